This design comes from an exercise in tuning for small area on the open sky130 flow, not from production work. Where RTL was checked, it was by simulation tests only, not by an equivalence proof against the original. The runs stand in the order in which they began. Some may have run side by side, so a run need not build on the results above it, and the first need not be the original design. Not every run is shown, and edits may drop behaviour that the tests do not exercise. Function not checked in runs 6 and 8: the RTL went through the layout flow alone. Power and IR drop assume default switching activity.

==> flow/design.v <==
`timescale 1ns / 1ps
module synch_fifo #(
    parameter   FIFO_WIDTH = 32,                       
    parameter   FIFO_DEPTH = 16,                       
    parameter   FIFO_PTR = 4                           
) (
    input       clk,                                   
    input       rst_n,                                 
    input       fifo_wren,                             
    input       fifo_rden,                             
    input       [FIFO_WIDTH-1:0] fifo_wrdata,          
    output reg  [FIFO_WIDTH-1:0] fifo_rddata,          
    output      fifo_full,                             
    output      fifo_empty,                            
    output      [FIFO_PTR:0] fifo_room_avail,          
    output      [FIFO_PTR:0] fifo_data_avail           
);
reg [FIFO_WIDTH-1:0] mem [0:FIFO_DEPTH-1];       
reg [FIFO_PTR-1:0] wr_ptr, rd_ptr;               
reg [FIFO_PTR:0] count;                          
assign fifo_data_avail = count;
assign fifo_full = (count == FIFO_DEPTH - 1);        
assign fifo_empty = (count == 0);                
assign fifo_room_avail = FIFO_DEPTH - count;
always @(posedge clk or negedge rst_n) begin
    if (!rst_n) begin
        wr_ptr <= 0;
        rd_ptr <= 0;
        count <= 0;
    end else begin
        if (fifo_wren && !fifo_full && !fifo_rden) begin
            mem[wr_ptr] <= fifo_wrdata;
            wr_ptr <= (wr_ptr + 1) % FIFO_DEPTH;
            count <= count + 1;
        end
        if (fifo_rden && !fifo_wren && !fifo_empty) begin
            fifo_rddata <= mem[rd_ptr];
            rd_ptr <= (rd_ptr + 1) % FIFO_DEPTH;
            count <= count - 1;
        end
        if (fifo_wren && fifo_rden && !fifo_full) begin
            if (fifo_empty)
                fifo_rddata <= fifo_wrdata;
            else begin
                mem[wr_ptr] <= fifo_wrdata;
                fifo_rddata <= mem[rd_ptr];
                wr_ptr <= wr_ptr + 1;
                rd_ptr <= rd_ptr + 1;
            end
        end
    end
end
endmodule
==> flow/run.sh <==
#!/bin/bash
# synth_recipe.tcl (not shown) runs the flow's synth.tcl, then flattens the netlist and writes it again
# the make line also repeats each setting of config.mk as NAME=value (left out here)
make -C /OpenROAD-flow-scripts/flow DESIGN_CONFIG=/design/flow/config.mk WORK_HOME=/design/flow/orfs CLKGATE_MAP_FILE= SYNTH_SCRIPT=/design/flow/synth_recipe.tcl finish
==> flow/config.mk <==
export PLATFORM = sky130hd
export DESIGN_NAME = synch_fifo
export DESIGN_NICKNAME = synch_fifo
export VERILOG_FILES = /design/flow/design.v
export SDC_FILE = /design/flow/constraint.sdc
export NUM_CORES = 4
export LEC_CHECK = 0
export CAP_MARGIN = 20
export CORE_MARGIN = 2
export CORE_UTILIZATION = 40
export SLEW_MARGIN = 20
==> flow/constraint.sdc <==
create_clock -name core_clock -period 10.0 [get_ports {clk}]
set_input_delay 2.0000 -clock core_clock [delete_from_list [all_inputs] [get_ports {clk}]]
set_output_delay 2.0000 -clock core_clock [all_outputs]
set_load 0.01 [all_outputs]
==> results of run 1 <==
-- through the flow --
stage	instances	hold WS (ns)	setup slack (ns)	util, %	instance area (µm²)
6_report	2880	0.567	5.14	44.8	31300
5_1_grt	2880	0.574	5.12	44.8	31300
4_1_cts	2879	0.570	5.21	44.8	31300
3_5_place_dp	2769	0.555	4.53	42.2	29400
3_3_place_gp	2769	0.539	4.59	42.2	29400
2_1_floorplan	1897	0.527	4.54	-	28100
-- routing by layer --
| layer | share of wire, % | vias to the layer above |
|---|---|---|
| met4 | 2.5 | 0 |
| met2 | 48 | 619 |
| met1 | 43 | 9107 |
| li1 | - | 7589 |
| met5 | 0 | - |
| met3 | 6.6 | 122 |
-- cells by family (layout without fill, tap and decap cells) --
group,after synthesis,after routing,share of synthesized area (%)
simple gates,207,207,4.30
fa+ha+maj,12,12,0.534
buf+inv,190,232,3.55
flops,557,557,59.3
compound gates,347,347,9.14
other cells,0,1,0
xor+xnor,13,13,0.405
mux,571,571,22.8
-- worst max-delay path by stage --
stage                                end  slack (ns)  depth (start not counted)
after floorplan           fifo_rddata[0]        4.54                          3
after global placement       mem[12][27]        4.59                          5
after detailed placement      mem[13][9]        4.53                          5
after CTS                     mem[13][9]        5.21                          5
after global routing         mem[13][14]        5.12                          5
final                         mem[13][9]        5.14                          5
-- power breakdown --
group	internal, mW	total [mW]	switching [mW]
clock network	1.21	2.12	0.910
logic	1.22	3.18	1.96
registers	3.07	3.34	0.267
-- cells in the final DEF (no fill, tap or decap), types with 8 or more instances in the layout --
cell	n
sky130_fd_sc_hd__a22o_1	15
sky130_fd_sc_hd__mux2_2	488
sky130_fd_sc_hd__a221oi_1	38
sky130_fd_sc_hd__buf_4	28
sky130_fd_sc_hd__ha_1	8
sky130_fd_sc_hd__edfxtp_1	544
sky130_fd_sc_hd__inv_1	13
sky130_fd_sc_hd__a211oi_1	15
sky130_fd_sc_hd__nand3_1	40
sky130_fd_sc_hd__mux2i_1	48
sky130_fd_sc_hd__clkbuf_16	61
sky130_fd_sc_hd__clkbuf_1	21
sky130_fd_sc_hd__a21oi_1	44
sky130_fd_sc_hd__nor3_1	10
sky130_fd_sc_hd__o21ai_0	45
sky130_fd_sc_hd__nand4_1	9
sky130_fd_sc_hd__nor4_1	8
sky130_fd_sc_hd__xnor2_1	11
sky130_fd_sc_hd__a22oi_1	57
sky130_fd_sc_hd__nor2_1	32
sky130_fd_sc_hd__a31oi_1	12
sky130_fd_sc_hd__nor2b_1	9
sky130_fd_sc_hd__nand2_1	59
sky130_fd_sc_hd__a222oi_1	18
sky130_fd_sc_hd__mux2_1	33
sky130_fd_sc_hd__o22ai_1	40
sky130_fd_sc_hd__dfrtp_1	11
sky130_fd_sc_hd__nand3_4	12
sky130_fd_sc_hd__o22ai_2	10
sky130_fd_sc_hd__clkdlybuf4s50_1	78
sky130_fd_sc_hd__clkinv_1	18
-- flip-flops by register name, summed over array words and instances (netlist names) --
signal       count
mem            512
fifo_rddata     32
count            5
rd_ptr           4
wr_ptr           4
-- final cells by class --
| cell class | instances | area [µm²] | share of cell area [%] |
|---|---|---|---|
| antenna | 1 | 2.50 | 0.00801 |
| clock buffer | 82 | 1610 | 5.14 |
| clock inverter | 28 | 218 | 0.696 |
| inverter | 14 | 52.6 | 0.168 |
| multi-input combinational | 1150 | 10500 | 33.6 |
| sequential | 557 | 16700 | 53.3 |
| tap | 940 | 1180 | 3.76 |
| timing repair buffer | 108 | 1030 | 3.28 |
==> results.py, run 1 <==
metrics = {
    "place": {
        "dp.final_hpwl_mm": 41.5,
        "buffer_ports.inserted": 79,
        "place.gp.congestion": 0.755,
    },
    "cells_and_area": {
        "flow.area_growth_from_synthesis_pct": 11.3,
        "layout-drive-gt1-share_pct": 32.7,
        "final_nets": 1938,
        "num-fill-cells": 6153,
    },
    "floorplanning": {
        "coreArea_mm2": 0.0698,
        "start_util_pct": 40.3,
        "rows": 97,
        "die_h_um": 269,
        "io_pins": 80,
        "floorplan.die_area_mm2": 0.0724,
        "die_width_um": 269,
    },
    "logic_synthesis": {
        "synth_enable_flop_cells": 544,
        "post_synth.cell_area_avg_um2": 14.8,
        "synth_cell_types": 69,
        "synth.top_cell.area_share_pct": 58.2,
        "top_cells_by_count_synth": "sky130_fd_sc_hd__edfxtp_1 (544), sky130_fd_sc_hd__mux2_2 (488), sky130_fd_sc_hd__buf_2 (78)",
        "yosysTopAreaCell": "sky130_fd_sc_hd__edfxtp_1",
        "yosys_register_bits": 557,
        "synthTopCellsByArea": "sky130_fd_sc_hd__edfxtp_1 (58%), sky130_fd_sc_hd__mux2_2 (20%), sky130_fd_sc_hd__mux2i_1 (1.7%)",
        "syn_nets": 1945,
        "syn-instance-count": 1897,
        "synth.cell_area_mm2": 0.0281,
        "synth_sequential_area_ratio_pct": 59.3,
        "dominantRegCellSynth": "sky130_fd_sc_hd__edfxtp_1",
        "synth.most_common_cell": "sky130_fd_sc_hd__edfxtp_1",
        "post_synthesis_async_set_or_reset_flop_share_pct": 2.33,
        "yosys_warnings": 2,
    },
    "global_route": {
        "grt_use_met3_pct": 3.91,
        "grt_use_total_pct": 22.1,
        "grt_antenna_before_repair": 3,
        "grt_use_met1_pct": 29.8,
        "groute.layer.met2.usage_pct": 36.6,
        "gr-max-usage-layer": "met2",
        "grt_remaining_overflow": 0,
        "grt_first_pass_wirelength_mm": 118,
        "grt_start_max_net_pins": 138,
        "first_global_vias": 17600,
    },
    "sta": {
        "setup_viol_count_final": 0,
        "report.final.hold_viol_count": 0,
        "timing.slew.headroom_pct": 23.8,
        "clock_tree_skew_after_final_layout_ns": 0.0154,
        "maxClockFrequency_ghz": 0.206,
        "share_of_the_cycle_needed_by_the_critical_path_after_routing_pct": 48.6,
        "maxSlewViolCount": 0,
        "final.setup.tns_ns": 0,
        "worst_pin_slew_ns": 1.14,
        "period_needed_ns": 4.86,
        "rsz0062_at_grt": "false",
    },
    "drt": {
        "route.final.wire_length_mm": 79.8,
        "routedWlPerCell_um": 27.7,
        "via_per_inst": 6.05,
        "drc": 0,
        "drtPass1Iterations": 5,
        "detailroute.via_count": 17400,
        "dr.first_iter.drc_count": 1982,
        "postRouteAntennaNets": 0,
    },
    "critical_path": {
        "worst_path_required_ns": 10.36,
        "crit_path_arrival_time_ns": 5.22,
        "worst_r2r_endpoint": "fifo_rddata[4]",
        "worstReg2RegStart": "rd_ptr[3]",
        "worst-setup-path-type": "primary input to flop",
        "critical_path.startpoint": "fifo_wren",
        "worst-r2r-cell-count": 6,
        "cpMaxStageDelayCell": "sky130_fd_sc_hd__nand4_4",
        "startpoint_type": "primary input",
        "cp_top_family": "simple AND/OR/NAND/NOR gates",
        "timing.reg2reg.setup_slack_ns": 5.71,
        "critical_path_buf_inv_count": 1,
        "crit_fanout": 32,
        "path_cells": "clkdlybuf4s50_1 > nand2_1 > a21oi_4 > nand4_4 > mux2_1",
        "critPathMaxStageDelay_ns": 1.00,
        "setup.worst_path.end_class": "flop",
    },
    "power": {
        "power.density_cell_area_mw_per_mm2": 277,
        "power_leakage_nw": 10.5,
        "totalPowerFinal_mw": 8.64,
        "irDropWorstVdd_mv": 0.139,
    },
    "clock_tree": {
        "clkSinkCount": 557,
        "cts_hold_buffers": 0,
        "post-cts-setup-buffers": 0,
        "clockBufferDepth": 3,
        "cts_root_buf": "sky130_fd_sc_hd__clkbuf_16",
        "cts_tree": "built",
        "clkLatencyLatePin_ns": 0.62,
        "ctsResizeCount": 0,
        "total_clock_buffers_created_by_cts": 59,
        "htree_num_levels": 2,
        "clkTransAtPathRegs_ns": 0.06,
    },
    "run": {
        "maxCapViolations": 0,
    },
    "run_status": {
        "status": "finished clean",
    },
    "worst_hold_path": {
        "hold_path.startpoint": "mem[0][21]",
        "min_delay_path_depth": 1,
        "holdPathEnd": "mem[0][21]",
        "worst_hold_path_type": "flop to flop",
    },
}
==> inputs of run 2 (changes only) <==
==> flow/design.v (replaced) <==
`timescale 1ns / 1ps
module synch_fifo #(
    parameter   FIFO_WIDTH = 32,                       
    parameter   FIFO_DEPTH = 16,                       
    parameter   FIFO_PTR = 4                           
) (
    input       clk,                                   
    input       rst_n,                                 
    input       fifo_wren,                             
    input       fifo_rden,                             
    input       [FIFO_WIDTH-1:0] fifo_wrdata,          
    output      [FIFO_WIDTH-1:0] fifo_rddata,          
    output      fifo_full,                             
    output      fifo_empty,                            
    output      [FIFO_PTR:0] fifo_room_avail,          
    output      [FIFO_PTR:0] fifo_data_avail           
);
reg [FIFO_WIDTH-1:0] mem [0:FIFO_DEPTH-1];       
reg [FIFO_PTR-1:0] count;                        
assign fifo_full = (count == FIFO_DEPTH - 1);
assign fifo_empty = (count == 0);
assign fifo_data_avail = {1'b0, count};
assign fifo_room_avail = FIFO_DEPTH - {1'b0, count};
assign fifo_rddata = mem[count];
wire shift = fifo_wren && !fifo_full;
integer i;
always @(posedge clk) begin
    if (shift) begin
        mem[0] <= fifo_wrdata;
        for (i = 1; i < FIFO_DEPTH; i = i + 1)
            mem[i] <= mem[i-1];
    end
end
always @(posedge clk or negedge rst_n) begin
    if (!rst_n)
        count <= 0;
    else if (fifo_wren && !fifo_rden && !fifo_full)
        count <= count + 1'b1;
    else if (fifo_rden && !fifo_wren && !fifo_empty)
        count <= count - 1'b1;
end
endmodule
==> run 2 against run 1 <==
Effect of this change: cell count decreased by 36%; largest power group unchanged; sequential cell count decreased by 41; clock skew decreased by 0.00084 ns; final area decreased by 27%; critical path type is now flop to output port; synthesized cell count decreased by 42%; sequential power decreased by 7.2%; fmax decreased by 24%; combinational power decreased by about 20%; routed wire length decreased by 44%; synthesized area decreased by 30%; setup slack got worse by 1.6 ns; largest cell class unchanged.
==> results.py, run 2 <==
metrics = {
    "logic_synthesis": {
        "syn-instance-count": 1101,
        "synth_cell_types": 49,
        "synth_sequential_area_ratio_pct": 78.9,
        "post_synth.cell_area_avg_um2": 17.8,
        "yosys_warnings": 2,
        "yosys.area_share.adder_pct": 0.319,
        "synth.most_common_cell": "sky130_fd_sc_hd__edfxtp_1",
        "yosysTopAreaCell": "sky130_fd_sc_hd__edfxtp_1",
        "top_cells_by_count_synth": "sky130_fd_sc_hd__edfxtp_1 (512), sky130_fd_sc_hd__a22oi_1 (83), sky130_fd_sc_hd__a221oi_1 (56)",
        "synth_compound_area_share_pct": 13.6,
        "synth_xor_xnor_area_share_pct": 0.223,
        "yosys_register_bits": 516,
        "synth.mux.area_fraction_pct": 2.19,
        "synth_enable_flop_cells": 512,
        "synth.cell_area_mm2": 0.0196,
        "synthTopCellsByArea": "sky130_fd_sc_hd__edfxtp_1 (78%), sky130_fd_sc_hd__a22oi_1 (3.2%), sky130_fd_sc_hd__a221oi_1 (2.5%)",
        "syn_nets": 1142,
        "dominantRegCellSynth": "sky130_fd_sc_hd__edfxtp_1",
        "post_synthesis_async_set_or_reset_flop_share_pct": 0.775,
        "share_of_synthesized_cell_area_in_and_or_nand_and_nor_gates_pct": 2.29,
        "synth_top_family_by_area": "compound AO/OA/AOI/OAI gates",
        "synth.top_cell.area_share_pct": 78.4,
    },
    "clock_tree": {
        "clockBufferDepth": 3,
        "clkSinkCount": 516,
        "cts_hold_buffers": 0,
        "clkLatencyLatePin_ns": 0.58,
        "total_clock_buffers_created_by_cts": 52,
        "ctsResizeCount": 0,
        "clkTransAtPathRegs_ns": 0.06,
        "post-cts-setup-buffers": 0,
        "cts_root_buf": "sky130_fd_sc_hd__clkbuf_16",
        "cts_tree": "built",
        "htree_num_levels": 2,
    },
    "critical_path": {
        "timing.reg2reg.setup_slack_ns": 6.07,
        "worst-r2r-cell-count": 7,
        "crit_path_arrival_time_ns": 4.43,
        "worst-setup-path-type": "flop to output port",
        "crit_fanout": 47,
        "startpoint_type": "flop",
        "worst_path_required_ns": 8.00,
        "setup.worst_path.end_class": "output port",
    },
    "power": {
        "p_int_mw": 5.11,
        "power.share.sequential_pct": 40.3,
        "p_sw_mw": 2.58,
        "irDropWorstVdd_mv": 0.395,
        "power.share.switching_pct": 33.5,
        "power_leakage_nw": 7.52,
        "power.density_cell_area_mw_per_mm2": 338,
        "power_frac_comb_pct": 33.1,
        "clockPowerShare_pct": 26.6,
    },
    "sta": {
        "clock_tree_skew_after_final_layout_ns": 0.0146,
        "final.setup.tns_ns": 0,
        "report.final.hold_viol_count": 0,
        "whs_ns": 0.443,
        "worst_pin_slew_ns": 1.13,
        "maxClockFrequency_ghz": 0.156,
        "setup_viol_count_final": 0,
        "share_of_the_cycle_needed_by_the_critical_path_after_routing_pct": 64.3,
        "timing.slew.headroom_pct": 24.7,
        "period_needed_ns": 6.43,
        "maxSlewViolCount": 0,
        "rsz0062_at_grt": "false",
    },
    "drt": {
        "routedWlPerCell_um": 24.5,
        "drc": 0,
        "postRouteAntennaNets": 0,
        "route.final.wire_length_mm": 44.9,
        "detailroute.via_count": 11000,
        "drtPass1Iterations": 5,
        "dr.first_iter.drc_count": 1362,
        "via_per_inst": 5.97,
    },
    "global_route": {
        "gr-max-usage-layer": "met1",
        "groute.layer.met2.usage_pct": 26.3,
        "grt_use_met3_pct": 3.00,
        "grt_first_pass_wirelength_mm": 69.0,
        "grt_remaining_overflow": 0,
        "first_global_vias": 11200,
        "grt_start_max_net_pins": 181,
        "grt_use_met1_pct": 26.8,
        "grt_use_total_pct": 17.8,
        "grt_antenna_before_repair": 0,
    },
    "worst_hold_path": {
        "worst_hold_path_type": "flop to flop",
        "min_delay_path_depth": 0,
    },
    "cells_and_area": {
        "final_standard_cell_utilization_of_the_core_pct": 46.7,
        "layout-drive-gt1-share_pct": 9.98,
        "reg_top3": "mem: 512 flops, count: 4 flops",
        "most_common_cell_after_layout_fill_and_taps_aside": "sky130_fd_sc_hd__edfxtp_1",
        "most-common-layout-cells": "sky130_fd_sc_hd__edfxtp_1 (512), sky130_fd_sc_hd__a22oi_1 (83), sky130_fd_sc_hd__clkdlybuf4s50_1 (78)",
        "flow.area_growth_from_synthesis_pct": 15.9,
        "largest_register": "mem",
        "final_nets": 1210,
        "number_of_antenna_cells_inserted": 0,
        "largest_reg_flops": 512,
    },
    "floorplanning": {
        "die_h_um": 225,
        "coreArea_mm2": 0.0486,
        "rows": 81,
        "die_width_um": 225,
        "floorplan.die_area_mm2": 0.0508,
        "start_util_pct": 40.3,
        "io_pins": 80,
    },
    "place": {
        "buffer_ports.inserted": 78,
        "dp.final_hpwl_mm": 23.6,
        "place.gp.congestion": 0.784,
    },
    "run": {
        "maxCapViolations": 0,
    },
    "run_status": {
        "status": "finished clean",
    },
}
[run 2: changes by cell type in the layout (fill, tap and decap cells not counted), sizes merged, moves of 25 or more]
| cell | before | now |
|---|---|---|
| nand2 | 61 | 16 |
| mux2 | 521 | 7 |
| a22o | 15 | 40 |
| a22oi | 57 | 83 |
| nand3 | 52 | 7 |
| edfxtp | 544 | 512 |
| o21ai | 45 | 7 |
[run 2: stage by stage]
stage | setup slack [ns] | cell area [µm²] | instances | total power [mW]
floorplan | -0.0766 | 19600 | 1101 | 4.64
global placement | 4.31 | 20900 | 1737 | 5.66
detailed placement | 4.18 | 20900 | 1737 | 5.68
finish | 3.57 | 22700 | 1834 | 7.69
global route | 3.40 | 22700 | 1834 | 8.04
CTS | 3.52 | 22700 | 1834 | 7.74
[run 2: final timing paths]
check,to,startpoint
max,fifo_rddata[8],count[3]
min,mem[4][8],mem[3][8]
max reg2reg,mem[6][13],count[0]
min reg2reg,mem[4][8],mem[3][8]
max in group asynchronous,count[3],rst_n
min in group asynchronous,count[3],rst_n
[run 2: layout make-up]
type	instances	area, µm²
Inverter	4	15.0
Tap cell	622	778
Clock inverter	35	422
Multi-Input combinational cell	498	3720
Clock buffer	62	1380
Sequential cell	516	15500
Timing Repair Buffer	97	936
Fill cell	4163	25900
[run 2: layer usage]
metal,wire length [µm],vias up
met2,20300,469
met5,0,-
met1,20100,5671
met4,1070,0
li1,-,4738
met3,3420,78
[run 2: power groups by stage]
stage               combinational (mW)  clock, mW  sequential [mW]
finish                            2.55       2.05             3.10
global route                      2.73       2.17             3.15
CTS                               2.56       2.09             3.10
detailed placement                2.54          0             3.14
global placement                  2.53          0             3.13
floorplan                         1.55          0             3.09
[run 2: logic make-up (layout without fill, tap and decap cells)]
logic type | after synthesis | after routing
mux | 42 | 42
flops | 516 | 516
other cells | 1 | 1
fa+ha+maj | 5 | 5
xor+xnor | 5 | 5
buf+inv | 87 | 198
simple gates | 93 | 93
compound gates | 352 | 352
[run 2: worst max-delay path: stages, from the launching register on]
cell and delay [ns]:
sky130_fd_sc_hd__dfrtp_4 0.91, sky130_fd_sc_hd__or2_2 0.79, sky130_fd_sc_hd__a21o_2 0.50, sky130_fd_sc_hd__buf_4 0.46
sky130_fd_sc_hd__o211ai_1 0.20, sky130_fd_sc_hd__o32a_1 0.43, sky130_fd_sc_hd__clkdlybuf4s50_1 0.50
==> inputs of run 3 (changes only) <==
--- a/flow/design.v
+++ b/flow/design.v
@@ -23,3 +23,2 @@
 assign fifo_room_avail = FIFO_DEPTH - {1'b0, count};
-assign fifo_rddata = mem[count];
 wire shift = fifo_wren && !fifo_full;
@@ -41,2 +40,45 @@
 end
+wire [FIFO_DEPTH-1:0] sel;
+fifo_dec u_dec (.a(count), .y(sel));
+genvar b, w;
+generate
+    for (b = 0; b < FIFO_WIDTH; b = b + 1) begin : g_bit
+        wire [FIFO_DEPTH-1:0] col;
+        for (w = 0; w < FIFO_DEPTH; w = w + 1) begin : g_word
+            assign col[w] = mem[w][b];
+        end
+        wire [5:0] y;
+        for (w = 0; w < 5; w = w + 1) begin : g_grp
+            fifo_aoi222 u_aoi (.a(col[3*w+2:3*w]), .s(sel[3*w+2:3*w]), .y(y[w]));
+        end
+        fifo_nand2 u_last (.a(col[15]), .b(sel[15]), .y(y[5]));
+        fifo_nand6 u_out (.a(y), .y(fifo_rddata[b]));
+    end
+endgenerate
 endmodule
+module fifo_dec (
+    input  [3:0] a,
+    output [15:0] y
+);
+assign y = 16'd1 << a;
+endmodule
+module fifo_aoi222 (
+    input  [2:0] a,
+    input  [2:0] s,
+    output y
+);
+assign y = ~|(a & s);
+endmodule
+module fifo_nand2 (
+    input  a,
+    input  b,
+    output y
+);
+assign y = ~(a & b);
+endmodule
+module fifo_nand6 (
+    input  [5:0] a,
+    output y
+);
+assign y = ~&a;
+endmodule
--- a/flow/config.mk
+++ b/flow/config.mk
@@ -11 +11,2 @@
 export SLEW_MARGIN = 20
+export SYNTH_HIERARCHICAL = 1
==> run 3 against run 2 <==
Effect of this change: critical path type unchanged; largest power group unchanged; still clean on timing, DRC and antenna; sequential power hardly changed; routed wire length is 17% lower; sequential share of layout area is 4.0 points higher; highest routed layer unchanged; first-iteration DRC count is 18% higher; clock skew is 0.0014 ns lower; total power is 15% lower.
==> results.py, run 3 <==
metrics = {
    "drt": {
        "detailroute.via_count": 9399,
        "postRouteAntennaNets": 0,
        "routedWlPerCell_um": 23.3,
        "dr.first_iter.drc_count": 1613,
        "drc": 0,
        "route.final.wire_length_mm": 37.4,
        "drtPass1Iterations": 10,
        "via_per_inst": 5.87,
    },
    "floorplanning": {
        "io_pins": 80,
        "start_util_pct": 40.8,
        "die_width_um": 217,
        "die_h_um": 217,
        "rows": 77,
        "floorplan.die_area_mm2": 0.0470,
        "coreArea_mm2": 0.0444,
    },
    "critical_path": {
        "crit_path_arrival_time_ns": 3.84,
        "crit_fanout": 32,
        "worst-setup-path-type": "flop to output port",
        "worst_path_required_ns": 8.00,
        "startpoint_type": "flop",
        "setup.worst_path.end_class": "output port",
    },
    "cells_and_area": {
        "reg_top3": "mem: 512 flops, count: 4 flops",
        "most-common-layout-cells": "sky130_fd_sc_hd__edfxtp_1 (512), sky130_fd_sc_hd__a222oi_1 (160), sky130_fd_sc_hd__clkdlybuf4s50_1 (78)",
        "final_std_cells_w_o_fill": 1602,
        "final_standard_cell_utilization_of_the_core_pct": 48.3,
        "stdcell_area_mm2": 0.0215,
        "final_nets": 1007,
        "largest_reg_flops": 512,
        "largest_register": "mem",
        "flow.area_growth_from_synthesis_pct": 18.5,
        "layout-drive-gt1-share_pct": 10.2,
        "most_common_cell_after_layout_fill_and_taps_aside": "sky130_fd_sc_hd__edfxtp_1",
        "number_of_antenna_cells_inserted": 0,
    },
    "power": {
        "clockPowerShare_pct": 28.4,
        "power.density_cell_area_mw_per_mm2": 304,
        "p_int_mw": 4.67,
        "p_sw_mw": 1.87,
        "power.share.sequential_pct": 47.9,
        "irDropWorstVdd_mv": 0.128,
        "power_leakage_nw": 6.93,
        "power.share.switching_pct": 28.6,
        "power_frac_comb_pct": 23.7,
    },
    "logic_synthesis": {
        "post_synthesis_async_set_or_reset_flop_share_pct": 0.775,
        "yosys_warnings": 8,
        "synthTopCellsByArea": "sky130_fd_sc_hd__edfxtp_1 (85%), sky130_fd_sc_hd__a222oi_1 (8.8%), sky130_fd_sc_hd__and4_1 (1.6%)",
        "synth.cell_area_mm2": 0.0181,
        "syn_nets": 862,
        "synth_cell_types": 27,
        "dominantRegCellSynth": "sky130_fd_sc_hd__edfxtp_1",
        "yosys_register_bits": 516,
        "synth_enable_flop_cells": 512,
        "syn-instance-count": 821,
        "yosysTopAreaCell": "sky130_fd_sc_hd__edfxtp_1",
        "top_cells_by_count_synth": "sky130_fd_sc_hd__edfxtp_1 (512), sky130_fd_sc_hd__a222oi_1 (160), sky130_fd_sc_hd__and4_1 (33), sky130_fd_sc_hd__nand3_1 (33), sky130_fd_sc_hd__nand2_1 (32)",
        "post_synth.cell_area_avg_um2": 22.1,
        "synth.most_common_cell": "sky130_fd_sc_hd__edfxtp_1",
        "synth_sequential_area_ratio_pct": 85.4,
        "synth.top_cell.area_share_pct": 84.9,
    },
    "sta": {
        "clock_tree_skew_after_final_layout_ns": 0.0132,
        "maxClockFrequency_ghz": 0.171,
        "maxSlewViolCount": 0,
        "final.setup.tns_ns": 0,
        "share_of_the_cycle_needed_by_the_critical_path_after_routing_pct": 58.4,
        "worst_pin_slew_ns": 1.13,
        "setup_viol_count_final": 0,
        "timing.slew.headroom_pct": 24.8,
        "period_needed_ns": 5.84,
        "report.final.hold_viol_count": 0,
        "rsz0062_at_grt": "false",
    },
    "global_route": {
        "first_global_vias": 9339,
        "grt_antenna_before_repair": 0,
        "grt_start_max_net_pins": 230,
        "grt_remaining_overflow": 0,
        "grt_use_total_pct": 15.7,
        "grt_first_pass_wirelength_mm": 57.0,
    },
    "clock_tree": {
        "post-cts-setup-buffers": 0,
        "cts_hold_buffers": 0,
        "htree_num_levels": 2,
        "clkSinkCount": 516,
        "total_clock_buffers_created_by_cts": 53,
        "clkLatencyLatePin_ns": 0.58,
        "cts_tree": "built",
        "cts_root_buf": "sky130_fd_sc_hd__clkbuf_16",
        "clkTransAtPathRegs_ns": 0.06,
        "clockBufferDepth": 3,
        "ctsResizeCount": 0,
    },
    "run": {
        "maxCapViolations": 0,
    },
    "place": {
        "buffer_ports.inserted": 78,
        "place.gp.congestion": 0.712,
        "dp.final_hpwl_mm": 18.8,
        "dpl.cell_count": 1501,
        "place_area_mm2": 0.0198,
    },
    "worst_hold_path": {
        "worst_hold_path_type": "flop to flop",
    },
    "run_status": {
        "status": "finished clean",
    },
}
==> run 3: critical path, cell delays in order, from the launching register on <==
cell and delay, ns:
sky130_fd_sc_hd__dfrtp_1 0.94, sky130_fd_sc_hd__and4bb_2 1.09, sky130_fd_sc_hd__a222oi_1 0.25, sky130_fd_sc_hd__and4_1 0.27, sky130_fd_sc_hd__nand3_1 0.14, sky130_fd_sc_hd__clkdlybuf4s50_1 0.57
==> run 3: final cells by class <==
class                      count  area [µm²]
clock buffer                  68        1380
tap                          592         741
clock inverter                31         249
timing repair buffer          97         988
inverter                       3        11.3
sequential                   516       15500
fill                        3603       22900
multi-input combinational    295        2620
==> run 3: stage by stage <==
stage / worst slack, ns / total power [mW] / hold WS, ns
final: 4.16 / 6.53 / 0.445
after global routing: 3.99 / 6.84 / 0.453
after CTS: 4.14 / 6.61 / 0.443
after detailed placement: 4.76 / 4.72 / 0.431
after global placement: 4.78 / 4.71 / 0.429
after floorplan: 1.33 / 3.93 / 0.426
==> run 3: kinds of logic after synthesis <==
logic type / synth area share [%]
other cells: 0.0207
flops: 85.4
fa+ha+maj: 0.387
mux: 0.221
compound gates: 8.91
buf+inv: 0.352
simple gates: 4.45
xor+xnor: 0.242
==> run 3: per-module statistics from Yosys (local to each module, per instance) <==
module       cells  flops+latches  times used
fifo_aoi222      1              0         160
fifo_dec        20              0           1
fifo_nand2       1              0          32
fifo_nand6       2              0          32
synch_fifo     545            516           1
==> run 3: worst paths after layout <==
path | cells past startpoint | to | start | slack, ns
max | 5 | fifo_rddata[30] | count[0] | 4.16
min | 0 | mem[14][7] | mem[13][7] | 0.45
max reg2reg | 5 | mem[12][23] | count[0] | 6.50
min reg2reg | 0 | mem[14][7] | mem[13][7] | 0.45
max in group asynchronous | 1 | count[1] | rst_n | 8.20
min in group asynchronous | 1 | count[3] | rst_n | 1.63
==> run 3: power by group through the flow <==
stage / Sequential (mW) / Combinational [mW] / Clock [mW]
after floorplan: 3.14 / 0.793 / 0
after global placement: 3.15 / 1.56 / 0
after detailed placement: 3.16 / 1.56 / 0
after CTS: 3.13 / 1.57 / 1.91
after global routing: 3.18 / 1.67 / 1.99
final: 3.13 / 1.55 / 1.86
==> run 3: routing by layer <==
layer  vias up  routed length (µm)  global-route usage (%)
li1       4100                   -                       -
met1      4793               16300                    23.3
met2       451               17100                    23.8
met3        55                3270                    2.75
met4         0                 777                    4.63
met5         -                   0                       0
==> inputs of run 4 (changes only) <==
--- a/flow/config.mk
+++ b/flow/config.mk
@@ -10,2 +10,3 @@
 export CORE_UTILIZATION = 40
+export CTS_BUF_LIST = sky130_fd_sc_hd__clkbuf_4
 export SLEW_MARGIN = 20
==> run 4 against run 3 <==
Effect of this change: still clean; setup slack worse by 0.26 ns; clock skew is 0.027 ns higher; sequential cell count did not move; routed wire length grew 3.1%; critical path depth unchanged; final area barely moved; non-clock buffer count is the same; register-to-register slack worse by 0.05 ns; cell count increased by 8.1%; critical endpoint is now fifo_rddata[7]; largest cell class unchanged; largest power group unchanged.
==> results.py, run 4 <==
metrics = {
    "logic_synthesis": {
        "synth_compound_area_share_pct": 8.91,
        "synthTopCellsByArea": "sky130_fd_sc_hd__edfxtp_1 (85%), sky130_fd_sc_hd__a222oi_1 (8.8%), sky130_fd_sc_hd__and4_1 (1.6%)",
        "post_synth.cell_area_avg_um2": 22.1,
        "synth_cell_types": 27,
        "yosys_warnings": 8,
        "share_of_synthesized_cell_area_in_and_or_nand_and_nor_gates_pct": 4.45,
        "synth_top_family_by_area": "compound AO/OA/AOI/OAI gates",
        "post_synthesis_async_set_or_reset_flop_share_pct": 0.775,
        "yosysTopAreaCell": "sky130_fd_sc_hd__edfxtp_1",
        "top_cells_by_count_synth": "sky130_fd_sc_hd__edfxtp_1 (512), sky130_fd_sc_hd__a222oi_1 (160), sky130_fd_sc_hd__and4_1 (33), sky130_fd_sc_hd__nand3_1 (33), sky130_fd_sc_hd__nand2_1 (32)",
        "synth_xor_xnor_area_share_pct": 0.242,
        "yosys_register_bits": 516,
        "dominantRegCellSynth": "sky130_fd_sc_hd__edfxtp_1",
        "synth_sequential_area_ratio_pct": 85.4,
        "synth_enable_flop_cells": 512,
        "yosys.area_share.adder_pct": 0.387,
        "synth.top_cell.area_share_pct": 84.9,
        "synth.mux.area_fraction_pct": 0.221,
        "syn-instance-count": 821,
        "synth.most_common_cell": "sky130_fd_sc_hd__edfxtp_1",
        "syn_nets": 862,
        "synth.cell_area_mm2": 0.0181,
    },
    "global_route": {
        "grt_first_pass_wirelength_mm": 58.9,
        "grt_remaining_overflow": 0,
        "first_global_vias": 10100,
        "grt_antenna_before_repair": 1,
        "grt_use_total_pct": 16.3,
        "grt_start_max_net_pins": 230,
    },
    "sta": {
        "rsz0062_at_grt": "false",
        "worst_pin_slew_ns": 1.12,
        "period_needed_ns": 6.10,
        "whs_ns": 0.412,
        "maxSlewViolCount": 0,
        "maxClockFrequency_ghz": 0.164,
        "setup_viol_count_final": 0,
        "clock_tree_skew_after_final_layout_ns": 0.0404,
        "report.final.hold_viol_count": 0,
        "share_of_the_cycle_needed_by_the_critical_path_after_routing_pct": 61.0,
        "timing.slew.headroom_pct": 25.1,
        "final.setup.tns_ns": 0,
        "final_critical_path_setup_slack_ns": 3.90,
    },
    "floorplanning": {
        "die_h_um": 217,
        "floorplan.die_area_mm2": 0.0470,
        "start_util_pct": 40.8,
        "die_width_um": 217,
        "rows": 77,
        "coreArea_mm2": 0.0444,
        "io_pins": 80,
    },
    "drt": {
        "detailroute.via_count": 9939,
        "postRouteAntennaNets": 0,
        "drc": 0,
        "drtPass1Iterations": 10,
        "route.final.wire_length_mm": 38.6,
        "routedWlPerCell_um": 22.3,
        "via_per_inst": 5.74,
        "dr.first_iter.drc_count": 1646,
    },
    "critical_path": {
        "startpoint_type": "flop",
        "critical_path_buf_inv_count": 1,
        "critPathMaxStageDelay_ns": 1.13,
        "crit_path_arrival_time_ns": 4.10,
        "path_cells": "and4bb_2 > a222oi_1 > and4_1 > nand3_1 > clkdlybuf4s50_1",
        "cp_top_family": "simple AND/OR/NAND/NOR gates",
        "worst_path_required_ns": 8.00,
        "worst-setup-path-type": "flop to output port",
        "crit_fanout": 32,
        "setup.worst_path.end_class": "output port",
        "cpMaxStageDelayCell": "sky130_fd_sc_hd__and4bb_2",
    },
    "clock_tree": {
        "clockBufferDepth": 3,
        "post-cts-setup-buffers": 0,
        "cts_root_buf": "sky130_fd_sc_hd__clkbuf_4",
        "clkLatencyLatePin_ns": 0.81,
        "cts_tree": "built",
        "clkSinkCount": 516,
        "ctsResizeCount": 0,
        "htree_num_levels": 4,
        "total_clock_buffers_created_by_cts": 133,
        "clkTransAtPathRegs_ns": 0.06,
        "cts_hold_buffers": 0,
    },
    "cells_and_area": {
        "most_common_cell_after_layout_fill_and_taps_aside": "sky130_fd_sc_hd__edfxtp_1",
        "largest_register": "mem",
        "layout-drive-gt1-share_pct": 20.9,
        "final_nets": 1087,
        "final_standard_cell_utilization_of_the_core_pct": 48.4,
        "largest_reg_flops": 512,
        "most-common-layout-cells": "sky130_fd_sc_hd__edfxtp_1 (512), sky130_fd_sc_hd__clkbuf_4 (194), sky130_fd_sc_hd__a222oi_1 (160)",
        "flow.area_growth_from_synthesis_pct": 18.6,
        "reg_top3": "mem: 512 flops, count: 4 flops",
    },
    "power": {
        "power.density_cell_area_mw_per_mm2": 300,
        "power_leakage_nw": 7.13,
        "totalPowerFinal_mw": 6.45,
        "irDropWorstVdd_mv": 0.110,
    },
    "worst_hold_path": {
        "worst_hold_path_type": "flop to flop",
    },
    "place": {
        "preCtsSetupSlack_ns": 4.76,
        "buffer_ports.inserted": 78,
        "place.gp.congestion": 0.712,
        "dp.final_hpwl_mm": 18.8,
    },
    "run_status": {
        "status": "finished clean",
    },
    "run": {
        "maxCapViolations": 0,
    },
}
==> run 4: cell counts after synthesis <==
Identical to the previous run, type by type.
==> run 4: routing by layer <==
| layer | global-route usage (%) | routed length (µm) |
|---|---|---|
| met5 | 0 | 0 |
| met1 | 23.2 | 16600 |
| met4 | 7.10 | 727 |
| met3 | 3.98 | 3410 |
| met2 | 24.1 | 17800 |
==> run 4: logic make-up after synthesis <==
group / count (synthesis)
AND/OR/NAND/NOR: 119
XOR/XNOR: 5
flip-flops: 516
multiplexers: 3
AO/OA/AOI/OAI: 162
buffers and inverters: 10
other: 1
adder cells (fa/ha/maj): 5
==> run 4: final timing paths <==
kind | from | endpoint | slack (ns) | depth (start not counted)
max in group asynchronous | rst_n | count[2] | 8.42 | 1
worst min-delay path | mem[2][29] | mem[3][29] | 0.41 | 0
min in group asynchronous | rst_n | count[3] | 1.41 | 1
worst max-delay path | count[2] | fifo_rddata[7] | 3.90 | 5
worst max register to register | count[0] | mem[14][22] | 6.45 | 5
worst min register to register | mem[2][29] | mem[3][29] | 0.41 | 0
==> run 4: final cells by class <==
| class | count | area (µm²) |
|---|---|---|
| inverters | 3 | 11.3 |
| clock inverters | 33 | 186 |
| repair buffers | 97 | 988 |
| flip-flops and latches | 516 | 15500 |
| fillers | 3683 | 22900 |
| multi-input cells | 295 | 2630 |
| well taps | 592 | 741 |
| clock buffers | 194 | 1460 |
| diodes | 1 | 2.50 |
==> run 4: where the power goes <==
| part | switching (mW) | internal [mW] |
|---|---|---|
| clock | 0.828 | 0.938 |
| sequential | 0.241 | 2.89 |
| combinational | 0.832 | 0.722 |
==> run 4: stage by stage <==
| step | cells | area, µm² |
|---|---|---|
| after global routing | 1731 | 21500 |
| after CTS | 1728 | 21400 |
| after global placement | 1501 | 19800 |
| after detailed placement | 1501 | 19800 |
| final | 1731 | 21500 |
| after floorplan | 821 | 18100 |
==> run 4: modules after synthesis (local to each module, per instance) <==
module       flops+latches  cells
synch_fifo             516    545
fifo_nand6               0      2
fifo_nand2               0      1
fifo_dec                 0     20
fifo_aoi222              0      1
==> inputs of run 5 (changes only) <==
--- a/flow/design.v
+++ b/flow/design.v
@@ -62,3 +62,24 @@
 );
-assign y = 16'd1 << a;
+wire [3:0] lo_n, hi_n;
+fifo_dec2n u_lo (.a(a[1:0]), .y_n(lo_n));
+fifo_dec2n u_hi (.a(a[3:2]), .y_n(hi_n));
+genvar k;
+generate
+    for (k = 0; k < 16; k = k + 1) begin : g_sel
+        fifo_nor2 u_nor (.a(lo_n[k%4]), .b(hi_n[k/4]), .y(y[k]));
+    end
+endgenerate
+endmodule
+module fifo_dec2n (
+    input  [1:0] a,
+    output [3:0] y_n
+);
+assign y_n = ~(4'd1 << a);
+endmodule
+module fifo_nor2 (
+    input  a,
+    input  b,
+    output y
+);
+assign y = ~(a | b);
 endmodule
==> flow/flow/run.sh (new file) <==
#!/bin/bash
# The standard layout, with smaller port buffers and no CTS dummy loads.
set -euo pipefail
export BUFFER_PORTS_ARGS="-buffer_cell sky130_fd_sc_hd__buf_1"
export CTS_ARGS="-sink_clustering_enable -repair_clock_nets -dont_use_dummy_load -buf_list sky130_fd_sc_hd__clkbuf_16 -sink_clustering_size 26 -sink_clustering_max_diameter 100"
bash standard.sh finish > standard.log 2>&1
==> flow/standard.sh (new file) <==
#!/bin/bash
# synth_recipe.tcl (not shown) runs the flow's synth.tcl, then flattens the netlist and writes it again
# the make line also repeats each setting of config.mk as NAME=value (left out here)
make -C /OpenROAD-flow-scripts/flow DESIGN_CONFIG=/design/flow/config.mk WORK_HOME=/design/flow/orfs CLKGATE_MAP_FILE= SYNTH_SCRIPT=/design/flow/synth_recipe.tcl "${@:-finish}"
--- a/flow/config.mk
+++ b/flow/config.mk
@@ -10,3 +10,2 @@
 export CORE_UTILIZATION = 40
-export CTS_BUF_LIST = sky130_fd_sc_hd__clkbuf_4
 export SLEW_MARGIN = 20
removed: flow/run.sh
==> run 5 against run 4 <==
Effect of this change: worst hold slack gained 0.028 ns; combinational power is 15% lower; sequential share of layout area up 6.1 points; via count down 6.7%; count of clock-buffer cells in the layout is 171 lower; die area fell by 0.66%; utilization down 3.7 points; critical path depth grew 1; final area fell by 7.8%; sequential power shrank 1%; clock skew fell by 0.0063 ns.
==> results.py, run 5 <==
metrics = {
    "critical_path": {
        "path_cells": "or2_1 > nor2_2 > buf_4 > a222oi_1 > nand3_1 > buf_1",
        "crit_fanout": 18,
        "worst-setup-path-type": "flop to output port",
        "setup.worst_path.end_class": "output port",
        "worst_path_required_ns": 8.00,
        "cpMaxStageDelayCell": "sky130_fd_sc_hd__nor2_2",
        "crit_path_arrival_time_ns": 3.24,
        "critPathMaxStageDelay_ns": 0.82,
        "startpoint_type": "flop",
    },
    "clock_tree": {
        "cts_root_buf": "sky130_fd_sc_hd__clkbuf_16",
        "post-cts-setup-buffers": 0,
        "clkSinkCount": 516,
        "clkTransAtPathRegs_ns": 0.10,
        "htree_num_levels": 1,
        "total_clock_buffers_created_by_cts": 23,
        "cts_tree": "built",
        "ctsResizeCount": 0,
        "cts_hold_buffers": 0,
        "clockBufferDepth": 3,
        "clkLatencyLatePin_ns": 0.56,
    },
    "global_route": {
        "grt_start_max_net_pins": 200,
        "grt_first_pass_wirelength_mm": 57.2,
        "grt_antenna_before_repair": 0,
        "grt_use_met3_pct": 2.01,
        "grt_use_total_pct": 15.7,
        "grt_remaining_overflow": 0,
        "grt_use_met1_pct": 24.3,
        "first_global_vias": 9074,
        "groute.layer.met2.usage_pct": 24.4,
        "gr-max-usage-layer": "met2",
    },
    "floorplanning": {
        "die_width_um": 216,
        "coreArea_mm2": 0.0443,
        "die_h_um": 216,
        "io_pins": 80,
        "start_util_pct": 40.6,
        "rows": 77,
        "floorplan.die_area_mm2": 0.0467,
    },
    "place": {
        "place.gp.congestion": 0.723,
        "buffer_ports.inserted": 78,
        "place_area_mm2": 0.0192,
        "dp.final_hpwl_mm": 19.3,
    },
    "logic_synthesis": {
        "yosysTopAreaCell": "sky130_fd_sc_hd__edfxtp_1",
        "synth.top_cell.area_share_pct": 85.4,
        "synthTopCellsByArea": "sky130_fd_sc_hd__edfxtp_1 (85%), sky130_fd_sc_hd__a222oi_1 (8.9%), sky130_fd_sc_hd__and4_1 (1.6%)",
        "synth_sequential_area_ratio_pct": 86.0,
        "syn_nets": 866,
        "yosys_register_bits": 516,
        "top_cells_by_count_synth": "sky130_fd_sc_hd__edfxtp_1 (512), sky130_fd_sc_hd__a222oi_1 (160), sky130_fd_sc_hd__nand2_1 (34)",
        "syn-instance-count": 825,
        "synth_enable_flop_cells": 512,
        "post_synthesis_async_set_or_reset_flop_share_pct": 0.775,
        "dominantRegCellSynth": "sky130_fd_sc_hd__edfxtp_1",
        "synth_cell_types": 26,
        "synth.most_common_cell": "sky130_fd_sc_hd__edfxtp_1",
        "post_synth.cell_area_avg_um2": 21.8,
        "synth.cell_area_mm2": 0.0180,
        "yosys_warnings": 8,
    },
    "cells_and_area": {
        "largest_reg_flops": 512,
        "final_nets": 985,
        "largest_register": "mem",
        "stdcell_area_mm2": 0.0198,
        "reg_top3": "mem: 512 flops, count: 4 flops",
        "most-common-layout-cells": "sky130_fd_sc_hd__edfxtp_1 (512), sky130_fd_sc_hd__a222oi_1 (160), sky130_fd_sc_hd__buf_1 (78)",
        "number_of_antenna_cells_inserted": 0,
        "num-fill-cells": 3786,
        "flow.area_growth_from_synthesis_pct": 10.2,
        "layout-drive-gt1-share_pct": 6.58,
        "most_common_cell_after_layout_fill_and_taps_aside": "sky130_fd_sc_hd__edfxtp_1",
    },
    "power": {
        "irDropWorstVdd_mv": 0.171,
        "totalPowerFinal_mw": 5.43,
        "power_leakage_nw": 6.16,
        "power.density_cell_area_mw_per_mm2": 274,
    },
    "sta": {
        "timing.slew.headroom_pct": 22.0,
        "setup_viol_count_final": 0,
        "maxClockFrequency_ghz": 0.191,
        "maxSlewViolCount": 0,
        "report.final.hold_viol_count": 0,
        "rsz0062_at_grt": "false",
        "worst_pin_slew_ns": 1.17,
        "final.setup.tns_ns": 0,
        "clock_tree_skew_after_final_layout_ns": 0.0342,
        "share_of_the_cycle_needed_by_the_critical_path_after_routing_pct": 52.4,
        "period_needed_ns": 5.24,
    },
    "drt": {
        "drtPass1Iterations": 8,
        "dr.first_iter.drc_count": 1973,
        "routedWlPerCell_um": 24.7,
        "drc": 0,
        "route.final.wire_length_mm": 37.8,
        "via_per_inst": 6.04,
        "postRouteAntennaNets": 0,
        "detailroute.via_count": 9272,
    },
    "worst_hold_path": {
        "worst_hold_path_type": "flop to flop",
    },
    "run": {
        "maxCapViolations": 0,
    },
    "run_status": {
        "status": "finished clean",
    },
}
## run 5: cell types whose count changed after synthesis
cell,previous run,this run
sky130_fd_sc_hd__nand2_1,32,34
sky130_fd_sc_hd__and4bb_2,6,0
sky130_fd_sc_hd__nor4_2,1,0
sky130_fd_sc_hd__and4_1,33,32
sky130_fd_sc_hd__or2_1,0,2
sky130_fd_sc_hd__nor2_1,0,16
sky130_fd_sc_hd__and4b_1,4,0
sky130_fd_sc_hd__nor4b_2,4,0
sky130_fd_sc_hd__nand2b_1,0,4
sky130_fd_sc_hd__buf_4,7,3
## run 5: layer usage
layer | up-vias | share of wire, %
li1 | 3979 | -
met1 | 4807 | 44
met2 | 460 | 46
met3 | 26 | 8.3
met4 | 0 | 0.90
met5 | - | 0
## run 5: final timing paths
path                        startpoint              end  slack (ns)  cells after the start
setup reg to reg              count[0]       mem[2][30]        6.93                      4
hold reg to reg            mem[10][31]      mem[11][31]        0.44                      0
hold / removal             mem[10][31]      mem[11][31]        0.44                      0
max in group asynchronous        rst_n         count[1]        8.53                      1
setup / recovery              count[2]  fifo_rddata[29]        4.76                      6
min in group asynchronous        rst_n         count[3]        1.28                      1
## run 5: through the flow
step                setup WS, ns  cells  hold slack (ns)  utilization, %
floorplan                   1.33    825            0.426               -
global placement            5.35   1511            0.429            43.4
global route                4.63   1534            0.447            44.7
detailed placement          5.28   1511            0.432            43.4
finish                      4.76   1534            0.440            44.7
CTS                         4.71   1534            0.436            44.7
## run 5: kinds of logic (layout without fill, tap and decap cells)
logic type / Yosys count / after routing / synth area share [%]
flops: 516 / 516 / 86.0
other cells: 1 / 1 / 0.0208
mux: 3 / 3 / 0.223
fa+ha+maj: 5 / 5 / 0.389
simple gates: 127 / 127 / 3.97
xor+xnor: 5 / 5 / 0.243
compound gates: 162 / 162 / 8.97
buf+inv: 6 / 123 / 0.188
## run 5: report_power, final
part / internal [mW] / total (mW) / switching [mW]
combinational: 0.439 / 1.32 / 0.883
clock: 0.414 / 1.02 / 0.603
sequential: 2.89 / 3.09 / 0.201
## run 5: per-module statistics from Yosys, one instance, submodules excluded, excerpt
module | cell area [µm²] | flip-flops and latches | times used
fifo_nand6 | 13.8 | 0 | 32
fifo_nand2 | 3.75 | 0 | 32
fifo_dec2n | 22.5 | 0 | 2
fifo_aoi222 | 10.0 | 0 | 160
synch_fifo | 15700 | 516 | 1
fifo_nor2 | 3.75 | 0 | 16
## run 5: layout make-up
type                       count  area [µm²]  area share [%]
multi-input combinational    303        2560            12.9
clock buffer                  23         576            2.90
tap                          592         741            3.74
timing repair buffer          97         460            2.32
sequential                   516       15500            78.1
inverter                       3        11.3          0.0568
## run 5: worst max-delay path, delay by kind of cell, from the launching register on
kind	cells	cell delay (ns)
compound gates	1	0.17
buf+inv	2	0.64
flops	1	0.51
simple gates	3	1.37
==> inputs of run 6 (changes only) <==
--- a/flow/design.v
+++ b/flow/design.v
@@ -40,31 +40,24 @@
 end
-wire [FIFO_DEPTH-1:0] sel;
-fifo_dec u_dec (.a(count), .y(sel));
-genvar b, w;
+wire [3:0] lo_n, hi_n;
+fifo_dec2n u_lo (.a(count[1:0]), .y_n(lo_n));
+fifo_dec2n u_hi (.a(count[3:2]), .y_n(hi_n));
+genvar b, w, h;
 generate
-    for (b = 0; b < FIFO_WIDTH; b = b + 1) begin : g_bit
-        wire [FIFO_DEPTH-1:0] col;
-        for (w = 0; w < FIFO_DEPTH; w = w + 1) begin : g_word
-            assign col[w] = mem[w][b];
+    for (h = 0; h < 2; h = h + 1) begin : g_half
+        wire [FIFO_DEPTH-1:0] sel;
+        for (w = 0; w < FIFO_DEPTH; w = w + 1) begin : g_sel
+            fifo_nor2 u_nor (.a(lo_n[w%4]), .b(hi_n[w/4]), .y(sel[w]));
         end
-        wire [5:0] y;
-        for (w = 0; w < 5; w = w + 1) begin : g_grp
-            fifo_aoi222 u_aoi (.a(col[3*w+2:3*w]), .s(sel[3*w+2:3*w]), .y(y[w]));
+        for (b = h * FIFO_WIDTH / 2; b < (h + 1) * FIFO_WIDTH / 2; b = b + 1) begin : g_bit
+            wire [FIFO_DEPTH-1:0] col;
+            for (w = 0; w < FIFO_DEPTH; w = w + 1) begin : g_word
+                assign col[w] = mem[w][b];
+            end
+            wire [5:0] y;
+            for (w = 0; w < 5; w = w + 1) begin : g_grp
+                fifo_aoi222 u_aoi (.a(col[3*w+2:3*w]), .s(sel[3*w+2:3*w]), .y(y[w]));
+            end
+            fifo_nand2 u_last (.a(col[15]), .b(sel[15]), .y(y[5]));
+            fifo_nand6 u_out (.a(y), .y(fifo_rddata[b]));
         end
-        fifo_nand2 u_last (.a(col[15]), .b(sel[15]), .y(y[5]));
-        fifo_nand6 u_out (.a(y), .y(fifo_rddata[b]));
-    end
-endgenerate
-endmodule
-module fifo_dec (
-    input  [3:0] a,
-    output [15:0] y
-);
-wire [3:0] lo_n, hi_n;
-fifo_dec2n u_lo (.a(a[1:0]), .y_n(lo_n));
-fifo_dec2n u_hi (.a(a[3:2]), .y_n(hi_n));
-genvar k;
-generate
-    for (k = 0; k < 16; k = k + 1) begin : g_sel
-        fifo_nor2 u_nor (.a(lo_n[k%4]), .b(hi_n[k/4]), .y(y[k]));
     end
==> flow/flow/run.sh (replaced) <==
#!/bin/bash
# The standard layout, with smaller port buffers and no CTS dummy loads.
set -euo pipefail
export BUFFER_PORTS_ARGS="-buffer_cell sky130_fd_sc_hd__buf_1"
export CTS_ARGS="-sink_clustering_enable -repair_clock_nets -dont_use_dummy_load -buf_list sky130_fd_sc_hd__clkbuf_16 -sink_clustering_size 30 -sink_clustering_max_diameter 100"
bash standard.sh finish > standard.log 2>&1
--- a/flow/config.mk
+++ b/flow/config.mk
@@ -7,6 +7,6 @@
 export LEC_CHECK = 0
-export CAP_MARGIN = 20
+export CAP_MARGIN = 5
 export CORE_MARGIN = 2
 export CORE_UTILIZATION = 40
-export SLEW_MARGIN = 20
+export SLEW_MARGIN = 5
 export SYNTH_HIERARCHICAL = 1
==> run 6 against run 5 <==
Effect of this change: synthesized area up 0.33%; via count is 1.5% higher; cell count rose by 0.98%; critical path type unchanged; still clean on timing, DRC and antenna.
==> results.py, run 6 <==
metrics = {
    "run_status": {
        "status": "finished clean",
    },
    "power": {
        "power.share.sequential_pct": 56.8,
        "totalPowerFinal_mw": 5.44,
        "power.density_cell_area_mw_per_mm2": 275,
        "power_frac_comb_pct": 25.4,
        "p_sw_mw": 1.73,
        "power.share.switching_pct": 31.8,
        "clockPowerShare_pct": 17.8,
        "irDropWorstVdd_mv": 0.259,
        "p_int_mw": 3.71,
        "power_leakage_nw": 6.16,
    },
    "drt": {
        "dr.first_iter.drc_count": 2138,
        "drtPass1Iterations": 11,
        "via_per_inst": 6.08,
        "detailroute.via_count": 9415,
        "drc": 0,
        "routedWlPerCell_um": 23.5,
        "route.final.wire_length_mm": 36.4,
        "postRouteAntennaNets": 0,
    },
    "clock_tree": {
        "clockBufferDepth": 3,
        "cts_root_buf": "sky130_fd_sc_hd__clkbuf_16",
        "ctsResizeCount": 0,
        "cts_tree": "built",
        "clkTransAtPathRegs_ns": 0.11,
        "total_clock_buffers_created_by_cts": 21,
        "post-cts-setup-buffers": 0,
        "htree_num_levels": 1,
        "clkSinkCount": 516,
        "cts_hold_buffers": 0,
        "clkLatencyLatePin_ns": 0.56,
    },
    "logic_synthesis": {
        "post_synthesis_async_set_or_reset_flop_share_pct": 0.775,
        "synth.cell_area_mm2": 0.0181,
        "synth_cell_types": 26,
        "dominantRegCellSynth": "sky130_fd_sc_hd__edfxtp_1",
        "top_cells_by_count_synth": "sky130_fd_sc_hd__edfxtp_1 (512), sky130_fd_sc_hd__a222oi_1 (160), sky130_fd_sc_hd__nand2_1 (34)",
        "synth.most_common_cell": "sky130_fd_sc_hd__edfxtp_1",
        "yosysTopAreaCell": "sky130_fd_sc_hd__edfxtp_1",
        "synth_sequential_area_ratio_pct": 85.7,
        "syn-instance-count": 841,
        "yosys_register_bits": 516,
        "syn_nets": 882,
        "yosys_warnings": 8,
        "post_synth.cell_area_avg_um2": 21.5,
        "synth_enable_flop_cells": 512,
        "synthTopCellsByArea": "sky130_fd_sc_hd__edfxtp_1 (85%), sky130_fd_sc_hd__a222oi_1 (8.9%), sky130_fd_sc_hd__and4_1 (1.6%)",
        "synth.top_cell.area_share_pct": 85.2,
    },
    "cells_and_area": {
        "flow.area_growth_from_synthesis_pct": 9.66,
        "reg_top3": "mem: 512 flops, count: 4 flops",
        "final_std_cells_w_o_fill": 1549,
        "layout-drive-gt1-share_pct": 6.48,
        "number_of_antenna_cells_inserted": 0,
        "most_common_cell_after_layout_fill_and_taps_aside": "sky130_fd_sc_hd__edfxtp_1",
        "largest_reg_flops": 512,
        "final_standard_cell_utilization_of_the_core_pct": 44.6,
        "largest_register": "mem",
        "final_nets": 1000,
        "most-common-layout-cells": "sky130_fd_sc_hd__edfxtp_1 (512), sky130_fd_sc_hd__a222oi_1 (160), sky130_fd_sc_hd__buf_1 (78)",
    },
    "place": {
        "buffer_ports.inserted": 78,
        "dpl.cell_count": 1528,
        "dp.final_hpwl_mm": 21.6,
        "preCtsSetupSlack_ns": 5.40,
        "place.gp.congestion": 0.768,
    },
    "critical_path": {
        "crit_path_arrival_time_ns": 3.25,
        "setup.worst_path.end_class": "output port",
        "worst_path_required_ns": 8.00,
        "crit_fanout": 16,
        "startpoint_type": "flop",
        "worst-setup-path-type": "flop to output port",
    },
    "sta": {
        "period_needed_ns": 5.25,
        "timing.slew.headroom_pct": 25.3,
        "clock_tree_skew_after_final_layout_ns": 0.0592,
        "report.final.hold_viol_count": 0,
        "setup_viol_count_final": 0,
        "maxSlewViolCount": 0,
        "rsz0062_at_grt": "false",
        "share_of_the_cycle_needed_by_the_critical_path_after_routing_pct": 52.5,
        "maxClockFrequency_ghz": 0.191,
        "final.setup.tns_ns": 0,
        "worst_pin_slew_ns": 1.12,
        "final_critical_path_setup_slack_ns": 4.75,
    },
    "global_route": {
        "grt_start_max_net_pins": 164,
        "grt_remaining_overflow": 0,
        "grt_antenna_before_repair": 0,
        "first_global_vias": 8881,
        "grt_use_total_pct": 14.8,
        "grt_first_pass_wirelength_mm": 54.4,
    },
    "floorplanning": {
        "start_util_pct": 40.7,
        "rows": 77,
        "coreArea_mm2": 0.0444,
        "io_pins": 80,
        "floorplan.die_area_mm2": 0.0469,
        "die_h_um": 216,
        "die_width_um": 216,
    },
    "run": {
        "maxCapViolations": 0,
    },
    "worst_hold_path": {
        "worst_hold_path_type": "flop to flop",
    },
}
run 6: changes by cell type after synthesis:
cell and change:
sky130_fd_sc_hd__nor2_1 +16
run 6: power groups by stage:
stage / registers, mW / clock network (mW) / logic, mW
6_report: 3.09 / 0.967 / 1.38
2_1_floorplan: 3.13 / 0 / 0.782
3_5_place_dp: 3.14 / 0 / 1.38
3_3_place_gp: 3.11 / 0 / 1.37
4_1_cts: 3.09 / 1.00 / 1.39
5_1_grt: 3.14 / 1.06 / 1.48
run 6: metrics by stage:
| step | hold WS [ns] | area [µm²] |
|---|---|---|
| after global routing | 0.393 | 19800 |
| after global placement | 0.428 | 19300 |
| after detailed placement | 0.433 | 19300 |
| after CTS | 0.385 | 19800 |
| final | 0.386 | 19800 |
| after floorplan | 0.426 | 18100 |
run 6: routing by layer:
metal  up-vias  GRT usage (%)  share of wire (%)
li1       4026              -                  -
met1      4868           23.6                 45
met2       495           21.8                 44
met3        26           2.09                9.2
met4         0           3.20                1.3
met5         -              0                  0
run 6: final timing paths:
check	from	endpoint	slack, ns	cells after the start
setup / recovery	count[0]	fifo_rddata[28]	4.75	6
hold reg to reg	mem[1][22]	mem[2][22]	0.39	0
min in group asynchronous	rst_n	count[2]	1.25	1
setup reg to reg	count[0]	mem[12][19]	7.00	4
hold / removal	mem[1][22]	mem[2][22]	0.39	0
max in group asynchronous	rst_n	count[3]	8.51	1
run 6: cell families (layout without fill, tap and decap cells):
kind of cell / count (synthesis) / count (layout) / synth area share (%)
other cells: 1 / 1 / 0.0208
simple gates: 143 / 143 / 4.29
buf+inv: 6 / 122 / 0.187
mux: 3 / 3 / 0.222
xor+xnor: 5 / 5 / 0.243
flops: 516 / 516 / 85.7
compound gates: 162 / 162 / 8.94
fa+ha+maj: 5 / 5 / 0.388
run 6: critical path, stage by stage, from the launching register on:
cell	delay [ns]
sky130_fd_sc_hd__dfrtp_1	0.62
sky130_fd_sc_hd__nand2_1	0.34
sky130_fd_sc_hd__nor2_2	0.85
sky130_fd_sc_hd__a222oi_1	0.20
sky130_fd_sc_hd__and4_1	0.29
sky130_fd_sc_hd__nand3_1	0.16
sky130_fd_sc_hd__buf_1	0.21
run 6: area by class of cell:
cell class | count | area [µm²]
Clock buffer | 21 | 526
Sequential cell | 516 | 15500
Multi-Input combinational cell | 319 | 2590
Tap cell | 592 | 741
Timing Repair Buffer | 98 | 455
Fill cell | 3754 | 24600
Inverter | 3 | 11.3
run 6: modules after synthesis, one instance, submodules excluded:
module,flip-flops and latches,cells inside,cell area [µm²]
synch_fifo,516,545,15700
fifo_dec2n,0,4,22.5
fifo_nand6,0,2,13.8
fifo_aoi222,0,1,10.0
fifo_nand2,0,1,3.75
fifo_nor2,0,1,3.75
==> inputs of run 7 (changes only) <==
--- a/flow/design.v
+++ b/flow/design.v
@@ -40,24 +40,31 @@
 end
+wire [FIFO_DEPTH-1:0] sel;
+fifo_dec u_dec (.a(count), .y(sel));
+genvar b, w;
+generate
+    for (b = 0; b < FIFO_WIDTH; b = b + 1) begin : g_bit
+        wire [FIFO_DEPTH-1:0] col;
+        for (w = 0; w < FIFO_DEPTH; w = w + 1) begin : g_word
+            assign col[w] = mem[w][b];
+        end
+        wire [5:0] y;
+        for (w = 0; w < 5; w = w + 1) begin : g_grp
+            fifo_aoi222 u_aoi (.a(col[3*w+2:3*w]), .s(sel[3*w+2:3*w]), .y(y[w]));
+        end
+        fifo_nand2 u_last (.a(col[15]), .b(sel[15]), .y(y[5]));
+        fifo_nand6 u_out (.a(y), .y(fifo_rddata[b]));
+    end
+endgenerate
+endmodule
+module fifo_dec (
+    input  [3:0] a,
+    output [15:0] y
+);
 wire [3:0] lo_n, hi_n;
-fifo_dec2n u_lo (.a(count[1:0]), .y_n(lo_n));
-fifo_dec2n u_hi (.a(count[3:2]), .y_n(hi_n));
-genvar b, w, h;
+fifo_dec2n u_lo (.a(a[1:0]), .y_n(lo_n));
+fifo_dec2n u_hi (.a(a[3:2]), .y_n(hi_n));
+genvar k;
 generate
-    for (h = 0; h < 2; h = h + 1) begin : g_half
-        wire [FIFO_DEPTH-1:0] sel;
-        for (w = 0; w < FIFO_DEPTH; w = w + 1) begin : g_sel
-            fifo_nor2 u_nor (.a(lo_n[w%4]), .b(hi_n[w/4]), .y(sel[w]));
-        end
-        for (b = h * FIFO_WIDTH / 2; b < (h + 1) * FIFO_WIDTH / 2; b = b + 1) begin : g_bit
-            wire [FIFO_DEPTH-1:0] col;
-            for (w = 0; w < FIFO_DEPTH; w = w + 1) begin : g_word
-                assign col[w] = mem[w][b];
-            end
-            wire [5:0] y;
-            for (w = 0; w < 5; w = w + 1) begin : g_grp
-                fifo_aoi222 u_aoi (.a(col[3*w+2:3*w]), .s(sel[3*w+2:3*w]), .y(y[w]));
-            end
-            fifo_nand2 u_last (.a(col[15]), .b(sel[15]), .y(y[5]));
-            fifo_nand6 u_out (.a(y), .y(fifo_rddata[b]));
-        end
+    for (k = 0; k < 16; k = k + 1) begin : g_sel
+        fifo_nor2 u_nor (.a(lo_n[k%4]), .b(hi_n[k/4]), .y(y[k]));
     end
==> flow/flow/run.sh (replaced) <==
#!/bin/bash
# The standard layout, with smaller port buffers and no CTS dummy loads.
set -euo pipefail
export BUFFER_PORTS_ARGS="-buffer_cell sky130_fd_sc_hd__buf_1"
export CTS_ARGS="-sink_clustering_enable -repair_clock_nets -dont_use_dummy_load -buf_list sky130_fd_sc_hd__clkbuf_8 -sink_clustering_size 16 -sink_clustering_max_diameter 80"
bash standard.sh finish > standard.log 2>&1
--- a/flow/config.mk
+++ b/flow/config.mk
@@ -7,6 +7,6 @@
 export LEC_CHECK = 0
-export CAP_MARGIN = 5
+export CAP_MARGIN = 20
 export CORE_MARGIN = 2
 export CORE_UTILIZATION = 40
-export SLEW_MARGIN = 5
+export SLEW_MARGIN = 20
 export SYNTH_HIERARCHICAL = 1
==> run 7 against run 6 <==
Effect of this change: highest routed layer unchanged; worst hold slack gained 0.023 ns; critical path type unchanged; final area shrank 0.15%; combinational power shrank 4%; clock power shrank 0.8%; cell count is the same; largest power group unchanged; still clean; sequential cell count is the same; non-clock buffer count shrank 1.
==> results.py, run 7 <==
metrics = {
    "cells_and_area": {
        "stdcell_area_mm2": 0.0198,
        "num-fill-cells": 3797,
        "most_common_cell_after_layout_fill_and_taps_aside": "sky130_fd_sc_hd__edfxtp_1",
        "largest_register": "mem",
        "layout-drive-gt1-share_pct": 8.05,
        "largest_reg_flops": 512,
        "number_of_antenna_cells_inserted": 0,
        "final_nets": 1000,
        "reg_top3": "mem: 512 flops, count: 4 flops",
        "most-common-layout-cells": "sky130_fd_sc_hd__edfxtp_1 (512), sky130_fd_sc_hd__a222oi_1 (160), sky130_fd_sc_hd__buf_1 (78)",
        "flow.area_growth_from_synthesis_pct": 9.86,
    },
    "clock_tree": {
        "cts_hold_buffers": 0,
        "clkTransAtPathRegs_ns": 0.10,
        "cts_tree": "built",
        "clkLatencyLatePin_ns": 0.54,
        "clkSinkCount": 516,
        "clockBufferDepth": 3,
        "post-cts-setup-buffers": 0,
        "total_clock_buffers_created_by_cts": 38,
        "cts_root_buf": "sky130_fd_sc_hd__clkbuf_8",
        "htree_num_levels": 2,
        "ctsResizeCount": 0,
    },
    "critical_path": {
        "critical_path_buf_inv_count": 2,
        "crit_fanout": 18,
        "worst-setup-path-type": "flop to output port",
        "cpMaxStageDelayCell": "sky130_fd_sc_hd__nor2_2",
        "critPathMaxStageDelay_ns": 0.83,
        "cp_top_family": "simple AND/OR/NAND/NOR gates",
        "startpoint_type": "flop",
        "worst_path_required_ns": 8.00,
        "crit_path_arrival_time_ns": 3.26,
        "setup.worst_path.end_class": "output port",
        "path_cells": "or2_1 > nor2_2 > buf_4 > a222oi_1 > nand3_1 > buf_1",
    },
    "logic_synthesis": {
        "post_synth.cell_area_avg_um2": 21.8,
        "post_synthesis_async_set_or_reset_flop_share_pct": 0.775,
        "synth.top_cell.area_share_pct": 85.4,
        "dominantRegCellSynth": "sky130_fd_sc_hd__edfxtp_1",
        "synthTopCellsByArea": "sky130_fd_sc_hd__edfxtp_1 (85%), sky130_fd_sc_hd__a222oi_1 (8.9%), sky130_fd_sc_hd__and4_1 (1.6%)",
        "top_cells_by_count_synth": "sky130_fd_sc_hd__edfxtp_1 (512), sky130_fd_sc_hd__a222oi_1 (160), sky130_fd_sc_hd__nand2_1 (34)",
        "syn_nets": 866,
        "yosys_register_bits": 516,
        "yosys_warnings": 8,
        "yosysTopAreaCell": "sky130_fd_sc_hd__edfxtp_1",
        "syn-instance-count": 825,
        "synth_enable_flop_cells": 512,
        "synth_sequential_area_ratio_pct": 86.0,
        "synth_cell_types": 26,
        "synth.most_common_cell": "sky130_fd_sc_hd__edfxtp_1",
        "synth.cell_area_mm2": 0.0180,
    },
    "global_route": {
        "grt_first_pass_wirelength_mm": 57.5,
        "grt_antenna_before_repair": 0,
        "grt_remaining_overflow": 0,
        "grt_use_total_pct": 15.9,
        "first_global_vias": 9241,
        "grt_start_max_net_pins": 200,
    },
    "floorplanning": {
        "coreArea_mm2": 0.0443,
        "floorplan.die_area_mm2": 0.0467,
        "die_h_um": 216,
        "rows": 77,
        "start_util_pct": 40.6,
        "die_width_um": 216,
        "io_pins": 80,
    },
    "run_status": {
        "status": "finished clean",
    },
    "drt": {
        "drtPass1Iterations": 10,
        "drc": 0,
        "routedWlPerCell_um": 24.6,
        "route.final.wire_length_mm": 38.2,
        "via_per_inst": 6.04,
        "postRouteAntennaNets": 0,
        "dr.first_iter.drc_count": 1932,
        "detailroute.via_count": 9349,
    },
    "worst_hold_path": {
        "worst_hold_path_type": "flop to flop",
    },
    "sta": {
        "worst_pin_slew_ns": 1.20,
        "share_of_the_cycle_needed_by_the_critical_path_after_routing_pct": 52.6,
        "clock_tree_skew_after_final_layout_ns": 0.0465,
        "final_critical_path_setup_slack_ns": 4.74,
        "report.final.hold_viol_count": 0,
        "timing.slew.headroom_pct": 20.0,
        "maxClockFrequency_ghz": 0.190,
        "rsz0062_at_grt": "false",
        "maxSlewViolCount": 0,
        "final.setup.tns_ns": 0,
        "setup_viol_count_final": 0,
        "period_needed_ns": 5.26,
    },
    "run": {
        "maxCapViolations": 0,
    },
    "place": {
        "dp.final_hpwl_mm": 19.3,
        "place.gp.congestion": 0.723,
        "place_area_mm2": 0.0192,
        "preCtsSetupSlack_ns": 5.28,
        "buffer_ports.inserted": 78,
    },
    "power": {
        "clockPowerShare_pct": 17.9,
        "power_leakage_nw": 6.15,
        "power_frac_comb_pct": 24.7,
        "p_sw_mw": 1.70,
        "irDropWorstVdd_mv": 0.169,
        "p_int_mw": 3.67,
        "power.density_cell_area_mw_per_mm2": 272,
        "power.share.sequential_pct": 57.5,
        "power.share.switching_pct": 31.7,
    },
}
-- run 7: cell count changes after synthesis --
cell and change:
sky130_fd_sc_hd__nor2_1 -16
-- run 7: per-layer routing --
metal / part of all wire, % / GRT usage, % / vias to the layer above
li1: - / - / 4006
met1: 44 / 24.1 / 4864
met2: 47 / 24.4 / 448
met3: 8.0 / 2.60 / 31
met5: 0 / 0 / -
met4: 1.3 / 3.49 / 0
-- run 7: final timing paths --
kind,from,end,slack (ns),cells after the start
worst min register to register,mem[1][7],mem[2][7],0.41,0
worst min-delay path,mem[1][7],mem[2][7],0.41,0
max in group asynchronous,rst_n,count[1],8.54,1
min in group asynchronous,rst_n,count[3],1.27,1
worst max-delay path,count[2],fifo_rddata[5],4.74,6
worst max register to register,count[0],mem[4][18],6.93,4
-- run 7: power by group through the flow --
stage / Combinational [mW] / Clock (mW) / Sequential, mW
finish: 1.33 / 0.959 / 3.09
global route: 1.43 / 1.08 / 3.13
CTS: 1.35 / 1.01 / 3.09
detailed placement: 1.34 / 0 / 3.13
global placement: 1.34 / 0 / 3.11
floorplan: 0.769 / 0 / 3.13
-- run 7: logic make-up after synthesis --
family	synth area share [%]
adder cells (fa/ha/maj)	0.389
multiplexers	0.223
buffers and inverters	0.188
XOR/XNOR	0.243
AO/OA/AOI/OAI	8.97
other	0.0208
flip-flops	86.0
AND/OR/NAND/NOR	3.97
-- run 7: area by class of cell --
class                   count  area (µm²)  share of cell area, %
inverters                   3        11.3                 0.0570
flip-flops and latches    516       15500                   78.3
well taps                 592         741                   3.75
multi-input cells         303        2560                   12.9
clock buffers              38         523                   2.65
repair buffers             97         460                   2.33
-- run 7: metrics by stage --
step           hold WS [ns]  utilization, %  cells  power (mW)
3_3_place_gp          0.429            43.4   1511        4.45
5_1_grt               0.408            44.6   1549        5.64
6_report              0.409            44.6   1549        5.37
4_1_cts               0.404            44.6   1549        5.44
2_1_floorplan         0.426               -    825        3.90
3_5_place_dp          0.432            43.4   1511        4.47
-- run 7: modules after synthesis (local to each module, per instance), a selection --
module	cells	times used	flip-flops and latches
fifo_dec2n	4	2	0
fifo_nor2	1	16	0
synch_fifo	545	1	516
fifo_nand6	2	32	0
fifo_nand2	1	32	0
fifo_aoi222	1	160	0
==> inputs of run 8 (changes only) <==
--- a/flow/design.v
+++ b/flow/design.v
@@ -40,31 +40,24 @@
 end
-wire [FIFO_DEPTH-1:0] sel;
-fifo_dec u_dec (.a(count), .y(sel));
-genvar b, w;
+wire [3:0] lo_n, hi_n;
+fifo_dec2n u_lo (.a(count[1:0]), .y_n(lo_n));
+fifo_dec2n u_hi (.a(count[3:2]), .y_n(hi_n));
+genvar b, w, h;
 generate
-    for (b = 0; b < FIFO_WIDTH; b = b + 1) begin : g_bit
-        wire [FIFO_DEPTH-1:0] col;
-        for (w = 0; w < FIFO_DEPTH; w = w + 1) begin : g_word
-            assign col[w] = mem[w][b];
+    for (h = 0; h < 2; h = h + 1) begin : g_half
+        wire [FIFO_DEPTH-1:0] sel;
+        for (w = 0; w < FIFO_DEPTH; w = w + 1) begin : g_sel
+            fifo_nor2 u_nor (.a(lo_n[w%4]), .b(hi_n[w/4]), .y(sel[w]));
         end
-        wire [5:0] y;
-        for (w = 0; w < 5; w = w + 1) begin : g_grp
-            fifo_aoi222 u_aoi (.a(col[3*w+2:3*w]), .s(sel[3*w+2:3*w]), .y(y[w]));
+        for (b = h * FIFO_WIDTH / 2; b < (h + 1) * FIFO_WIDTH / 2; b = b + 1) begin : g_bit
+            wire [FIFO_DEPTH-1:0] col;
+            for (w = 0; w < FIFO_DEPTH; w = w + 1) begin : g_word
+                assign col[w] = mem[w][b];
+            end
+            wire [5:0] y;
+            for (w = 0; w < 5; w = w + 1) begin : g_grp
+                fifo_aoi222 u_aoi (.a(col[3*w+2:3*w]), .s(sel[3*w+2:3*w]), .y(y[w]));
+            end
+            fifo_nand2 u_last (.a(col[15]), .b(sel[15]), .y(y[5]));
+            fifo_nand6 u_out (.a(y), .y(fifo_rddata[b]));
         end
-        fifo_nand2 u_last (.a(col[15]), .b(sel[15]), .y(y[5]));
-        fifo_nand6 u_out (.a(y), .y(fifo_rddata[b]));
-    end
-endgenerate
-endmodule
-module fifo_dec (
-    input  [3:0] a,
-    output [15:0] y
-);
-wire [3:0] lo_n, hi_n;
-fifo_dec2n u_lo (.a(a[1:0]), .y_n(lo_n));
-fifo_dec2n u_hi (.a(a[3:2]), .y_n(hi_n));
-genvar k;
-generate
-    for (k = 0; k < 16; k = k + 1) begin : g_sel
-        fifo_nor2 u_nor (.a(lo_n[k%4]), .b(hi_n[k/4]), .y(y[k]));
     end
==> flow/flow/run.sh (replaced) <==
#!/bin/bash
# The standard layout, with smaller port buffers and no CTS dummy loads.
set -euo pipefail
export BUFFER_PORTS_ARGS="-buffer_cell sky130_fd_sc_hd__buf_1"
export CTS_ARGS="-sink_clustering_enable -repair_clock_nets -dont_use_dummy_load -buf_list sky130_fd_sc_hd__clkbuf_16 -sink_clustering_size 30 -sink_clustering_max_diameter 100"
bash standard.sh finish > standard.log 2>&1
--- a/flow/config.mk
+++ b/flow/config.mk
@@ -7,6 +7,6 @@
 export LEC_CHECK = 0
-export CAP_MARGIN = 20
+export CAP_MARGIN = 5
 export CORE_MARGIN = 2
-export CORE_UTILIZATION = 40
-export SLEW_MARGIN = 20
+export CORE_UTILIZATION = 65
+export SLEW_MARGIN = 5
 export SYNTH_HIERARCHICAL = 1
==> run 8 against run 7 <==
Effect of this change: critical path type unchanged; first-iteration DRC count is 14% higher; largest power group unchanged; clock skew increased by 0.017 ns; clock power about the same; utilization up 26 points; highest routed layer is now met5; worst hold slack got worse by 0.017 ns.
==> results.py, run 8 <==
metrics = {
    "power": {
        "power_frac_comb_pct": 25.6,
        "power.share.switching_pct": 32.1,
        "power_leakage_nw": 6.15,
        "power.density_cell_area_mw_per_mm2": 280,
        "p_int_mw": 3.71,
        "power.share.sequential_pct": 56.9,
        "irDropWorstVdd_mv": 0.303,
        "p_sw_mw": 1.75,
        "clockPowerShare_pct": 17.5,
    },
    "clock_tree": {
        "clockBufferDepth": 3,
        "ctsResizeCount": 0,
        "total_clock_buffers_created_by_cts": 21,
        "cts_root_buf": "sky130_fd_sc_hd__clkbuf_16",
        "post-cts-setup-buffers": 0,
        "cts_tree": "built",
        "clkTransAtPathRegs_ns": 0.11,
        "cts_hold_buffers": 0,
        "clkSinkCount": 516,
        "clkLatencyLatePin_ns": 0.54,
        "htree_num_levels": 1,
    },
    "global_route": {
        "grt_start_max_net_pins": 202,
        "grt_first_pass_wirelength_mm": 54.2,
        "grt_antenna_before_repair": 1,
        "first_global_vias": 8804,
        "grt_remaining_overflow": 0,
        "grt_use_total_pct": 24.8,
    },
    "worst_hold_path": {
        "worst_hold_path_type": "flop to flop",
    },
    "place": {
        "dp.final_hpwl_mm": 21.6,
        "place.gp.congestion": 0.842,
        "buffer_ports.inserted": 78,
    },
    "logic_synthesis": {
        "yosys_register_bits": 516,
        "synth.top_cell.area_share_pct": 85.2,
        "synth_cell_types": 26,
        "synth.mux.area_fraction_pct": 0.222,
        "yosysTopAreaCell": "sky130_fd_sc_hd__edfxtp_1",
        "synth.cell_area_mm2": 0.0181,
        "synth_compound_area_share_pct": 8.94,
        "synth.most_common_cell": "sky130_fd_sc_hd__edfxtp_1",
        "post_synth.cell_area_avg_um2": 21.5,
        "share_of_synthesized_cell_area_in_and_or_nand_and_nor_gates_pct": 4.29,
        "synth_enable_flop_cells": 512,
        "synth_xor_xnor_area_share_pct": 0.243,
        "yosys_warnings": 8,
        "yosys.area_share.adder_pct": 0.388,
        "dominantRegCellSynth": "sky130_fd_sc_hd__edfxtp_1",
        "synthTopCellsByArea": "sky130_fd_sc_hd__edfxtp_1 (85%), sky130_fd_sc_hd__a222oi_1 (8.9%), sky130_fd_sc_hd__and4_1 (1.6%)",
        "synth_top_family_by_area": "compound AO/OA/AOI/OAI gates",
        "post_synthesis_async_set_or_reset_flop_share_pct": 0.775,
        "synth_sequential_area_ratio_pct": 85.7,
        "syn-instance-count": 841,
        "top_cells_by_count_synth": "sky130_fd_sc_hd__edfxtp_1 (512), sky130_fd_sc_hd__a222oi_1 (160), sky130_fd_sc_hd__nand2_1 (34)",
        "syn_nets": 882,
    },
    "critical_path": {
        "crit_path_arrival_time_ns": 3.22,
        "worst-setup-path-type": "flop to output port",
        "worst_r2r_endpoint": "mem[1][16]",
        "worst-r2r-cell-count": 4,
        "worst_path_required_ns": 8.00,
        "setup.worst_path.end_class": "output port",
        "capture_point_of_the_worst_path": "fifo_rddata[24]",
        "critical_path.startpoint": "count[0]",
        "startpoint_type": "flop",
        "worstReg2RegStart": "count[0]",
        "crit_fanout": 16,
        "timing.reg2reg.setup_slack_ns": 6.71,
    },
    "sta": {
        "timing.slew.headroom_pct": 20.9,
        "final.setup.tns_ns": 0,
        "report.final.hold_viol_count": 0,
        "maxClockFrequency_ghz": 0.191,
        "share_of_the_cycle_needed_by_the_critical_path_after_routing_pct": 52.2,
        "rsz0062_at_grt": "false",
        "worst_pin_slew_ns": 1.18,
        "maxSlewViolCount": 0,
        "setup_viol_count_final": 0,
        "period_needed_ns": 5.22,
        "whs_ns": 0.392,
        "clock_tree_skew_after_final_layout_ns": 0.0635,
    },
    "cells_and_area": {
        "most_common_cell_after_layout_fill_and_taps_aside": "sky130_fd_sc_hd__edfxtp_1",
        "flow.area_growth_from_synthesis_pct": 8.02,
        "largest_reg_flops": 512,
        "largest_register": "mem",
        "final_nets": 996,
        "reg_top3": "mem: 512 flops, count: 4 flops",
        "number_of_antenna_cells_inserted": 0,
        "most-common-layout-cells": "sky130_fd_sc_hd__edfxtp_1 (512), sky130_fd_sc_hd__a222oi_1 (160), sky130_fd_sc_hd__buf_1 (78)",
        "layout-drive-gt1-share_pct": 5.67,
        "num-fill-cells": 1721,
        "final_standard_cell_utilization_of_the_core_pct": 70.8,
    },
    "drt": {
        "drtPass1Iterations": 10,
        "dr.first_iter.drc_count": 2205,
        "detailroute.via_count": 9602,
        "drc": 0,
        "postRouteAntennaNets": 0,
        "routedWlPerCell_um": 27.2,
        "route.final.wire_length_mm": 36.1,
        "via_per_inst": 7.21,
    },
    "floorplanning": {
        "start_util_pct": 65.5,
        "io_pins": 80,
        "rows": 61,
        "floorplan.die_area_mm2": 0.0291,
        "coreArea_mm2": 0.0276,
        "die_h_um": 171,
        "die_width_um": 171,
    },
    "run_status": {
        "status": "finished clean",
    },
    "run": {
        "maxCapViolations": 0,
    },
}
==> run 8: cell types whose count changed after synthesis <==
cell and change:
sky130_fd_sc_hd__nor2_1 +16
==> run 8: worst min path at each step <==
stage                startpoint           to  cells after the start
global placement     mem[4][11]   mem[5][11]                      0
global route        mem[13][27]  mem[14][27]                      0
detailed placement    mem[3][5]    mem[4][5]                      0
floorplan             mem[9][0]   mem[10][0]                      0
finish              mem[13][27]  mem[14][27]                      0
CTS                 mem[13][27]  mem[14][27]                      0
==> run 8: routing by layer <==
metal / track usage [%] / up-vias / share of wire [%] / routed length (µm)
li1: - / 4019 / - / -
met1: 42.4 / 4882 / 44 / 15800
met2: 33.4 / 661 / 43 / 15400
met3: 5.78 / 38 / 12 / 4450
met4: 3.94 / 2 / 1.3 / 479
met5: 0 / - / 0.028 / 10
==> run 8: kinds of logic (layout without fill, tap and decap cells) <==
group           count (synthesis)  after routing
flops                         516            516
xor+xnor                        5              5
mux                             3              3
compound gates                162            162
simple gates                  143            143
buf+inv                         6            118
fa+ha+maj                       5              5
other cells                     1              1
==> run 8: final cells by class <==
cell class	instances	area, µm²	area share [%]
Tap cell	378	473	2.42
Inverter	3	11.3	0.0577
Clock buffer	21	526	2.69
Multi-Input combinational cell	319	2580	13.2
Timing Repair Buffer	94	438	2.25
Sequential cell	516	15500	79.3
==> run 8: critical path: stages (launching register included) <==
cell and delay [ns]:
sky130_fd_sc_hd__dfrtp_1 0.54, sky130_fd_sc_hd__nand2b_1 0.38, sky130_fd_sc_hd__nor2_2 0.83, sky130_fd_sc_hd__a222oi_1 0.27, sky130_fd_sc_hd__and4_1 0.34, sky130_fd_sc_hd__nand3_1 0.14, sky130_fd_sc_hd__buf_1 0.17
==> run 8: power by group through the flow <==
stage / registers [mW] / clock network (mW) / logic, mW
after global routing: 3.15 / 1.04 / 1.49
final: 3.11 / 0.958 / 1.40
after CTS: 3.10 / 0.977 / 1.38
after global placement: 3.11 / 0 / 1.35
after floorplan: 3.13 / 0 / 0.782
after detailed placement: 3.14 / 0 / 1.37
==> run 8: through the flow <==
step                      power (mW)  setup WS, ns  cells  instance area (µm²)
after global routing            5.68          4.64   1331                19500
final                           5.46          4.78   1331                19500
after global placement          4.47          5.43   1310                19000
after CTS                       5.46          4.75   1331                19500
after floorplan                 3.91          1.33    841                18100
after detailed placement        4.51          5.39   1310                19000
==> run 8: modules after synthesis, one instance, submodules excluded <==
module       flops+latches  times used
fifo_aoi222              0         160
fifo_dec2n               0           2
fifo_nand2               0          32
fifo_nand6               0          32
fifo_nor2                0          32
synch_fifo             516           1
==> inputs of run 9 (changes only) <==
==> flow/design.v (replaced) <==
`timescale 1ns / 1ps
module synch_fifo #(
    parameter   FIFO_WIDTH = 32,                       
    parameter   FIFO_DEPTH = 16,                       
    parameter   FIFO_PTR = 4                           
) (
    input       clk,                                   
    input       rst_n,                                 
    input       fifo_wren,                             
    input       fifo_rden,                             
    input       [FIFO_WIDTH-1:0] fifo_wrdata,          
    output      [FIFO_WIDTH-1:0] fifo_rddata,          
    output      fifo_full,                             
    output      fifo_empty,                            
    output      [FIFO_PTR:0] fifo_room_avail,          
    output      [FIFO_PTR:0] fifo_data_avail           
);
reg [FIFO_WIDTH-1:0] mem [0:FIFO_DEPTH-1];       
reg [FIFO_PTR-1:0] count;                        
wire shift, shift_n;                             
wire [FIFO_PTR-1:0] count_nxt;
fifo_ctl u_ctl (
    .wren(fifo_wren), .rden(fifo_rden), .count(count), .count_nxt(count_nxt),
    .full(fifo_full), .empty(fifo_empty), .room(fifo_room_avail), .shift(shift),
    .shift_n(shift_n)
);
assign fifo_data_avail = {1'b0, count};
wire [FIFO_WIDTH-1:0] mem_d [0:FIFO_DEPTH-1];
genvar p;
generate
    for (p = 0; p < FIFO_DEPTH; p = p + 1) begin : g_place
        fifo_hold #(.W(FIFO_WIDTH)) u_hold (
            .a(p == 0 ? fifo_wrdata : mem[p == 0 ? 0 : p-1]), .q(mem[p]),
            .s(shift), .sn(shift_n), .y(mem_d[p])
        );
    end
endgenerate
integer i;
always @(posedge clk) begin
    for (i = 0; i < FIFO_DEPTH; i = i + 1)
        mem[i] <= mem_d[i];
end
always @(posedge clk or negedge rst_n) begin
    if (!rst_n)
        count <= 0;
    else
        count <= count_nxt;
end
wire [FIFO_DEPTH-1:0] sel;
fifo_dec u_dec (.a(count), .y(sel));
genvar b, w;
generate
    for (b = 0; b < FIFO_WIDTH; b = b + 1) begin : g_bit
        wire [FIFO_DEPTH-1:0] col;
        for (w = 0; w < FIFO_DEPTH; w = w + 1) begin : g_word
            assign col[w] = mem[w][b];
        end
        wire [5:0] y;
        for (w = 0; w < 5; w = w + 1) begin : g_grp
            fifo_aoi222 u_aoi (.a(col[3*w+2:3*w]), .s(sel[3*w+2:3*w]), .y(y[w]));
        end
        fifo_nand2 u_last (.a(col[15]), .b(sel[15]), .y(y[5]));
        fifo_nand6 u_out (.a(y), .y(fifo_rddata[b]));
    end
endgenerate
endmodule
module fifo_ctl (
    input        wren,
    input        rden,
    input  [3:0] count,
    output [3:0] count_nxt,
    output       full,
    output       empty,
    output [4:0] room,
    output       shift,
    output       shift_n
);
wire o1 = count[0] | count[1];
wire o2 = o1 | count[2];
wire a1 = count[0] & count[1];
wire a2 = a1 & count[2];
assign full = a2 & count[3];
assign empty = ~(o2 | count[3]);
assign room = {empty, count[3] ^ o2, count[2] ^ o1, count[1] ^ count[0], count[0]};
assign shift = wren & ~full;
assign shift_n = ~(wren & ~full);
wire en = (wren ^ rden) & (wren ? ~full : ~empty);
wire [3:0] tog = {en & (wren ? a2 : ~o2), en & (wren ? a1 : ~o1), en & ~(wren ^ count[0]), en};
assign count_nxt = count ^ tog;
endmodule
module fifo_hold #(parameter W = 32) (
    input  [W-1:0] a,
    input  [W-1:0] q,
    input          s,
    input          sn,
    output [W-1:0] y
);
assign y = (a & {W{s}}) | (q & {W{sn}});
endmodule
module fifo_dec (
    input  [3:0] a,
    output [15:0] y
);
wire [3:0] lo_n, hi_n;
fifo_dec2n u_lo (.a(a[1:0]), .y_n(lo_n));
fifo_dec2n u_hi (.a(a[3:2]), .y_n(hi_n));
genvar k;
generate
    for (k = 0; k < 16; k = k + 1) begin : g_sel
        fifo_nor2 u_nor (.a(lo_n[k%4]), .b(hi_n[k/4]), .y(y[k]));
    end
endgenerate
endmodule
module fifo_dec2n (
    input  [1:0] a,
    output [3:0] y_n
);
assign y_n = ~(4'd1 << a);
endmodule
module fifo_nor2 (
    input  a,
    input  b,
    output y
);
assign y = ~(a | b);
endmodule
module fifo_aoi222 (
    input  [2:0] a,
    input  [2:0] s,
    output y
);
assign y = ~|(a & s);
endmodule
module fifo_nand2 (
    input  a,
    input  b,
    output y
);
assign y = ~(a & b);
endmodule
module fifo_nand6 (
    input  [5:0] a,
    output y
);
assign y = ~&a;
endmodule
==> flow/flow/run.sh (replaced) <==
#!/bin/bash
# The standard layout, with smaller port buffers and no CTS dummy loads.
set -euo pipefail
export BUFFER_PORTS_ARGS="-buffer_cell sky130_fd_sc_hd__buf_1"
export CTS_ARGS="-sink_clustering_enable -repair_clock_nets -dont_use_dummy_load -buf_list sky130_fd_sc_hd__clkbuf_8 -sink_clustering_size 16 -sink_clustering_max_diameter 80"
bash standard.sh finish > standard.log 2>&1
--- a/flow/config.mk
+++ b/flow/config.mk
@@ -7,6 +7,6 @@
 export LEC_CHECK = 0
-export CAP_MARGIN = 5
+export CAP_MARGIN = 20
 export CORE_MARGIN = 2
-export CORE_UTILIZATION = 65
-export SLEW_MARGIN = 5
+export CORE_UTILIZATION = 40
+export SLEW_MARGIN = 20
 export SYNTH_HIERARCHICAL = 1
==> run 9 against run 8 <==
Effect of this change: cell count rose by 56%; synthesized area rose by 2.2%; synthesized cell count rose by 71%; register-to-register slack got worse by 0.35 ns; worst hold slack improved by 0.078 ns; still clean; utilization fell by 29 points; total power rose by 22%; sequential share of layout area fell by 25 points.
==> results.py, run 9 <==
metrics = {
    "cells_and_area": {
        "largest_reg_flops": 512,
        "most-common-layout-cells": "sky130_fd_sc_hd__dfxtp_1 (512), sky130_fd_sc_hd__a22o_1 (480), sky130_fd_sc_hd__a222oi_1 (160)",
        "layout-drive-gt1-share_pct": 7.66,
        "most_common_cell_after_layout_fill_and_taps_aside": "sky130_fd_sc_hd__dfxtp_1",
        "final_nets": 1518,
        "number_of_antenna_cells_inserted": 0,
        "seqCellArea_mm2": 0.0103,
        "reg_top3": "mem: 512 flops, count: 4 flops",
        "largest_register": "mem",
        "final_standard_cell_utilization_of_the_core_pct": 42.2,
        "num-fill-cells": 4257,
        "multiInputGateArea_mm2": 0.00704,
        "flow.area_growth_from_synthesis_pct": 4.07,
    },
    "clock_tree": {
        "clkSinkCount": 516,
        "htree_num_levels": 2,
        "post-cts-setup-buffers": 0,
        "clkLatencyLatePin_ns": 0.59,
        "cts_hold_buffers": 0,
        "clockBufferDepth": 3,
        "cts_root_buf": "sky130_fd_sc_hd__clkbuf_8",
        "cts_tree": "built",
        "clkTransAtPathRegs_ns": 0.10,
        "ctsResizeCount": 0,
        "total_clock_buffers_created_by_cts": 38,
    },
    "logic_synthesis": {
        "yosysTopAreaCell": "sky130_fd_sc_hd__dfxtp_1",
        "syn_nets": 1476,
        "top_cells_by_count_synth": "sky130_fd_sc_hd__dfxtp_1 (512), sky130_fd_sc_hd__a22o_1 (480), sky130_fd_sc_hd__a222oi_1 (160)",
        "post_synthesis_async_set_or_reset_flop_share_pct": 0.775,
        "synth_enable_flop_cells": 0,
        "synthTopCellsByArea": "sky130_fd_sc_hd__dfxtp_1 (56%), sky130_fd_sc_hd__a22o_1 (23%), sky130_fd_sc_hd__a222oi_1 (8.7%)",
        "syn-instance-count": 1436,
        "synth_sequential_area_ratio_pct": 56.1,
        "yosys_register_bits": 516,
        "dominantRegCellSynth": "sky130_fd_sc_hd__dfxtp_1",
        "post_synth.cell_area_avg_um2": 12.9,
        "synth.most_common_cell": "sky130_fd_sc_hd__dfxtp_1",
        "synth.cell_area_mm2": 0.0185,
        "synth.top_cell.area_share_pct": 55.5,
        "yosys_warnings": 9,
        "synth_cell_types": 25,
    },
    "drt": {
        "route.final.wire_length_mm": 48.6,
        "drc": 0,
        "dr.first_iter.drc_count": 1989,
        "detailroute.via_count": 13400,
        "drtPass1Iterations": 9,
        "via_per_inst": 6.43,
        "postRouteAntennaNets": 0,
        "routedWlPerCell_um": 23.4,
    },
    "power": {
        "irDropWorstVdd_mv": 0.131,
        "p_int_mw": 4.25,
        "power.share.switching_pct": 36.3,
        "power.density_cell_area_mw_per_mm2": 347,
        "clockPowerShare_pct": 14.6,
        "power_frac_comb_pct": 29.9,
        "power.share.sequential_pct": 55.4,
        "p_sw_mw": 2.42,
        "power_leakage_nw": 7.24,
    },
    "global_route": {
        "gr-max-usage-layer": "met2",
        "grt_antenna_before_repair": 0,
        "grt_first_pass_wirelength_mm": 74.8,
        "grt_use_met3_pct": 2.48,
        "grt_start_max_net_pins": 258,
        "grt_remaining_overflow": 0,
        "groute.layer.met2.usage_pct": 31.4,
        "grt_use_total_pct": 19.7,
        "grt_use_met1_pct": 27.4,
        "first_global_vias": 12700,
    },
    "floorplanning": {
        "floorplan.die_area_mm2": 0.0479,
        "io_pins": 80,
        "start_util_pct": 40.6,
        "rows": 78,
        "die_h_um": 219,
        "die_width_um": 219,
        "coreArea_mm2": 0.0455,
    },
    "sta": {
        "share_of_the_cycle_needed_by_the_critical_path_after_routing_pct": 53.1,
        "period_needed_ns": 5.31,
        "rsz0062_at_grt": "false",
        "maxClockFrequency_ghz": 0.188,
        "maxSlewViolCount": 0,
        "clock_tree_skew_after_final_layout_ns": 0.0355,
        "final.setup.tns_ns": 0,
        "setup_viol_count_final": 0,
        "timing.slew.headroom_pct": 27.4,
        "report.final.hold_viol_count": 0,
        "worst_pin_slew_ns": 1.09,
    },
    "critical_path": {
        "worst-setup-path-type": "flop to output port",
        "startpoint_type": "flop",
        "cpMaxStageDelayCell": "sky130_fd_sc_hd__nor2_2",
        "crit_path_arrival_time_ns": 3.31,
        "path_cells": "or2_1 > nor2_2 > buf_4 > a222oi_1 > nand3_1 > buf_1",
        "setup.worst_path.end_class": "output port",
        "worst_path_required_ns": 8.00,
        "crit_fanout": 17,
        "critPathMaxStageDelay_ns": 0.80,
    },
    "run": {
        "maxCapViolations": 0,
    },
    "place": {
        "buffer_ports.inserted": 78,
        "place.gp.congestion": 0.738,
        "dp.final_hpwl_mm": 26.7,
    },
    "run_status": {
        "status": "finished clean",
    },
    "worst_hold_path": {
        "worst_hold_path_type": "flop to flop",
    },
}
run 9: changes by cell type in the layout (fill, tap and decap cells not counted), sizes merged, moves of 2 or more:
| cell | previous run | this run |
|---|---|---|
| a22o | 0 | 512 |
| a31oi | 0 | 2 |
| and2 | 2 | 0 |
| and4 | 32 | 34 |
| buf | 94 | 101 |
| clkbuf | 21 | 38 |
| dfxtp | 0 | 512 |
| edfxtp | 512 | 0 |
| inv | 3 | 6 |
| mux2 | 2 | 0 |
| nand2 | 34 | 37 |
| nor2 | 32 | 17 |
| xor2 | 2 | 0 |
run 9: kinds of logic after synthesis:
kind of cell	share of synthesized area, %
adders and majority gates	0.271
buffers and inverters	6.10
and+or+nand+nor	3.95
DFF	56.1
AOI/OAI and AO/OA	33.5
other	0.0203
xor gates and xnor gates	0.0949
run 9: per-layer routing:
metal / vias up / part of all wire, %
li1: 6104 / -
met1: 6709 / 45
met2: 453 / 47
met3: 90 / 6.2
met4: 0 / 2.7
met5: - / 0
run 9: worst max-delay path, delay by kind of cell, from the launching register on:
family | cells | cell delay [ns]
AND/OR/NAND/NOR | 3 | 1.37
buffers and inverters | 2 | 0.63
flip-flops | 1 | 0.55
AO/OA/AOI/OAI | 1 | 0.13
run 9: path summary, 6_finish.rpt:
check	end	start	slack, ns	cells after the start
max	fifo_rddata[20]	count[0]	4.69	6
min reg2reg	mem[14][22]	mem[13][22]	0.47	1
min	mem[14][22]	mem[13][22]	0.47	1
max reg2reg	mem[5][31]	count[0]	6.36	6
min in group asynchronous	count[0]	rst_n	1.23	1
max in group asynchronous	count[1]	rst_n	8.58	1
run 9: power groups by stage:
stage / clock, mW / sequential (mW) / combinational, mW
after floorplan: 0 / 3.52 / 1.67
after global placement: 0 / 3.70 / 1.94
after detailed placement: 0 / 3.72 / 1.99
after CTS: 1.01 / 3.68 / 2.00
after global routing: 1.08 / 3.82 / 2.17
final: 0.976 / 3.70 / 2.00
run 9: per-stage QoR:
step                power [mW]  area, µm²  hold WS (ns)  cells  setup slack (ns)
detailed placement        5.70      18700         0.453   2037              5.04
floorplan                 5.18      18500         0.440   1436              2.93
CTS                       6.69      19200         0.476   2075              4.52
finish                    6.67      19200         0.470   2076              4.69
global route              7.07      19200         0.482   2076              4.54
global placement          5.64      18700         0.453   2037              5.08
run 9: area by class of cell:
cell class              instances  share of cell area [%]
flip-flops and latches        516                    53.9
multi-input cells             815                    36.7
well taps                     600                    3.91
clock buffers                  38                    2.72
repair buffers                101                    2.66
inverters                       6                   0.156
run 9: Yosys stat by module, one instance, submodules excluded, excerpt:
| module | area (µm²) | flops+latches | cells |
|---|---|---|---|
| fifo_nand6 | 13.8 | 0 | 2 |
| fifo_nand2 | 3.75 | 0 | 1 |
| fifo_dec2n | 22.5 | 0 | 4 |
| fifo_aoi222 | 10.0 | 0 | 1 |
| synch_fifo | 10400 | 516 | 518 |
| fifo_nor2 | 3.75 | 0 | 1 |
| fifo_ctl | 219 | 0 | 30 |
==> inputs of run 10 (changes only) <==
==> flow/flow/run.sh (replaced) <==
#!/bin/bash
# The standard layout, with smaller port buffers and no CTS dummy loads.
set -euo pipefail
export BUFFER_PORTS_ARGS="-buffer_cell sky130_fd_sc_hd__buf_1"
export CTS_ARGS="-sink_clustering_enable -repair_clock_nets -dont_use_dummy_load -buf_list sky130_fd_sc_hd__clkbuf_16 -sink_clustering_size 30 -sink_clustering_max_diameter 100"
bash standard.sh finish > standard.log 2>&1
--- a/flow/config.mk
+++ b/flow/config.mk
@@ -7,6 +7,6 @@
 export LEC_CHECK = 0
-export CAP_MARGIN = 20
+export CAP_MARGIN = 0
 export CORE_MARGIN = 2
-export CORE_UTILIZATION = 40
-export SLEW_MARGIN = 20
+export CORE_UTILIZATION = 60
+export SLEW_MARGIN = 0
 export SYNTH_HIERARCHICAL = 1
==> run 10 against run 9 <==
Effect of this change: fmax decreased by 1.9%; sequential share of layout area increased by 0.83 points; critical endpoint is now fifo_rddata[24]; sequential power about the same; count of clock-buffer cells in the layout decreased by 17; largest power group unchanged; combinational power about the same; final area decreased by 1.5%; die area decreased by 33%; total power decreased by 0.47%; non-clock buffer count decreased by 1; clock power increased by 1%; highest routed layer unchanged; setup slack got worse by 0.10 ns; utilization increased by 20 points.
==> results.py, run 10 <==
metrics = {
    "logic_synthesis": {
        "post_synthesis_async_set_or_reset_flop_share_pct": 0.775,
        "synth_enable_flop_cells": 0,
        "synth_top_family_by_area": "compound AO/OA/AOI/OAI gates",
        "yosys_warnings": 9,
        "syn_nets": 1476,
        "dominantRegCellSynth": "sky130_fd_sc_hd__dfxtp_1",
        "yosysTopAreaCell": "sky130_fd_sc_hd__dfxtp_1",
        "synth_xor_xnor_area_share_pct": 0.0949,
        "yosys.area_share.adder_pct": 0.271,
        "synth.mux.area_fraction_pct": 0,
        "synth.top_cell.area_share_pct": 55.5,
        "share_of_synthesized_cell_area_in_and_or_nand_and_nor_gates_pct": 3.95,
        "synth.most_common_cell": "sky130_fd_sc_hd__dfxtp_1",
        "top_cells_by_count_synth": "sky130_fd_sc_hd__dfxtp_1 (512), sky130_fd_sc_hd__a22o_1 (480), sky130_fd_sc_hd__a222oi_1 (160)",
        "synth_sequential_area_ratio_pct": 56.1,
        "synth.cell_area_mm2": 0.0185,
        "synth_compound_area_share_pct": 33.5,
        "synth_cell_types": 25,
        "yosys_register_bits": 516,
        "syn-instance-count": 1436,
        "post_synth.cell_area_avg_um2": 12.9,
        "synthTopCellsByArea": "sky130_fd_sc_hd__dfxtp_1 (56%), sky130_fd_sc_hd__a22o_1 (23%), sky130_fd_sc_hd__a222oi_1 (8.7%)",
    },
    "sta": {
        "maxSlewViolCount": 0,
        "report.final.hold_viol_count": 0,
        "period_needed_ns": 5.41,
        "rsz0062_at_grt": "false",
        "share_of_the_cycle_needed_by_the_critical_path_after_routing_pct": 54.1,
        "final_critical_path_setup_slack_ns": 4.59,
        "timing.slew.headroom_pct": 24.5,
        "final.setup.tns_ns": 0,
        "maxClockFrequency_ghz": 0.185,
        "setup_viol_count_final": 0,
        "clock_tree_skew_after_final_layout_ns": 0.0611,
        "worst_pin_slew_ns": 1.13,
    },
    "clock_tree": {
        "htree_num_levels": 1,
        "clockBufferDepth": 3,
        "cts_tree": "built",
        "cts_hold_buffers": 0,
        "cts_root_buf": "sky130_fd_sc_hd__clkbuf_16",
        "total_clock_buffers_created_by_cts": 21,
        "clkSinkCount": 516,
        "clkLatencyLatePin_ns": 0.56,
        "clkTransAtPathRegs_ns": 0.11,
        "post-cts-setup-buffers": 0,
        "ctsResizeCount": 0,
    },
    "run": {
        "maxCapViolations": 0,
    },
    "cells_and_area": {
        "final_standard_cell_utilization_of_the_core_pct": 62.2,
        "most_common_cell_after_layout_fill_and_taps_aside": "sky130_fd_sc_hd__dfxtp_1",
        "largest_reg_flops": 512,
        "num-fill-cells": 2504,
        "final_nets": 1500,
        "stdcell_area_mm2": 0.0189,
        "largest_register": "mem",
        "number_of_antenna_cells_inserted": 0,
        "most-common-layout-cells": "sky130_fd_sc_hd__dfxtp_1 (512), sky130_fd_sc_hd__a22o_1 (480), sky130_fd_sc_hd__a222oi_1 (160)",
        "reg_top3": "mem: 512 flops, count: 4 flops",
        "flow.area_growth_from_synthesis_pct": 2.50,
        "layout-drive-gt1-share_pct": 6.52,
    },
    "critical_path": {
        "setup.worst_path.end_class": "output port",
        "startpoint_type": "flop",
        "timing.reg2reg.setup_slack_ns": 5.47,
        "worst-setup-path-type": "flop to output port",
        "worst_path_required_ns": 8.00,
        "worst-r2r-cell-count": 7,
        "crit_fanout": 22,
        "crit_path_arrival_time_ns": 3.41,
    },
    "power": {
        "clockPowerShare_pct": 14.9,
        "power.density_cell_area_mw_per_mm2": 351,
        "irDropWorstVdd_mv": 0.222,
        "power_frac_comb_pct": 29.6,
        "p_sw_mw": 2.36,
        "power_leakage_nw": 7.21,
        "power.share.switching_pct": 35.6,
        "power.share.sequential_pct": 55.5,
        "p_int_mw": 4.28,
    },
    "run_status": {
        "status": "finished clean",
    },
    "drt": {
        "postRouteAntennaNets": 0,
        "drc": 0,
        "via_per_inst": 7.02,
        "drtPass1Iterations": 9,
        "dr.first_iter.drc_count": 2058,
        "routedWlPerCell_um": 24.0,
        "route.final.wire_length_mm": 44.6,
        "detailroute.via_count": 13000,
    },
    "floorplanning": {
        "io_pins": 80,
        "coreArea_mm2": 0.0304,
        "start_util_pct": 60.6,
        "die_h_um": 179,
        "floorplan.die_area_mm2": 0.0322,
        "rows": 64,
        "die_width_um": 179,
    },
    "global_route": {
        "grt_start_max_net_pins": 275,
        "grt_remaining_overflow": 0,
        "first_global_vias": 11600,
        "grt_antenna_before_repair": 0,
        "grt_use_total_pct": 26.8,
        "grt_first_pass_wirelength_mm": 68.4,
    },
    "place": {
        "place_area_mm2": 0.0184,
        "buffer_ports.inserted": 78,
        "place.gp.congestion": 0.726,
        "preCtsSetupSlack_ns": 4.48,
        "dp.final_hpwl_mm": 23.5,
    },
    "worst_hold_path": {
        "worst_hold_path_type": "flop to flop",
        "min_delay_path_depth": 1,
    },
}
[run 10: cell counts after synthesis]
No cell type changed its count.
[run 10: Yosys stat by module, one instance, submodules excluded, a selection]
module,cell area [µm²],cells inside,flip-flops and latches
fifo_ctl,219,30,0
fifo_dec2n,22.5,4,0
fifo_nand6,13.8,2,0
fifo_nand2,3.75,1,0
synch_fifo,10400,518,516
fifo_aoi222,10.0,1,0
fifo_nor2,3.75,1,0
[run 10: path summary, 6_finish.rpt]
path,startpoint,end
setup / recovery,count[1],fifo_rddata[24]
hold reg to reg,mem[14][25],mem[15][25]
max in group asynchronous,rst_n,count[1]
hold / removal,mem[14][25],mem[15][25]
min in group asynchronous,rst_n,count[2]
setup reg to reg,count[0],mem[15][23]
[run 10: final cells by class]
class	instances	area, µm²	area share (%)
clock buffers	21	526	2.78
repair buffers	100	483	2.55
flip-flops and latches	516	10300	54.7
well taps	396	495	2.62
multi-input cells	815	7030	37.2
inverters	6	30.0	0.159
[run 10: power groups by stage]
| stage | Clock [mW] | Sequential (mW) | Combinational (mW) |
|---|---|---|---|
| 2_1_floorplan | 0 | 3.52 | 1.67 |
| 3_3_place_gp | 0 | 3.69 | 1.91 |
| 3_5_place_dp | 0 | 3.71 | 1.95 |
| 4_1_cts | 1.01 | 3.67 | 1.96 |
| 5_1_grt | 1.08 | 3.81 | 2.14 |
| 6_report | 0.987 | 3.68 | 1.97 |
[run 10: worst max-delay path, cell delays in order (launching register included)]
cell and delay, ns:
sky130_fd_sc_hd__dfrtp_1 0.50, sky130_fd_sc_hd__nand2b_1 0.29, sky130_fd_sc_hd__nor2_2 0.78, sky130_fd_sc_hd__buf_4 0.49
sky130_fd_sc_hd__a222oi_1 0.19, sky130_fd_sc_hd__and4_1 0.23, sky130_fd_sc_hd__nand3_1 0.20, sky130_fd_sc_hd__buf_1 0.19
[run 10: metrics by stage]
stage | cells | power (mW) | hold slack [ns]
2_1_floorplan | 1436 | 5.18 | 0.440
3_3_place_gp | 1833 | 5.61 | 0.452
3_5_place_dp | 1833 | 5.65 | 0.453
4_1_cts | 1854 | 6.64 | 0.450
5_1_grt | 1854 | 7.02 | 0.457
6_report | 1854 | 6.64 | 0.449
[run 10: per-layer routing]
metal  vias to the layer above  track usage (%)  part of all wire [%]
met5                         -                0                     0
met1                      6489             41.2                    47
met4                         0             6.08                   2.2
met2                       398             39.9                    44
li1                       6073                -                     -
met3                        53             3.63                   6.7
[run 10: cell families (layout without fill, tap and decap cells)]
kind of cell	after synthesis	after routing
other	1	1
AOI/OAI and AO/OA	678	678
DFF	516	516
and+or+nand+nor	130	130
adders and majority gates	4	4
xor gates and xnor gates	2	2
buffers and inverters	105	127
==> inputs of run 11 (changes only) <==
--- a/flow/design.v
+++ b/flow/design.v
@@ -28,9 +28,9 @@
 wire [FIFO_WIDTH-1:0] mem_d [0:FIFO_DEPTH-1];
-genvar p;
+genvar p, q;
 generate
     for (p = 0; p < FIFO_DEPTH; p = p + 1) begin : g_place
-        fifo_hold #(.W(FIFO_WIDTH)) u_hold (
-            .a(p == 0 ? fifo_wrdata : mem[p == 0 ? 0 : p-1]), .q(mem[p]),
-            .s(shift), .sn(shift_n), .y(mem_d[p])
-        );
+        wire [FIFO_WIDTH-1:0] a = (p == 0) ? fifo_wrdata : mem[p == 0 ? 0 : p-1];
+        for (q = 0; q < FIFO_WIDTH; q = q + 1) begin : g_bit
+            fifo_hold u_hold (.a(a[q]), .q(mem[p][q]), .s(shift), .sn(shift_n), .y(mem_d[p][q]));
+        end
     end
@@ -90,10 +90,10 @@
 endmodule
-module fifo_hold #(parameter W = 32) (
-    input  [W-1:0] a,
-    input  [W-1:0] q,
-    input          s,
-    input          sn,
-    output [W-1:0] y
+module fifo_hold (
+    input  a,
+    input  q,
+    input  s,
+    input  sn,
+    output y
 );
-assign y = (a & {W{s}}) | (q & {W{sn}});
+assign y = (a & s) | (q & sn);
 endmodule
==> run 11 against run 10 <==
Effect of this change: synthesized cell count shrank 6.7%; cell count down 0.54%; fmax increased by 1.7%; global-route usage down 0.43 points; first-iteration DRC count shrank 10%; register-to-register slack better by 0.73 ns; critical path depth shrank 1; die area fell by 5.9%; sequential cell count unchanged; final area down 0.26%; routed wire length is 6.6% lower; sequential share of layout area is 0.14 points higher; critical path type unchanged; largest cell class unchanged; highest routed layer unchanged.
==> results.py, run 11 <==
metrics = {
    "sta": {
        "maxSlewViolCount": 0,
        "report.final.hold_viol_count": 0,
        "share_of_the_cycle_needed_by_the_critical_path_after_routing_pct": 53.3,
        "setup_viol_count_final": 0,
        "final.setup.tns_ns": 0,
        "rsz0062_at_grt": "false",
        "maxClockFrequency_ghz": 0.188,
        "worst_pin_slew_ns": 1.27,
        "period_needed_ns": 5.33,
        "timing.slew.headroom_pct": 15.5,
        "clock_tree_skew_after_final_layout_ns": 0.0597,
    },
    "global_route": {
        "grt_start_max_net_pins": 239,
        "first_global_vias": 11900,
        "grt_antenna_before_repair": 0,
        "grt_remaining_overflow": 0,
        "grt_first_pass_wirelength_mm": 65.9,
        "grt_use_total_pct": 26.4,
    },
    "drt": {
        "dr.first_iter.drc_count": 1851,
        "postRouteAntennaNets": 0,
        "drtPass1Iterations": 10,
        "route.final.wire_length_mm": 41.6,
        "wl_met3_mm": 2.58,
        "routedWlPerCell_um": 22.6,
        "via_per_inst": 7.13,
        "drc": 0,
        "highest_layer": "met4",
        "detailroute.via_count": 13200,
        "wirelength_met1_mm": 19.7,
        "detailroute.wirelength.met2_mm": 18.6,
    },
    "critical_path": {
        "worst-r2r-cell-count": 6,
        "worst-setup-path-type": "flop to output port",
        "critPathMaxStageDelay_ns": 0.97,
        "crit_fanout": 17,
        "crit_path_arrival_time_ns": 3.33,
        "worst_r2r_endpoint": "mem[1][4]",
        "worstReg2RegStart": "count[0]",
        "timing.reg2reg.setup_slack_ns": 6.20,
        "path_cells": "or2_1 > nor2_2 > buf_4 > a222oi_1 > nand3_1 > buf_1",
        "cp_top_family": "simple AND/OR/NAND/NOR gates",
        "worst_path_required_ns": 8.00,
        "path_length_in_cells_of_the_critical_path": 6,
        "startpoint_type": "flop",
        "cpMaxStageDelayCell": "sky130_fd_sc_hd__nor2_2",
        "capture_point_of_the_worst_path": "fifo_rddata[29]",
        "critical_path_buf_inv_count": 2,
        "setup.worst_path.end_class": "output port",
        "critical_path.startpoint": "count[0]",
    },
    "cells_and_area": {
        "largest_reg_flops": 512,
        "flow.area_growth_from_synthesis_pct": 8.84,
        "layout-drive-gt1-share_pct": 4.45,
        "num-fill-cells": 2310,
        "most-common-layout-cells": "sky130_fd_sc_hd__a22o_1 (512), sky130_fd_sc_hd__dfxtp_1 (512), sky130_fd_sc_hd__a222oi_1 (160)",
        "final_nets": 1502,
        "stdcell_area_mm2": 0.0189,
        "multiInputGateArea_mm2": 0.00699,
        "reg_top3": "mem: 512 flops, count: 4 flops",
        "number_of_antenna_cells_inserted": 0,
        "largest_register": "mem",
        "seqCellArea_mm2": 0.0103,
    },
    "run_status": {
        "status": "finished clean",
    },
    "logic_synthesis": {
        "synth_top_family_by_area": "compound AO/OA/AOI/OAI gates",
        "yosysTopAreaCell": "sky130_fd_sc_hd__dfxtp_1",
        "dominantRegCellSynth": "sky130_fd_sc_hd__dfxtp_1",
        "post_synth.cell_area_avg_um2": 12.9,
        "synth.top_cell.area_share_pct": 59.1,
        "post_synthesis_async_set_or_reset_flop_share_pct": 0.775,
        "synth_cell_types": 23,
        "share_of_synthesized_cell_area_in_and_or_nand_and_nor_gates_pct": 4.21,
        "syn_nets": 1380,
        "synth_sequential_area_ratio_pct": 59.7,
        "syn-instance-count": 1340,
        "synth_xor_xnor_area_share_pct": 0.101,
        "synth_compound_area_share_pct": 35.4,
        "yosys.area_share.adder_pct": 0.289,
        "synthTopCellsByArea": "sky130_fd_sc_hd__dfxtp_1 (59%), sky130_fd_sc_hd__a22o_1 (26%), sky130_fd_sc_hd__a222oi_1 (9.2%)",
        "synth_enable_flop_cells": 0,
        "synth.mux.area_fraction_pct": 0,
        "yosys_warnings": 9,
        "synth.cell_area_mm2": 0.0173,
        "yosys_register_bits": 516,
        "top_cells_by_count_synth": "sky130_fd_sc_hd__a22o_1 (512), sky130_fd_sc_hd__dfxtp_1 (512), sky130_fd_sc_hd__a222oi_1 (160)",
    },
    "floorplanning": {
        "coreArea_mm2": 0.0285,
        "io_pins": 80,
        "die_width_um": 174,
        "start_util_pct": 60.7,
        "floorplan.die_area_mm2": 0.0303,
        "rows": 62,
        "die_h_um": 174,
    },
    "clock_tree": {
        "clkTransAtPathRegs_ns": 0.11,
        "total_clock_buffers_created_by_cts": 21,
        "clockBufferDepth": 3,
        "cts_hold_buffers": 0,
        "cts_tree": "built",
        "clkLatencyLatePin_ns": 0.55,
        "ctsResizeCount": 0,
        "cts_root_buf": "sky130_fd_sc_hd__clkbuf_16",
        "clkSinkCount": 516,
        "post-cts-setup-buffers": 0,
        "htree_num_levels": 1,
    },
    "power": {
        "irDropWorstVdd_mv": 0.256,
        "power.density_cell_area_mw_per_mm2": 348,
        "totalPowerFinal_mw": 6.56,
        "power_leakage_nw": 7.19,
    },
    "place": {
        "place_area_mm2": 0.0183,
        "buffer_ports.inserted": 78,
        "dp.final_hpwl_mm": 21.1,
        "place.gp.congestion": 0.736,
    },
    "worst_hold_path": {
        "hold_path.startpoint": "mem[14][9]",
        "worst_hold_path_type": "flop to flop",
    },
    "run": {
        "maxCapViolations": 0,
    },
}
run 11: cell types whose count changed after synthesis:
cell                     previous run  this run
sky130_fd_sc_hd__buf_6             96         0
sky130_fd_sc_hd__a22o_1           480       512
sky130_fd_sc_hd__a22o_2            32         0
run 11: area by class of cell:
class	instances	share of cell area, %
timing repair buffer	102	2.57
tap	384	2.55
inverter	6	0.159
clock buffer	21	2.79
multi-input combinational	815	37.1
sequential	516	54.9
run 11: cell families after synthesis:
family,Yosys count
XOR/XNOR,2
flip-flops,516
buffers and inverters,9
other,1
AO/OA/AOI/OAI,678
adder cells (fa/ha/maj),4
AND/OR/NAND/NOR,130
run 11: worst min-delay path by stage:
stage	to	slack, ns	depth (start not counted)
2_1_floorplan	mem[15][0]	0.44	1
3_3_place_gp	mem[15][26]	0.46	1
3_5_place_dp	mem[15][25]	0.46	1
4_1_cts	mem[8][15]	0.45	1
5_1_grt	mem[15][9]	0.47	1
6_report	mem[15][9]	0.46	1
run 11: power by group:
part	internal [mW]	switching [mW]
sequential	2.97	0.706
combinational	0.939	0.979
clock	0.380	0.594
run 11: through the flow:
stage          util (%)  cells  hold slack, ns  setup WS, ns
6_report           66.1   1844           0.460          4.67
2_1_floorplan         -   1340           0.443         -1.62
3_3_place_gp       64.2   1823           0.455          5.02
4_1_cts            66.1   1844           0.449          4.73
3_5_place_dp       64.2   1823           0.456          4.99
5_1_grt            66.1   1844           0.472          4.59
run 11: Yosys stat by module, one instance, submodules excluded, excerpt:
module | times used | area, µm² | flip-flops and latches | cells inside
fifo_nand6 | 32 | 13.8 | 0 | 2
fifo_aoi222 | 160 | 10.0 | 0 | 1
fifo_ctl | 1 | 219 | 0 | 30
fifo_hold | 512 | 8.76 | 0 | 1
fifo_nor2 | 16 | 3.75 | 0 | 1
fifo_nand2 | 32 | 3.75 | 0 | 1
synch_fifo | 1 | 10400 | 516 | 518
run 11: metal layers:
metal / GRT usage [%] / vias to the layer above
met2: 39.3 / 436
met3: 2.14 / 51
met5: 0 / -
met4: 5.92 / 0
met1: 41.7 / 6589
li1: - / 6080
==> inputs of run 12 (changes only) <==
==> flow/flow/run.sh (replaced) <==
#!/bin/bash
# The standard layout, with smaller port buffers and no CTS dummy loads.
set -euo pipefail
export BUFFER_PORTS_ARGS="-buffer_cell sky130_fd_sc_hd__buf_1"
export CTS_ARGS="-sink_clustering_enable -repair_clock_nets -dont_use_dummy_load -buf_list sky130_fd_sc_hd__clkbuf_8 -sink_clustering_size 16 -sink_clustering_max_diameter 80"
bash standard.sh finish > standard.log 2>&1
==> run 12 against run 11 <==
Effect of this change: sequential cell count stayed put; still clean on timing, DRC and antenna; highest routed layer unchanged; critical path type unchanged; total power is 0.35% lower; synthesized area stayed put; largest power group unchanged.
==> results.py, run 12 <==
metrics = {
    "sta": {
        "clock_tree_skew_after_final_layout_ns": 0.0599,
        "report.final.hold_viol_count": 0,
        "timing.slew.headroom_pct": 16.6,
        "maxClockFrequency_ghz": 0.191,
        "period_needed_ns": 5.23,
        "rsz0062_at_grt": "false",
        "worst_pin_slew_ns": 1.25,
        "final_critical_path_setup_slack_ns": 4.77,
        "maxSlewViolCount": 0,
        "share_of_the_cycle_needed_by_the_critical_path_after_routing_pct": 52.3,
        "setup_viol_count_final": 0,
    },
    "logic_synthesis": {
        "synth_compound_area_share_pct": 35.4,
        "post_synth.cell_area_avg_um2": 12.9,
        "yosys_register_bits": 516,
        "top_cells_by_count_synth": "sky130_fd_sc_hd__a22o_1 (512), sky130_fd_sc_hd__dfxtp_1 (512), sky130_fd_sc_hd__a222oi_1 (160)",
        "yosysTopAreaCell": "sky130_fd_sc_hd__dfxtp_1",
        "post_synthesis_async_set_or_reset_flop_share_pct": 0.775,
        "yosys.area_share.adder_pct": 0.289,
        "synth.top_cell.area_share_pct": 59.1,
        "yosys_warnings": 9,
        "syn_nets": 1380,
        "synth.mux.area_fraction_pct": 0,
        "synth_enable_flop_cells": 0,
        "synthTopCellsByArea": "sky130_fd_sc_hd__dfxtp_1 (59%), sky130_fd_sc_hd__a22o_1 (26%), sky130_fd_sc_hd__a222oi_1 (9.2%)",
        "synth_top_family_by_area": "compound AO/OA/AOI/OAI gates",
        "share_of_synthesized_cell_area_in_and_or_nand_and_nor_gates_pct": 4.21,
        "synth.cell_area_mm2": 0.0173,
        "synth_sequential_area_ratio_pct": 59.7,
        "syn-instance-count": 1340,
        "synth_cell_types": 23,
        "synth_xor_xnor_area_share_pct": 0.101,
        "dominantRegCellSynth": "sky130_fd_sc_hd__dfxtp_1",
    },
    "drt": {
        "dr.first_iter.drc_count": 1920,
        "drc": 0,
        "detailroute.via_count": 13300,
        "route.final.wire_length_mm": 41.6,
        "routedWlPerCell_um": 22.4,
        "drtPass1Iterations": 8,
        "via_per_inst": 7.12,
        "postRouteAntennaNets": 0,
    },
    "cells_and_area": {
        "layout-drive-gt1-share_pct": 5.55,
        "stdcell_area_mm2": 0.0189,
        "num-fill-cells": 2308,
        "final_nets": 1519,
        "most-common-layout-cells": "sky130_fd_sc_hd__a22o_1 (512), sky130_fd_sc_hd__dfxtp_1 (512), sky130_fd_sc_hd__a222oi_1 (160)",
        "flow.area_growth_from_synthesis_pct": 8.83,
        "seqCellArea_mm2": 0.0103,
        "largest_register": "mem",
        "multiInputGateArea_mm2": 0.00699,
        "largest_reg_flops": 512,
        "reg_top3": "mem: 512 flops, count: 4 flops",
        "final_standard_cell_utilization_of_the_core_pct": 66.1,
        "number_of_antenna_cells_inserted": 0,
    },
    "place": {
        "buffer_ports.inserted": 78,
        "place.gp.congestion": 0.736,
        "dp.final_hpwl_mm": 21.1,
        "preCtsSetupSlack_ns": 4.99,
        "place_area_mm2": 0.0183,
    },
    "worst_hold_path": {
        "min_delay_path_depth": 1,
        "worst_hold_path_type": "flop to flop",
        "holdPathEnd": "mem[2][9]",
        "hold_path.startpoint": "mem[1][9]",
    },
    "critical_path": {
        "critPathMaxStageDelay_ns": 0.98,
        "timing.reg2reg.setup_slack_ns": 6.22,
        "worst-setup-path-type": "flop to output port",
        "crit_fanout": 17,
        "startpoint_type": "flop",
        "worst_r2r_endpoint": "mem[13][0]",
        "worst-r2r-cell-count": 6,
        "crit_path_arrival_time_ns": 3.23,
        "cpMaxStageDelayCell": "sky130_fd_sc_hd__nor2_2",
        "worstReg2RegStart": "count[0]",
        "worst_path_required_ns": 8.00,
        "path_cells": "nand2b_1 > nor2_2 > buf_4 > a222oi_1 > nand3_1 > buf_1",
        "setup.worst_path.end_class": "output port",
    },
    "global_route": {
        "grt_antenna_before_repair": 0,
        "grt_remaining_overflow": 0,
        "grt_start_max_net_pins": 239,
        "first_global_vias": 12000,
        "grt_first_pass_wirelength_mm": 66.2,
        "grt_use_total_pct": 26.5,
    },
    "floorplanning": {
        "coreArea_mm2": 0.0285,
        "io_pins": 80,
        "die_h_um": 174,
        "rows": 62,
        "die_width_um": 174,
        "start_util_pct": 60.7,
        "floorplan.die_area_mm2": 0.0303,
    },
    "clock_tree": {
        "clockBufferDepth": 3,
        "ctsResizeCount": 0,
        "post-cts-setup-buffers": 0,
        "clkLatencyLatePin_ns": 0.57,
        "clkTransAtPathRegs_ns": 0.09,
        "htree_num_levels": 2,
        "cts_hold_buffers": 0,
        "cts_root_buf": "sky130_fd_sc_hd__clkbuf_8",
        "total_clock_buffers_created_by_cts": 38,
        "clkSinkCount": 516,
        "cts_tree": "built",
    },
    "power": {
        "power.share.sequential_pct": 56.2,
        "power.density_cell_area_mw_per_mm2": 347,
        "power_leakage_nw": 7.20,
        "power_frac_comb_pct": 29.3,
        "irDropWorstVdd_mv": 0.241,
        "p_int_mw": 4.25,
        "totalPowerFinal_mw": 6.54,
        "power.share.switching_pct": 35.0,
        "clockPowerShare_pct": 14.6,
        "p_sw_mw": 2.29,
    },
    "run": {
        "maxCapViolations": 0,
    },
    "run_status": {
        "status": "finished clean",
    },
}
[run 12: how the worst max path moves through the flow]
stage               slack (ns)       from         endpoint
finish                    4.77   count[1]  fifo_rddata[29]
global route              4.66   count[2]  fifo_rddata[29]
CTS                       4.78   count[0]  fifo_rddata[29]
detailed placement        4.99  fifo_wren       mem[3][22]
global placement          5.02  fifo_wren       mem[2][23]
floorplan                -1.62  fifo_wren        mem[0][0]
[run 12: final cells by class]
class                      instances  area share [%]
tap                              384            2.55
timing repair buffer             102            2.57
sequential                       516            54.9
inverter                           6           0.159
multi-input combinational        815            37.1
clock buffer                      38            2.77
[run 12: cell families after synthesis]
| family | after synthesis |
|---|---|
| other | 1 |
| AO/OA/AOI/OAI | 678 |
| flip-flops | 516 |
| buffers and inverters | 9 |
| XOR/XNOR | 2 |
| AND/OR/NAND/NOR | 130 |
| adder cells (fa/ha/maj) | 4 |
[run 12: worst max-delay path, delay by kind of cell, from the launching register on]
kind                   cells  cell delay (ns)
flip-flops                 1             0.47
AO/OA/AOI/OAI              1             0.14
AND/OR/NAND/NOR            3             1.41
buffers and inverters      2             0.65
[run 12: modules after synthesis (local to each module, per instance), a selection]
module       cells inside  copies in the design  flops+latches
fifo_dec2n              4                     2              0
fifo_hold               1                   512              0
synch_fifo            518                     1            516
fifo_nand6              2                    32              0
fifo_nor2               1                    16              0
fifo_aoi222             1                   160              0
fifo_ctl               30                     1              0
fifo_nand2              1                    32              0
[run 12: power groups by stage]
stage	sequential [mW]	combinational [mW]	clock (mW)
6_report	3.67	1.91	0.953
5_1_grt	3.79	2.09	1.06
4_1_cts	3.65	1.92	0.985
2_1_floorplan	3.51	1.48	0
3_5_place_dp	3.68	1.91	0
3_3_place_gp	3.67	1.86	0
[run 12: routing by layer]
metal | part of all wire (%) | GRT usage (%) | wire length, µm
met2 | 44 | 39.0 | 18300
met5 | 0 | 0 | 0
met3 | 7.2 | 2.71 | 2990
met1 | 47 | 41.8 | 19700
met4 | 1.6 | 6.62 | 666
[run 12: through the flow]
stage,instances,hold WS (ns),setup TNS [ns]
after floorplan,1340,0.443,-829.28
after global placement,1823,0.455,0
after detailed placement,1823,0.456,0
after CTS,1861,0.470,0
after global routing,1861,0.499,0
final,1861,0.464,0
==> inputs of run 13 (changes only) <==
==> flow/flow/run.sh (replaced) <==
#!/bin/bash
# The standard layout, with smaller port buffers and no CTS dummy loads.
set -euo pipefail
export BUFFER_PORTS_ARGS="-buffer_cell sky130_fd_sc_hd__buf_1"
export CTS_ARGS="-sink_clustering_enable -repair_clock_nets -dont_use_dummy_load -buf_list {sky130_fd_sc_hd__clkbuf_4 sky130_fd_sc_hd__clkbuf_8 sky130_fd_sc_hd__clkbuf_16} -sink_clustering_size 24 -sink_clustering_max_diameter 80"
bash standard.sh finish > standard.log 2>&1
==> run 13 against run 12 <==
Effect of this change: utilization up 0.36 points; cell count down 0.70%; worst hold slack better by 0.013 ns; count of clock-buffer cells in the layout down 13; register-to-register slack worse by 0.07 ns; clock power up 11%; sequential share of layout area down 0.30 points; critical path type unchanged.
==> results.py, run 13 <==
metrics = {
    "sta": {
        "setup_viol_count_final": 0,
        "whs_ns": 0.478,
        "report.final.hold_viol_count": 0,
        "maxClockFrequency_ghz": 0.189,
        "final.setup.tns_ns": 0,
        "period_needed_ns": 5.29,
        "maxSlewViolCount": 0,
        "clock_tree_skew_after_final_layout_ns": 0.0238,
        "worst_pin_slew_ns": 1.24,
        "timing.slew.headroom_pct": 17.2,
        "rsz0062_at_grt": "false",
        "share_of_the_cycle_needed_by_the_critical_path_after_routing_pct": 52.9,
        "final_critical_path_setup_slack_ns": 4.71,
    },
    "clock_tree": {
        "cts_hold_buffers": 0,
        "cts_root_buf": "sky130_fd_sc_hd__clkbuf_16",
        "clkSinkCount": 516,
        "total_clock_buffers_created_by_cts": 25,
        "clkLatencyLatePin_ns": 0.55,
        "ctsResizeCount": 0,
        "post-cts-setup-buffers": 0,
        "clockBufferDepth": 3,
        "htree_num_levels": 1,
        "cts_tree": "built",
        "clkTransAtPathRegs_ns": 0.09,
    },
    "global_route": {
        "grt_remaining_overflow": 0,
        "grt_first_pass_wirelength_mm": 66.2,
        "grt_start_max_net_pins": 239,
        "grt_use_total_pct": 26.3,
        "first_global_vias": 12100,
        "grt_antenna_before_repair": 0,
    },
    "drt": {
        "via_per_inst": 7.12,
        "routedWlPerCell_um": 22.4,
        "detailroute.via_count": 13200,
        "dr.first_iter.drc_count": 1881,
        "drc": 0,
        "postRouteAntennaNets": 0,
        "route.final.wire_length_mm": 41.4,
        "drtPass1Iterations": 9,
    },
    "cells_and_area": {
        "num-fill-cells": 2304,
        "layout-drive-gt1-share_pct": 4.71,
        "number_of_antenna_cells_inserted": 0,
        "reg_top3": "mem: 512 flops, count: 4 flops",
        "largest_reg_flops": 512,
        "most-common-layout-cells": "sky130_fd_sc_hd__a22o_1 (512), sky130_fd_sc_hd__dfxtp_1 (512), sky130_fd_sc_hd__a222oi_1 (160)",
        "flow.area_growth_from_synthesis_pct": 9.42,
        "largest_register": "mem",
        "stdcell_area_mm2": 0.0190,
        "final_nets": 1506,
    },
    "critical_path": {
        "cpMaxStageDelayCell": "sky130_fd_sc_hd__nor2_2",
        "critical_path_buf_inv_count": 2,
        "critPathMaxStageDelay_ns": 0.93,
        "crit_path_arrival_time_ns": 3.29,
        "worst-setup-path-type": "flop to output port",
        "setup.worst_path.end_class": "output port",
        "path_cells": "or2_1 > nor2_2 > buf_4 > a222oi_1 > nand3_1 > buf_1",
        "worst_path_required_ns": 8.00,
        "cp_top_family": "simple AND/OR/NAND/NOR gates",
        "crit_fanout": 17,
        "startpoint_type": "flop",
    },
    "power": {
        "p_sw_mw": 2.29,
        "p_int_mw": 4.35,
        "power_frac_comb_pct": 28.9,
        "power.share.switching_pct": 34.5,
        "irDropWorstVdd_mv": 0.283,
        "power.density_cell_area_mw_per_mm2": 351,
        "power_leakage_nw": 7.24,
        "clockPowerShare_pct": 15.9,
        "power.share.sequential_pct": 55.3,
    },
    "logic_synthesis": {
        "dominantRegCellSynth": "sky130_fd_sc_hd__dfxtp_1",
        "post_synthesis_async_set_or_reset_flop_share_pct": 0.775,
        "synth_enable_flop_cells": 0,
        "synth_sequential_area_ratio_pct": 59.7,
        "synth.cell_area_mm2": 0.0173,
        "yosys_warnings": 9,
        "yosys_register_bits": 516,
        "synth_cell_types": 23,
        "synthTopCellsByArea": "sky130_fd_sc_hd__dfxtp_1 (59%), sky130_fd_sc_hd__a22o_1 (26%), sky130_fd_sc_hd__a222oi_1 (9.2%)",
        "synth.top_cell.area_share_pct": 59.1,
        "top_cells_by_count_synth": "sky130_fd_sc_hd__a22o_1 (512), sky130_fd_sc_hd__dfxtp_1 (512), sky130_fd_sc_hd__a222oi_1 (160)",
        "syn_nets": 1380,
        "yosysTopAreaCell": "sky130_fd_sc_hd__dfxtp_1",
        "post_synth.cell_area_avg_um2": 12.9,
        "syn-instance-count": 1340,
    },
    "place": {
        "dp.final_hpwl_mm": 21.1,
        "place_area_mm2": 0.0183,
        "place.gp.congestion": 0.736,
        "preCtsSetupSlack_ns": 4.99,
        "buffer_ports.inserted": 78,
    },
    "floorplanning": {
        "rows": 62,
        "start_util_pct": 60.7,
        "floorplan.die_area_mm2": 0.0303,
        "coreArea_mm2": 0.0285,
        "die_h_um": 174,
        "die_width_um": 174,
        "io_pins": 80,
    },
    "worst_hold_path": {
        "worst_hold_path_type": "flop to flop",
    },
    "run": {
        "maxCapViolations": 0,
    },
    "run_status": {
        "status": "finished clean",
    },
}
-- run 13: cell families (layout without fill, tap and decap cells) --
family / Yosys count / in the layout / synth area share, %
other: 1 / 1 / 0.0216
buffers and inverters: 9 / 133 / 0.260
xor gates and xnor gates: 2 / 2 / 0.101
adders and majority gates: 4 / 4 / 0.289
AOI/OAI and AO/OA: 678 / 678 / 35.4
DFF: 516 / 516 / 59.7
and+or+nand+nor: 130 / 130 / 4.21
-- run 13: layer usage --
| metal | track usage (%) | vias up | share of wire, % |
|---|---|---|---|
| li1 | - | 6087 | - |
| met1 | 41.3 | 6546 | 47 |
| met2 | 39.7 | 472 | 45 |
| met3 | 2.36 | 46 | 6.7 |
| met4 | 5.25 | 0 | 1.2 |
| met5 | 0 | - | 0 |
-- run 13: power groups by stage --
| stage | Clock, mW | Sequential (mW) | Combinational (mW) |
|---|---|---|---|
| final | 1.06 | 3.67 | 1.92 |
| after global routing | 1.15 | 3.80 | 2.09 |
| after CTS | 1.08 | 3.65 | 1.92 |
| after detailed placement | 0 | 3.68 | 1.91 |
| after global placement | 0 | 3.67 | 1.86 |
| after floorplan | 0 | 3.51 | 1.48 |
-- run 13: cell type report --
class / instances / area [µm²] / area share [%]
tap: 384 / 480 / 2.53
clock buffer: 25 / 626 / 3.30
timing repair buffer: 102 / 485 / 2.56
multi-input combinational: 815 / 6990 / 36.9
inverter: 6 / 30.0 / 0.158
sequential: 516 / 10300 / 54.6
-- run 13: worst paths after layout --
check / cells after the start / startpoint / slack [ns] / end
worst max-delay path: 6 / count[2] / 4.71 / fifo_rddata[29]
worst min-delay path: 1 / mem[15][25] / 0.48 / mem[15][25]
worst max register to register: 6 / count[0] / 6.15 / mem[8][23]
worst min register to register: 1 / mem[15][25] / 0.48 / mem[15][25]
max in group asynchronous: 1 / rst_n / 8.53 / count[0]
min in group asynchronous: 1 / rst_n / 1.27 / count[1]
-- run 13: worst register-to-register path, delay by kind of cell, from the launching register on --
family	cells	cell delay [ns]
buffers and inverters	2	2.04
AND/OR/NAND/NOR	2	0.58
flip-flops	1	0.51
AO/OA/AOI/OAI	1	0.35
adder cells (fa/ha/maj)	1	0.30
-- run 13: modules after synthesis, one instance, submodules excluded, excerpt --
| module | flip-flops and latches | times used |
|---|---|---|
| fifo_dec2n | 0 | 2 |
| fifo_aoi222 | 0 | 160 |
| synch_fifo | 516 | 1 |
| fifo_nor2 | 0 | 16 |
| fifo_hold | 0 | 512 |
| fifo_ctl | 0 | 1 |
| fifo_nand2 | 0 | 32 |
| fifo_nand6 | 0 | 32 |
-- run 13: metrics by stage --
stage               utilization [%]  std cells  power (mW)
floorplan                         -       1340        5.00
global placement               64.2       1823        5.53
detailed placement             64.2       1823        5.59
CTS                            66.4       1848        6.66
global route                   66.4       1848        7.04
finish                         66.4       1848        6.65
==> inputs of run 14 (changes only) <==
==> flow/flow/run.sh (replaced) <==
#!/bin/bash
# The standard layout, with smaller port buffers and no CTS dummy loads.
set -euo pipefail
export BUFFER_PORTS_ARGS="-buffer_cell sky130_fd_sc_hd__buf_1"
export CTS_ARGS="-sink_clustering_enable -repair_clock_nets -dont_use_dummy_load -buf_list sky130_fd_sc_hd__clkbuf_4 -sink_clustering_size 10 -sink_clustering_max_diameter 50"
bash standard.sh finish > standard.log 2>&1
==> run 14 against run 13 <==
Effect of this change: fmax shrank 3.4%; count of clock-buffer cells in the layout grew 32; routed wire length grew 1.3%; register-to-register slack lost 0.04 ns; synthesized cell count is the same; via count grew 1.7%; clock power shrank 16%; critical path depth is the same; highest routed layer is now met5.
==> results.py, run 14 <==
metrics = {
    "run_status": {
        "status": "finished clean",
    },
    "global_route": {
        "grt_remaining_overflow": 0,
        "grt_first_pass_wirelength_mm": 66.6,
        "grt_start_max_net_pins": 239,
        "grt_use_total_pct": 26.7,
        "grt_antenna_before_repair": 2,
        "first_global_vias": 12200,
    },
    "sta": {
        "worst_pin_slew_ns": 1.27,
        "whs_ns": 0.483,
        "report.final.hold_viol_count": 0,
        "share_of_the_cycle_needed_by_the_critical_path_after_routing_pct": 54.7,
        "setup_viol_count_final": 0,
        "maxSlewViolCount": 0,
        "maxClockFrequency_ghz": 0.183,
        "period_needed_ns": 5.47,
        "timing.slew.headroom_pct": 15.0,
        "final.setup.tns_ns": 0,
        "clock_tree_skew_after_final_layout_ns": 0.0564,
        "final_critical_path_setup_slack_ns": 4.53,
        "rsz0062_at_grt": "false",
    },
    "logic_synthesis": {
        "synth_cell_types": 23,
        "post_synthesis_async_set_or_reset_flop_share_pct": 0.775,
        "syn-instance-count": 1340,
        "synth.cell_area_mm2": 0.0173,
        "post_synth.cell_area_avg_um2": 12.9,
        "yosys_register_bits": 516,
        "synth_sequential_area_ratio_pct": 59.7,
        "synth.top_cell.area_share_pct": 59.1,
        "synth_enable_flop_cells": 0,
        "syn_nets": 1380,
        "dominantRegCellSynth": "sky130_fd_sc_hd__dfxtp_1",
        "synthTopCellsByArea": "sky130_fd_sc_hd__dfxtp_1 (59%), sky130_fd_sc_hd__a22o_1 (26%), sky130_fd_sc_hd__a222oi_1 (9.2%)",
        "top_cells_by_count_synth": "sky130_fd_sc_hd__a22o_1 (512), sky130_fd_sc_hd__dfxtp_1 (512), sky130_fd_sc_hd__a222oi_1 (160)",
        "yosysTopAreaCell": "sky130_fd_sc_hd__dfxtp_1",
        "yosys_warnings": 9,
    },
    "place": {
        "dp.final_hpwl_mm": 21.1,
        "preCtsSetupSlack_ns": 4.99,
        "dpl.cell_count": 1823,
        "place.gp.congestion": 0.736,
        "buffer_ports.inserted": 78,
        "place_area_mm2": 0.0183,
    },
    "cells_and_area": {
        "largest_reg_flops": 512,
        "layout-drive-gt1-share_pct": 6.75,
        "most-common-layout-cells": "sky130_fd_sc_hd__a22o_1 (512), sky130_fd_sc_hd__dfxtp_1 (512), sky130_fd_sc_hd__a222oi_1 (160)",
        "final_standard_cell_utilization_of_the_core_pct": 65.7,
        "stdcell_area_mm2": 0.0188,
        "flow.area_growth_from_synthesis_pct": 8.30,
        "reg_top3": "mem: 512 flops, count: 4 flops",
        "num-fill-cells": 2350,
        "largest_register": "mem",
        "final_std_cells_w_o_fill": 1881,
        "final_nets": 1538,
    },
    "run": {
        "maxCapViolations": 0,
    },
    "drt": {
        "detailroute.via_count": 13400,
        "dr.first_iter.drc_count": 1975,
        "postRouteAntennaNets": 0,
        "drtPass1Iterations": 9,
        "routedWlPerCell_um": 22.3,
        "drc": 0,
        "via_per_inst": 7.11,
        "route.final.wire_length_mm": 42.0,
    },
    "clock_tree": {
        "total_clock_buffers_created_by_cts": 57,
        "cts_root_buf": "sky130_fd_sc_hd__clkbuf_4",
        "ctsResizeCount": 0,
        "clkTransAtPathRegs_ns": 0.11,
        "clockBufferDepth": 3,
        "htree_num_levels": 2,
        "clkSinkCount": 516,
        "cts_hold_buffers": 0,
        "clkLatencyLatePin_ns": 0.75,
        "cts_tree": "built",
        "post-cts-setup-buffers": 0,
    },
    "critical_path": {
        "cpMaxStageDelayCell": "sky130_fd_sc_hd__nor2_2",
        "path_cells": "or2_1 > nor2_2 > buf_4 > a222oi_1 > nand3_1 > buf_1",
        "critical_path_buf_inv_count": 2,
        "critPathMaxStageDelay_ns": 0.94,
        "crit_fanout": 17,
        "worst-setup-path-type": "flop to output port",
        "cp_top_family": "simple AND/OR/NAND/NOR gates",
        "startpoint_type": "flop",
        "setup.worst_path.end_class": "output port",
        "worst_path_required_ns": 8.00,
        "crit_path_arrival_time_ns": 3.47,
    },
    "floorplanning": {
        "die_width_um": 174,
        "rows": 62,
        "floorplan.die_area_mm2": 0.0303,
        "die_h_um": 174,
        "io_pins": 80,
        "start_util_pct": 60.7,
        "coreArea_mm2": 0.0285,
    },
    "power": {
        "totalPowerFinal_mw": 6.48,
        "irDropWorstVdd_mv": 0.243,
        "power.density_cell_area_mw_per_mm2": 345,
        "power_leakage_nw": 7.19,
    },
    "worst_hold_path": {
        "worst_hold_path_type": "flop to flop",
    },
}
==> run 14: path summary, 6_finish.rpt <==
kind / startpoint / to / slack, ns / depth (start not counted)
max: count[2] / fifo_rddata[29] / 4.53 / 6
min: mem[15][25] / mem[15][25] / 0.48 / 1
max reg2reg: count[0] / mem[12][5] / 6.11 / 6
min reg2reg: mem[15][25] / mem[15][25] / 0.48 / 1
max in group asynchronous: rst_n / count[3] / 8.70 / 1
min in group asynchronous: rst_n / count[1] / 1.10 / 1
==> run 14: worst reg2reg max path: cells and delay by family, from the launching register on <==
kind / cells / cell delay, ns
buffers and inverters: 2 / 2.10
AND/OR/NAND/NOR: 2 / 0.57
flip-flops: 1 / 0.51
AO/OA/AOI/OAI: 1 / 0.34
adder cells (fa/ha/maj): 1 / 0.30
==> run 14: routing by layer <==
metal / vias to the layer above / track usage [%] / part of all wire, %
li1: 6165 / - / -
met1: 6623 / 41.8 / 47
met2: 517 / 38.8 / 44
met3: 63 / 3.67 / 7.1
met4: 2 / 6.90 / 1.5
met5: - / 0 / 0.031
==> run 14: kinds of logic (layout without fill, tap and decap cells) <==
| logic type | count (synthesis) | in the layout | synth area share, % |
|---|---|---|---|
| buf+inv | 9 | 165 | 0.260 |
| fa+ha+maj | 4 | 4 | 0.289 |
| simple gates | 130 | 130 | 4.21 |
| flops | 516 | 516 | 59.7 |
| other cells | 1 | 2 | 0.0216 |
| compound gates | 678 | 678 | 35.4 |
| xor+xnor | 2 | 2 | 0.101 |
==> run 14: cell type report <==
type / count / area, µm² / area share (%)
antenna: 1 / 2.50 / 0.0133
timing repair buffer: 102 / 485 / 2.59
sequential: 516 / 10300 / 55.1
tap: 384 / 480 / 2.56
clock buffer: 57 / 428 / 2.28
inverter: 6 / 30.0 / 0.160
multi-input combinational: 815 / 6990 / 37.3
==> run 14: power by group <==
part,internal (mW),switching (mW),total [mW]
Clock,0.261,0.628,0.889
Combinational,0.939,0.980,1.92
Sequential,2.97,0.705,3.67
Total,4.17,2.31,6.48
==> run 14: per-module statistics from Yosys (local to each module, per instance), a selection <==
module / flip-flops and latches / area (µm²) / copies in the design
synch_fifo: 516 / 10400 / 1
fifo_ctl: 0 / 219 / 1
fifo_dec2n: 0 / 22.5 / 2
fifo_nand6: 0 / 13.8 / 32
fifo_aoi222: 0 / 10.0 / 160
fifo_hold: 0 / 8.76 / 512
fifo_nand2: 0 / 3.75 / 32
fifo_nor2: 0 / 3.75 / 16
==> inputs of run 15 (changes only) <==
==> flow/flow/run.sh (replaced) <==
#!/bin/bash
# The standard layout, with smaller port buffers and no CTS dummy loads.
set -euo pipefail
export BUFFER_PORTS_ARGS="-buffer_cell sky130_fd_sc_hd__buf_1"
export CTS_ARGS="-sink_clustering_enable -repair_clock_nets -dont_use_dummy_load -buf_list sky130_fd_sc_hd__clkbuf_2 -sink_clustering_size 6 -sink_clustering_max_diameter 40"
bash standard.sh finish > standard.log 2>&1
==> run 15 against run 14 <==
Effect of this change: total power up 0.54%; sequential power about the same; critical endpoint is now fifo_rddata[16]; sequential share of layout area down 0.14 points; non-clock buffer count unchanged; setup slack worse by 0.20 ns; fmax down 3.5%; clock skew up 0.085 ns; first-iteration DRC count down 6.8%.
==> results.py, run 15 <==
metrics = {
    "floorplanning": {
        "start_util_pct": 60.7,
        "floorplan.die_area_mm2": 0.0303,
        "io_pins": 80,
        "die_h_um": 174,
        "coreArea_mm2": 0.0285,
        "rows": 62,
        "die_width_um": 174,
    },
    "clock_tree": {
        "cts_hold_buffers": 0,
        "htree_num_levels": 3,
        "total_clock_buffers_created_by_cts": 95,
        "cts_root_buf": "sky130_fd_sc_hd__clkbuf_2",
        "post-cts-setup-buffers": 0,
        "cts_tree": "built",
        "clkLatencyLatePin_ns": 0.95,
        "clockBufferDepth": 3,
        "ctsResizeCount": 0,
        "clkSinkCount": 516,
        "clkTransAtPathRegs_ns": 0.12,
    },
    "sta": {
        "report.final.hold_viol_count": 0,
        "maxClockFrequency_ghz": 0.176,
        "share_of_the_cycle_needed_by_the_critical_path_after_routing_pct": 56.7,
        "period_needed_ns": 5.67,
        "setup_viol_count_final": 0,
        "clock_tree_skew_after_final_layout_ns": 0.141,
        "final_critical_path_setup_slack_ns": 4.33,
        "timing.slew.headroom_pct": 15.5,
        "maxSlewViolCount": 0,
        "worst_pin_slew_ns": 1.27,
        "rsz0062_at_grt": "false",
    },
    "drt": {
        "route.final.wire_length_mm": 42.6,
        "drtPass1Iterations": 9,
        "detailroute.via_count": 13600,
        "dr.first_iter.drc_count": 1840,
        "drc": 0,
        "postRouteAntennaNets": 0,
        "routedWlPerCell_um": 22.2,
        "via_per_inst": 7.07,
    },
    "place": {
        "place.gp.congestion": 0.736,
        "preCtsSetupSlack_ns": 4.99,
        "buffer_ports.inserted": 78,
        "dp.final_hpwl_mm": 21.1,
        "place_area_mm2": 0.0183,
        "dpl.cell_count": 1823,
    },
    "logic_synthesis": {
        "synthTopCellsByArea": "sky130_fd_sc_hd__dfxtp_1 (59%), sky130_fd_sc_hd__a22o_1 (26%), sky130_fd_sc_hd__a222oi_1 (9.2%)",
        "dominantRegCellSynth": "sky130_fd_sc_hd__dfxtp_1",
        "yosys_warnings": 9,
        "post_synthesis_async_set_or_reset_flop_share_pct": 0.775,
        "top_cells_by_count_synth": "sky130_fd_sc_hd__a22o_1 (512), sky130_fd_sc_hd__dfxtp_1 (512), sky130_fd_sc_hd__a222oi_1 (160)",
        "yosysTopAreaCell": "sky130_fd_sc_hd__dfxtp_1",
        "yosys_register_bits": 516,
        "synth_sequential_area_ratio_pct": 59.7,
        "synth.cell_area_mm2": 0.0173,
        "synth.top_cell.area_share_pct": 59.1,
        "synth_enable_flop_cells": 0,
        "post_synth.cell_area_avg_um2": 12.9,
        "syn_nets": 1380,
        "synth_cell_types": 23,
        "syn-instance-count": 1340,
    },
    "power": {
        "power.share.switching_pct": 36.3,
        "p_sw_mw": 2.36,
        "power_frac_comb_pct": 29.5,
        "power.density_cell_area_mw_per_mm2": 346,
        "power.share.sequential_pct": 56.4,
        "irDropWorstVdd_mv": 0.260,
        "p_int_mw": 4.15,
        "totalPowerFinal_mw": 6.52,
        "power_leakage_nw": 7.32,
        "clockPowerShare_pct": 14.2,
    },
    "critical_path": {
        "worstReg2RegStart": "count[0]",
        "startpoint_type": "flop",
        "worst_r2r_endpoint": "mem[14][29]",
        "setup.worst_path.end_class": "output port",
        "crit_path_arrival_time_ns": 3.67,
        "worst-r2r-cell-count": 6,
        "crit_fanout": 17,
        "timing.reg2reg.setup_slack_ns": 6.11,
        "worst-setup-path-type": "flop to output port",
        "critical_path.startpoint": "count[2]",
        "worst_path_required_ns": 8.00,
        "capture_point_of_the_worst_path": "fifo_rddata[16]",
    },
    "global_route": {
        "grt_start_max_net_pins": 239,
        "grt_antenna_before_repair": 1,
        "grt_use_total_pct": 27.3,
        "grt_first_pass_wirelength_mm": 67.8,
        "first_global_vias": 12500,
        "grt_remaining_overflow": 0,
    },
    "worst_hold_path": {
        "min_delay_path_depth": 1,
        "hold_path.startpoint": "mem[13][21]",
        "worst_hold_path_type": "flop to flop",
    },
    "run_status": {
        "status": "finished clean",
    },
    "cells_and_area": {
        "largest_register": "mem",
        "final_nets": 1576,
        "final_std_cells_w_o_fill": 1919,
        "stdcell_area_mm2": 0.0188,
        "layout-drive-gt1-share_pct": 9.06,
        "flow.area_growth_from_synthesis_pct": 8.57,
        "most-common-layout-cells": "sky130_fd_sc_hd__a22o_1 (512), sky130_fd_sc_hd__dfxtp_1 (512), sky130_fd_sc_hd__a222oi_1 (160)",
        "largest_reg_flops": 512,
        "reg_top3": "mem: 512 flops, count: 4 flops",
    },
    "run": {
        "maxCapViolations": 0,
    },
}
run 15: cell counts after synthesis:
No cell type changed its count.
run 15: layout make-up:
class / count / area [µm²]
sequential: 516 / 10300
antenna: 1 / 2.50
fill: 2364 / 9730
inverter: 6 / 30.0
tap: 384 / 480
timing repair buffer: 102 / 485
clock buffer: 95 / 475
multi-input combinational: 815 / 6990
run 15: worst min-delay path by stage:
stage             endpoint  slack [ns]
2_1_floorplan   mem[15][0]        0.44
3_3_place_gp   mem[15][26]        0.46
3_5_place_dp   mem[15][25]        0.46
4_1_cts        mem[14][21]        0.41
5_1_grt        mem[14][19]        0.41
6_report       mem[14][21]        0.39
run 15: through the flow:
stage               hold slack [ns]  utilization (%)  TNS, ns
floorplan                     0.443                -  -829.28
global placement              0.455             64.2        0
CTS                           0.410             65.9        0
global route                  0.412             65.9        0
detailed placement            0.456             64.2        0
finish                        0.388             65.9        0
run 15: per-module statistics from Yosys, one instance, submodules excluded, a selection:
module | area (µm²) | cells
fifo_hold | 8.76 | 1
synch_fifo | 10400 | 518
fifo_nand2 | 3.75 | 1
fifo_nand6 | 13.8 | 2
fifo_nor2 | 3.75 | 1
fifo_dec2n | 22.5 | 4
fifo_ctl | 219 | 30
fifo_aoi222 | 10.0 | 1
run 15: power groups by stage:
| stage | clock, mW | sequential [mW] | combinational (mW) |
|---|---|---|---|
| after floorplan | 0 | 3.51 | 1.48 |
| after global placement | 0 | 3.67 | 1.86 |
| after detailed placement | 0 | 3.68 | 1.91 |
| after CTS | 0.953 | 3.65 | 1.92 |
| after global routing | 1.05 | 3.79 | 2.09 |
| final | 0.923 | 3.67 | 1.92 |
run 15: worst max-delay path, cell delays in order, from the launching register on:
cell and delay (ns):
sky130_fd_sc_hd__dfrtp_1 0.49, sky130_fd_sc_hd__or2_1 0.35, sky130_fd_sc_hd__nor2_2 0.95, sky130_fd_sc_hd__buf_4 0.48, sky130_fd_sc_hd__a222oi_1 0.17, sky130_fd_sc_hd__nand3_1 0.15, sky130_fd_sc_hd__buf_1 0.17
run 15: cell families after synthesis:
logic type	after synthesis	share of synthesized area (%)
other	1	0.0216
buffers and inverters	9	0.260
flip-flops	516	59.7
AND/OR/NAND/NOR	130	4.21
AO/OA/AOI/OAI	678	35.4
XOR/XNOR	2	0.101
adder cells (fa/ha/maj)	4	0.289
run 15: routing by layer:
layer	track usage, %	routed length [µm]	vias to the layer above
li1	-	-	6237
met1	42.0	19900	6760
met5	0	0	-
met2	39.0	18700	490
met3	4.20	3260	76
met4	9.14	777	0
==> inputs of run 16 (changes only) <==
==> flow/flow/run.sh (replaced) <==
#!/bin/bash
# The standard layout, with smaller port buffers and no CTS dummy loads.
set -euo pipefail
export BUFFER_PORTS_ARGS="-buffer_cell sky130_fd_sc_hd__buf_1"
export CTS_ARGS="-sink_clustering_enable -repair_clock_nets -dont_use_dummy_load -buf_list sky130_fd_sc_hd__clkbuf_4 -sink_clustering_size 10 -sink_clustering_max_diameter 50"
bash standard.sh finish > standard.log 2>&1
--- a/flow/config.mk
+++ b/flow/config.mk
@@ -9,3 +9,3 @@
 export CORE_MARGIN = 2
-export CORE_UTILIZATION = 60
+export CORE_UTILIZATION = 75
 export SLEW_MARGIN = 0
==> run 16 against run 15 <==
Effect of this change: synthesized cell count unchanged; first-iteration DRC count up 11%; clock power down 6.3%; sequential power about the same; die area down 20%; setup slack better by 0.28 ns; cell count down 7.3%; critical path type unchanged; register-to-register slack better by 0.15 ns; sequential share of layout area up 0.57 points; largest cell class unchanged.
==> results.py, run 16 <==
metrics = {
    "critical_path": {
        "worst-setup-path-type": "flop to output port",
        "timing.reg2reg.setup_slack_ns": 6.26,
        "critical_path.startpoint": "count[0]",
        "worstReg2RegStart": "count[0]",
        "setup.worst_path.end_class": "output port",
        "worst_r2r_endpoint": "mem[1][0]",
        "crit_path_arrival_time_ns": 3.40,
        "startpoint_type": "flop",
        "capture_point_of_the_worst_path": "fifo_rddata[23]",
        "worst-r2r-cell-count": 6,
        "crit_fanout": 22,
        "worst_path_required_ns": 8.00,
    },
    "global_route": {
        "grt_first_pass_wirelength_mm": 65.7,
        "grt_remaining_overflow": 0,
        "groute.layer.met2.usage_pct": 51.2,
        "first_global_vias": 12600,
        "grt_use_met1_pct": 47.8,
        "grt_use_met3_pct": 5.67,
        "grt_antenna_before_repair": 1,
        "grt_start_max_net_pins": 223,
        "grt_use_total_pct": 33.1,
        "gr-max-usage-layer": "met2",
    },
    "sta": {
        "maxSlewViolCount": 0,
        "clock_tree_skew_after_final_layout_ns": 0.0761,
        "maxClockFrequency_ghz": 0.185,
        "report.final.hold_viol_count": 0,
        "share_of_the_cycle_needed_by_the_critical_path_after_routing_pct": 54.0,
        "timing.slew.headroom_pct": 19.9,
        "final.setup.tns_ns": 0,
        "worst_pin_slew_ns": 1.20,
        "setup_viol_count_final": 0,
        "period_needed_ns": 5.40,
        "rsz0062_at_grt": "false",
    },
    "clock_tree": {
        "post-cts-setup-buffers": 0,
        "clockBufferDepth": 3,
        "total_clock_buffers_created_by_cts": 57,
        "cts_root_buf": "sky130_fd_sc_hd__clkbuf_4",
        "clkTransAtPathRegs_ns": 0.10,
        "clkSinkCount": 516,
        "cts_hold_buffers": 0,
        "cts_tree": "built",
        "htree_num_levels": 2,
        "clkLatencyLatePin_ns": 0.73,
        "ctsResizeCount": 0,
    },
    "drt": {
        "drc": 0,
        "via_per_inst": 7.63,
        "dr.first_iter.drc_count": 2035,
        "drtPass1Iterations": 8,
        "route.final.wire_length_mm": 41.2,
        "routedWlPerCell_um": 23.2,
        "postRouteAntennaNets": 0,
        "detailroute.via_count": 13600,
    },
    "cells_and_area": {
        "flow.area_growth_from_synthesis_pct": 7.46,
        "reg_top3": "mem: 512 flops, count: 4 flops",
        "multiInputGateArea_mm2": 0.00701,
        "layout-drive-gt1-share_pct": 6.38,
        "seqCellArea_mm2": 0.0103,
        "final_nets": 1532,
        "num-fill-cells": 1382,
        "most-common-layout-cells": "sky130_fd_sc_hd__a22o_1 (512), sky130_fd_sc_hd__dfxtp_1 (512), sky130_fd_sc_hd__a222oi_1 (160)",
        "final_standard_cell_utilization_of_the_core_pct": 82.3,
        "stdcell_area_mm2": 0.0186,
        "largest_reg_flops": 512,
        "largest_register": "mem",
    },
    "logic_synthesis": {
        "synth.top_cell.area_share_pct": 59.1,
        "synthTopCellsByArea": "sky130_fd_sc_hd__dfxtp_1 (59%), sky130_fd_sc_hd__a22o_1 (26%), sky130_fd_sc_hd__a222oi_1 (9.2%)",
        "post_synthesis_async_set_or_reset_flop_share_pct": 0.775,
        "yosys_warnings": 9,
        "post_synth.cell_area_avg_um2": 12.9,
        "dominantRegCellSynth": "sky130_fd_sc_hd__dfxtp_1",
        "synth_enable_flop_cells": 0,
        "yosys_register_bits": 516,
        "synth_cell_types": 23,
        "synth.cell_area_mm2": 0.0173,
        "syn-instance-count": 1340,
        "yosysTopAreaCell": "sky130_fd_sc_hd__dfxtp_1",
        "top_cells_by_count_synth": "sky130_fd_sc_hd__a22o_1 (512), sky130_fd_sc_hd__dfxtp_1 (512), sky130_fd_sc_hd__a222oi_1 (160)",
        "synth_sequential_area_ratio_pct": 59.7,
        "syn_nets": 1380,
    },
    "floorplanning": {
        "rows": 55,
        "coreArea_mm2": 0.0226,
        "die_h_um": 156,
        "die_width_um": 156,
        "io_pins": 80,
        "start_util_pct": 76.6,
        "floorplan.die_area_mm2": 0.0243,
    },
    "place": {
        "place_area_mm2": 0.0182,
        "place.gp.congestion": 0.737,
        "buffer_ports.inserted": 78,
        "dp.final_hpwl_mm": 21.8,
    },
    "run": {
        "maxCapViolations": 0,
    },
    "power": {
        "irDropWorstVdd_mv": 0.348,
        "power_leakage_nw": 7.16,
        "power.density_cell_area_mw_per_mm2": 348,
    },
    "worst_hold_path": {
        "worst_hold_path_type": "flop to flop",
    },
    "run_status": {
        "status": "finished clean",
    },
}
-- run 16: worst max-delay path, cell delays in order, from the launching register on --
cell and delay, ns:
sky130_fd_sc_hd__dfrtp_1 0.51, sky130_fd_sc_hd__or2_1 0.37, sky130_fd_sc_hd__nor2_2 0.56, sky130_fd_sc_hd__buf_4 0.48
sky130_fd_sc_hd__a222oi_1 0.15, sky130_fd_sc_hd__and4_1 0.30, sky130_fd_sc_hd__nand3_1 0.15, sky130_fd_sc_hd__buf_1 0.18
-- run 16: worst min path at each step --
stage / startpoint / endpoint / slack [ns] / cells past startpoint
6_report: mem[15][18] / mem[15][18] / 0.48 / 1
5_1_grt: mem[15][18] / mem[15][18] / 0.49 / 1
4_1_cts: mem[15][18] / mem[15][18] / 0.48 / 1
3_5_place_dp: mem[15][15] / mem[15][15] / 0.45 / 1
3_3_place_gp: mem[15][8] / mem[15][8] / 0.46 / 1
2_1_floorplan: mem[15][0] / mem[15][0] / 0.44 / 1
-- run 16: cell families after synthesis --
kind of cell    synth area share [%]
xor+xnor                       0.101
fa+ha+maj                      0.289
buf+inv                        0.260
flops                           59.7
simple gates                    4.21
compound gates                  35.4
other cells                   0.0216
-- run 16: area by class of cell --
type	instances	area share, %
Sequential cell	516	55.6
Inverter	6	0.161
Tap cell	285	1.91
Multi-Input combinational cell	815	37.7
Antenna cell	3	0.0403
Clock buffer	57	2.30
Timing Repair Buffer	96	2.36
-- run 16: report_power, final --
part           leakage, nW  internal (mW)  total (mW)  switching (mW)
clock                0.262          0.261       0.865           0.603
combinational         2.63          0.936        1.91           0.979
sequential            4.27           2.97        3.70           0.733
-- run 16: metrics by stage --
step                instances  worst slack, ns  power, mW  hold slack (ns)
floorplan                1340            -1.62       5.00            0.443
global placement         1718             5.19       5.48            0.456
detailed placement       1718             5.12       5.60            0.454
CTS                      1775             4.63       6.45            0.484
global route             1778             4.49       6.83            0.492
finish                   1778             4.60       6.48            0.483
-- run 16: Yosys stat by module (local to each module, per instance), a selection --
module	cells inside	copies in the design
fifo_nand2	1	32
fifo_nand6	2	32
fifo_dec2n	4	2
fifo_ctl	30	1
synch_fifo	518	1
fifo_aoi222	1	160
fifo_hold	1	512
fifo_nor2	1	16
-- run 16: layer usage --
layer	part of all wire, %	up-vias
met5	0	-
met2	46	677
met1	43	6642
met4	2.1	0
met3	9.2	84
li1	-	6156
==> inputs of run 17 (changes only) <==
--- a/flow/design.v
+++ b/flow/design.v
@@ -27,2 +27,11 @@
 assign fifo_data_avail = {1'b0, count};
+reg phase;
+always @(posedge clk or negedge rst_n) begin
+    if (!rst_n)
+        phase <= 1'b0;
+    else
+        phase <= !phase;
+end
+wire [FIFO_WIDTH-1:0] wr_enc;                    
+wire [FIFO_WIDTH-1:0] rd_enc;                    
 wire [FIFO_WIDTH-1:0] mem_d [0:FIFO_DEPTH-1];
@@ -30,4 +39,8 @@
 generate
+    for (q = 0; q < FIFO_WIDTH; q = q + 1) begin : g_io
+        fifo_xor2 u_wr (.a(fifo_wrdata[q]), .b(phase), .y(wr_enc[q]));
+        fifo_xor2 u_rd (.a(rd_enc[q]), .b(phase), .y(fifo_rddata[q]));
+    end
     for (p = 0; p < FIFO_DEPTH; p = p + 1) begin : g_place
-        wire [FIFO_WIDTH-1:0] a = (p == 0) ? fifo_wrdata : mem[p == 0 ? 0 : p-1];
+        wire [FIFO_WIDTH-1:0] a = (p == 0) ? wr_enc : mem[p == 0 ? 0 : p-1];
         for (q = 0; q < FIFO_WIDTH; q = q + 1) begin : g_bit
@@ -62,3 +75,3 @@
         fifo_nand2 u_last (.a(col[15]), .b(sel[15]), .y(y[5]));
-        fifo_nand6 u_out (.a(y), .y(fifo_rddata[b]));
+        fifo_nand6 u_out (.a(y), .y(rd_enc[b]));
     end
@@ -97,3 +110,10 @@
 );
-assign y = (a & s) | (q & sn);
+assign y = ~((a | sn) & (q | s));
+endmodule
+module fifo_xor2 (
+    input  a,
+    input  b,
+    output y
+);
+assign y = a ^ b;
 endmodule
--- a/flow/config.mk
+++ b/flow/config.mk
@@ -9,3 +9,3 @@
 export CORE_MARGIN = 2
-export CORE_UTILIZATION = 75
+export CORE_UTILIZATION = 60
 export SLEW_MARGIN = 0
==> run 17 against run 16 <==
Effect of this change: routed wire length is 0.67% higher; register-to-register slack worse by 0.32 ns; clock power is 1% higher; cell count is 8.9% higher; synthesized cell count is 4.9% higher; first-iteration DRC count is 9.9% lower; total power is 11% higher; combinational power is about 20% higher; sequential cell count is 1 higher.
==> results.py, run 17 <==
metrics = {
    "critical_path": {
        "cpMaxStageDelayCell": "sky130_fd_sc_hd__nor2_2",
        "worst_r2r_endpoint": "mem[4][13]",
        "setup.worst_path.end_class": "output port",
        "critPathMaxStageDelay_ns": 0.92,
        "worst_path_required_ns": 8.00,
        "crit_path_arrival_time_ns": 3.63,
        "worst-r2r-cell-count": 6,
        "timing.reg2reg.setup_slack_ns": 5.94,
        "path_cells": "or2_1 > nor2_2 > buf_4 > a222oi_1 > nand3_1 > xor2_1 > buf_1",
        "startpoint_type": "flop",
        "worstReg2RegStart": "count[0]",
        "crit_fanout": 17,
        "worst-setup-path-type": "flop to output port",
    },
    "global_route": {
        "first_global_vias": 12700,
        "grt_remaining_overflow": 0,
        "grt_first_pass_wirelength_mm": 65.9,
        "grt_antenna_before_repair": 1,
        "grt_start_max_net_pins": 265,
        "grt_use_total_pct": 27.9,
    },
    "sta": {
        "final.setup.tns_ns": 0,
        "clock_tree_skew_after_final_layout_ns": 0.0547,
        "rsz0062_at_grt": "false",
        "share_of_the_cycle_needed_by_the_critical_path_after_routing_pct": 56.3,
        "worst_pin_slew_ns": 1.41,
        "maxClockFrequency_ghz": 0.177,
        "timing.slew.headroom_pct": 5.68,
        "setup_viol_count_final": 0,
        "report.final.hold_viol_count": 0,
        "period_needed_ns": 5.63,
        "maxSlewViolCount": 0,
    },
    "clock_tree": {
        "post-cts-setup-buffers": 0,
        "cts_hold_buffers": 0,
        "clkTransAtPathRegs_ns": 0.10,
        "total_clock_buffers_created_by_cts": 58,
        "clkLatencyLatePin_ns": 0.74,
        "htree_num_levels": 2,
        "clockBufferDepth": 3,
        "clkSinkCount": 517,
        "cts_root_buf": "sky130_fd_sc_hd__clkbuf_4",
        "cts_tree": "built",
        "ctsResizeCount": 0,
    },
    "cells_and_area": {
        "reg_top3": "mem: 512 flops, count: 4 flops, phase: 1 flops",
        "flow.area_growth_from_synthesis_pct": 8.59,
        "layout-drive-gt1-share_pct": 6.53,
        "most-common-layout-cells": "sky130_fd_sc_hd__o22ai_1 (512), sky130_fd_sc_hd__dfxtp_1 (512), sky130_fd_sc_hd__a222oi_1 (160)",
        "final_nets": 1604,
        "largest_register": "mem",
        "final_standard_cell_utilization_of_the_core_pct": 66.7,
        "largest_reg_flops": 512,
    },
    "place": {
        "buffer_ports.inserted": 78,
        "dp.final_hpwl_mm": 20.8,
        "place.gp.congestion": 0.744,
    },
    "power": {
        "power.density_cell_area_mw_per_mm2": 398,
        "power_leakage_nw": 6.32,
        "irDropWorstVdd_mv": 0.326,
        "totalPowerFinal_mw": 7.20,
    },
    "logic_synthesis": {
        "synth_cell_types": 24,
        "syn_nets": 1446,
        "synth.mux.area_fraction_pct": 0,
        "synth.cell_area_mm2": 0.0166,
        "synth_sequential_area_ratio_pct": 62.4,
        "synth_enable_flop_cells": 0,
        "yosys_register_bits": 517,
        "synthTopCellsByArea": "sky130_fd_sc_hd__dfxtp_1 (62%), sky130_fd_sc_hd__o22ai_1 (19%), sky130_fd_sc_hd__a222oi_1 (9.6%)",
        "share_of_synthesized_cell_area_in_and_or_nand_and_nor_gates_pct": 4.38,
        "yosys_warnings": 9,
        "synth_compound_area_share_pct": 29.2,
        "post_synthesis_async_set_or_reset_flop_share_pct": 0.967,
        "post_synth.cell_area_avg_um2": 11.8,
        "syn-instance-count": 1406,
        "synth_top_family_by_area": "compound AO/OA/AOI/OAI gates",
        "yosysTopAreaCell": "sky130_fd_sc_hd__dfxtp_1",
        "synth_xor_xnor_area_share_pct": 3.47,
        "top_cells_by_count_synth": "sky130_fd_sc_hd__dfxtp_1 (512), sky130_fd_sc_hd__o22ai_1 (512), sky130_fd_sc_hd__a222oi_1 (160)",
        "dominantRegCellSynth": "sky130_fd_sc_hd__dfxtp_1",
        "yosys.area_share.adder_pct": 0.301,
        "synth.top_cell.area_share_pct": 61.6,
    },
    "drt": {
        "detailroute.via_count": 13500,
        "drtPass1Iterations": 8,
        "postRouteAntennaNets": 0,
        "drc": 0,
        "route.final.wire_length_mm": 41.5,
        "dr.first_iter.drc_count": 1834,
        "via_per_inst": 6.99,
        "routedWlPerCell_um": 21.4,
    },
    "floorplanning": {
        "coreArea_mm2": 0.0271,
        "rows": 60,
        "start_util_pct": 61.4,
        "io_pins": 80,
        "die_h_um": 171,
        "floorplan.die_area_mm2": 0.0291,
        "die_width_um": 171,
    },
    "run_status": {
        "status": "finished clean",
    },
    "worst_hold_path": {
        "worst_hold_path_type": "flop to flop",
        "hold_path.startpoint": "mem[4][16]",
        "holdPathEnd": "mem[5][16]",
        "min_delay_path_depth": 1,
    },
    "run": {
        "maxCapViolations": 0,
    },
}
## run 17: changes by cell type in the layout (fill, tap and decap cells not counted), sizes merged
cell and change:
xor2 +64, a22o -512, o22ai +512, inv +1, buf +5, diode -1
clkbuf +1, dfrtp +1
## run 17: cell type report
class / instances / area (µm²)
multi-input combinational: 879 / 6270
sequential: 517 / 10400
antenna: 2 / 5.00
timing repair buffer: 101 / 478
inverter: 7 / 33.8
fill: 2203 / 9030
clock buffer: 58 / 435
tap: 372 / 465
## run 17: modules after synthesis (local to each module, per instance), excerpt
module       times used  flops+latches
fifo_aoi222         160              0
fifo_ctl              1              0
fifo_dec2n            2              0
fifo_hold           512              0
fifo_nand2           32              0
fifo_nand6           32              0
fifo_nor2            16              0
fifo_xor2            64              0
synch_fifo            1            517
## run 17: worst max-delay path, delay by kind of cell (launching register included)
family / cells / cell delay (ns)
AOI/OAI and AO/OA: 1 / 0.19
buffers and inverters: 2 / 0.64
and+or+nand+nor: 3 / 1.40
DFF: 1 / 0.50
xor gates and xnor gates: 1 / 0.16
## run 17: worst max path at each step
| stage | from | end | slack (ns) |
|---|---|---|---|
| 6_report | count[0] | fifo_rddata[5] | 4.37 |
| 4_1_cts | count[0] | fifo_rddata[5] | 4.39 |
| 3_5_place_dp | fifo_wren | mem[6][3] | 5.00 |
| 2_1_floorplan | fifo_wren | mem[0][0] | -1.77 |
| 5_1_grt | count[0] | fifo_rddata[4] | 4.25 |
| 3_3_place_gp | fifo_wren | mem[4][3] | 5.09 |
## run 17: where the power goes
part | switching [mW] | internal (mW)
combinational | 1.28 | 1.01
clock | 0.611 | 0.265
sequential | 0.839 | 3.19
## run 17: cell families after synthesis
| family | Yosys count |
|---|---|
| AOI/OAI and AO/OA | 678 |
| DFF | 517 |
| and+or+nand+nor | 130 |
| xor gates and xnor gates | 66 |
| buffers and inverters | 10 |
| adders and majority gates | 4 |
| other | 1 |
## run 17: routing by layer
layer / global-route usage [%] / vias up / part of all wire [%]
li1: - / 6440 / -
met1: 37.8 / 6578 / 45
met2: 47.2 / 446 / 47
met3: 3.84 / 61 / 6.6
met4: 7.17 / 0 / 1.6
met5: 0 / - / 0
## run 17: per-stage QoR
step                      worst slack (ns)  hold WS (ns)  area [µm²]  cells
after floorplan                      -1.77         0.423       16700   1406
after global placement                5.09         0.432       17600   1876
after detailed placement              5.00         0.439       17600   1876
after CTS                             4.39         0.421       18100   1934
after global routing                  4.25         0.436       18100   1936
final                                 4.37         0.423       18100   1936
==> inputs of run 18 (changes only) <==
--- a/flow/config.mk
+++ b/flow/config.mk
@@ -9,3 +9,3 @@
 export CORE_MARGIN = 2
-export CORE_UTILIZATION = 60
+export CORE_UTILIZATION = 75
 export SLEW_MARGIN = 0
==> run 18 against run 17 <==
Effect of this change: still clean on timing, DRC and antenna; critical path depth increased by 1; non-clock buffer count shrank 2; sequential cell count stayed put; critical endpoint is now fifo_rddata[29]; highest routed layer unchanged.
==> results.py, run 18 <==
metrics = {
    "logic_synthesis": {
        "dominantRegCellSynth": "sky130_fd_sc_hd__dfxtp_1",
        "synth_enable_flop_cells": 0,
        "synth.cell_area_mm2": 0.0166,
        "syn-instance-count": 1406,
        "yosys_warnings": 9,
        "syn_nets": 1446,
        "yosysTopAreaCell": "sky130_fd_sc_hd__dfxtp_1",
        "synth_sequential_area_ratio_pct": 62.4,
        "yosys_register_bits": 517,
        "top_cells_by_count_synth": "sky130_fd_sc_hd__dfxtp_1 (512), sky130_fd_sc_hd__o22ai_1 (512), sky130_fd_sc_hd__a222oi_1 (160)",
        "post_synthesis_async_set_or_reset_flop_share_pct": 0.967,
        "synthTopCellsByArea": "sky130_fd_sc_hd__dfxtp_1 (62%), sky130_fd_sc_hd__o22ai_1 (19%), sky130_fd_sc_hd__a222oi_1 (9.6%)",
        "synth.top_cell.area_share_pct": 61.6,
        "post_synth.cell_area_avg_um2": 11.8,
        "synth_cell_types": 24,
    },
    "place": {
        "place_area_mm2": 0.0175,
        "place.gp.congestion": 0.790,
        "buffer_ports.inserted": 78,
        "dp.final_hpwl_mm": 22.5,
    },
    "critical_path": {
        "timing.reg2reg.setup_slack_ns": 5.96,
        "path_cells": "or2_1 > nor2_2 > buf_4 > a222oi_1 > and4_1 > nand3_1 > xor2_1 > buf_1",
        "startpoint_type": "flop",
        "critPathMaxStageDelay_ns": 0.85,
        "crit_path_arrival_time_ns": 3.80,
        "crit_fanout": 17,
        "setup.worst_path.end_class": "output port",
        "worstReg2RegStart": "count[0]",
        "worst-setup-path-type": "flop to output port",
        "cpMaxStageDelayCell": "sky130_fd_sc_hd__nor2_2",
        "worst_path_required_ns": 8.00,
        "critical_path.startpoint": "count[0]",
    },
    "clock_tree": {
        "clkLatencyLatePin_ns": 0.74,
        "htree_num_levels": 2,
        "clkTransAtPathRegs_ns": 0.11,
        "total_clock_buffers_created_by_cts": 57,
        "cts_root_buf": "sky130_fd_sc_hd__clkbuf_4",
        "post-cts-setup-buffers": 0,
        "cts_tree": "built",
        "clkSinkCount": 517,
        "ctsResizeCount": 0,
        "clockBufferDepth": 3,
        "cts_hold_buffers": 0,
    },
    "drt": {
        "postRouteAntennaNets": 0,
        "via_per_inst": 7.51,
        "drtPass1Iterations": 10,
        "detailroute.via_count": 13800,
        "routedWlPerCell_um": 22.5,
        "route.final.wire_length_mm": 41.3,
        "dr.first_iter.drc_count": 2100,
        "drc": 0,
    },
    "cells_and_area": {
        "largest_reg_flops": 512,
        "most-common-layout-cells": "sky130_fd_sc_hd__o22ai_1 (512), sky130_fd_sc_hd__dfxtp_1 (512), sky130_fd_sc_hd__a222oi_1 (160)",
        "largest_register": "mem",
        "stdcell_area_mm2": 0.0179,
        "num-fill-cells": 1368,
        "layout-drive-gt1-share_pct": 6.35,
        "flow.area_growth_from_synthesis_pct": 7.76,
        "reg_top3": "mem: 512 flops, count: 4 flops, phase: 1 flops",
        "final_nets": 1601,
    },
    "global_route": {
        "grt_remaining_overflow": 0,
        "grt_first_pass_wirelength_mm": 66.5,
        "grt_antenna_before_repair": 1,
        "grt_use_total_pct": 34.1,
        "grt_start_max_net_pins": 185,
        "first_global_vias": 13100,
    },
    "floorplanning": {
        "start_util_pct": 76.2,
        "floorplan.die_area_mm2": 0.0234,
        "die_width_um": 153,
        "coreArea_mm2": 0.0218,
        "io_pins": 80,
        "die_h_um": 153,
        "rows": 54,
    },
    "sta": {
        "maxSlewViolCount": 0,
        "whs_ns": 0.453,
        "timing.slew.headroom_pct": 19.1,
        "clock_tree_skew_after_final_layout_ns": 0.0366,
        "rsz0062_at_grt": "false",
        "setup_viol_count_final": 0,
        "report.final.hold_viol_count": 0,
        "period_needed_ns": 5.80,
        "share_of_the_cycle_needed_by_the_critical_path_after_routing_pct": 58.0,
        "maxClockFrequency_ghz": 0.172,
        "worst_pin_slew_ns": 1.21,
    },
    "power": {
        "p_int_mw": 4.46,
        "irDropWorstVdd_mv": 0.268,
        "power.share.switching_pct": 38.4,
        "p_sw_mw": 2.78,
        "power.share.sequential_pct": 56.2,
        "power.density_cell_area_mw_per_mm2": 404,
        "clockPowerShare_pct": 12.0,
        "power_leakage_nw": 6.30,
        "power_frac_comb_pct": 31.8,
    },
    "worst_hold_path": {
        "worst_hold_path_type": "flop to flop",
        "hold_path.startpoint": "mem[4][12]",
    },
    "run_status": {
        "status": "finished clean",
    },
    "run": {
        "maxCapViolations": 0,
    },
}
run 18: cell counts after synthesis:
No cell type changed its count.
run 18: power by group through the flow:
stage	registers [mW]	logic [mW]	clock network [mW]
5_1_grt	4.21	2.50	0.955
2_1_floorplan	3.88	1.77	0
3_3_place_gp	4.01	2.18	0
4_1_cts	4.05	2.27	0.879
3_5_place_dp	4.07	2.27	0
6_report	4.07	2.30	0.869
run 18: area by class of cell:
class	instances	area, µm²	share of cell area [%]
Tap cell	280	350	1.95
Antenna cell	1	2.50	0.0140
Timing Repair Buffer	99	450	2.51
Multi-Input combinational cell	879	6290	35.1
Sequential cell	517	10400	57.9
Inverter	7	33.8	0.188
Clock buffer	57	428	2.39
run 18: logic make-up (layout without fill, tap and decap cells):
logic type / count (synthesis) / count (layout) / synth area share [%]
xor+xnor: 66 / 66 / 3.47
compound gates: 678 / 678 / 29.2
simple gates: 130 / 130 / 4.38
other cells: 1 / 2 / 0.0225
flops: 517 / 517 / 62.4
buf+inv: 10 / 163 / 0.293
fa+ha+maj: 4 / 4 / 0.301
run 18: worst max-delay path, delay by kind of cell (launching register included):
family / cells / cell delay [ns]
AO/OA/AOI/OAI: 1 / 0.14
AND/OR/NAND/NOR: 4 / 1.62
XOR/XNOR: 1 / 0.19
buffers and inverters: 2 / 0.63
flip-flops: 1 / 0.50
run 18: metrics by stage:
stage                     TNS, ns  setup WS [ns]  std cells  power, mW  utilization [%]
after global routing            0           4.12       1840       7.67             82.2
after CTS                       0           4.26       1839       7.20             82.2
final                           0           4.20       1840       7.25             82.2
after floorplan           -740.58          -1.77       1406       5.64                -
after global placement          0           4.92       1782       6.19             80.2
after detailed placement        0           4.83       1782       6.35             80.2
run 18: final timing paths:
kind	endpoint	cells past startpoint
hold / removal	mem[5][12]	1
setup reg to reg	mem[10][15]	6
setup / recovery	fifo_rddata[29]	8
min in group asynchronous	phase	1
hold reg to reg	mem[5][12]	1
max in group asynchronous	phase	1
run 18: modules after synthesis (local to each module, per instance), excerpt:
module	times used	cell area, µm²	flops+latches
fifo_nor2	16	3.75	0
fifo_nand2	32	3.75	0
fifo_nand6	32	13.8	0
fifo_dec2n	2	22.5	0
fifo_aoi222	160	10.0	0
fifo_ctl	1	219	0
fifo_hold	512	6.26	0
fifo_xor2	64	8.76	0
synch_fifo	1	10400	517
run 18: layer usage:
layer,vias to the layer above,GRT usage (%),routed length [µm]
met5,-,0,0
met2,715,53.5,19600
met4,0,14.2,1080
met1,6605,47.6,16500
met3,92,5.67,4210
li1,6400,-,-
==> inputs of run 19 (changes only) <==
==> flow/flow/run.sh (replaced) <==
#!/bin/bash
# The standard layout, with smaller port buffers and no CTS dummy loads.
set -euo pipefail
export BUFFER_PORTS_ARGS="-buffer_cell sky130_fd_sc_hd__buf_1"
export CTS_ARGS="-sink_clustering_enable -repair_clock_nets -dont_use_dummy_load -buf_list sky130_fd_sc_hd__clkbuf_8 -sink_clustering_size 20 -sink_clustering_max_diameter 60"
bash standard.sh finish > standard.log 2>&1
==> run 19 against run 18 <==
Effect of this change: count of clock-buffer cells in the layout fell by 26; total power is 0.18% lower; cell count is 1.5% lower; critical path depth stayed put; clock skew decreased by 0.00083 ns; clock power is 1% lower; sequential power barely moved; first-iteration DRC count increased by 6.4%; utilization barely moved; largest cell class unchanged.
==> results.py, run 19 <==
metrics = {
    "logic_synthesis": {
        "synth.top_cell.area_share_pct": 61.6,
        "share_of_synthesized_cell_area_in_and_or_nand_and_nor_gates_pct": 4.38,
        "syn_nets": 1446,
        "synth_sequential_area_ratio_pct": 62.4,
        "yosys_register_bits": 517,
        "post_synthesis_async_set_or_reset_flop_share_pct": 0.967,
        "synth_cell_types": 24,
        "yosysTopAreaCell": "sky130_fd_sc_hd__dfxtp_1",
        "synth.cell_area_mm2": 0.0166,
        "synth.mux.area_fraction_pct": 0,
        "syn-instance-count": 1406,
        "yosys_warnings": 9,
        "synth_enable_flop_cells": 0,
        "dominantRegCellSynth": "sky130_fd_sc_hd__dfxtp_1",
        "synth_top_family_by_area": "compound AO/OA/AOI/OAI gates",
        "yosys.area_share.adder_pct": 0.301,
        "synth_xor_xnor_area_share_pct": 3.47,
        "synthTopCellsByArea": "sky130_fd_sc_hd__dfxtp_1 (62%), sky130_fd_sc_hd__o22ai_1 (19%), sky130_fd_sc_hd__a222oi_1 (9.6%)",
        "synth_compound_area_share_pct": 29.2,
        "post_synth.cell_area_avg_um2": 11.8,
        "top_cells_by_count_synth": "sky130_fd_sc_hd__dfxtp_1 (512), sky130_fd_sc_hd__o22ai_1 (512), sky130_fd_sc_hd__a222oi_1 (160)",
    },
    "sta": {
        "final_critical_path_setup_slack_ns": 4.36,
        "setup_viol_count_final": 0,
        "rsz0062_at_grt": "false",
        "share_of_the_cycle_needed_by_the_critical_path_after_routing_pct": 56.4,
        "maxClockFrequency_ghz": 0.177,
        "whs_ns": 0.455,
        "maxSlewViolCount": 0,
        "period_needed_ns": 5.64,
        "report.final.hold_viol_count": 0,
        "clock_tree_skew_after_final_layout_ns": 0.0358,
        "worst_pin_slew_ns": 1.23,
        "timing.slew.headroom_pct": 18.1,
    },
    "cells_and_area": {
        "flow.area_growth_from_synthesis_pct": 7.74,
        "largest_reg_flops": 512,
        "most-common-layout-cells": "sky130_fd_sc_hd__o22ai_1 (512), sky130_fd_sc_hd__dfxtp_1 (512), sky130_fd_sc_hd__a222oi_1 (160)",
        "layout-drive-gt1-share_pct": 4.76,
        "final_standard_cell_utilization_of_the_core_pct": 82.1,
        "final_std_cells_w_o_fill": 1813,
        "reg_top3": "mem: 512 flops, count: 4 flops, phase: 1 flops",
        "largest_register": "mem",
        "number_of_antenna_cells_inserted": 0,
        "final_nets": 1575,
    },
    "drt": {
        "postRouteAntennaNets": 0,
        "drtPass1Iterations": 8,
        "dr.first_iter.drc_count": 2234,
        "drc": 0,
        "detailroute.via_count": 13700,
        "routedWlPerCell_um": 22.6,
        "route.final.wire_length_mm": 41.0,
        "via_per_inst": 7.54,
    },
    "place": {
        "preCtsSetupSlack_ns": 4.83,
        "dpl.cell_count": 1782,
        "buffer_ports.inserted": 78,
        "place.gp.congestion": 0.790,
        "dp.final_hpwl_mm": 22.5,
    },
    "floorplanning": {
        "coreArea_mm2": 0.0218,
        "io_pins": 80,
        "rows": 54,
        "start_util_pct": 76.2,
        "die_width_um": 153,
        "floorplan.die_area_mm2": 0.0234,
        "die_h_um": 153,
    },
    "clock_tree": {
        "clockBufferDepth": 3,
        "cts_hold_buffers": 0,
        "clkTransAtPathRegs_ns": 0.09,
        "cts_root_buf": "sky130_fd_sc_hd__clkbuf_8",
        "cts_tree": "built",
        "clkSinkCount": 517,
        "clkLatencyLatePin_ns": 0.62,
        "ctsResizeCount": 0,
        "total_clock_buffers_created_by_cts": 31,
        "post-cts-setup-buffers": 0,
        "htree_num_levels": 1,
    },
    "global_route": {
        "first_global_vias": 12800,
        "grt_remaining_overflow": 0,
        "grt_antenna_before_repair": 0,
        "grt_start_max_net_pins": 185,
        "grt_use_total_pct": 33.7,
        "grt_first_pass_wirelength_mm": 65.9,
    },
    "power": {
        "totalPowerFinal_mw": 7.23,
        "irDropWorstVdd_mv": 0.323,
        "power.density_cell_area_mw_per_mm2": 403,
        "power_leakage_nw": 6.26,
    },
    "critical_path": {
        "worst-r2r-cell-count": 6,
        "setup.worst_path.end_class": "output port",
        "crit_fanout": 17,
        "worst-setup-path-type": "flop to output port",
        "crit_path_arrival_time_ns": 3.64,
        "worst_path_required_ns": 8.00,
        "startpoint_type": "flop",
    },
    "worst_hold_path": {
        "min_delay_path_depth": 1,
        "worst_hold_path_type": "flop to flop",
    },
    "run_status": {
        "status": "finished clean",
    },
    "run": {
        "maxCapViolations": 0,
    },
}
## run 19: cells by family (layout without fill, tap and decap cells)
| logic type | count (synthesis) | count (layout) |
|---|---|---|
| xor gates and xnor gates | 66 | 66 |
| adders and majority gates | 4 | 4 |
| buffers and inverters | 10 | 137 |
| and+or+nand+nor | 130 | 130 |
| AOI/OAI and AO/OA | 678 | 678 |
| DFF | 517 | 517 |
| other | 1 | 1 |
## run 19: worst max-delay path, cell delays in order (launching register included)
cell and delay (ns):
sky130_fd_sc_hd__dfrtp_1 0.50, sky130_fd_sc_hd__or2_1 0.37, sky130_fd_sc_hd__nor2_2 0.82, sky130_fd_sc_hd__buf_4 0.44, sky130_fd_sc_hd__a222oi_1 0.14, sky130_fd_sc_hd__and4_1 0.28, sky130_fd_sc_hd__nand3_1 0.09, sky130_fd_sc_hd__xor2_1 0.22
sky130_fd_sc_hd__buf_1 0.18
## run 19: per-stage QoR
step                      TNS (ns)  instance area [µm²]
after floorplan            -740.58                16700
after global placement           0                17500
after detailed placement         0                17500
after CTS                        0                17900
after global routing             0                17900
final                            0                17900
## run 19: area by class of cell
cell class | instances | area (µm²)
well taps | 280 | 350
inverters | 7 | 33.8
clock buffers | 31 | 427
fillers | 1358 | 3900
flip-flops and latches | 517 | 10400
multi-input cells | 879 | 6290
repair buffers | 99 | 450
## run 19: routing by layer
metal,vias up,share of wire [%],GRT usage (%)
met5,-,0,0
met4,0,3.0,11.8
met3,105,9.5,4.65
met2,664,47,53.4
met1,6566,40,47.9
li1,6341,-,-
## run 19: per-module statistics from Yosys (local to each module, per instance), a selection
module,cells inside,flip-flops and latches
fifo_aoi222,1,0
fifo_ctl,30,0
fifo_dec2n,4,0
fifo_hold,1,0
fifo_nand2,1,0
fifo_nand6,2,0
fifo_nor2,1,0
fifo_xor2,1,0
synch_fifo,520,517
## run 19: power breakdown
group          internal [mW]  switching [mW]
logic                   1.01            1.29
registers               3.19           0.881
clock network          0.278           0.580
total                   4.48            2.75
## run 19: final timing paths
check                             from              end  slack [ns]
hold / removal             mem[15][14]      mem[15][14]        0.45
hold reg to reg            mem[15][14]      mem[15][14]        0.45
max in group asynchronous        rst_n            phase        8.51
setup / recovery              count[0]  fifo_rddata[24]        4.36
setup reg to reg              count[0]      mem[10][15]        5.99
min in group asynchronous        rst_n            phase        1.25

[re-timing with driven ports]
In the flow no input, the clock included, has a driving cell. The finished layouts below were timed again as built, in two steps. Step 1 sets driving cells, clkbuf_16 on the clock port and buf_2 on the other inputs (assumed; they add their load-dependent delay and slew). Step 2 times the ports against the registers' clock, not the clock port: input delays grow and output delays shrink by t, the midpoint of the rising clock arrivals with the driver on. a / b / c = no drivers / after step 1 / after step 2; a / b = the first two.
| run | t (ns) | setup slack, ns | hold WS [ns] | worst setup path after step 2 | pins driven straight from the clock port |
|---|---|---|---|---|---|
| run 1 | 0.676 | 5.140 / 5.177 / 4.501 | 0.567 / 0.567 / 0.567 | input to register | 1 |
| run 2 | 0.635 | 3.570 / 3.511 / 4.146 | 0.443 / 0.443 / 0.443 | register to output | 1 |
| run 3 | 0.629 | 4.159 / 4.106 / 4.736 | 0.445 / 0.445 / 0.445 | register to output | 1 |
| run 4 | 0.835 | 3.902 / 3.850 / 4.686 | 0.412 / 0.412 / 0.412 | register to output | 1 |
| run 5 | 0.589 | 4.765 / 4.714 / 5.303 | 0.440 / 0.440 / 0.440 | register to output | 1 |
| run 6 | 0.586 | 4.753 / 4.704 / 5.290 | 0.386 / 0.386 / 0.386 | register to output | 1 |
| run 7 | 0.591 | 4.740 / 4.688 / 5.279 | 0.409 / 0.409 / 0.409 | register to output | 1 |
| run 8 | 0.563 | 4.777 / 4.725 / 5.288 | 0.392 / 0.392 / 0.392 | register to output | 1 |
| run 9 | 0.623 | 4.690 / 4.638 / 5.148 | 0.470 / 0.470 / 0.470 | input to register | 1 |
| run 10 | 0.579 | 4.585 / 4.533 / 4.413 | 0.449 / 0.449 / 0.449 | input to register | 1 |
| run 11 | 0.569 | 4.674 / 4.622 / 4.906 | 0.460 / 0.460 / 0.460 | input to register | 1 |
| run 12 | 0.589 | 4.767 / 4.714 / 4.845 | 0.464 / 0.464 / 0.464 | input to register | 1 |
| run 13 | 0.587 | 4.711 / 4.661 / 4.836 | 0.478 / 0.478 / 0.478 | input to register | 1 |
| run 14 | 0.762 | 4.526 / 4.483 / 4.769 | 0.483 / 0.483 / 0.483 | input to register | 1 |
| run 15 | 0.926 | 4.326 / 4.278 / 4.792 | 0.388 / 0.388 / 0.388 | input to register | 1 |
| run 16 | 0.741 | 4.602 / 4.554 / 5.042 | 0.483 / 0.483 / 0.483 | input to register | 1 |
| run 17 | 0.758 | 4.366 / 4.321 / 4.913 | 0.423 / 0.423 / 0.423 | input to register | 1 |
| run 18 | 0.768 | 4.198 / 4.155 / 4.615 | 0.453 / 0.453 / 0.453 | input to register | 1 |
| run 19 | 0.647 | 4.358 / 4.314 / 4.648 | 0.455 / 0.455 / 0.455 | input to register | 1 |
After both steps setup and hold are still met in every run listed. The setup slack of run 1, which loses most, moves by +0.037 ns with the drivers and by -0.639 ns with both steps.
